From an optimization exercise on the open Yosys and OpenROAD flow, aimed at small area, a short achievable clock period and few clock cycles per item; shortcuts taken in it are not production practice.
In this exercise RTL edits were held to simulation tests only and were not proved equivalent to the original.
The runs stand in the order in which they began. Some may have run side by side, so a run need not build on the results above it, and the first need not be the original design.
The series may have gaps, and a smaller design here may also do less where the tests do not look.
Power is estimated from default activity; no workload was simulated. The flow treats the clock pin as an ideal source, which a real chip does not have.

==> run.sh <==
#!/bin/bash
# synth_recipe.tcl (not shown) runs the flow's synth.tcl, then flattens the netlist and writes it again
# the make line also repeats each setting of config.mk as NAME=value (left out here)
make -C /OpenROAD-flow-scripts/flow DESIGN_CONFIG=/design/flow/config.mk WORK_HOME=/design/flow/orfs CLKGATE_MAP_FILE= SYNTH_SCRIPT=/design/flow/synth_recipe.tcl finish
==> config.mk <==
export PLATFORM = sky130hd
export DESIGN_NAME = cache
export DESIGN_NICKNAME = cache
export VERILOG_FILES = /design/flow/design.v
export SDC_FILE = /design/flow/constraint.sdc
export NUM_CORES = 4
export LEC_CHECK = 0
export CAP_MARGIN = 20
export CORE_MARGIN = 2
export CORE_UTILIZATION = 40
export SETUP_SLACK_MARGIN = 0.5
export SLEW_MARGIN = 20
==> constraint.sdc <==
create_clock -name core_clock -period 5.0 [get_ports {clk}]
set_input_delay 1.0000 -clock core_clock [delete_from_list [all_inputs] [get_ports {clk}]]
set_output_delay 1.0000 -clock core_clock [all_outputs]
set_load 0.01 [all_outputs]
==> design.v <==
module cache(
    clk,
    proc_reset,
    proc_read,
    proc_write,
    proc_addr,
    proc_rdata,
    proc_wdata,
    proc_stall,
    mem_read,
    mem_write,
    mem_addr,
    mem_rdata,
    mem_wdata,
    mem_ready
);
	parameter IDLE   = 4'b0000;
	parameter RCOM   = 4'b0001;
	parameter MRMEM  = 4'b0010;
	parameter RMEM   = 4'b0011;
	parameter ROK    = 4'b0100;
	parameter WCOM   = 4'b0101;
	parameter H_WMEM = 4'b0110;
	parameter M_WMEM = 4'b0111;
	parameter WMEM   = 4'b1000;
	parameter WOK    = 4'b1001;
	parameter WMRMEM = 4'b1010;
    input          clk;
    input          proc_reset;
    input          proc_read, proc_write;
    input   [29:0] proc_addr;
    input   [31:0] proc_wdata;
    output         proc_stall;
    output  [31:0] proc_rdata;
    input  [127:0] mem_rdata;
    input          mem_ready;
    output         mem_read, mem_write;
    output  [27:0] mem_addr;
    output [127:0] mem_wdata;
    reg proc_stall;
	reg mem_read;
	reg mem_write;
	wire [24:0] tag;
	wire [2:0] index;
	wire [1:0] offset;
	reg  [153:0] c[7:0];
	reg  [3:0] curr_state;
	reg  [3:0] next_state;
	wire [153:0] c_chosen;
	wire c_v;
	wire [24:0] c_tag;
	wire [31:0] c_data0;
	wire [31:0] c_data1;
	wire [31:0] c_data2;
	wire [31:0] c_data3;
	wire [31:0] data;
	wire tag_equal;
	wire prehit;
	wire hit;
	assign tag = proc_addr[29:5];
	assign index = proc_addr[4:2];
	assign offset = proc_addr[1:0];
	assign c_chosen = c[index];
	assign c_v = c_chosen[153];
	assign c_tag = c_chosen[152:128];
	assign c_data0 = c_chosen[127:96];
	assign c_data1 = c_chosen[95:64];
	assign c_data2 = c_chosen[63:32];
	assign c_data3 = c_chosen[31:0];
	assign prehit = (tag==c_tag)? 1 : 0;
	assign hit = (c_v&prehit)? 1 : 0;
	assign data = (!offset)? c_data0:
				  (offset==2'b01)? c_data1:
				  (offset==2'b10)? c_data2:
				  c_data3;
	assign proc_rdata=data;
	always@(*)
		case(curr_state)
			IDLE:	if     (proc_read  && !proc_write) next_state = RCOM;
					else if(!proc_read && proc_write ) next_state = WCOM;
					else                               next_state = IDLE;
			RCOM:	if     (hit)                       next_state = ROK;
					else                               next_state = MRMEM;
			MRMEM:	if     (mem_ready)                 next_state = RMEM;
					else                               next_state = MRMEM;
			RMEM:	                                   next_state = ROK;
			ROK:	                                   next_state = IDLE;
			WCOM:	if     (hit)                       next_state = H_WMEM;
					else                               next_state = WMRMEM;
			WMRMEM:	if     (mem_ready)                 next_state = M_WMEM;
					else                               next_state = WMRMEM;
			H_WMEM:                                    next_state = WMEM;
			M_WMEM:                                    next_state = WMEM;
			WMEM:   if     (mem_ready)                 next_state = WOK;
					else                               next_state = WMEM;
			WOK:	                                   next_state = IDLE;    
			default:                                   next_state = IDLE;
		endcase
	always@(*)
		case (curr_state)
			IDLE:begin	
						proc_stall=1;
						mem_read =0;
						mem_write=0;
			end
			RCOM:begin		
						proc_stall=1;
						mem_read =0;
						mem_write=0;
			end
			MRMEM:begin		
						proc_stall=1;
						mem_read =1;
						mem_write=0;
			end
			RMEM:begin		
						proc_stall=1;
						mem_read =0;
						mem_write=0;
			end
			ROK:begin		
						proc_stall=0;
						mem_read =0;
						mem_write=0;
			end
			WCOM:begin		
						proc_stall=1;
						mem_read =0;
						mem_write=0;
			end
			H_WMEM:begin	
						proc_stall=1;
						mem_read =0;
						mem_write=0; 
			end
			M_WMEM:begin		
						proc_stall=1;
						mem_read =0;
						mem_write=0;
			end
			WMRMEM:begin		
						proc_stall=1;
						mem_read =1;
						mem_write=0;
			end
			WMEM:begin		
						proc_stall=1;
						mem_read =0;
						mem_write=1;
			end
			WOK:begin
						proc_stall=0;
						mem_read =0;
						mem_write=0;
			end
			default: begin
						proc_stall=0;
						mem_read =0;
						mem_write=1;
			end
		endcase
	assign mem_wdata =  (!offset)?       {c_data3,c_data2,c_data1,proc_wdata}:
						(offset==2'b01)? {c_data3,c_data2,proc_wdata,c_data0}:
						(offset==2'b10)? {c_data3,proc_wdata,c_data1,c_data0}:
						{proc_wdata,c_data2,c_data1,c_data0};
	assign mem_addr = {tag,index};
always@( posedge clk or posedge proc_reset ) begin
    if( proc_reset ) begin
		c[0]<=154'b0;
		c[1]<=154'b0;
		c[2]<=154'b0;
		c[3]<=154'b0;
		c[4]<=154'b0;
		c[5]<=154'b0;
		c[6]<=154'b0;
		c[7]<=154'b0;
		curr_state<=IDLE;
    end
    else begin
		curr_state <= next_state;
		if( curr_state == M_WMEM ) begin
			case(offset)
				2'b00: c[index]<={1'b1,tag,proc_wdata,mem_rdata[63:32],mem_rdata[95:64],mem_rdata[127:96]};
				2'b01: c[index]<={1'b1,tag,mem_rdata[31:0],proc_wdata,mem_rdata[95:64],mem_rdata[127:96]};
				2'b10: c[index]<={1'b1,tag,mem_rdata[31:0],mem_rdata[63:32],proc_wdata,mem_rdata[127:96]};
				2'b11: c[index]<={1'b1,tag,mem_rdata[31:0],mem_rdata[63:32],mem_rdata[95:64],proc_wdata};
				default: c[index]<=154'b0;
			endcase
		end
		else if( curr_state == H_WMEM ) begin
			case(offset)
				2'b00: c[index]<={1'b1,tag,proc_wdata,c_data1,c_data2,c_data3};
				2'b01: c[index]<={1'b1,tag,c_data0,proc_wdata,c_data2,c_data3};
				2'b10: c[index]<={1'b1,tag,c_data0,c_data1,proc_wdata,c_data3};   
				2'b11: c[index]<={1'b1,tag,c_data0,c_data1,c_data2,proc_wdata};
				default: c[index]<=154'b0;
			endcase
		end
		else if(curr_state == RMEM)
			c[index]<={1'b1,tag,mem_rdata[31:0],mem_rdata[63:32],mem_rdata[95:64],mem_rdata[127:96]};
    end
end
endmodule
==> summary.txt, run 1 <==
sw frac: 0.339
die area: 147000 um^2
skew final: 0.0345 ns
pre-CTS setup slack: -0.0743 ns
DRC: 0
share of cells above drive strength 1: 0.198
Die W: 384 um
# rows: 139
Worst Setup Start Kind: input pin
sequential cell fraction of total power: 0.427
Mapped Area: 57600 um^2
Max Used Layer: met5
TritonCTS Buffers: 135
fmax: 215 MHz
antenna violations before repair: 35
Yosys cell types: 60
Clock Path Buffers: 3
Gate power share: 0.303
number of H-tree levels: 4
Leakage: 31.7 nW
# hold bufs at CTS: 0
Setup violations, final: 0
Mapped Cells: 5638
initial core utilization: 0.402
Post-synth top cells: dfrtp_1 (1236), nand2_1 (1092), o21ai_0 (967)
Synthesized Nets: 5838
Synth warnings: 2
maximum vdd drop: 0.380 mV
largest net degree at the start of global routing: 205
internal power: 24.9 mW
Primary FF master, synth: dfrtp_1
Post-synth EDFFs: 0
core footprint: 143000 um^2
first-pass GRT wire length: 339000 um
clock-pin transition on the worst setup and hold timing paths: 0.05 ns
critical path, cell by cell: buf_12, nand2b_2, buf_6, buf_4, o21ai_0, o221ai_1, o21a_1, mux2i_2, a21oi_1, clkdlybuf4s50_1
CP startpoint: proc_addr[4]
All-Layer GR Usage: 0.317
Final WS setup: 0.344 ns
Yosys reg bits: 1236
CTS root buf: clkbuf_16
Slew headroom: 0.148
R2R Setup Slk: 1.30 ns
post-DR vias/cell: 6.02
status: finished clean
slowest cell on the critical path: clkdlybuf4s50_1
Remaining Overflow, GRT: 0
minimum clock period: 4.66 ns
clk sink count: 1236
Die Ht: 384 um
Crit path required time: 4.00 ns
dominant cells by area after synthesis: dfrtp_1 (54%), o21ai_0 (8.4%), mux2_2 (7.7%)
area grow syn2layout: 23.0%
leading area contributor after synthesis: dfrtp_1
Metal-1 WL: 95300 um
top-area cell type share of the netlist area: 0.537
worst r2r dst: c[3][24]
unrepaired setup endpoints after global routing: true
DR WL/cell: 29.4 um
fin. max-slew vios: 0
crit path max fanout: 21
Async S/R FF share, synth: 1.00
IO Port Bufs: 385
number of global-route vias before repair: 46000
Hold Crit Start: c[1][153]
WL met2: 96400 um
Antenna Violating Nets Remaining: 0
TritonCTS clock tree: built
post-synthesis sequential area ratio: 0.537
worst hold path class: register to register
measured slew at the worst slew-check pin: 1.27 ns
Data arrival, critical path: 3.66 ns
WL final: 236000 um
PD cells: 530 nW/um^2
Pre-Repair DR Iteration Count: 10
initial drt markers: 6001
detailed placement HPWL: 156000 um
Mapped Avg Cell Area: 10.2 um^2
Worst R2R Start: curr_state[0]
vias: 48400
MaxCap Viol Count: 0
WS Path Type: input pin to output pin
final number of hold-violating endpoints: 0
NumNets Final: 6228
Ports: 386
P_sw: 12.7 mW
WL met3: 30500 um
Final GP Congestion: 0.930
top-count cell post-synth: dfrtp_1
Critical Path End Type: output pin
Clock Power Share: 0.270
CP Capture Point: proc_rdata[26]
Final period util: 0.931
worst-skew pair later-pin latency: 0.79 ns
Power, Total: 37.6 mW
Largest stage delay, worst path: 0.62 ns
Worst R2R Path Depth: 7
## worst min path at each step
stage / end / slack (ns) / cells after the start
after global routing: c[1][153] / 0.47 / 1
after global placement: c[3][153] / 0.44 / 1
after detailed placement: c[1][153] / 0.45 / 1
final: c[1][153] / 0.46 / 1
after CTS: c[1][153] / 0.46 / 1
after floorplan: c[3][153] / 0.43 / 1
## placed cells by master, fill, tap and decap left out, types with 10 or more instances in the layout
cell / n
clkdlybuf4s50_1: 360
o21ai_1: 39
a22oi_1: 18
a22o_1: 10
mux4_2: 89
buf_6: 15
dfrtp_1: 1236
xnor2_1: 13
o221ai_1: 78
nor2_2: 12
a221oi_2: 25
buf_4: 283
nor2_1: 305
nand2b_1: 12
a221oi_1: 37
o21a_1: 22
nand2_1: 1087
clkbuf_8: 32
dlymetal6s2s_1: 10
inv_1: 12
clkbuf_1: 33
a21boi_0: 21
a211oi_1: 11
buf_16: 12
a222oi_1: 127
o31ai_1: 15
a21oi_1: 187
mux2i_1: 128
buf_12: 73
mux2_2: 395
o2bb2ai_1: 23
nor2b_1: 17
clkbuf_16: 147
clkinv_2: 14
a21oi_2: 24
o22ai_1: 66
o21ai_0: 960
## through the flow
step           area, um^2  setup TNS, ns  hold WS, ns  std cells  utilization
2_1_floorplan       57600              -        0.426       5638            -
3_3_place_gp        65300        -0.0673        0.441       7758        0.456
3_5_place_dp        65300        -0.0743        0.447       7761        0.456
4_1_cts             70400              0        0.459       8018        0.491
5_1_grt             70800              0        0.473       8031        0.494
6_report            70900              0        0.457       8039        0.494
## cells by family after synthesis
group,after synthesis,synth area share
AOI/OAI and AO/OA,1718,0.180
xor gates and xnor gates,22,0.00334
adders and majority gates,5,0.00109
buffers and inverters,545,0.0428
DFF,1236,0.537
muxes,617,0.135
and+or+nand+nor,1495,0.101
## critical path: cells and delay by family
family	cells	cell delay, ns
mux	1	0.12
buf+inv	4	1.33
compound gates	4	0.83
simple gates	1	0.26
## flip-flops by register name, summed over array words and instances (netlist names)
register / flops
curr_state: 4
c: 1232
## area by class of cell
type	instances	area, um^2
Antenna cell	8	20.0
Clock buffer	209	4170
Clock inverter	28	288
Fill cell	13000	72400
Inverter	16	83.8
Multi-Input combinational cell	3857	24800
Sequential cell	1236	30900
Tap cell	1903	2380
Timing Repair Buffer	782	8210
## layer usage
layer / global-route usage / vias up
met2: 0.441 / 2644
met5: 0 / -
met1: 0.434 / 24300
li1: - / 20900
met4: 0.163 / 22
met3: 0.114 / 517
## power groups by stage
stage / registers [mW] / logic, mW / clock network, mW
floorplan: 15.7 / 6.64 / 0
global placement: 16.0 / 10.7 / 0
detailed placement: 16.1 / 10.9 / 0
CTS: 16.0 / 11.1 / 10.2
global route: 16.5 / 12.3 / 10.6
finish: 16.0 / 11.4 / 10.1
## repair_timing
action / CTS / global route
endpoints found under the setup margin: 94 / 47
cloned: 6 / 3
pin swaps: 5 / 5
resized for setup: 91 / 60
hold endpoints to repair: 0 / 0
buffers inserted: 14 / 4
Testbench counts, summed over its fixed seeds: cycles 208,236, items 32,000.
==> run 2, diff against run 1 <==
==> design.v (replaced) <==
module cache(
    clk,
    proc_reset,
    proc_read,
    proc_write,
    proc_addr,
    proc_rdata,
    proc_wdata,
    proc_stall,
    mem_read,
    mem_write,
    mem_addr,
    mem_rdata,
    mem_wdata,
    mem_ready
);
    input          clk;
    input          proc_reset;
    input          proc_read, proc_write;
    input   [29:0] proc_addr;
    input   [31:0] proc_wdata;
    output         proc_stall;
    output  [31:0] proc_rdata;
    input  [127:0] mem_rdata;
    input          mem_ready;
    output         mem_read, mem_write;
    output  [27:0] mem_addr;
    output [127:0] mem_wdata;
    localparam S_IDLE = 2'd0;
    localparam S_RD   = 2'd1;
    localparam S_WR   = 2'd2;
    reg  [1:0]   state;
    reg  [1:0]   next_state;
    reg  [7:0]   valid;
    reg  [24:0]  tags  [0:7];
    reg  [127:0] lines [0:7];
    wire [24:0]  tag    = proc_addr[29:5];
    wire [2:0]   index  = proc_addr[4:2];
    wire [1:0]   offset = proc_addr[1:0];
    wire [127:0] line = lines[index];
    wire         hit  = valid[index] && (tags[index] == tag);
    wire s_idle = (state == S_IDLE);
    wire s_rd   = (state == S_RD);
    wire s_wr   = (state == S_WR);
    reg  [127:0] merged;
    reg  [127:0] fill;
    always @(*) begin
        merged = line;
        merged[offset*32 +: 32] = proc_wdata;
        fill = mem_rdata;
        if (proc_write) fill[offset*32 +: 32] = proc_wdata;
    end
    wire [31:0] cache_word = line[offset*32 +: 32];
    wire [31:0] mem_word   = mem_rdata[offset*32 +: 32];
    assign proc_rdata = s_rd ? mem_word : cache_word;
    assign mem_addr   = proc_addr[29:2];
    assign mem_wdata  = merged;
    assign mem_read   = (s_idle && (proc_read || proc_write) && !hit) || s_rd;
    assign mem_write  = (s_idle && proc_write && hit) || s_wr;
    assign proc_stall = s_idle ? !(hit && !proc_write)
                               : !(mem_ready && (s_wr || !proc_write));
    always @(*) begin
        next_state = state;
        case (state)
            S_IDLE: if (proc_write && hit)                      next_state = S_WR;
                    else if ((proc_read || proc_write) && !hit) next_state = S_RD;
            S_RD:   if (mem_ready) next_state = proc_write ? S_WR : S_IDLE;
            S_WR:   if (mem_ready) next_state = S_IDLE;
            default:               next_state = S_IDLE;
        endcase
    end
    always @(posedge clk or posedge proc_reset) begin
        if (proc_reset) begin
            state <= S_IDLE;
            valid <= 8'b0;
        end else begin
            state <= next_state;
            if (s_rd) valid[index] <= 1'b1;
        end
    end
    integer i, w;
    always @(posedge clk) begin
        for (i = 0; i < 8; i = i + 1) begin
            if (s_rd && index == i) tags[i] <= tag;
            for (w = 0; w < 4; w = w + 1)
                if (index == i && (s_rd || (s_wr && offset == w)))
                    lines[i][w*32 +: 32] <= fill[w*32 +: 32];
        end
    end
endmodule
==> summary.txt, run 2 <==
Worst R2R Start: state[1]
slowest cell on the critical path: a222oi_1
sw frac: 0.281
Yosys cell types: 62
top-area cell type share of the netlist area: 0.714
Ports: 386
Async S/R FF share, synth: 0.00810
Top Registers: lines (1024), tags (200), valid (8)
Worst R2R Path Depth: 4
worst r2r dst: lines[0][6]
Antenna Violating Nets Remaining: 0
Die W: 363 um
max reg flops: 1024
measured slew at the worst slew-check pin: 1.19 ns
Mapped Avg Cell Area: 15.1 um^2
Hold Crit Start: valid[1]
Remaining Overflow, GRT: 0
fmax: 211 MHz
first-pass GRT wire length: 267000 um
All-Layer GR Usage: 0.285
Post-synth EDFFs: 1224
area grow syn2layout: 32.0%
Critical Path End Type: output pin
CTS root buf: clkbuf_16
clk sink count: 1234
post-route cell area: 67900 um^2
Yosys reg bits: 1234
TritonCTS clock tree: built
status: finished clean
DRC: 0
commonest cells after routing, fill and taps aside: edfxtp_1 (1224), buf_4 (455), clkdlybuf4s50_1 (234), nand2_1 (226), mux2_2 (206)
share of cells above drive strength 1: 0.311
sequential cell fraction of total power: 0.451
Register Area: 37000 um^2
Worst path most repeated cell: buf_8
WL final: 194000 um
worst-skew pair later-pin latency: 0.76 ns
antenna violations before repair: 16
Clock Power Share: 0.340
Post-synth top cells: edfxtp_1 (1224), o21ai_0 (263), nand2_1 (239)
IO Port Bufs: 385
minimum clock period: 4.73 ns
Die Ht: 363 um
Primary FF master, synth: edfxtp_1
hold_ws: 0.467 ns
skew final: 0.0349 ns
worst hold path class: register to register
most common cell after layout, fill and taps aside: edfxtp_1
NumNets Final: 4413
Setup violations, final: 0
Clock Path Buffers: 3
leading area contributor after synthesis: edfxtp_1
number of H-tree levels: 4
crit path max fanout: 10
Final GP Congestion: 0.874
vias: 37300
MaxCap Viol Count: 0
number of global-route vias before repair: 35700
WHS Endpoint: valid[1]
post-synthesis sequential area ratio: 0.719
fin. max-slew vios: 0
detailed placement HPWL: 119000 um
post-DR vias/cell: 6.24
Gate power share: 0.209
Synth warnings: 3
maximum vdd drop: 0.315 mV
Largest stage delay, worst path: 0.36 ns
DR WL/cell: 32.4 um
PD cells: 403 nW/um^2
Pre-Repair DR Iteration Count: 8
largest net degree at the start of global routing: 82
WS Path Type: input pin to output pin
R2R Setup Slk: 1.66 ns
Worst Setup Start Kind: input pin
core footprint: 128000 um^2
top-count cell post-synth: edfxtp_1
critical path, cell by cell: buf_8, buf_8, ha_4, buf_12, bufbuf_16, a222oi_1, nand3_1, o211ai_1, xor2_1, nand4_1, or3_4, nor4_4, buf_4, o31ai_2, buf_2
final number of hold-violating endpoints: 0
Data arrival, critical path: 3.73 ns
FILL cells: 10300
P_sw: 7.68 mW
TritonCTS Buffers: 130
initial drt markers: 5121
# rows: 131
area post-placement: 60600 um^2
Crit path required time: 4.00 ns
clock-pin transition on the worst setup and hold timing paths: 0.05 ns
most flop-heavy register: lines
Mapped Area: 51500 um^2
Final period util: 0.946
Leakage: 23.5 nW
initial core utilization: 0.403
Slew headroom: 0.209
die area: 132000 um^2
unrepaired setup endpoints after global routing: true
internal power: 19.7 mW
area of the multi-input gates: 14600 um^2
Mapped Cells: 3414
worst hold path depth: 1
dominant cells by area after synthesis: edfxtp_1 (71%), mux2_2 (4.5%), a22o_1 (2.9%)
Synthesized Nets: 3620
run 2: cell types whose count changed after synthesis, moves of 81 or more:
cell	before	now
a22oi_1	18	182
mux2_2	396	206
a21oi_1	213	117
clkbuf_1	333	170
nor2_1	323	168
o221ai_1	81	0
dfrtp_1	1236	10
nand2_1	1092	239
edfxtp_1	0	1224
a22o_1	10	170
o21ai_0	967	263
mux2i_1	130	2
run 2: metal layers:
metal | global-route usage | part of all wire
met5 | 0.0129 | 0.0020
met4 | 0.0941 | 0.031
met3 | 0.104 | 0.14
met2 | 0.432 | 0.45
met1 | 0.380 | 0.38
run 2: repair_timing:
| item | 4_1_cts | 5_1_grt |
|---|---|---|
| pin swaps | 90 | 102 |
| setup buffers | 65 | 54 |
| cloned | 16 | 10 |
| resized for setup | 464 | 284 |
| hold buffers | 0 | 0 |
| setup endpoints to repair | 163 | 93 |
run 2: area by class of cell:
type,count,area share
well taps,1662,0.0306
clock buffers,160,0.0518
flip-flops and latches,1234,0.545
repair buffers,991,0.149
diodes,9,0.000332
inverters,9,0.000553
multi-input cells,1841,0.214
clock inverters,69,0.00809
run 2: through the flow:
| stage | instances | utilization | total power, mW | TNS (ns) | setup slack (ns) |
|---|---|---|---|---|---|
| 2_1_floorplan | 3414 | - | 14.7 | 0 | 0.527 |
| 3_3_place_gp | 5592 | 0.474 | 17.7 | -33.80 | -0.787 |
| 3_5_place_dp | 5592 | 0.474 | 17.7 | -41.08 | -0.806 |
| 4_1_cts | 5902 | 0.519 | 27.0 | 0 | 0.288 |
| 5_1_grt | 5970 | 0.532 | 28.1 | 0 | 0.176 |
| 6_report | 5975 | 0.532 | 27.4 | 0 | 0.269 |
run 2: cells by family after synthesis:
family	count (synthesis)	synth area share
AO/OA/AOI/OAI	1032	0.143
XOR/XNOR	25	0.00426
adder cells (fa/ha/maj)	11	0.00267
buffers and inverters	339	0.0286
flip-flops	1234	0.719
multiplexers	238	0.0585
AND/OR/NAND/NOR	535	0.0441
run 2: worst max-delay path, delay by kind of cell:
family                     cells  cell delay [ns]
AOI/OAI and AO/OA              3             0.54
xor gates and xnor gates       1             0.23
adders and majority gates      1             0.19
buffers and inverters          6             0.99
and+or+nand+nor                4             0.76
run 2: how the worst max path moves through the flow:
stage,from,to,slack (ns),cells after the start
2_1_floorplan,proc_addr[3],lines[1][0],0.53,10
3_5_place_dp,proc_addr[3],proc_rdata[22],-0.81,13
6_report,proc_addr[3],mem_read,0.27,15
3_3_place_gp,proc_addr[3],proc_rdata[22],-0.79,13
5_1_grt,proc_addr[3],mem_read,0.18,16
4_1_cts,proc_addr[2],mem_read,0.29,16
run 2: power by group through the flow:
stage          clock (mW)  sequential [mW]  combinational [mW]
2_1_floorplan           0             12.5                2.22
3_3_place_gp            0             12.5                5.14
3_5_place_dp            0             12.5                5.16
4_1_cts              9.36             12.3                5.34
5_1_grt              9.76             12.4                5.93
6_report             9.31             12.3                5.72
Testbench counts for the RTL of run 2, summed over its fixed seeds: cycles 109,150, items 32,000.
==> run 3, diff against run 2 <==
--- a/design.v
+++ b/design.v
@@ -32,22 +32,41 @@
     reg  [1:0]   state;
     reg  [1:0]   next_state;
-    reg  [7:0]   valid;
-    reg  [24:0]  tags  [0:7];
-    reg  [127:0] lines [0:7];
     wire [24:0]  tag    = proc_addr[29:5];
     wire [2:0]   index  = proc_addr[4:2];
     wire [1:0]   offset = proc_addr[1:0];
-    wire [127:0] line = lines[index];
-    wire         hit  = valid[index] && (tags[index] == tag);
     wire s_idle = (state == S_IDLE);
     wire s_rd   = (state == S_RD);
     wire s_wr   = (state == S_WR);
+    reg  [127:0] fill;
+    always @(*) begin
+        fill = mem_rdata;
+        if (proc_write) fill[offset*32 +: 32] = proc_wdata;
+    end
+    reg  [7:0]   valid;
+    wire [7:0]   line_hit;
+    wire [127:0] line_data [0:7];
+    genvar gi, gw;
+    generate
+        for (gi = 0; gi < 8; gi = gi + 1) begin : g_line
+            reg  [24:0]  ltag;
+            reg  [127:0] ldata;
+            wire sel = (index == gi);
+            assign line_hit[gi]  = valid[gi] && (ltag == tag);
+            assign line_data[gi] = ldata;
+            always @(posedge clk)
+                if (sel && s_rd) ltag <= tag;
+            for (gw = 0; gw < 4; gw = gw + 1) begin : g_word
+                always @(posedge clk)
+                    if (sel && (s_rd || (s_wr && offset == gw)))
+                        ldata[gw*32 +: 32] <= fill[gw*32 +: 32];
+            end
+        end
+    endgenerate
+    wire         hit  = line_hit[index];
+    wire [127:0] line = line_data[index];
     reg  [127:0] merged;
-    reg  [127:0] fill;
     always @(*) begin
         merged = line;
         merged[offset*32 +: 32] = proc_wdata;
-        fill = mem_rdata;
-        if (proc_write) fill[offset*32 +: 32] = proc_wdata;
     end
     wire [31:0] cache_word = line[offset*32 +: 32];
@@ -79,12 +98,3 @@
         end
     end
-    integer i, w;
-    always @(posedge clk) begin
-        for (i = 0; i < 8; i = i + 1) begin
-            if (s_rd && index == i) tags[i] <= tag;
-            for (w = 0; w < 4; w = w + 1)
-                if (index == i && (s_rd || (s_wr && offset == w)))
-                    lines[i][w*32 +: 32] <= fill[w*32 +: 32];
-        end
-    end
 endmodule
==> summary.txt, run 3 <==
sequential cell fraction of total power: 0.449
commonest cells after routing, fill and taps aside: edfxtp_1 (1224), buf_4 (483), nand2_1 (328), a222oi_1 (226), clkdlybuf4s50_1 (193)
Mapped Avg Cell Area: 15.0 um^2
Primary FF master, synth: edfxtp_1
post-DR vias/cell: 6.36
fin. max-slew vios: 0
Setup violations, final: 0
Adder-Cell Fraction of Synth Area: 0.00270
detailed placement HPWL: 130000 um
Final GP Congestion: 0.974
pre-CTS setup slack: -0.955 ns
Data arrival, critical path: 3.72 ns
Worst Setup Start Kind: input pin
most common cell after layout, fill and taps aside: edfxtp_1
sw frac: 0.286
initial drt markers: 7087
post-route cell area: 68200 um^2
Yosys cell types: 58
All-Layer GR Usage: 0.300
top-area cell type share of the netlist area: 0.721
DR WL/cell: 33.5 um
post-synthesis sequential area ratio: 0.726
Synthesized Nets: 3606
leading area contributor after synthesis: edfxtp_1
dominant cells by area after synthesis: edfxtp_1 (72%), a222oi_1 (4.4%), a22o_1 (2.7%)
Clock Power Share: 0.329
minimum clock period: 4.72 ns
CTS root buf: clkbuf_16
crit path max fanout: 8
fmax: 212 MHz
TritonCTS clock tree: built
Final period util: 0.944
Synth warnings: 1
share of cells above drive strength 1: 0.291
WL met3: 31300 um
# rows: 130
top-count cell post-synth: edfxtp_1
Metal-1 WL: 77900 um
XOR/XNOR share of the synthesized area: 0.0344
final core occ: 0.541
largest net degree at the start of global routing: 68
Critical Path End Type: output pin
largest family of logic cells by synthesized area: compound AO/OA/AOI/OAI gates
Async S/R FF share, synth: 0.00810
worst-skew pair later-pin latency: 0.75 ns
Antenna Violating Nets Remaining: 0
most flop-heavy register: g_line.ldata
PD cells: 402 nW/um^2
initial core utilization: 0.404
Slew headroom: 0.204
WL final: 202000 um
critical path, cell by cell: buf_12, buf_8, ha_4, buf_12, buf_16, buf_4, buf_12, buf_6, a222oi_1, nand2_1, a221o_1, o21ai_2, o211ai_1, nand3_1, o31ai_4, buf_4, buf_6
P_sw: 7.84 mW
final number of hold-violating endpoints: 0
maximum vdd drop: 0.351 mV
vias: 38200
status: finished clean
clock-pin transition on the worst setup and hold timing paths: 0.06 ns
Worst path most repeated cell: buf_12
area post-placement: 61000 um^2
Final WS setup: 0.282 ns
Die Ht: 361 um
Top Registers: g_line.ldata (1024), g_line.ltag (200), valid (8)
DRC: 0
clk sink count: 1234
core footprint: 126000 um^2
slowest cell on the critical path: a222oi_1
WS Path Type: input pin to output pin
WL met2: 84400 um
Leakage: 23.7 nW
Largest stage delay, worst path: 0.38 ns
Compound-Gate Fraction of Synth Area: 0.155
first-pass GRT wire length: 277000 um
Ports: 386
Mapped Cells: 3400
max reg flops: 1024
Pre-Repair DR Iteration Count: 9
IO Port Bufs: 385
simple-gate share of the synthesized area: 0.0450
number of global-route vias before repair: 36000
Crit path required time: 4.00 ns
Post-synth EDFFs: 1224
MaxCap Viol Count: 0
post-synthesis mux area share: 0.00724
number of H-tree levels: 3
NumNets Final: 4463
Post-synth top cells: edfxtp_1 (1224), nand2_1 (332), o21ai_0 (246)
worst hold path class: register to register
skew final: 0.0547 ns
Yosys reg bits: 1234
measured slew at the worst slew-check pin: 1.19 ns
TritonCTS Buffers: 121
Gate power share: 0.222
Remaining Overflow, GRT: 0
die area: 130000 um^2
internal power: 19.6 mW
unrepaired setup endpoints after global routing: true
Max Used Layer: met5
area grow syn2layout: 33.8%
Die W: 361 um
Clock Path Buffers: 3
antenna violations before repair: 21
Mapped Area: 51000 um^2
==> run 3: changes by cell type after synthesis, moves of 27 or more <==
cell      change
xnor2_1      +47
a221o_1      +81
xor2_1      +128
mux2_2      -205
nand2_1      +93
a22oi_1     -122
mux2i_1      +27
nor4_1       +38
nor2_1       -83
a221oi_1     -77
clkbuf_1     +36
nand3_1      -54
a222oi_1    +147
==> run 3: worst paths after layout <==
path / start / end / slack [ns] / cells past startpoint
max in group asynchronous: proc_reset / valid[5] / 4.03 / 2
max reg2reg: state[1] / g_line[7].ldata[22] / 2.06 / 4
max: proc_addr[2] / proc_rdata[6] / 0.28 / 17
min reg2reg: valid[7] / valid[7] / 0.46 / 1
min: valid[7] / valid[7] / 0.46 / 1
min in group asynchronous: proc_reset / valid[2] / 0.66 / 2
==> run 3: worst max-delay path: cells and delay by family <==
family | cells | cell delay, ns
buffers and inverters | 9 | 1.24
adders and majority gates | 1 | 0.19
and+or+nand+nor | 2 | 0.26
AOI/OAI and AO/OA | 5 | 1.01
==> run 3: logic make-up (layout without fill, tap and decap cells) <==
logic type,count (synthesis),count (layout)
xor+xnor,200,200
fa+ha+maj,11,11
buf+inv,353,1311
mux,33,33
other cells,0,3
compound gates,1036,1036
simple gates,533,533
flops,1234,1234
==> run 3: metal layers <==
layer / vias up / GRT usage
li1: 15500 / -
met2: 2984 / 0.429
met1: 19300 / 0.421
met4: 18 / 0.113
met3: 443 / 0.105
met5: - / 0
==> run 3: final cells by class <==
| cell class | instances | area (um^2) |
|---|---|---|
| timing repair buffer | 1074 | 10900 |
| inverter | 13 | 63.8 |
| tap | 1650 | 2060 |
| antenna | 3 | 7.51 |
| clock buffer | 143 | 3130 |
| multi-input combinational | 1813 | 14200 |
| sequential | 1234 | 37000 |
| fill | 10000 | 57900 |
| clock inverter | 81 | 761 |
==> run 3: power groups by stage <==
stage / logic, mW / clock network (mW) / registers [mW]
finish: 6.08 / 9.02 / 12.3
global route: 6.25 / 9.47 / 12.4
CTS: 5.67 / 9.09 / 12.3
detailed placement: 5.32 / 0 / 12.5
global placement: 5.29 / 0 / 12.5
floorplan: 2.21 / 0 / 12.5
==> run 3: what timing repair did <==
item / CTS / global route
hold buffers: 0 / 0
buffers inserted: 61 / 40
resized for setup: 763 / 295
pin swaps: 176 / 198
endpoints found under the setup margin: 163 / 118
cloned: 18 / 5
==> run 3: metrics by stage <==
| stage | power (mW) | hold WS (ns) | setup TNS, ns | instances |
|---|---|---|---|---|
| final | 27.4 | 0.458 | 0 | 6011 |
| after detailed placement | 17.8 | 0.450 | -53.73 | 5660 |
| after global routing | 28.1 | 0.468 | 0 | 6011 |
| after CTS | 27.1 | 0.462 | 0 | 5963 |
| after floorplan | 14.7 | 0.427 | 0 | 3400 |
| after global placement | 17.8 | 0.441 | -53.14 | 5660 |
Testbench counts for the RTL of run 3, summed over its fixed seeds: cycles 109,150, items 32,000.
==> run 4, diff against run 3 <==
--- a/config.mk
+++ b/config.mk
@@ -9,4 +9,4 @@
 export CORE_MARGIN = 2
 export CORE_UTILIZATION = 40
-export SETUP_SLACK_MARGIN = 0.5
+export SETUP_SLACK_MARGIN = 1.8
 export SLEW_MARGIN = 20
==> summary.txt, run 4 <==
Top Registers: g_line.ldata (1024), g_line.ltag (200), valid (8)
pre-CTS setup slack: -0.883 ns
WS Path Type: input pin to output pin
Die Ht: 361 um
measured slew at the worst slew-check pin: 1.19 ns
final core occ: 0.560
Hold Crit Start: proc_addr[24]
most flop-heavy register: g_line.ldata
top-area cell type share of the netlist area: 0.721
Setup TNS: 0 ns
simple-gate share of the synthesized area: 0.0450
post-DR vias/cell: 6.39
sequential cell fraction of total power: 0.433
Mapped Cells: 3400
Setup violations, final: 0
Yosys cell types: 58
dominant cells by area after synthesis: edfxtp_1 (72%), a222oi_1 (4.4%), a22o_1 (2.7%)
skew final: 0.0305 ns
first-pass GRT wire length: 279000 um
die area: 130000 um^2
critical path, cell by cell: buf_12, clkinvlp_4, ha_4, ha_4, or4_4, buf_12, buf_16, o21ai_4, o211ai_1, buf_4, o211ai_1, buf_4, o31ai_4, buf_2
sw frac: 0.291
Ports: 386
initial drt markers: 6487
# rows: 130
Worst Setup Start Kind: input pin
IO Port Bufs: 385
Clock Path Buffers: 3
TritonCTS clock tree: built
PD cells: 404 nW/um^2
Die W: 361 um
WL final: 206000 um
Pre-Repair DR Iteration Count: 10
All-Layer GR Usage: 0.303
unrepaired setup endpoints after global routing: true
Post-synth top cells: edfxtp_1 (1224), nand2_1 (332), o21ai_0 (246)
Critical Path End Type: output pin
Data arrival, critical path: 3.78 ns
Power, Total: 28.5 mW
P_sw: 8.29 mW
detailed placement HPWL: 131000 um
antenna violations before repair: 6
core footprint: 126000 um^2
Antenna Violating Nets Remaining: 0
Final period util: 0.957
post-synthesis sequential area ratio: 0.726
number of H-tree levels: 4
CTS root buf: clkbuf_16
largest family of logic cells by synthesized area: compound AO/OA/AOI/OAI gates
Async S/R FF share, synth: 0.00810
fin. max-slew vios: 0
most common cell after layout, fill and taps aside: edfxtp_1
Buf/Inv on CP: 7
Clock Power Share: 0.335
DRC: 0
DR WL/cell: 34.0 um
crit path max fanout: 6
internal power: 20.2 mW
Leakage: 24.5 nW
MaxCap Viol Count: 0
R2R Setup Slk: 2.10 ns
Worst R2R Path Depth: 6
clock-pin transition on the worst setup and hold timing paths: 0.06 ns
commonest cells after routing, fill and taps aside: edfxtp_1 (1224), buf_4 (462), nand2_1 (327), a222oi_1 (226), clkdlybuf4s50_1 (193)
slowest cell on the critical path: or4_4
Synth warnings: 1
status: finished clean
post-synthesis mux area share: 0.00724
WHS Endpoint: g_line[1].ltag[19]
final number of hold-violating endpoints: 0
NumNets Final: 4523
area grow syn2layout: 38.6%
Post-synth EDFFs: 1224
Slew headroom: 0.206
Worst R2R Start: state[0]
Adder-Cell Fraction of Synth Area: 0.00270
Yosys reg bits: 1234
Primary FF master, synth: edfxtp_1
Gate power share: 0.233
fmax: 209 MHz
number of global-route vias before repair: 36100
XOR/XNOR share of the synthesized area: 0.0344
Mapped Avg Cell Area: 15.0 um^2
largest net degree at the start of global routing: 74
worst r2r dst: g_line[4].ldata[22]
Crit path required time: 4.00 ns
clk sink count: 1234
Final GP Congestion: 0.896
leading area contributor after synthesis: edfxtp_1
TritonCTS Buffers: 131
Finished Layout Cells: 6066
Largest stage delay, worst path: 0.65 ns
share of cells above drive strength 1: 0.352
maximum vdd drop: 0.378 mV
Final WS setup: 0.215 ns
worst-skew pair later-pin latency: 0.76 ns
vias: 38800
worst hold path class: input pin to register
worst hold path depth: 1
Mapped Area: 51000 um^2
Synthesized Nets: 3606
CP top delay family: buffers and inverters
minimum clock period: 4.78 ns
top-count cell post-synth: edfxtp_1
Remaining Overflow, GRT: 0
Compound-Gate Fraction of Synth Area: 0.155
max reg flops: 1024
initial core utilization: 0.404
Inst Count DP: 5667
run 4: cell count changes in the layout (fill, tap and decap cells not counted), sizes merged, moves of 2 or more:
| cell | before | now |
|---|---|---|
| bufinv | 12 | 10 |
| clkbuf | 180 | 208 |
| dlymetal6s2s | 23 | 20 |
| dlygate4sd2 | 74 | 6 |
| clkinvlp | 6 | 3 |
| clkinv | 60 | 50 |
| buf | 734 | 854 |
| clkdlybuf4s15 | 11 | 3 |
run 4: kinds of logic after synthesis:
| group | after synthesis |
|---|---|
| buf+inv | 353 |
| mux | 33 |
| fa+ha+maj | 11 |
| compound gates | 1036 |
| simple gates | 533 |
| flops | 1234 |
| xor+xnor | 200 |
run 4: how the worst max path moves through the flow:
stage	slack, ns	cells after the start	to	startpoint
finish	0.22	14	proc_rdata[15]	proc_addr[3]
global route	0.22	14	proc_rdata[24]	proc_addr[3]
CTS	0.31	14	proc_rdata[20]	proc_addr[3]
detailed placement	-0.88	14	proc_rdata[15]	proc_addr[3]
global placement	-0.87	11	proc_rdata[18]	proc_addr[3]
floorplan	0.83	11	proc_rdata[1]	proc_addr[3]
run 4: power by group through the flow:
stage / sequential, mW / clock [mW] / combinational [mW]
global route: 12.4 / 9.98 / 6.77
finish: 12.3 / 9.54 / 6.63
detailed placement: 12.5 / 0 / 5.62
CTS: 12.3 / 9.57 / 6.07
floorplan: 12.5 / 0 / 2.56
global placement: 12.5 / 0 / 5.60
run 4: area by class of cell:
type                       count  area [um^2]
tap                         1650         2060
sequential                  1234        37000
clock buffer                 164         3490
antenna                        3         7.51
inverter                      13         61.3
fill                        9914        55400
multi-input combinational   1814        15600
clock inverter                65          646
timing repair buffer        1123        11700
run 4: metal layers:
metal,track usage,part of all wire,vias to the layer above
li1,-,-,15600
met1,0.414,0.37,19600
met2,0.431,0.42,3037
met3,0.117,0.16,492
met4,0.121,0.045,10
met5,0.00999,0.0010,-
run 4: stage by stage:
step           hold slack [ns]  cell area, um^2
2_1_floorplan            0.427            52400
3_3_place_gp             0.460            61900
3_5_place_dp             0.463            61900
4_1_cts                  0.477            68400
5_1_grt                  0.438            70600
6_report                 0.451            70600
run 4: what timing repair did:
item                                    in CTS  in global routing
endpoints found under the setup margin     845                763
pin swaps                                  117                210
resized for setup                          549                710
setup buffers                               70                 62
gates cloned                                22                 13
hold buffers                                 0                  0
==> run 5, diff against run 4 <==
--- a/config.mk
+++ b/config.mk
@@ -6,7 +6,9 @@
 export NUM_CORES = 4
 export LEC_CHECK = 0
+export ABC_CLOCK_PERIOD_IN_PS = 1500
 export CAP_MARGIN = 20
 export CORE_MARGIN = 2
 export CORE_UTILIZATION = 40
+export CTS_BUF_LIST = sky130_fd_sc_hd__clkbuf_8
 export SETUP_SLACK_MARGIN = 1.8
 export SLEW_MARGIN = 20
==> summary.txt, run 5 <==
status: finished clean
Primary FF master, synth: edfxtp_1
DRC: 0
fin. max-slew vios: 0
post-synthesis sequential area ratio: 0.726
Synth warnings: 1
Mapped Area: 51000 um^2
Yosys reg bits: 1234
TritonCTS clock tree: built
WL final: 206000 um
unrepaired setup endpoints after global routing: true
NumNets Final: 4568
Clock Path Buffers: 3
Remaining Overflow, GRT: 0
Yosys cell types: 58
maximum vdd drop: 0.317 mV
All-Layer GR Usage: 0.306
Pre-Repair DR Iteration Count: 9
post-route cell area: 69400 um^2
Mapped Avg Cell Area: 15.0 um^2
vias: 38900
top-count cell post-synth: edfxtp_1
fmax: 211 MHz
area grow syn2layout: 36.1%
DR WL/cell: 33.4 um
TritonCTS Buffers: 196
area post-placement: 61900 um^2
dominant cells by area after synthesis: edfxtp_1 (72%), a222oi_1 (4.4%), a22o_1 (2.7%)
MaxCap Viol Count: 0
Final period util: 0.948
Critical Path End Type: output pin
minimum clock period: 4.74 ns
core footprint: 126000 um^2
worst-skew pair later-pin latency: 0.94 ns
most flop-heavy register: g_line.ldata
clock-pin transition on the worst setup and hold timing paths: 0.06 ns
Antenna Violating Nets Remaining: 0
Post-synth top cells: edfxtp_1 (1224), nand2_1 (332), o21ai_0 (246)
Synthesized Nets: 3606
crit path max fanout: 6
first-pass GRT wire length: 282000 um
max reg flops: 1024
initial core utilization: 0.404
Power, Total: 27.0 mW
top-area cell type share of the netlist area: 0.721
largest net degree at the start of global routing: 69
Post-synth EDFFs: 1224
PD cells: 389 nW/um^2
Ports: 386
die area: 130000 um^2
initial drt markers: 5877
worst hold path class: input pin to register
Die Ht: 361 um
most common cell after layout, fill and taps aside: edfxtp_1
number of global-route vias before repair: 36800
Top Registers: g_line.ldata (1024), g_line.ltag (200), valid (8)
IO Port Bufs: 385
post-DR vias/cell: 6.32
Leakage: 24.5 nW
WS Path Type: input pin to output pin
CTS root buf: clkbuf_8
number of H-tree levels: 4
Async S/R FF share, synth: 0.00810
Data arrival, critical path: 3.74 ns
Setup violations, final: 0
# hold bufs at CTS: 0
commonest cells after routing, fill and taps aside: edfxtp_1 (1224), buf_4 (482), nand2_1 (325), a222oi_1 (226), clkbuf_8 (200)
share of cells above drive strength 1: 0.346
# rows: 130
Slew headroom: 0.175
detailed placement HPWL: 131000 um
final number of hold-violating endpoints: 0
Final GP Congestion: 0.896
antenna violations before repair: 8
clk sink count: 1234
skew final: 0.0360 ns
Die W: 361 um
Worst Setup Start Kind: input pin
measured slew at the worst slew-check pin: 1.23 ns
leading area contributor after synthesis: edfxtp_1
Crit path required time: 4.00 ns
Mapped Cells: 3400
[run 5: cell counts after synthesis]
Identical to the previous run, type by type.
[run 5: critical path: stages]
cell and delay, ns:
buf_12 0.09, clkinvlp_4 0.13, ha_4 0.26, buf_12 0.18, nor4_4 0.31, buf_4 0.17
buf_12 0.14, buf_12 0.14, a221o_1 0.17, o21ai_4 0.08, o211ai_1 0.30, buf_4 0.22
a21oi_2 0.06, a21oi_2 0.19, buf_6 0.16, buf_6 0.10
[run 5: layout make-up]
cell class | count | area, um^2
Clock buffer | 200 | 2750
Sequential cell | 1234 | 37000
Fill cell | 10100 | 56700
Timing Repair Buffer | 1104 | 11400
Multi-Input combinational cell | 1813 | 15200
Clock inverter | 145 | 808
Tap cell | 1650 | 2060
Antenna cell | 3 | 7.51
Inverter | 13 | 58.8
[run 5: kinds of logic (layout without fill, tap and decap cells)]
group                      count (synthesis)  after routing  synth area share
DFF                                     1234           1234             0.726
AOI/OAI and AO/OA                       1036           1036             0.155
and+or+nand+nor                          533            533            0.0450
buffers and inverters                    353           1462            0.0298
xor gates and xnor gates                 200            200            0.0344
muxes                                     33             33           0.00724
adders and majority gates                 11             11           0.00270
other                                      0              3                 0
[run 5: through the flow]
step	TNS [ns]	instances	setup WS [ns]	hold slack, ns	util
after floorplan	0	3400	0.833	0.427	-
after global placement	-61.72	5667	-0.869	0.460	0.491
after detailed placement	-64.39	5667	-0.883	0.463	0.491
after CTS	0	6111	0.333	0.419	0.540
after global routing	0	6160	0.240	0.309	0.550
final	0	6162	0.259	0.343	0.550
[run 5: where the power goes]
part	switching [mW]	internal [mW]
Combinational	4.01	2.57
Sequential	0.190	12.1
Clock	4.07	3.98
Total	8.26	18.7
[run 5: timing repair]
action	CTS	global route
buffers inserted	73	42
gates cloned	26	6
setup endpoints to repair	222	355
resized for setup	612	507
pin swaps	145	169
[run 5: path summary, 6_finish.rpt]
| path | startpoint | endpoint | slack, ns | depth (start not counted) |
|---|---|---|---|---|
| setup / recovery | proc_addr[3] | proc_rdata[17] | 0.26 | 16 |
| min in group asynchronous | proc_reset | valid[4] | 0.51 | 2 |
| hold / removal | proc_addr[24] | g_line[1].ltag[19] | 0.34 | 1 |
| hold reg to reg | valid[3] | valid[3] | 0.48 | 1 |
| max in group asynchronous | proc_reset | valid[1] | 4.20 | 2 |
| setup reg to reg | state[0] | g_line[4].ldata[23] | 1.95 | 6 |
[run 5: metal layers]
layer	vias to the layer above	routed length, um	GRT usage
met5	-	273	0
met4	8	9690	0.132
met3	499	31400	0.111
met2	3071	86700	0.435
met1	19600	77800	0.421
li1	15700	-	-
==> run 6, diff against run 5 <==
==> design.v (replaced) <==
module cache(
    clk,
    proc_reset,
    proc_read,
    proc_write,
    proc_addr,
    proc_rdata,
    proc_wdata,
    proc_stall,
    mem_read,
    mem_write,
    mem_addr,
    mem_rdata,
    mem_wdata,
    mem_ready
);
    input          clk;
    input          proc_reset;
    input          proc_read, proc_write;
    input   [29:0] proc_addr;
    input   [31:0] proc_wdata;
    output         proc_stall;
    output  [31:0] proc_rdata;
    input  [127:0] mem_rdata;
    input          mem_ready;
    output         mem_read, mem_write;
    output  [27:0] mem_addr;
    output [127:0] mem_wdata;
    localparam S_IDLE = 2'd0;
    localparam S_RD   = 2'd1;
    localparam S_WR   = 2'd2;
    reg  [1:0]   state;
    reg  [1:0]   next_state;
    wire [24:0]  tag    = proc_addr[29:5];
    wire [2:0]   index  = proc_addr[4:2];
    wire [1:0]   offset = proc_addr[1:0];
    wire s_idle = (state == S_IDLE);
    wire s_rd   = (state == S_RD);
    wire s_wr   = (state == S_WR);
    wire req    = proc_read || proc_write;
    reg  [2:0]   lb_idx;
    reg          lb_v;
    reg  [24:0]  lb_tag;
    reg  [127:0] lb_data;
    wire lmatch = (lb_idx == index);
    wire hit    = lb_v && (lb_tag == tag);
    wire go     = s_idle && req && lmatch;
    wire done = (go && hit && !proc_write)
             || (s_rd && mem_ready && !proc_write)
             || (s_wr && mem_ready);
    reg  [127:0] fill;
    always @(*) begin
        fill = mem_rdata;
        if (proc_write) fill[offset*32 +: 32] = proc_wdata;
    end
    reg  [127:0] merged;
    always @(*) begin
        merged = lb_data;
        merged[offset*32 +: 32] = proc_wdata;
    end
    wire [31:0] lb_word  = lb_data[offset*32 +: 32];
    wire [31:0] mem_word = mem_rdata[offset*32 +: 32];
    assign proc_rdata = s_rd ? mem_word : lb_word;
    assign mem_addr   = proc_addr[29:2];
    assign mem_wdata  = merged;
    assign mem_read   = (go && !hit) || s_rd;
    assign mem_write  = (go && hit && proc_write) || s_wr;
    assign proc_stall = !done;
    always @(*) begin
        next_state = state;
        case (state)
            S_IDLE: if (go) next_state = hit ? (proc_write ? S_WR : S_IDLE) : S_RD;
            S_RD:   if (mem_ready) next_state = proc_write ? S_WR : S_IDLE;
            S_WR:   if (mem_ready) next_state = S_IDLE;
            default:               next_state = S_IDLE;
        endcase
    end
    reg  [7:0]   valid;
    reg  [24:0]  tags  [0:7];
    reg  [127:0] lines [0:7];
    wire load_miss = s_idle && req && !lmatch;
    wire load_next = done && (offset == 2'd3);
    wire [2:0] load_idx = load_miss ? index : index + 3'd1;
    always @(posedge clk or posedge proc_reset) begin
        if (proc_reset) begin
            state  <= S_IDLE;
            valid  <= 8'b0;
            lb_idx <= 3'd0;
            lb_v   <= 1'b0;
        end else begin
            state <= next_state;
            if (s_rd) valid[index] <= 1'b1;
            if (load_miss || load_next) begin
                lb_idx <= load_idx;
                lb_v   <= valid[load_idx];
            end else if (s_rd) begin
                lb_v   <= 1'b1;
            end
        end
    end
    integer i, w;
    always @(posedge clk) begin
        for (i = 0; i < 8; i = i + 1) begin
            if (s_rd && index == i) tags[i] <= tag;
            for (w = 0; w < 4; w = w + 1)
                if (index == i && (s_rd || (s_wr && offset == w)))
                    lines[i][w*32 +: 32] <= fill[w*32 +: 32];
        end
        if (load_miss || load_next) begin
            lb_tag  <= tags[load_idx];
            lb_data <= lines[load_idx];
        end else begin
            if (s_rd) lb_tag <= tag;
            for (w = 0; w < 4; w = w + 1)
                if (s_rd || (s_wr && offset == w))
                    lb_data[w*32 +: 32] <= fill[w*32 +: 32];
        end
    end
endmodule
--- a/config.mk
+++ b/config.mk
@@ -6,9 +6,7 @@
 export NUM_CORES = 4
 export LEC_CHECK = 0
-export ABC_CLOCK_PERIOD_IN_PS = 1500
 export CAP_MARGIN = 20
 export CORE_MARGIN = 2
 export CORE_UTILIZATION = 40
-export CTS_BUF_LIST = sky130_fd_sc_hd__clkbuf_8
-export SETUP_SLACK_MARGIN = 1.8
+export SETUP_SLACK_MARGIN = 0.5
 export SLEW_MARGIN = 20
==> summary.txt, run 6 <==
status: finished clean
Clock Path Buffers: 3
CTS root buf: clkbuf_16
number of global-route vias before repair: 37700
TritonCTS clock tree: built
minimum clock period: 4.53 ns
Inst Count DP: 6307
Die Ht: 386 um
initial core utilization: 0.402
Slew headroom: 0.255
Synth warnings: 3
Async S/R FF share, synth: 0.0101
Remaining Overflow, GRT: 0
share of cells above drive strength 1: 0.128
final number of hold-violating endpoints: 0
Setup violations, final: 0
R2R Setup Slk: 1.27 ns
most flop-heavy register: lines
area grow syn2layout: 21.0%
Mapped Avg Cell Area: 14.2 um^2
Largest stage delay, worst path: 0.64 ns
Power, Total: 38.2 mW
sw frac: 0.336
Worst Setup Start Kind: input pin
core footprint: 145000 um^2
initial drt markers: 5892
critical path, cell by cell: buf_4, inv_1, buf_4, ha_2, buf_4, o21ai_0, clkdlybuf4s50_1
WL met2: 92400 um
# hold bufs at CTS: 0
All-Layer GR Usage: 0.278
Die W: 386 um
TritonCTS Buffers: 141
WS Path Type: input pin to output pin
Final period util: 0.906
internal power: 25.3 mW
worst hold path class: register to register
Mapped Area: 58300 um^2
post-synthesis sequential area ratio: 0.715
worst-skew pair later-pin latency: 0.77 ns
die area: 149000 um^2
P_sw: 12.8 mW
largest net degree at the start of global routing: 103
maximum vdd drop: 0.686 mV
Max Used Layer: met5
antenna violations before repair: 16
final core occ: 0.486
post-route cell area: 70600 um^2
Synthesized Nets: 4322
max reg flops: 1024
vias: 40200
DRC: 0
Metal-1 WL: 82900 um
crit path max fanout: 22
area post-placement: 65800 um^2
leading area contributor after synthesis: edfxtp_1
Data arrival, critical path: 3.53 ns
Clock Power Share: 0.277
DR WL/cell: 32.1 um
PD cells: 541 nW/um^2
# rows: 140
Worst path most repeated cell: buf_4
top-area cell type share of the netlist area: 0.709
Post-synth EDFFs: 1377
dominant cells by area after synthesis: edfxtp_1 (71%), o21ai_0 (4.2%), nand2_1 (3.8%)
Leakage: 24.0 nW
Primary FF master, synth: edfxtp_1
Yosys reg bits: 1391
hold_ws: 0.452 ns
skew final: 0.0291 ns
Gate power share: 0.320
unrepaired setup endpoints after global routing: true
fin. max-slew vios: 0
clock-pin transition on the worst setup and hold timing paths: 0.05 ns
Yosys cell types: 63
slowest cell on the critical path: ha_2
Pre-Repair DR Iteration Count: 8
IO Port Bufs: 385
Crit path required time: 4.00 ns
commonest cells after routing, fill and taps aside: edfxtp_1 (1377), nand2_1 (591), o21ai_0 (480), clkdlybuf4s50_1 (377), buf_4 (182)
detailed placement HPWL: 135000 um
clk sink count: 1391
Antenna Violating Nets Remaining: 0
WL met3: 27100 um
post-DR vias/cell: 6.12
top-count cell post-synth: edfxtp_1
Ports: 386
number of H-tree levels: 4
NumNets Final: 4745
fmax: 221 MHz
sequential cell fraction of total power: 0.403
first-pass GRT wire length: 291000 um
Post-synth top cells: edfxtp_1 (1377), nand2_1 (596), o21ai_0 (484)
most common cell after layout, fill and taps aside: edfxtp_1
WL final: 211000 um
Critical Path End Type: output pin
MaxCap Viol Count: 0
Top Registers: lines (1024), tags (200), lb_data (128)
Finished Layout Cells: 6564
Final GP Congestion: 0.914
measured slew at the worst slew-check pin: 1.12 ns
Mapped Cells: 4113
[run 6: changes by cell type in the layout (fill, tap and decap cells not counted), moves of 87 or more]
cell / previous run / this run
clkbuf_8: 200 / 0
xor2_1: 130 / 14
buf_4: 482 / 182
o21ai_0: 21 / 480
o21ai_2: 137 / 0
buf_6: 149 / 2
a222oi_1: 226 / 54
edfxtp_1: 1224 / 1377
o211a_1: 11 / 98
and3_1: 2 / 145
nand2_1: 325 / 591
clkdlybuf4s50_1: 192 / 377
clkbuf_16: 6 / 148
[run 6: kinds of logic (layout without fill, tap and decap cells)]
logic type	after synthesis	after routing	share of synthesized area
multiplexers	172	172	0.0433
AO/OA/AOI/OAI	1169	1169	0.133
flip-flops	1391	1391	0.715
buffers and inverters	476	1002	0.0354
adder cells (fa/ha/maj)	14	14	0.00300
other	0	8	0
AND/OR/NAND/NOR	860	860	0.0653
XOR/XNOR	31	31	0.00465
[run 6: cell type report]
cell class	count	area [um^2]
Antenna cell	8	20.0
Clock buffer	172	3790
Clock inverter	74	776
Fill cell	12300	74600
Inverter	136	510
Multi-Input combinational cell	2246	15100
Sequential cell	1391	41700
Tap cell	1917	2400
Timing Repair Buffer	620	6300
[run 6: power groups by stage]
stage	clock network (mW)	logic [mW]	registers (mW)
floorplan	0	6.40	15.1
detailed placement	0	11.9	15.6
global placement	0	11.8	15.6
CTS	10.7	12.0	15.4
global route	11.1	12.8	15.5
finish	10.6	12.2	15.4
[run 6: what timing repair did]
action,in CTS,in global routing
cloned,1,0
buffers inserted,2,0
gates resized for setup,12,19
setup endpoints to repair,18,13
pin swaps,2,6
[run 6: worst max-delay path, delay by kind of cell]
family	cells	cell delay (ns)
buffers and inverters	5	1.66
adders and majority gates	1	0.64
AOI/OAI and AO/OA	1	0.20
[run 6: path summary, 6_finish.rpt]
check,from,to,cells after the start
max in group asynchronous,proc_reset,valid[1],2
setup / recovery,proc_addr[0],mem_wdata[64],7
hold reg to reg,valid[2],valid[2],1
min in group asynchronous,proc_reset,state[1],2
hold / removal,valid[2],valid[2],1
setup reg to reg,state[0],lb_data[17],8
[run 6: stage by stage]
| stage | TNS [ns] | setup WS (ns) |
|---|---|---|
| floorplan | 0 | 0.690 |
| global placement | 0 | 0.00207 |
| detailed placement | -0.0378 | -0.0378 |
| CTS | 0 | 0.413 |
| global route | 0 | 0.482 |
| finish | 0 | 0.468 |
[run 6: routing by layer]
layer  track usage  up-vias
li1              -    16600
met4         0.108       10
met2         0.409     2713
met3        0.0847      379
met5       0.00292        -
met1         0.385    20500
Testbench counts for the RTL of run 6, summed over its fixed seeds: cycles 121,768, items 32,000.
==> run 7, diff against run 6 <==
--- a/config.mk
+++ b/config.mk
@@ -9,4 +9,4 @@
 export CORE_MARGIN = 2
 export CORE_UTILIZATION = 40
-export SETUP_SLACK_MARGIN = 0.5
+export SETUP_SLACK_MARGIN = 2.0
 export SLEW_MARGIN = 20
==> summary.txt, run 7 <==
final number of hold-violating endpoints: 0
leading area contributor after synthesis: edfxtp_1
Die Ht: 386 um
minimum clock period: 4.13 ns
Final GP Congestion: 0.991
Critical Path End Type: output pin
All-Layer GR Usage: 0.284
Pre-Repair DR Iteration Count: 8
DR WL/cell: 34.0 um
vias: 42000
die area: 149000 um^2
Post-synth top cells: edfxtp_1 (1377), nand2_1 (596), o21ai_0 (484)
MaxCap Viol Count: 0
Final period util: 0.826
Setup violations, final: 0
measured slew at the worst slew-check pin: 1.11 ns
WL met3: 31100 um
max reg flops: 1024
Clock Path Buffers: 3
Primary FF master, synth: edfxtp_1
CTS root buf: clkbuf_16
fmax: 242 MHz
Metal-1 WL: 85900 um
Remaining Overflow, GRT: 0
Ports: 386
Max Used Layer: met5
initial core utilization: 0.402
share of cells above drive strength 1: 0.251
PD cells: 538 nW/um^2
WL met2: 101000 um
number of global-route vias before repair: 38400
Leakage: 26.4 nW
Mapped Avg Cell Area: 14.2 um^2
Setup TNS: 0 ns
WL final: 230000 um
IO Port Bufs: 385
DRC: 0
detailed placement HPWL: 133000 um
first-pass GRT wire length: 297000 um
Power, Total: 40.1 mW
# rows: 140
Worst Setup Start Kind: input pin
largest net degree at the start of global routing: 92
Antenna Violating Nets Remaining: 0
commonest cells after routing, fill and taps aside: edfxtp_1 (1377), nand2_1 (439), o21ai_0 (333), buf_4 (223), clkdlybuf4s50_1 (171)
maximum vdd drop: 0.436 mV
Post-synth EDFFs: 1377
FILL cells: 12000
Yosys cell types: 63
unrepaired setup endpoints after global routing: true
Crit path required time: 4.00 ns
initial drt markers: 6420
Mapped Area: 58300 um^2
status: finished clean
antenna violations before repair: 15
Mapped Cells: 4113
area of the multi-input gates: 16700 um^2
top-area cell type share of the netlist area: 0.709
Async S/R FF share, synth: 0.0101
Synth warnings: 3
NumNets Final: 4946
fin. max-slew vios: 0
Slew headroom: 0.261
Die W: 386 um
number of H-tree levels: 4
TritonCTS clock tree: built
post-DR vias/cell: 6.21
TritonCTS Buffers: 141
dominant cells by area after synthesis: edfxtp_1 (71%), o21ai_0 (4.2%), nand2_1 (3.8%)
Synthesized Nets: 4322
# hold bufs at CTS: 0
clock-pin transition on the worst setup and hold timing paths: 0.06 ns
Register Area: 41700 um^2
top-count cell post-synth: edfxtp_1
most flop-heavy register: lines
skew final: 0.0366 ns
clk sink count: 1391
Data arrival, critical path: 3.13 ns
worst-skew pair later-pin latency: 0.79 ns
post-synthesis sequential area ratio: 0.715
crit path max fanout: 2
most common cell after layout, fill and taps aside: edfxtp_1
Yosys reg bits: 1391
worst hold path class: register to register
area grow syn2layout: 27.8%
Top Registers: lines (1024), tags (200), lb_data (128)
WS Path Type: input pin to output pin
core footprint: 145000 um^2
-- run 7: cell types whose count changed in the layout (fill, tap and decap cells not counted), sizes merged --
cell	before	now
o211ai	1	2
clkinv	52	51
dlymetal6s2s	6	22
bufinv	15	10
inv	140	144
diode	8	4
clkbuf	172	218
clkdlybuf4s50	377	171
buf	236	535
clkdlybuf4s15	0	8
dlygate4sd2	0	40
-- run 7: worst paths after layout --
check	start	to	slack, ns	cells after the start
min	valid[2]	valid[2]	0.45	1
max in group asynchronous	proc_reset	state[1]	3.78	2
min in group asynchronous	proc_reset	state[0]	0.74	2
max reg2reg	state[1]	lb_data[39]	1.73	13
min reg2reg	valid[2]	valid[2]	0.45	1
max	proc_addr[27]	proc_stall	0.87	11
-- run 7: cells by family (layout without fill, tap and decap cells) --
group,after synthesis,in the layout,share of synthesized area
adder cells (fa/ha/maj),14,14,0.00300
flip-flops,1391,1391,0.715
AND/OR/NAND/NOR,860,860,0.0653
multiplexers,172,172,0.0433
XOR/XNOR,31,31,0.00465
buffers and inverters,476,1203,0.0354
AO/OA/AOI/OAI,1169,1170,0.133
other,0,4,0
-- run 7: cell type report --
| type | instances | area share |
|---|---|---|
| inverters | 136 | 0.00696 |
| repair buffers | 820 | 0.120 |
| clock buffers | 175 | 0.0493 |
| diodes | 4 | 0.000134 |
| flip-flops and latches | 1391 | 0.559 |
| multi-input cells | 2247 | 0.224 |
| clock inverters | 72 | 0.00856 |
| well taps | 1917 | 0.0322 |
-- run 7: what timing repair did --
action / CTS / global route
buffers inserted: 83 / 115
hold endpoints to repair: 0 / 0
cloned: 10 / 31
setup endpoints to repair: 992 / 1595
pin swaps: 30 / 16
gates resized for setup: 507 / 684
-- run 7: layer usage --
metal | vias to the layer above | track usage
met3 | 485 | 0.0843
met1 | 21300 | 0.389
met4 | 18 | 0.132
li1 | 17000 | -
met5 | - | 0
met2 | 3140 | 0.415
-- run 7: power breakdown --
part | switching (mW) | total (mW) | internal [mW]
Clock | 4.44 | 10.2 | 5.73
Combinational | 8.99 | 14.5 | 5.55
Sequential | 0.812 | 15.4 | 14.6
-- run 7: critical path, stage by stage --
cell and delay [ns]:
dlygate4sd2_1 0.27, xnor2_2 0.27, nand4_1 0.19, nor4_4 0.23, buf_4 0.18, nand2b_4 0.07
nor3_4 0.38, buf_6 0.18, a21oi_4 0.04, a2bb2oi_2 0.16, buf_2 0.17
-- run 7: metrics by stage --
stage | instances | hold WS, ns | worst slack (ns) | utilization | area (um^2)
floorplan | 4113 | 0.424 | 1.45 | - | 59300
global placement | 6272 | 0.442 | -0.460 | 0.454 | 66000
detailed placement | 6272 | 0.445 | -0.398 | 0.454 | 66000
CTS | 6612 | 0.458 | 0.873 | 0.496 | 72100
global route | 6760 | 0.478 | 0.798 | 0.513 | 74500
finish | 6762 | 0.454 | 0.869 | 0.513 | 74600
==> run 8, diff against run 7 <==
--- a/design.v
+++ b/design.v
@@ -80,5 +80,8 @@
     reg  [127:0] lines [0:7];
     wire load_miss = s_idle && req && !lmatch;
-    wire load_next = done && (offset == 2'd3);
+    wire load_next = (offset == 2'd3)
+                  && ((s_idle && proc_read && lmatch)
+                   || (s_rd && mem_ready && !proc_write)
+                   || (s_wr && mem_ready));
     wire [2:0] load_idx = load_miss ? index : index + 3'd1;
     always @(posedge clk or posedge proc_reset) begin
@@ -95,4 +98,5 @@
                 lb_v   <= valid[load_idx];
             end else if (s_rd) begin
+                lb_idx <= index;
                 lb_v   <= 1'b1;
             end
==> summary.txt, run 8 <==
Die W: 398 um
Yosys reg bits: 1391
Critical Path End Type: output pin
WL final: 279000 um
Mapped Avg Cell Area: 13.4 um^2
TritonCTS clock tree: built
FILL cells: 12400
Worst path most repeated cell: nand4_1
minimum clock period: 4.11 ns
P_sw: 21.2 mW
sequential cell fraction of total power: 0.300
PD cells: 630 nW/um^2
TritonCTS Buffers: 149
fin. max-slew vios: 0
DR WL/cell: 36.9 um
most common cell after layout, fill and taps aside: edfxtp_1
GR Util met1: 0.437
antenna violations before repair: 17
GRT met3 Usage: 0.136
Worst Setup Start Kind: register
Post-synth top cells: edfxtp_1 (1377), nand2_1 (929), o21ai_0 (297)
CP top delay family: simple AND/OR/NAND/NOR gates
Mapped Cells: 4630
Setup TNS: 0 ns
measured slew at the worst slew-check pin: 1.37 ns
unrepaired setup endpoints after global routing: true
Post-synth EDFFs: 1377
final number of hold-violating endpoints: 0
maximum vdd drop: 0.412 mV
top-count cell post-synth: edfxtp_1
Die Ht: 398 um
post-synthesis sequential area ratio: 0.672
clock-pin transition on the worst setup and hold timing paths: 0.06 ns
CTS root buf: clkbuf_16
largest net degree at the start of global routing: 97
# rows: 144
max reg flops: 1024
Yosys cell types: 64
slowest cell on the critical path: edfxtp_1
Buf/Inv on CP: 3
WS Path Type: register to output pin
skew final: 0.0409 ns
initial drt markers: 9072
detailed placement HPWL: 151000 um
All-Layer GR Usage: 0.329
Antenna Violating Nets Remaining: 0
top-area cell type share of the netlist area: 0.666
worst hold path class: register to register
Synth warnings: 3
MaxCap Viol Count: 0
hold_ws: 0.466 ns
Clock Power Share: 0.207
area grow syn2layout: 35.0%
Top Usage Layer GRT: met2
Gate power share: 0.493
number of H-tree levels: 4
initial core utilization: 0.403
crit path max fanout: 2
dominant cells by area after synthesis: edfxtp_1 (67%), nand2_1 (5.6%), o21ai_0 (2.4%)
Data arrival, critical path: 3.11 ns
share of cells above drive strength 1: 0.351
vias: 50200
worst-skew pair later-pin latency: 0.83 ns
post-DR vias/cell: 6.66
core footprint: 154000 um^2
Remaining Overflow, GRT: 0
Mapped Area: 62100 um^2
internal power: 31.7 mW
number of global-route vias before repair: 46300
Clock Path Buffers: 3
first-pass GRT wire length: 364000 um
NumNets Final: 5582
Final period util: 0.822
Final GP Congestion: 0.878
status: finished clean
Ports: 386
IO Port Bufs: 385
# hold bufs at CTS: 0
die area: 158000 um^2
critical path, cell by cell: xnor2_2, nand4_1, nor4_2, nand4_1, buf_4, nor3_4, buf_6, a21oi_2, a2bb2oi_2, buf_2
fmax: 243 MHz
Primary FF master, synth: edfxtp_1
Leakage: 29.5 nW
Synthesized Nets: 4838
Largest stage delay, worst path: 0.51 ns
Top Registers: lines (1024), tags (200), lb_data (128)
DRC: 0
clk sink count: 1391
Pre-Repair DR Iteration Count: 8
Async S/R FF share, synth: 0.0101
commonest cells after routing, fill and taps aside: edfxtp_1 (1377), nand2_1 (652), buf_4 (229), buf_6 (209), clkbuf_16 (179)
Setup violations, final: 0
met2 GRT Util: 0.465
Crit path required time: 4.00 ns
sw frac: 0.401
leading area contributor after synthesis: edfxtp_1
most flop-heavy register: lines
Slew headroom: 0.0879
-- run 8: changes by cell type after synthesis, sizes merged, moves of 70 or more --
| cell | previous run | this run |
|---|---|---|
| a211oi | 1 | 82 |
| a221oi | 2 | 81 |
| nand3 | 14 | 84 |
| o211a | 98 | 1 |
| clkbuf | 239 | 310 |
| nand2 | 596 | 931 |
| mux2i | 107 | 12 |
| o21a | 0 | 76 |
| o221ai | 0 | 72 |
| and3 | 146 | 5 |
| a32o | 0 | 139 |
| mux2 | 1 | 81 |
| a221o | 1 | 89 |
| o21ai | 588 | 381 |
-- run 8: power groups by stage --
stage / clock, mW / combinational (mW) / sequential (mW)
floorplan: 0 / 10.8 / 15.4
global placement: 0 / 18.2 / 16.0
detailed placement: 0 / 18.4 / 16.0
CTS: 11.0 / 22.3 / 15.8
global route: 11.4 / 26.6 / 15.9
finish: 10.9 / 26.0 / 15.9
-- run 8: cells by family (layout without fill, tap and decap cells) --
kind of cell	count (synthesis)	count (layout)	share of synthesized area
flip-flops	1391	1391	0.672
AO/OA/AOI/OAI	1340	1340	0.169
AND/OR/NAND/NOR	1125	1133	0.0729
buffers and inverters	573	1426	0.0400
multiplexers	157	157	0.0398
XOR/XNOR	31	31	0.00437
adder cells (fa/ha/maj)	13	13	0.00262
other	0	9	0
-- run 8: metal layers --
metal,share of wire,up-vias
met5,0.0020,-
met2,0.42,4562
met1,0.36,25200
met3,0.17,789
met4,0.051,12
li1,-,19700
-- run 8: final cells by class --
cell class / count / area, um^2 / share of cell area
antenna: 9 / 22.5 / 0.000269
clock buffer: 181 / 3910 / 0.0466
clock inverter: 87 / 827 / 0.00986
inverter: 136 / 532 / 0.00634
multi-input combinational: 2674 / 21800 / 0.260
sequential: 1391 / 41700 / 0.497
tap: 2044 / 2560 / 0.0305
timing repair buffer: 1022 / 12500 / 0.149
-- run 8: worst register-to-register path, stage by stage (launching register included) --
cell	delay (ns)
dfrtp_1	0.38
buf_4	0.15
buf_4	0.15
or2_4	0.30
nor2_4	0.14
buf_4	0.23
a32oi_4	0.19
a211oi_4	0.24
buf_6	0.16
buf_12	0.13
buf_16	0.16
buf_12	0.16
buf_16	0.15
nand2_1	0.06
a32o_1	0.25
-- run 8: what timing repair did --
item	4_1_cts	5_1_grt
cloned	52	37
buffers inserted	203	118
hold endpoints to repair	0	0
resized for setup	1204	526
pin swaps	126	247
setup endpoints to repair	1013	630
-- run 8: metrics by stage --
step	worst slack, ns	cells	total power, mW	instance area (um^2)	util
6_report	0.890	7544	52.9	83800	0.544
5_1_grt	0.771	7539	53.9	83800	0.544
4_1_cts	0.916	7380	49.1	80000	0.519
3_5_place_dp	0.249	6857	34.4	70600	0.458
3_3_place_gp	0.214	6857	34.2	70600	0.458
2_1_floorplan	1.38	4630	26.2	63700	-
-- run 8: final timing paths --
kind,startpoint,endpoint,slack [ns],depth (start not counted)
max in group asynchronous,proc_reset,lb_idx[2],3.84,2
max,lb_tag[23],proc_stall,0.89,10
max reg2reg,state[0],lb_tag[7],1.88,14
min in group asynchronous,proc_reset,state[0],0.69,2
min reg2reg,valid[6],valid[6],0.47,1
min,valid[6],valid[6],0.47,1
Testbench counts for the RTL of run 8, summed over its fixed seeds: cycles 121,768, items 32,000.
==> run 9, diff against run 8 <==
==> design.v: back to that of run 2 <==
==> flow/run.sh (new file) <==
#!/bin/bash
# Layout flow: the standard ORFS flow (standard.sh, standard synthesis
# unchanged), with two changes to how the layout is made:
#  - the port buffers that global placement inserts are buf_2 cells rather
#    than the delay cells the resizer picks by default;
#  - clock tree synthesis runs with ORFS's default arguments plus
#    -dont_use_dummy_load, so no dummy loads are added to the clock tree.
# make's full output goes to standard.log in this folder; ORFS's per-step
# logs stay under orfs/logs/.
set -euo pipefail
export BUFFER_PORTS_ARGS="-buffer_cell sky130_fd_sc_hd__buf_2"
export CTS_ARGS="-sink_clustering_enable -repair_clock_nets -dont_use_dummy_load"
bash standard.sh > standard.log 2>&1
==> standard.sh (new file) <==
#!/bin/bash
# synth_recipe.tcl (not shown) runs the flow's synth.tcl, then flattens the netlist and writes it again
# the make line also repeats each setting of config.mk as NAME=value (left out here)
make -C /OpenROAD-flow-scripts/flow DESIGN_CONFIG=/design/flow/config.mk WORK_HOME=/design/flow/orfs CLKGATE_MAP_FILE= SYNTH_SCRIPT=/design/flow/synth_recipe.tcl "${@:-finish}"
--- a/config.mk
+++ b/config.mk
@@ -9,4 +9,4 @@
 export CORE_MARGIN = 2
 export CORE_UTILIZATION = 40
-export SETUP_SLACK_MARGIN = 2.0
+export SETUP_SLACK_MARGIN = 0.5
 export SLEW_MARGIN = 20
removed: run.sh
==> summary.txt, run 9 <==
top-area cell type share of the netlist area: 0.714
clock-pin transition on the worst setup and hold timing paths: 0.05 ns
number of H-tree levels: 3
fin. max-slew vios: 0
Remaining Overflow, GRT: 0
minimum clock period: 4.71 ns
simple-gate share of the synthesized area: 0.0441
Final WS setup: 0.287 ns
worst hold path class: input pin to async pin
All-Layer GR Usage: 0.271
Finished Layout Cells: 5617
clk sink count: 1234
Top Registers: lines (1024), tags (200), valid (8)
Antenna Violating Nets Remaining: 0
dominant cells by area after synthesis: edfxtp_1 (71%), mux2_2 (4.5%), a22o_1 (2.9%)
first-pass GRT wire length: 254000 um
IO Port Bufs: 385
detailed placement HPWL: 115000 um
CTS root buf: clkbuf_16
NumNets Final: 4154
unrepaired setup endpoints after global routing: true
Synthesized Nets: 3620
post-synthesis sequential area ratio: 0.719
Crit path required time: 4.00 ns
Mapped Area: 51500 um^2
Setup violations, final: 0
Worst R2R Path Depth: 5
Slew headroom: 0.332
Die W: 363 um
PD cells: 403 nW/um^2
WL met2: 82500 um
Leakage: 21.0 nW
skew final: 0.0993 ns
most flop-heavy register: lines
Final period util: 0.943
Setup TNS: 0 ns
core footprint: 128000 um^2
Clock Path Buffers: 3
TritonCTS Buffers: 121
number of global-route vias before repair: 34200
Critical Path End Type: output pin
Async S/R FF share, synth: 0.00810
commonest cells after routing, fill and taps aside: edfxtp_1 (1224), buf_2 (373), buf_4 (241), nand2_1 (223), mux2_2 (206)
maximum vdd drop: 0.307 mV
antenna violations before repair: 30
DR WL/cell: 33.2 um
final number of hold-violating endpoints: 0
status: finished clean
Max Used Layer: met5
WS Path Type: input pin to output pin
XOR/XNOR share of the synthesized area: 0.00426
Primary FF master, synth: edfxtp_1
worst r2r dst: lines[2][120]
initial drt markers: 5386
Post-synth EDFFs: 1224
Yosys cell types: 62
TritonCTS clock tree: built
Data arrival, critical path: 3.71 ns
post-DR vias/cell: 6.43
DRC: 0
Worst Setup Start Kind: input pin
worst-skew pair later-pin latency: 0.74 ns
# rows: 131
leading area contributor after synthesis: edfxtp_1
area grow syn2layout: 21.3%
vias: 36100
Compound-Gate Fraction of Synth Area: 0.143
area of the multi-input gates: 14100 um^2
pre-CTS setup slack: -0.148 ns
Yosys reg bits: 1234
WL met3: 25900 um
Post-synth top cells: edfxtp_1 (1224), o21ai_0 (263), nand2_1 (239)
fmax: 212 MHz
WL final: 187000 um
Metal-1 WL: 70700 um
Register Area: 37000 um^2
measured slew at the worst slew-check pin: 0.999 ns
Worst R2R Start: state[0]
initial core utilization: 0.403
most common cell after layout, fill and taps aside: edfxtp_1
post-synthesis mux area share: 0.0585
Mapped Avg Cell Area: 15.1 um^2
top-count cell post-synth: edfxtp_1
largest family of logic cells by synthesized area: compound AO/OA/AOI/OAI gates
crit path max fanout: 18
share of cells above drive strength 1: 0.330
Synth warnings: 3
Pre-Repair DR Iteration Count: 8
MaxCap Viol Count: 0
R2R Setup Slk: 2.06 ns
Ports: 386
Final GP Congestion: 0.875
Die Ht: 363 um
die area: 132000 um^2
max reg flops: 1024
Inst Count DP: 5376
largest net degree at the start of global routing: 76
FILL cells: 10700
Mapped Cells: 3414
CP startpoint: proc_addr[2]
Adder-Cell Fraction of Synth Area: 0.00267
## run 9: cell count changes in the layout (fill, tap and decap cells not counted), sizes merged, moves of 93 or more
cell           change
mux2             +126
edfxtp           -153
inv              -138
clkdlybuf4s50    -167
a22oi            +110
a21oi             +93
o21ai            -118
a32o             -138
nand2            -696
nor2             +134
## run 9: cell type report
class                           count  area share
Sequential cell                  1234       0.593
Multi-Input combinational cell   1842       0.226
Timing Repair Buffer              740      0.0987
Clock buffer                      121      0.0485
Tap cell                         1662      0.0333
Inverter                            9    0.000682
Antenna cell                        9    0.000361
## run 9: kinds of logic after synthesis
logic type | count (synthesis)
AOI/OAI and AO/OA | 1032
DFF | 1234
and+or+nand+nor | 535
adders and majority gates | 11
buffers and inverters | 339
xor gates and xnor gates | 25
muxes | 238
## run 9: what timing repair did
item	4_1_cts	5_1_grt
hold buffers	0	0
pin swaps	45	77
gates cloned	12	12
endpoints found under the setup margin	41	39
buffers inserted	57	30
resized for setup	153	176
## run 9: stage by stage
stage	hold slack [ns]	util	cell area [um^2]	total power, mW
after floorplan	0.423	-	51500	14.7
after global placement	0.451	0.446	56900	17.0
after detailed placement	0.455	0.446	56900	17.0
after CTS	0.307	0.480	61200	24.8
after global routing	0.368	0.489	62400	25.8
final	0.339	0.489	62400	25.1
## run 9: how the worst max path moves through the flow
stage                     endpoint  slack, ns  depth (start not counted)
global route              mem_read       0.23                         14
floorplan              lines[1][0]       0.53                         10
detailed placement   proc_rdata[1]      -0.15                         14
finish              proc_rdata[10]       0.29                         13
global placement     proc_rdata[1]      -0.12                         14
CTS                       mem_read       0.35                         15
## run 9: power by group
| group | leakage (nW) | internal (mW) | switching, mW |
|---|---|---|---|
| registers | 11.2 | 12.2 | 0.162 |
| clock network | 1.49 | 4.20 | 3.54 |
| logic | 8.32 | 1.68 | 3.38 |
## run 9: worst max-delay path: stages
cell and delay, ns:
buf_8 0.11, buf_6 0.12, ha_4 0.20, or3_4 0.45
buf_12 0.19, buf_12 0.17, buf_4 0.17, nor2_1 0.10
a21oi_1 0.08, mux4_2 0.67, nand2_1 0.11, o21ai_0 0.12
buf_2 0.20
## run 9: per-layer routing
metal,global-route usage,vias up
met4,0.100,14
met3,0.0803,424
li1,-,14700
met2,0.410,2629
met1,0.371,18400
met5,0,-
Testbench counts for the RTL of run 9, summed over its fixed seeds: cycles 109,150, items 32,000.
==> run 10, diff against run 9 <==
==> design.v (replaced) <==
module cache(
    clk,
    proc_reset,
    proc_read,
    proc_write,
    proc_addr,
    proc_rdata,
    proc_wdata,
    proc_stall,
    mem_read,
    mem_write,
    mem_addr,
    mem_rdata,
    mem_wdata,
    mem_ready
);
    input          clk;
    input          proc_reset;
    input          proc_read, proc_write;
    input   [29:0] proc_addr;
    input   [31:0] proc_wdata;
    output         proc_stall;
    output  [31:0] proc_rdata;
    input  [127:0] mem_rdata;
    input          mem_ready;
    output         mem_read, mem_write;
    output  [27:0] mem_addr;
    output [127:0] mem_wdata;
    localparam S_IDLE = 2'd0;
    localparam S_RD   = 2'd1;
    localparam S_WR   = 2'd2;
    reg  [1:0]   state;
    reg  [1:0]   next_state;
    wire [24:0]  tag    = proc_addr[29:5];
    wire [2:0]   index  = proc_addr[4:2];
    wire [1:0]   offset = proc_addr[1:0];
    wire s_idle = (state == S_IDLE);
    wire s_rd   = (state == S_RD);
    wire s_wr   = (state == S_WR);
    wire req    = proc_read || proc_write;
    reg  [2:0]   lb_idx;
    reg          lb_v;
    reg  [24:0]  lb_tag;
    reg  [127:0] lb_data;
    wire lmatch = (lb_idx == index);
    wire go     = s_idle && req && lmatch;
    wire hit;
    wire done;
    cache_tag_cmp u_cmp (
        .v(lb_v), .a(lb_tag), .b(tag), .hit(hit)
    );
    cache_ctl_out u_ctl (
        .hit(hit),
        .go_rd(go && !proc_write),
        .go_wr(go && proc_write),
        .ready_done((s_rd && mem_ready && !proc_write) || (s_wr && mem_ready)),
        .s_rd(s_rd), .s_wr(s_wr),
        .mem_read(mem_read), .mem_write(mem_write), .done(done)
    );
    reg  [127:0] fill;
    always @(*) begin
        fill = mem_rdata;
        if (proc_write) fill[offset*32 +: 32] = proc_wdata;
    end
    reg  [127:0] merged;
    always @(*) begin
        merged = lb_data;
        merged[offset*32 +: 32] = proc_wdata;
    end
    wire [31:0] lb_word  = lb_data[offset*32 +: 32];
    wire [31:0] mem_word = mem_rdata[offset*32 +: 32];
    assign proc_rdata = s_rd ? mem_word : lb_word;
    assign mem_addr   = proc_addr[29:2];
    assign mem_wdata  = merged;
    assign proc_stall = !done;
    always @(*) begin
        next_state = state;
        case (state)
            S_IDLE: if (go) next_state = hit ? (proc_write ? S_WR : S_IDLE) : S_RD;
            S_RD:   if (mem_ready) next_state = proc_write ? S_WR : S_IDLE;
            S_WR:   if (mem_ready) next_state = S_IDLE;
            default:               next_state = S_IDLE;
        endcase
    end
    reg  [7:0]   valid;
    reg  [24:0]  tags  [0:7];
    reg  [127:0] lines [0:7];
    wire load_miss = s_idle && req && !lmatch;
    wire load_next = (offset == 2'd3)
                  && ((s_idle && proc_read && lmatch)
                   || (s_rd && mem_ready && !proc_write)
                   || (s_wr && mem_ready));
    wire [2:0] load_idx = load_miss ? index : index + 3'd1;
    wire [7:0]   load_sel = 8'b1 << load_idx;
    wire [152:0] load_line;
    cache_sel8 u_sel (
        .sel(load_sel),
        .d0({tags[0], lines[0]}), .d1({tags[1], lines[1]}),
        .d2({tags[2], lines[2]}), .d3({tags[3], lines[3]}),
        .d4({tags[4], lines[4]}), .d5({tags[5], lines[5]}),
        .d6({tags[6], lines[6]}), .d7({tags[7], lines[7]}),
        .q(load_line)
    );
    always @(posedge clk or posedge proc_reset) begin
        if (proc_reset) begin
            state  <= S_IDLE;
            valid  <= 8'b0;
            lb_idx <= 3'd0;
            lb_v   <= 1'b0;
        end else begin
            state <= next_state;
            if (s_rd) valid[index] <= 1'b1;
            if (load_miss || load_next) begin
                lb_idx <= load_idx;
                lb_v   <= valid[load_idx];
            end else if (s_rd) begin
                lb_idx <= index;
                lb_v   <= 1'b1;
            end
        end
    end
    integer i, w;
    always @(posedge clk) begin
        for (i = 0; i < 8; i = i + 1) begin
            if (s_rd && index == i) tags[i] <= tag;
            for (w = 0; w < 4; w = w + 1)
                if (index == i && (s_rd || (s_wr && offset == w)))
                    lines[i][w*32 +: 32] <= fill[w*32 +: 32];
        end
        if (load_miss || load_next) begin
            {lb_tag, lb_data} <= load_line;
        end else begin
            if (s_rd) lb_tag <= tag;
            for (w = 0; w < 4; w = w + 1)
                if (s_rd || (s_wr && offset == w))
                    lb_data[w*32 +: 32] <= fill[w*32 +: 32];
        end
    end
endmodule
module cache_tag_cmp(v, a, b, hit);
    input        v;
    input [24:0] a, b;
    output       hit;
    assign hit = v && (a == b);
endmodule
module cache_ctl_out(hit, go_rd, go_wr, ready_done, s_rd, s_wr,
                     mem_read, mem_write, done);
    input  hit, go_rd, go_wr, ready_done, s_rd, s_wr;
    output mem_read, mem_write, done;
    assign mem_read  = ((go_rd || go_wr) && !hit) || s_rd;
    assign mem_write = (go_wr && hit) || s_wr;
    assign done      = (go_rd && hit) || ready_done;
endmodule
module cache_sel8(sel, d0, d1, d2, d3, d4, d5, d6, d7, q);
    input  [7:0]   sel;
    input  [152:0] d0, d1, d2, d3, d4, d5, d6, d7;
    output [152:0] q;
    assign q = ({153{sel[0]}} & d0) | ({153{sel[1]}} & d1)
             | ({153{sel[2]}} & d2) | ({153{sel[3]}} & d3)
             | ({153{sel[4]}} & d4) | ({153{sel[5]}} & d5)
             | ({153{sel[6]}} & d6) | ({153{sel[7]}} & d7);
endmodule
==> run.sh (new file) <==
#!/bin/bash
# synth_recipe.tcl (not shown) runs the flow's synth.tcl, then flattens the netlist and writes it again
# the make line also repeats each setting of config.mk as NAME=value (left out here)
make -C /OpenROAD-flow-scripts/flow DESIGN_CONFIG=/design/flow/config.mk WORK_HOME=/design/flow/orfs CLKGATE_MAP_FILE= SYNTH_SCRIPT=/design/flow/synth_recipe.tcl finish
--- a/config.mk
+++ b/config.mk
@@ -9,4 +9,6 @@
 export CORE_MARGIN = 2
 export CORE_UTILIZATION = 40
-export SETUP_SLACK_MARGIN = 0.5
+export SETUP_SLACK_MARGIN = 2.0
 export SLEW_MARGIN = 20
+export SYNTH_HIERARCHICAL = 1
+export TNS_END_PERCENT = 0
removed: flow/run.sh
removed: standard.sh
==> summary.txt, run 10 <==
status: finished clean
Critical Path End Type: output pin
Final period util: 0.794
Setup TNS: 0 ns
post-route cell area: 69700 um^2
Async S/R FF share, synth: 0.0101
WL met3: 28300 um
final number of hold-violating endpoints: 0
Largest stage delay, worst path: 1.11 ns
TritonCTS Buffers: 145
minimum clock period: 3.97 ns
Mapped Cells: 3895
Buf/Inv on CP: 2
Hold Crit Start: valid[6]
commonest cells after routing, fill and taps aside: edfxtp_1 (1377), nand2_1 (706), a22oi_1 (542), clkdlybuf4s50_1 (195), buf_4 (183)
Synthesized Nets: 4104
Finished Layout Cells: 6366
clock-pin transition on the worst setup and hold timing paths: 0.06 ns
Post-synth top cells: edfxtp_1 (1377), nand2_1 (740), a22oi_1 (542)
number of H-tree levels: 4
All-Layer GR Usage: 0.279
max reg flops: 1024
share of cells above drive strength 1: 0.175
area grow syn2layout: 21.5%
fmax: 252 MHz
WHS Endpoint: valid[6]
top-area cell type share of the netlist area: 0.720
skew final: 0.0469 ns
Worst path most repeated cell: clkdlybuf4s50_1
vias: 39300
cell count along the critical path: 4
Yosys reg bits: 1391
worst r2r dst: lb_data[21]
Data arrival, critical path: 2.97 ns
critical path, cell by cell: clkdlybuf4s50_1, nand3_1, o21ai_2, clkdlybuf4s50_1
Top Registers: lines (1024), tags (200), lb_data (128)
dominant cells by area after synthesis: edfxtp_1 (72%), a22oi_1 (7.1%), nand2_1 (4.8%)
Leakage: 24.1 nW
IO Port Bufs: 385
Power, Total: 39.1 mW
core footprint: 143000 um^2
FILL cells: 12200
Clock Power Share: 0.269
Yosys cell types: 58
slowest cell on the critical path: clkdlybuf4s50_1
Ports: 386
Worst Setup Start Kind: input pin
Metal-1 WL: 80900 um
worst hold path depth: 2
worst-skew pair later-pin latency: 0.80 ns
CP top delay family: buffers and inverters
Final GP Congestion: 0.983
CTS root buf: clkbuf_16
fin. max-slew vios: 0
measured slew at the worst slew-check pin: 1.11 ns
crit path max fanout: 8
Die W: 383 um
sequential cell fraction of total power: 0.401
largest net degree at the start of global routing: 94
Setup violations, final: 0
antenna violations before repair: 12
Crit path required time: 4.00 ns
internal power: 25.0 mW
post-DR vias/cell: 6.17
Synth warnings: 9
sw frac: 0.359
Die Ht: 383 um
clk sink count: 1391
PD cells: 560 nW/um^2
Worst R2R Start: state[1]
Mapped Avg Cell Area: 14.7 um^2
Inst Count DP: 6062
Post-synth EDFFs: 1377
TritonCTS clock tree: built
WS Path Type: input pin to output pin
Primary FF master, synth: edfxtp_1
P_sw: 14.0 mW
WL final: 209000 um
Mapped Area: 57400 um^2
Remaining Overflow, GRT: 0
number of global-route vias before repair: 37000
DR WL/cell: 32.9 um
Pre-Repair DR Iteration Count: 5
Clock Path Buffers: 3
detailed placement HPWL: 127000 um
unrepaired setup endpoints after global routing: true
initial drt markers: 5869
final core occ: 0.487
DRC: 0
die area: 147000 um^2
maximum vdd drop: 0.489 mV
R2R Setup Slk: 1.32 ns
first-pass GRT wire length: 290000 um
post-synthesis sequential area ratio: 0.726
MaxCap Viol Count: 0
WL met2: 89600 um
top-count cell post-synth: edfxtp_1
initial core utilization: 0.401
Register Area: 41700 um^2
# rows: 139
worst hold path class: register to register
leading area contributor after synthesis: edfxtp_1
Gate power share: 0.330
Antenna Violating Nets Remaining: 0
most flop-heavy register: lines
Slew headroom: 0.262
area of the multi-input gates: 14300 um^2
most common cell after layout, fill and taps aside: edfxtp_1
Max Used Layer: met5
NumNets Final: 4561
Worst R2R Path Depth: 13
area post-placement: 64100 um^2
run 10: logic make-up after synthesis:
| kind of cell | synth area share |
|---|---|
| flops | 0.726 |
| simple gates | 0.0775 |
| compound gates | 0.120 |
| buf+inv | 0.0430 |
| mux | 0.0260 |
| xor+xnor | 0.00427 |
| fa+ha+maj | 0.00305 |
run 10: worst max-delay path by stage:
stage               slack, ns       endpoint          start
finish                   1.03   mem_wdata[3]  proc_wdata[3]
global route             1.01    lb_data[46]      proc_read
CTS                      1.03     proc_stall      lb_tag[3]
detailed placement      -0.02    lb_data[69]   proc_addr[2]
global placement         0.07    lb_data[86]   proc_addr[2]
floorplan                1.44  lines[0][100]   proc_addr[0]
run 10: final cells by class:
class / instances / area share
flip-flops and latches: 1391 / 0.598
multi-input cells: 2048 / 0.205
repair buffers: 626 / 0.0898
clock buffers: 190 / 0.0555
well taps: 1903 / 0.0341
clock inverters: 64 / 0.00994
inverters: 140 / 0.00779
diodes: 4 / 0.000144
run 10: worst register-to-register path: stages, from the launching register on:
cell and delay [ns]:
dfrtp_2 0.41, buf_4 0.17, buf_4 0.17, or2_1 0.27, a311oi_4 0.32, buf_12 0.19
nor2_1 0.05, a31oi_1 0.63, nor2_4 0.30, buf_12 0.30, a22oi_1 0.37, nand4_1 0.11
nand2_1 0.08, nand2_1 0.06
run 10: per-layer routing:
metal	up-vias	global-route usage
met5	-	0.00794
met4	6	0.114
met3	440	0.0873
met2	2999	0.401
met1	19900	0.392
li1	15900	-
run 10: per-module statistics from Yosys, one instance, submodules excluded:
module	flops+latches	cells	cell area [um^2]
cache	1391	2956	50200
cache_sel8	0	901	6940
cache_tag_cmp	0	34	279
cache_ctl_out	0	4	30.0
run 10: repair_timing:
action,4_1_cts,5_1_grt
cloned,9,4
buffers inserted,28,5
hold endpoints to repair,0,0
hold buffers,0,0
resized for setup,338,94
pin swaps,17,17
setup endpoints to repair,2051,1755
run 10: power groups by stage:
stage               Sequential [mW]  Combinational [mW]  Clock (mW)
detailed placement             15.8                12.3           0
CTS                            15.6                12.5        10.6
floorplan                      15.2                6.89           0
finish                         15.7                12.9        10.5
global placement               15.8                12.2           0
global route                   15.7                13.5        11.0
run 10: metrics by stage:
step           hold slack, ns  worst slack (ns)
2_1_floorplan           0.414              1.44
3_3_place_gp            0.431            0.0743
3_5_place_dp            0.441           -0.0240
4_1_cts                 0.455              1.03
5_1_grt                 0.483              1.01
6_report                0.457              1.03
Testbench counts for the RTL of run 10, summed over its fixed seeds: cycles 121,768, items 32,000.
==> run 11, diff against run 10 <==
==> design.v (replaced) <==
module cache(
    clk,
    proc_reset,
    proc_read,
    proc_write,
    proc_addr,
    proc_rdata,
    proc_wdata,
    proc_stall,
    mem_read,
    mem_write,
    mem_addr,
    mem_rdata,
    mem_wdata,
    mem_ready
);
    input          clk;
    input          proc_reset;
    input          proc_read, proc_write;
    input   [29:0] proc_addr;
    input   [31:0] proc_wdata;
    output         proc_stall;
    output  [31:0] proc_rdata;
    input  [127:0] mem_rdata;
    input          mem_ready;
    output         mem_read, mem_write;
    output  [27:0] mem_addr;
    output [127:0] mem_wdata;
    localparam S_IDLE = 2'd0;
    localparam S_RD   = 2'd1;
    localparam S_WR   = 2'd2;
    reg  [1:0]   state;
    reg  [1:0]   next_state;
    wire [24:0]  tag    = proc_addr[29:5];
    wire [2:0]   index  = proc_addr[4:2];
    wire [1:0]   offset = proc_addr[1:0];
    wire s_idle = (state == S_IDLE);
    wire s_rd   = (state == S_RD);
    wire s_wr   = (state == S_WR);
    wire req    = proc_read || proc_write;
    reg  [127:0] fill;
    always @(*) begin
        fill = mem_rdata;
        if (proc_write) fill[offset*32 +: 32] = proc_wdata;
    end
    reg  [7:0]   valid;
    wire [7:0]   line_hit;
    wire [127:0] line_data [0:7];
    wire [7:0]   sel = 8'b1 << index;
    genvar gi, gw;
    generate
        for (gi = 0; gi < 8; gi = gi + 1) begin : g_line
            reg  [24:0]  ltag;
            reg  [127:0] ldata;
            cache_tag_cmp u_cmp (
                .v(valid[gi]), .a(ltag), .b(tag), .hit(line_hit[gi])
            );
            assign line_data[gi] = ldata;
            always @(posedge clk)
                if (sel[gi] && s_rd) ltag <= tag;
            for (gw = 0; gw < 4; gw = gw + 1) begin : g_word
                always @(posedge clk)
                    if (sel[gi] && (s_rd || (s_wr && offset == gw)))
                        ldata[gw*32 +: 32] <= fill[gw*32 +: 32];
            end
        end
    endgenerate
    wire [128:0] picked;
    cache_sel8 u_sel (
        .sel(sel),
        .d0({line_hit[0], line_data[0]}), .d1({line_hit[1], line_data[1]}),
        .d2({line_hit[2], line_data[2]}), .d3({line_hit[3], line_data[3]}),
        .d4({line_hit[4], line_data[4]}), .d5({line_hit[5], line_data[5]}),
        .d6({line_hit[6], line_data[6]}), .d7({line_hit[7], line_data[7]}),
        .q(picked)
    );
    wire         hit  = picked[128];
    wire [127:0] line = picked[127:0];
    reg  [127:0] merged;
    always @(*) begin
        merged = line;
        merged[offset*32 +: 32] = proc_wdata;
    end
    wire [31:0] cache_word = line[offset*32 +: 32];
    wire [31:0] mem_word   = mem_rdata[offset*32 +: 32];
    wire        done;
    assign proc_rdata = s_rd ? mem_word : cache_word;
    assign mem_addr   = proc_addr[29:2];
    assign mem_wdata  = merged;
    assign proc_stall = !done;
    cache_ctl_out u_ctl (
        .hit(hit),
        .go_rd(s_idle && proc_read && !proc_write),
        .go_wr(s_idle && proc_write),
        .ready_done(mem_ready && (s_wr || (s_rd && !proc_write))),
        .s_rd(s_rd), .s_wr(s_wr),
        .mem_read(mem_read), .mem_write(mem_write), .done(done)
    );
    always @(*) begin
        next_state = state;
        case (state)
            S_IDLE: if (proc_write && hit)                      next_state = S_WR;
                    else if ((proc_read || proc_write) && !hit) next_state = S_RD;
            S_RD:   if (mem_ready) next_state = proc_write ? S_WR : S_IDLE;
            S_WR:   if (mem_ready) next_state = S_IDLE;
            default:               next_state = S_IDLE;
        endcase
    end
    always @(posedge clk or posedge proc_reset) begin
        if (proc_reset) begin
            state <= S_IDLE;
            valid <= 8'b0;
        end else begin
            state <= next_state;
            if (s_rd) valid[index] <= 1'b1;
        end
    end
endmodule
module cache_tag_cmp(v, a, b, hit);
    input        v;
    input [24:0] a, b;
    output       hit;
    assign hit = v && (a == b);
endmodule
module cache_sel8(sel, d0, d1, d2, d3, d4, d5, d6, d7, q);
    input  [7:0]   sel;
    input  [128:0] d0, d1, d2, d3, d4, d5, d6, d7;
    output [128:0] q;
    assign q = ({129{sel[0]}} & d0) | ({129{sel[1]}} & d1)
             | ({129{sel[2]}} & d2) | ({129{sel[3]}} & d3)
             | ({129{sel[4]}} & d4) | ({129{sel[5]}} & d5)
             | ({129{sel[6]}} & d6) | ({129{sel[7]}} & d7);
endmodule
module cache_ctl_out(hit, go_rd, go_wr, ready_done, s_rd, s_wr,
                     mem_read, mem_write, done);
    input  hit, go_rd, go_wr, ready_done, s_rd, s_wr;
    output mem_read, mem_write, done;
    assign mem_read  = ((go_rd || go_wr) && !hit) || s_rd;
    assign mem_write = (go_wr && hit) || s_wr;
    assign done      = (go_rd && hit) || ready_done;
endmodule
==> summary.txt, run 11 <==
critical path, cell by cell: buf_6, buf_4, ha_4, nand2_8, inv_16, bufbuf_16, a22oi_1, nand4_1, mux4_2, mux2_4, buf_2
pre-CTS setup slack: -0.536 ns
final number of hold-violating endpoints: 0
unrepaired setup endpoints after global routing: true
TritonCTS clock tree: built
commonest cells after routing, fill and taps aside: edfxtp_1 (1224), buf_4 (436), a22oi_1 (430), clkdlybuf4s50_1 (321), nand4_1 (145)
vias: 34500
max reg flops: 1024
Leakage: 22.4 nW
Slew headroom: 0.222
Data arrival, critical path: 3.51 ns
Max Used Layer: met5
DRC: 0
top-area cell type share of the netlist area: 0.721
Yosys cell types: 44
# rows: 130
WS Path Type: input pin to output pin
Post-synth top cells: edfxtp_1 (1224), a22oi_1 (516), nand4_1 (145)
WL final: 188000 um
number of H-tree levels: 4
maximum vdd drop: 0.348 mV
crit path max fanout: 10
most flop-heavy register: g_line.ldata
P_sw: 7.21 mW
share of cells above drive strength 1: 0.266
minimum clock period: 4.51 ns
TritonCTS Buffers: 132
dominant cells by area after synthesis: edfxtp_1 (72%), a22oi_1 (7.6%), mux4_2 (2.8%)
status: finished clean
Crit path required time: 4.00 ns
Final WS setup: 0.494 ns
Antenna Violating Nets Remaining: 0
WL met2: 84900 um
largest net degree at the start of global routing: 65
initial core utilization: 0.404
CP top delay family: multiplexers
IO Port Bufs: 385
fin. max-slew vios: 0
Largest stage delay, worst path: 0.67 ns
skew final: 0.0442 ns
fmax: 222 MHz
post-DR vias/cell: 6.05
Synthesized Nets: 3340
Setup violations, final: 0
WL met3: 19700 um
clk sink count: 1234
Worst Setup Start Kind: input pin
PD cells: 406 nW/um^2
Ports: 386
Remaining Overflow, GRT: 0
post-synthesis sequential area ratio: 0.726
sequential cell fraction of total power: 0.458
Yosys reg bits: 1234
Mapped Area: 50900 um^2
leading area contributor after synthesis: edfxtp_1
Die Ht: 361 um
Power, Total: 27.0 mW
post-route cell area: 66400 um^2
initial drt markers: 4473
Gate power share: 0.182
DR WL/cell: 32.9 um
sw frac: 0.268
worst hold path class: register to register
die area: 130000 um^2
Mapped Cells: 3133
measured slew at the worst slew-check pin: 1.15 ns
slowest cell on the critical path: mux4_2
Metal-1 WL: 68700 um
Primary FF master, synth: edfxtp_1
worst-skew pair later-pin latency: 0.77 ns
internal power: 19.7 mW
Clock Power Share: 0.360
FILL cells: 10200
Critical Path End Type: output pin
MaxCap Viol Count: 0
Final period util: 0.901
Die W: 361 um
area post-placement: 59400 um^2
first-pass GRT wire length: 259000 um
Async S/R FF share, synth: 0.00810
antenna violations before repair: 10
All-Layer GR Usage: 0.284
detailed placement HPWL: 118000 um
Buf/Inv on CP: 5
most common cell after layout, fill and taps aside: edfxtp_1
area grow syn2layout: 30.4%
clock-pin transition on the worst setup and hold timing paths: 0.06 ns
top-count cell post-synth: edfxtp_1
Top Registers: g_line.ldata (1024), g_line.ltag (200), valid (8)
CTS root buf: clkbuf_16
core footprint: 126000 um^2
Post-synth EDFFs: 1224
final core occ: 0.527
Final GP Congestion: 0.968
Mapped Avg Cell Area: 16.3 um^2
Clock Path Buffers: 3
number of global-route vias before repair: 33200
Synth warnings: 7
NumNets Final: 4161
Pre-Repair DR Iteration Count: 5
==> run 11: power groups by stage <==
| stage | Combinational [mW] | Sequential (mW) | Clock (mW) |
|---|---|---|---|
| after floorplan | 2.00 | 12.5 | 0 |
| after global placement | 4.50 | 12.5 | 0 |
| after detailed placement | 4.53 | 12.6 | 0 |
| after CTS | 4.75 | 12.3 | 9.79 |
| after global routing | 5.01 | 12.4 | 10.2 |
| final | 4.91 | 12.4 | 9.69 |
==> run 11: path summary, 6_finish.rpt <==
kind | cells past startpoint | slack, ns | endpoint | from
setup / recovery | 11 | 0.49 | proc_rdata[17] | proc_addr[3]
min in group asynchronous | 2 | 0.59 | state[1] | proc_reset
max in group asynchronous | 2 | 4.03 | valid[7] | proc_reset
hold reg to reg | 1 | 0.46 | valid[7] | valid[7]
hold / removal | 1 | 0.46 | valid[7] | valid[7]
setup reg to reg | 4 | 1.74 | g_line[5].ldata[12] | state[0]
==> run 11: cell families after synthesis <==
| family | Yosys count | synth area share |
|---|---|---|
| simple gates | 437 | 0.0450 |
| compound gates | 791 | 0.113 |
| xor+xnor | 200 | 0.0344 |
| buf+inv | 363 | 0.0420 |
| fa+ha+maj | 12 | 0.00295 |
| flops | 1234 | 0.726 |
| mux | 96 | 0.0357 |
==> run 11: layout make-up <==
cell class / count / area (um^2) / area share
clock buffers: 169 / 3580 / 0.0539
flip-flops and latches: 1234 / 37000 / 0.557
multi-input cells: 1536 / 13000 / 0.196
diodes: 6 / 15.0 / 0.000226
repair inverters: 4 / 40.0 / 0.000603
repair buffers: 933 / 9460 / 0.142
well taps: 1650 / 2060 / 0.0311
clock inverters: 69 / 696 / 0.0105
inverters: 113 / 524 / 0.00789
==> run 11: what timing repair did <==
| item | CTS | global route |
|---|---|---|
| gates cloned | 22 | 1 |
| hold buffers | 0 | 0 |
| setup endpoints to repair | 1496 | 1009 |
| endpoints found under the hold margin | 0 | 0 |
| buffers inserted | 94 | 25 |
| gates resized for setup | 371 | 58 |
| pin swaps | 104 | 42 |
==> run 11: worst register-to-register path, stage by stage (launching register included) <==
cell and delay [ns]:
dfrtp_1 0.48, nor2b_1 0.87, a21oi_2 0.49, nor2_4 0.74
buf_4 0.35
==> run 11: stage by stage <==
step                setup TNS (ns)  instances  hold WS [ns]
floorplan                        0       3133         0.427
detailed placement          -16.48       5328         0.447
finish                           0       5714         0.458
global route                     0       5708         0.476
CTS                              0       5682         0.460
global placement            -14.00       5328         0.437
==> run 11: layer usage <==
metal | up-vias | track usage
met5 | - | 0
met4 | 4 | 0.191
met3 | 473 | 0.0714
met2 | 2217 | 0.433
met1 | 17600 | 0.357
li1 | 14200 | -
==> run 11: per-module statistics from Yosys (local to each module, per instance) <==
module / copies in the design / area [um^2] / cells inside
cache_tag_cmp: 8 / 279 / 34
cache_sel8: 1 / 5660 / 757
cache_ctl_out: 1 / 30.0 / 4
cache: 1 / 43000 / 2100
Testbench counts for the RTL of run 11, summed over its fixed seeds: cycles 109,150, items 32,000.
==> run 12, diff against run 11 <==
==> design.v: back to that of run 10 <==
==> flow/run.sh (new file) <==
#!/bin/bash
# Layout flow: the standard ORFS flow (standard.sh, standard synthesis
# unchanged), with two changes to how the layout is made:
#  - the port buffers that global placement inserts are buf_2 cells rather
#    than the delay cells the resizer picks by default;
#  - clock tree synthesis runs with ORFS's default arguments plus
#    -dont_use_dummy_load, so no dummy loads are added to the clock tree.
# make's full output goes to standard.log in this folder; ORFS's per-step
# logs stay under orfs/logs/.
set -euo pipefail
export BUFFER_PORTS_ARGS="-buffer_cell sky130_fd_sc_hd__buf_2"
export CTS_ARGS="-sink_clustering_enable -repair_clock_nets -dont_use_dummy_load"
bash standard.sh > standard.log 2>&1
==> standard.sh (new file) <==
#!/bin/bash
# synth_recipe.tcl (not shown) runs the flow's synth.tcl, then flattens the netlist and writes it again
# the make line also repeats each setting of config.mk as NAME=value (left out here)
make -C /OpenROAD-flow-scripts/flow DESIGN_CONFIG=/design/flow/config.mk WORK_HOME=/design/flow/orfs CLKGATE_MAP_FILE= SYNTH_SCRIPT=/design/flow/synth_recipe.tcl "${@:-finish}"
removed: run.sh
==> summary.txt, run 12 <==
Setup TNS: 0 ns
P_sw: 13.2 mW
Top Registers: lines (1024), tags (200), lb_data (128)
XOR/XNOR share of the synthesized area: 0.00427
first-pass GRT wire length: 277000 um
sw frac: 0.358
Data arrival, critical path: 2.73 ns
Synth warnings: 9
Mapped Area: 57400 um^2
Setup violations, final: 0
share of cells above drive strength 1: 0.233
maximum vdd drop: 0.562 mV
minimum clock period: 3.73 ns
number of global-route vias before repair: 35800
vias: 37900
sequential cell fraction of total power: 0.422
WS Path Type: input pin to output pin
final number of hold-violating endpoints: 0
area grow syn2layout: 15.3%
WL final: 201000 um
NumNets Final: 4466
final core occ: 0.463
simple-gate share of the synthesized area: 0.0775
Yosys cell types: 58
max reg flops: 1024
Leakage: 22.7 nW
fin. max-slew vios: 0
antenna violations before repair: 21
post-synthesis mux area share: 0.0260
Adder-Cell Fraction of Synth Area: 0.00305
Die W: 383 um
Pre-Repair DR Iteration Count: 6
Slew headroom: 0.266
Compound-Gate Fraction of Synth Area: 0.120
largest family of logic cells by synthesized area: compound AO/OA/AOI/OAI gates
internal power: 23.7 mW
post-route cell area: 66200 um^2
initial core utilization: 0.401
Gate power share: 0.330
Worst Setup Start Kind: input pin
die area: 147000 um^2
most flop-heavy register: lines
dominant cells by area after synthesis: edfxtp_1 (72%), a22oi_1 (7.1%), nand2_1 (4.8%)
most common cell after layout, fill and taps aside: edfxtp_1
Die Ht: 383 um
IO Port Bufs: 385
TritonCTS Buffers: 146
Post-synth top cells: edfxtp_1 (1377), nand2_1 (740), a22oi_1 (542)
unrepaired setup endpoints after global routing: true
Ports: 386
CTS root buf: clkbuf_16
skew final: 0.0937 ns
Critical Path End Type: output pin
leading area contributor after synthesis: edfxtp_1
Clock Path Buffers: 3
Antenna Violating Nets Remaining: 0
largest net degree at the start of global routing: 116
Async S/R FF share, synth: 0.0101
worst hold path class: input pin to async pin
TritonCTS clock tree: built
Clock Power Share: 0.248
Synthesized Nets: 4104
fmax: 268 MHz
top-area cell type share of the netlist area: 0.720
number of H-tree levels: 4
status: finished clean
# hold bufs at CTS: 0
Final GP Congestion: 0.971
area post-placement: 61600 um^2
initial drt markers: 5398
Mapped Avg Cell Area: 14.7 um^2
top-count cell post-synth: edfxtp_1
worst-skew pair later-pin latency: 0.80 ns
Remaining Overflow, GRT: 0
All-Layer GR Usage: 0.268
post-DR vias/cell: 6.15
MaxCap Viol Count: 0
crit path max fanout: 17
DRC: 0
Mapped Cells: 3895
commonest cells after routing, fill and taps aside: edfxtp_1 (1377), nand2_1 (702), a22oi_1 (542), buf_2 (371), nand4_1 (155)
Final period util: 0.746
Primary FF master, synth: edfxtp_1
core footprint: 143000 um^2
detailed placement HPWL: 120000 um
post-synthesis sequential area ratio: 0.726
Post-synth EDFFs: 1377
clock-pin transition on the worst setup and hold timing paths: 0.06 ns
Crit path required time: 4.00 ns
measured slew at the worst slew-check pin: 1.10 ns
Yosys reg bits: 1391
DR WL/cell: 32.6 um
# rows: 139
clk sink count: 1391
PD cells: 558 nW/um^2
FILL cells: 12500
[run 12: cell types whose count changed after synthesis, sizes merged, moves of 33 or more]
cell,change
xnor2,-60
buf,+60
o21ai,+33
xor2,-112
edfxtp,+153
nand2,+599
a22oi,+96
nor4,-34
[run 12: final timing paths]
kind                                   start             to  slack (ns)  cells after the start
worst max-delay path            proc_addr[0]  mem_wdata[95]        1.27                      9
worst min-delay path              proc_reset       valid[0]        0.35                      2
worst max register to register      state[0]    lb_data[46]        1.57                     13
worst min register to register      valid[6]       valid[6]        0.45                      2
max in group asynchronous         proc_reset       state[0]        4.22                      2
min in group core_clock             valid[6]       valid[6]        0.45                      2
[run 12: per-layer routing]
metal / wire, um / global-route usage
met5: 45 / 0
met4: 10100 / 0.121
met3: 28000 / 0.0946
met2: 85700 / 0.381
met1: 77100 / 0.369
[run 12: cell type report]
type	count	area, um^2	area share
antenna	5	12.5	0.000189
clock buffer	146	3650	0.0552
inverter	140	533	0.00805
multi-input combinational	2044	14100	0.214
sequential	1391	41700	0.630
tap	1903	2380	0.0360
timing repair buffer	534	3790	0.0572
[run 12: repair_timing]
item / CTS / global route
pin swaps: 10 / 4
endpoints found under the setup margin: 1147 / 536
setup buffers: 16 / 2
resized for setup: 167 / 10
gates cloned: 8 / 0
[run 12: critical path: stages]
cell and delay (ns):
buf_6 0.14, inv_8 0.10, ha_4 0.33, nor4b_4 0.26, buf_12 0.19, buf_12 0.18
nand2_1 0.09, o21ai_2 0.19, buf_2 0.21
[run 12: logic make-up (layout without fill, tap and decap cells)]
logic type,after synthesis,after routing
DFF,1391,1391
and+or+nand+nor,1026,1027
AOI/OAI and AO/OA,906,906
buffers and inverters,461,820
muxes,69,69
xor gates and xnor gates,28,28
adders and majority gates,14,14
other,0,5
[run 12: power by group through the flow]
stage          logic [mW]  registers (mW)  clock network (mW)
2_1_floorplan        6.89            15.2                   0
3_3_place_gp         11.3            15.8                   0
3_5_place_dp         11.4            15.7                   0
4_1_cts              12.0            15.5                9.26
5_1_grt              12.9            15.6                9.66
6_report             12.2            15.6                9.18
[run 12: modules after synthesis (local to each module, per instance)]
module / flip-flops and latches / copies in the design / cell area [um^2]
cache_tag_cmp: 0 / 1 / 279
cache_ctl_out: 0 / 1 / 30.0
cache_sel8: 0 / 1 / 6940
cache: 1391 / 1 / 50200
[run 12: metrics by stage]
step	hold WS, ns	setup slack [ns]	power, mW	instances
floorplan	0.414	1.44	22.1	3895
global placement	0.436	0.848	27.1	5986
detailed placement	0.442	0.793	27.1	5986
CTS	0.333	1.33	36.8	6156
global route	0.392	1.26	38.2	6160
finish	0.354	1.27	37.0	6163
Testbench counts for the RTL of run 12, summed over its fixed seeds: cycles 121,768, items 32,000.
==> run 13, diff against run 12 <==
==> design.v: back to that of run 11 <==
==> summary.txt, run 13 <==
slowest cell on the critical path: mux4_2
Ports: 386
area of the multi-input gates: 12700 um^2
Worst R2R Start: state[0]
Final period util: 0.888
Largest stage delay, worst path: 0.56 ns
Setup TNS: 0 ns
CTS root buf: clkbuf_16
Worst path most repeated cell: buf_6
Remaining Overflow, GRT: 0
Synth warnings: 7
Critical Path End Type: output pin
status: finished clean
max reg flops: 1024
Die W: 361 um
unrepaired setup endpoints after global routing: true
Crit path required time: 4.00 ns
NumNets Final: 3857
Primary FF master, synth: edfxtp_1
Async S/R FF share, synth: 0.00810
Mapped Area: 50900 um^2
WL final: 182000 um
number of global-route vias before repair: 31600
Final WS setup: 0.558 ns
worst r2r dst: g_line[4].ldata[15]
core footprint: 126000 um^2
first-pass GRT wire length: 249000 um
largest net degree at the start of global routing: 65
most flop-heavy register: g_line.ldata
antenna violations before repair: 1
clock-pin transition on the worst setup and hold timing paths: 0.06 ns
initial drt markers: 4891
leading area contributor after synthesis: edfxtp_1
Post-synth EDFFs: 1224
measured slew at the worst slew-check pin: 1.12 ns
Yosys cell types: 44
IO Port Bufs: 385
top-area cell type share of the netlist area: 0.721
Register Area: 37000 um^2
share of cells above drive strength 1: 0.276
crit path max fanout: 23
Post-synth top cells: edfxtp_1 (1224), a22oi_1 (516), nand4_1 (145)
dominant cells by area after synthesis: edfxtp_1 (72%), a22oi_1 (7.6%), mux4_2 (2.8%)
TritonCTS Buffers: 133
Setup violations, final: 0
MaxCap Viol Count: 0
CP Capture Point: proc_rdata[11]
post-DR vias/cell: 6.34
area grow syn2layout: 18.5%
fin. max-slew vios: 0
DRC: 0
fmax: 225 MHz
maximum vdd drop: 0.475 mV
Power, Total: 24.9 mW
Worst Setup Start Kind: input pin
Synthesized Nets: 3340
Worst R2R Path Depth: 5
area post-placement: 54800 um^2
clk sink count: 1234
TritonCTS clock tree: built
PD cells: 412 nW/um^2
Antenna Violating Nets Remaining: 0
worst-skew pair later-pin latency: 0.76 ns
post-synthesis sequential area ratio: 0.726
WS Path Type: input pin to output pin
Mapped Cells: 3133
Yosys reg bits: 1234
# rows: 130
initial core utilization: 0.404
R2R Setup Slk: 1.81 ns
CP startpoint: proc_addr[4]
pre-CTS setup slack: 0.246 ns
Die Ht: 361 um
All-Layer GR Usage: 0.273
most common cell after layout, fill and taps aside: edfxtp_1
Mapped Avg Cell Area: 16.3 um^2
Clock Path Buffers: 3
DR WL/cell: 34.4 um
minimum clock period: 4.44 ns
Final GP Congestion: 0.964
FILL cells: 10700
detailed placement HPWL: 110000 um
die area: 130000 um^2
post-route cell area: 60400 um^2
Data arrival, critical path: 3.44 ns
# hold bufs at CTS: 0
commonest cells after routing, fill and taps aside: edfxtp_1 (1224), a22oi_1 (465), buf_2 (377), buf_4 (175), nand4_1 (145)
Pre-Repair DR Iteration Count: 6
Top Registers: g_line.ldata (1024), g_line.ltag (200), valid (8)
vias: 33600
top-count cell post-synth: edfxtp_1
number of H-tree levels: 4
Slew headroom: 0.244
Leakage: 20.1 nW
critical path, cell by cell: buf_6, clkinvlp_4, buf_12, nand2_8, inv_16, buf_6, a22oi_1, nand4_1, mux4_2, mux2_4, buf_2
skew final: 0.0552 ns
final number of hold-violating endpoints: 0
worst hold path class: input pin to async pin
## run 13: cell count changes after synthesis, moves of 28 or more
cell      change
o21ai_0      -33
edfxtp_1    -153
nand2_1     -599
xor2_1      +112
nor4_1       +28
xnor2_1      +60
a22oi_2      -70
buf_2        -73
a22o_1       +32
## run 13: how the worst min path moves through the flow
stage | start | end | depth (start not counted)
after global routing | proc_reset | state[1] | 2
after floorplan | valid[5] | valid[5] | 1
final | proc_reset | state[0] | 2
after global placement | valid[7] | valid[7] | 1
after CTS | proc_reset | state[1] | 2
after detailed placement | valid[7] | valid[7] | 1
## run 13: kinds of logic (layout without fill, tap and decap cells)
logic type	after synthesis	count (layout)	share of synthesized area
AOI/OAI and AO/OA	791	791	0.113
adders and majority gates	12	12	0.00295
DFF	1234	1234	0.726
muxes	96	96	0.0357
other	0	5	0
buffers and inverters	363	878	0.0420
xor gates and xnor gates	200	200	0.0344
and+or+nand+nor	437	437	0.0450
## run 13: cell type report
type	instances	share of cell area
sequential	1234	0.613
multi-input combinational	1536	0.210
timing repair buffer	622	0.0767
clock buffer	133	0.0551
tap	1650	0.0342
inverter	113	0.00916
timing repair inverter	10	0.00158
antenna	5	0.000207
## run 13: through the flow
stage | util | hold slack [ns] | instances
floorplan | - | 0.427 | 3133
global placement | 0.435 | 0.445 | 5039
detailed placement | 0.435 | 0.450 | 5039
CTS | 0.477 | 0.306 | 5290
global route | 0.479 | 0.337 | 5298
finish | 0.479 | 0.349 | 5303
## run 13: repair_timing
item | 4_1_cts | 5_1_grt
gates cloned | 24 | 2
resized for setup | 156 | 18
pin swaps | 84 | 7
endpoints found under the setup margin | 2145 | 1580
setup buffers | 94 | 6
## run 13: modules after synthesis, one instance, submodules excluded
module,area (um^2),copies in the design
cache,43000,1
cache_sel8,5660,1
cache_tag_cmp,279,8
cache_ctl_out,30.0,1
## run 13: where the power goes
| group | switching (mW) | internal [mW] | total (mW) |
|---|---|---|---|
| clock | 3.60 | 4.65 | 8.25 |
| combinational | 2.88 | 1.39 | 4.27 |
| sequential | 0.179 | 12.2 | 12.4 |
## run 13: worst max-delay path, delay by kind of cell
family,cells,cell delay (ns)
buf+inv,6,0.91
compound gates,1,0.21
mux,2,0.86
simple gates,2,0.43
## run 13: routing by layer
layer	GRT usage	vias up	share of wire
met4	0.174	2	0.076
met3	0.0702	462	0.12
met2	0.408	2527	0.44
met1	0.355	17100	0.36
met5	0.00592	-	0.00057
li1	-	13500	-
Testbench counts for the RTL of run 13, summed over its fixed seeds: cycles 109,150, items 32,000.
==> run 14, diff against run 13 <==
==> design.v (replaced) <==
module cache(
    clk,
    proc_reset,
    proc_read,
    proc_write,
    proc_addr,
    proc_rdata,
    proc_wdata,
    proc_stall,
    mem_read,
    mem_write,
    mem_addr,
    mem_rdata,
    mem_wdata,
    mem_ready
);
    input          clk;
    input          proc_reset;
    input          proc_read, proc_write;
    input   [29:0] proc_addr;
    input   [31:0] proc_wdata;
    output         proc_stall;
    output  [31:0] proc_rdata;
    input  [127:0] mem_rdata;
    input          mem_ready;
    output         mem_read, mem_write;
    output  [27:0] mem_addr;
    output [127:0] mem_wdata;
    localparam S_IDLE = 2'd0;
    localparam S_RD   = 2'd1;
    localparam S_WR   = 2'd2;
    reg  [1:0]   state;
    reg  [1:0]   next_state;
    wire [24:0]  tag    = proc_addr[29:5];
    wire [2:0]   index  = proc_addr[4:2];
    wire [1:0]   offset = proc_addr[1:0];
    wire s_idle = (state == S_IDLE);
    wire s_rd   = (state == S_RD);
    wire s_wr   = (state == S_WR);
    wire req    = proc_read || proc_write;
    reg  [7:0]   lb_sel;    
    reg          lb_v;
    reg  [24:0]  lb_tag;
    reg  [127:0] lb_data;
    wire [7:0] isel;
    genvar gk;
    generate
        for (gk = 0; gk < 8; gk = gk + 1) begin : g_isel
            assign isel[gk] = (index == gk);
        end
    endgenerate
    wire [7:0] isel_next = {isel[6:0], isel[7]};
    wire lmatch = |(lb_sel & isel);
    wire go     = s_idle && req && lmatch;
    wire hit;
    wire done;
    cache_tag_cmp u_cmp (
        .v(lb_v), .a(lb_tag), .b(tag), .hit(hit)
    );
    cache_ctl_out u_ctl (
        .hit(hit),
        .go_rd(go && !proc_write),
        .go_wr(go && proc_write),
        .ready_done((s_rd && mem_ready && !proc_write) || (s_wr && mem_ready)),
        .s_rd(s_rd), .s_wr(s_wr),
        .mem_read(mem_read), .mem_write(mem_write), .done(done)
    );
    wire [3:0] wsel = {offset == 2'd3, offset == 2'd2, offset == 2'd1, offset == 2'd0};
    reg  [127:0] fill;
    integer fw;
    always @(*)
        for (fw = 0; fw < 4; fw = fw + 1)
            fill[fw*32 +: 32] = (proc_write && wsel[fw]) ? proc_wdata
                                                         : mem_rdata[fw*32 +: 32];
    reg  [127:0] merged;
    integer mw;
    always @(*)
        for (mw = 0; mw < 4; mw = mw + 1)
            merged[mw*32 +: 32] = wsel[mw] ? proc_wdata : lb_data[mw*32 +: 32];
    wire [31:0] lb_word  = lb_data[offset*32 +: 32];
    wire [31:0] mem_word = mem_rdata[offset*32 +: 32];
    assign proc_rdata = s_rd ? mem_word : lb_word;
    assign mem_addr   = proc_addr[29:2];
    assign mem_wdata  = merged;
    assign proc_stall = !done;
    always @(*) begin
        next_state = state;
        case (state)
            S_IDLE: if (go) next_state = hit ? (proc_write ? S_WR : S_IDLE) : S_RD;
            S_RD:   if (mem_ready) next_state = proc_write ? S_WR : S_IDLE;
            S_WR:   if (mem_ready) next_state = S_IDLE;
            default:               next_state = S_IDLE;
        endcase
    end
    reg  [7:0]   valid;
    reg  [24:0]  tags  [0:7];
    reg  [127:0] lines [0:7];
    wire load_miss = s_idle && req && !lmatch;
    wire load_next = (offset == 2'd3)
                  && ((s_idle && proc_read && lmatch)
                   || (s_rd && mem_ready && !proc_write)
                   || (s_wr && mem_ready));
    wire [7:0]   load_sel = load_miss ? isel : isel_next;
    wire [152:0] load_line;
    cache_sel8 u_sel (
        .sel(load_sel),
        .d0({tags[0], lines[0]}), .d1({tags[1], lines[1]}),
        .d2({tags[2], lines[2]}), .d3({tags[3], lines[3]}),
        .d4({tags[4], lines[4]}), .d5({tags[5], lines[5]}),
        .d6({tags[6], lines[6]}), .d7({tags[7], lines[7]}),
        .q(load_line)
    );
    always @(posedge clk or posedge proc_reset) begin
        if (proc_reset) begin
            state  <= S_IDLE;
            valid  <= 8'b0;
            lb_sel <= 8'b1;
            lb_v   <= 1'b0;
        end else begin
            state <= next_state;
            if (s_rd) valid[index] <= 1'b1;
            if (load_miss || load_next) begin
                lb_sel <= load_sel;
                lb_v   <= |(valid & load_sel);
            end else if (s_rd) begin
                lb_sel <= isel;
                lb_v   <= 1'b1;
            end
        end
    end
    integer i, w;
    always @(posedge clk) begin
        for (i = 0; i < 8; i = i + 1) begin
            if (s_rd && index == i) tags[i] <= tag;
            for (w = 0; w < 4; w = w + 1)
                if (index == i && (s_rd || (s_wr && offset == w)))
                    lines[i][w*32 +: 32] <= fill[w*32 +: 32];
        end
        if (load_miss || load_next) begin
            {lb_tag, lb_data} <= load_line;
        end else begin
            if (s_rd) lb_tag <= tag;
            for (w = 0; w < 4; w = w + 1)
                if (s_rd || (s_wr && offset == w))
                    lb_data[w*32 +: 32] <= fill[w*32 +: 32];
        end
    end
endmodule
module cache_tag_cmp(v, a, b, hit);
    input        v;
    input [24:0] a, b;
    output       hit;
    assign hit = v && (a == b);
endmodule
module cache_ctl_out(hit, go_rd, go_wr, ready_done, s_rd, s_wr,
                     mem_read, mem_write, done);
    input  hit, go_rd, go_wr, ready_done, s_rd, s_wr;
    output mem_read, mem_write, done;
    assign mem_read  = ((go_rd || go_wr) && !hit) || s_rd;
    assign mem_write = (go_wr && hit) || s_wr;
    assign done      = (go_rd && hit) || ready_done;
endmodule
module cache_sel8(sel, d0, d1, d2, d3, d4, d5, d6, d7, q);
    input  [7:0]   sel;
    input  [152:0] d0, d1, d2, d3, d4, d5, d6, d7;
    output [152:0] q;
    assign q = ({153{sel[0]}} & d0) | ({153{sel[1]}} & d1)
             | ({153{sel[2]}} & d2) | ({153{sel[3]}} & d3)
             | ({153{sel[4]}} & d4) | ({153{sel[5]}} & d5)
             | ({153{sel[6]}} & d6) | ({153{sel[7]}} & d7);
endmodule
==> summary.txt, run 14 <==
status: finished clean
number of global-route vias before repair: 36600
initial core utilization: 0.404
Final WS setup: 1.16 ns
Remaining Overflow, GRT: 0
fin. max-slew vios: 0
Final GP Congestion: 0.938
R2R Setup Slk: 1.51 ns
antenna violations before repair: 39
Yosys cell types: 45
IO Port Bufs: 385
crit path max fanout: 19
Worst R2R Start: state[0]
worst-skew pair later-pin latency: 0.80 ns
Post-synth EDFFs: 1377
post-synthesis sequential area ratio: 0.730
MaxCap Viol Count: 0
measured slew at the worst slew-check pin: 1.17 ns
Worst path most repeated cell: buf_6
core footprint: 142000 um^2
# rows: 138
top-count cell post-synth: edfxtp_1
area post-placement: 62000 um^2
dominant cells by area after synthesis: edfxtp_1 (72%), a22oi_1 (7.1%), nand2_1 (4.2%)
Mapped Area: 57300 um^2
Inst Count DP: 6127
Ports: 386
pre-CTS setup slack: 0.475 ns
hold_ws: 0.363 ns
detailed placement HPWL: 131000 um
Synthesized Nets: 4184
worst hold path class: input pin to async pin
Mapped Cells: 3983
Final period util: 0.769
share of cells above drive strength 1: 0.250
DRC: 0
Data arrival, critical path: 2.84 ns
Setup violations, final: 0
PD cells: 516 nW/um^2
Slew headroom: 0.214
critical path, cell by cell: buf_4, nand2_4, buf_12, a21oi_2, buf_6, or4_4, buf_6
final number of hold-violating endpoints: 0
Worst Setup Start Kind: input pin
leading area contributor after synthesis: edfxtp_1
WS Path Type: input pin to output pin
maximum vdd drop: 0.352 mV
Power, Total: 34.4 mW
slowest cell on the critical path: or4_4
Crit path required time: 4.00 ns
Async S/R FF share, synth: 0.0136
most flop-heavy register: lines
Top Registers: lines (1024), tags (200), lb_data (128)
skew final: 0.107 ns
Yosys reg bits: 1396
NumNets Final: 4623
commonest cells after routing, fill and taps aside: edfxtp_1 (1377), nand2_1 (631), a22oi_1 (545), nor2_1 (399), buf_2 (379)
# hold bufs at CTS: 0
TritonCTS Buffers: 145
Leakage: 22.6 nW
Worst R2R Path Depth: 7
post-DR vias/cell: 6.23
FILL cells: 12300
largest net degree at the start of global routing: 104
top-area cell type share of the netlist area: 0.722
clock-pin transition on the worst setup and hold timing paths: 0.06 ns
Critical Path End Type: output pin
initial drt markers: 6088
Synth warnings: 9
Clock Path Buffers: 3
Setup TNS: 0 ns
Antenna Violating Nets Remaining: 0
minimum clock period: 3.84 ns
WL final: 214000 um
post-route cell area: 66600 um^2
most common cell after layout, fill and taps aside: edfxtp_1
Primary FF master, synth: edfxtp_1
die area: 146000 um^2
Mapped Avg Cell Area: 14.4 um^2
fmax: 260 MHz
number of H-tree levels: 4
area grow syn2layout: 16.3%
Die Ht: 382 um
CTS root buf: clkbuf_16
vias: 39500
max reg flops: 1024
Die W: 382 um
unrepaired setup endpoints after global routing: true
worst r2r dst: lines[0][21]
DR WL/cell: 33.8 um
Post-synth top cells: edfxtp_1 (1377), nand2_1 (641), a22oi_1 (545)
Largest stage delay, worst path: 0.59 ns
All-Layer GR Usage: 0.287
final core occ: 0.470
TritonCTS clock tree: built
Pre-Repair DR Iteration Count: 8
first-pass GRT wire length: 294000 um
clk sink count: 1396
Finished Layout Cells: 6337
## run 14: cell count changes after synthesis, moves of 101 or more
cell      delta
a21oi_1    +144
edfxtp_1   +153
nor2_1     +401
xor2_1     -112
o21ai_0    -124
nand2_1    +500
mux2_2     +139
inv_1      -101
a22o_1     -128
## run 14: modules after synthesis (local to each module, per instance)
module | area (um^2) | cells inside | flops+latches
cache_ctl_out | 30.0 | 4 | 0
cache | 50000 | 3044 | 1396
cache_sel8 | 6940 | 901 | 0
cache_tag_cmp | 279 | 34 | 0
## run 14: cells by family (layout without fill, tap and decap cells)
kind of cell    Yosys count  count (layout)  synth area share
flops                  1396            1396             0.730
simple gates           1294            1296            0.0949
compound gates          790             790             0.104
buf+inv                 298             733            0.0320
mux                     174             174            0.0340
xor+xnor                 25              25           0.00382
fa+ha+maj                 6               6           0.00131
other cells               0              27                 0
## run 14: how the worst max path moves through the flow
| stage | startpoint | end | slack, ns | cells after the start |
|---|---|---|---|---|
| after CTS | state[1] | proc_rdata[2] | 1.20 | 8 |
| final | proc_addr[1] | proc_rdata[25] | 1.16 | 7 |
| after global placement | proc_addr[0] | proc_rdata[16] | 0.42 | 6 |
| after floorplan | proc_addr[3] | proc_stall | 1.58 | 8 |
| after global routing | state[0] | proc_rdata[27] | 1.15 | 8 |
| after detailed placement | proc_addr[0] | proc_rdata[17] | 0.47 | 6 |
## run 14: report_power, final
part	internal [mW]	switching (mW)	total (mW)
Combinational	2.95	6.75	9.70
Sequential	14.7	0.859	15.5
Clock	5.06	4.07	9.14
Total	22.7	11.7	34.4
## run 14: critical path: cells and delay by family
family	cells	cell delay (ns)
AND/OR/NAND/NOR	2	0.97
buffers and inverters	4	0.76
AO/OA/AOI/OAI	1	0.05
## run 14: cell type report
cell class              instances  area (um^2)  share of cell area
well taps                    1890         2360              0.0355
repair inverters                4         46.3            0.000695
diodes                         27         67.6             0.00101
repair buffers                573         4110              0.0617
inverters                      11         77.6             0.00116
flip-flops and latches       1396        41800               0.628
multi-input cells            2291        14500               0.217
clock buffers                 145         3630              0.0545
## run 14: per-layer routing
layer  wire length (um)  global-route usage  up-vias
met5                276                   0        -
met4               8990               0.106       28
met3              31700               0.109      431
met2              90900               0.411     2930
met1              82400               0.397    20000
li1                   -                   -    16100
## run 14: repair_timing
| item | CTS | global route |
|---|---|---|
| cloned | 10 | 0 |
| gates resized for setup | 98 | 9 |
| buffers inserted | 22 | 5 |
| endpoints found under the setup margin | 1678 | 1323 |
| pin swaps | 13 | 7 |
Testbench counts for the RTL of run 14, summed over its fixed seeds: cycles 121,768, items 32,000.
==> run 15, diff against run 14 <==
==> flow/run.sh (replaced) <==
#!/bin/bash
# Layout flow: the standard ORFS flow (standard.sh, standard synthesis
# unchanged), with two changes to how the layout is made:
#  - the port buffers that global placement inserts are buf_2 cells rather
#    than the delay cells the resizer picks by default;
#  - clock tree synthesis runs with ORFS's default arguments plus
#    -dont_use_dummy_load, so no dummy loads are added to the clock tree,
#    and with sinks clustered 30 to a leaf buffer (at most 120 um across).
# make's full output goes to standard.log in this folder; ORFS's per-step
# logs stay under orfs/logs/.
set -euo pipefail
export BUFFER_PORTS_ARGS="-buffer_cell sky130_fd_sc_hd__buf_2"
export CTS_ARGS="-sink_clustering_enable -repair_clock_nets -dont_use_dummy_load -sink_clustering_size 30 -sink_clustering_max_diameter 120"
bash standard.sh > standard.log 2>&1
==> summary.txt, run 15 <==
status: finished clean
die area: 146000 um^2
top-count cell post-synth: edfxtp_1
Critical Path End Type: output pin
Final period util: 0.766
crit path max fanout: 19
clock-pin transition on the worst setup and hold timing paths: 0.12 ns
Slew headroom: 0.242
Yosys cell types: 45
Mapped Cells: 3983
Primary FF master, synth: edfxtp_1
R2R Setup Slk: 1.54 ns
Synthesized Nets: 4184
largest net degree at the start of global routing: 104
Setup violations, final: 0
Worst R2R Start: lb_sel[6]
sw frac: 0.359
worst hold path class: input pin to async pin
All-Layer GR Usage: 0.281
detailed placement HPWL: 131000 um
Crit path required time: 4.00 ns
share of cells above drive strength 1: 0.229
Worst path most repeated cell: buf_4
Clock Power Share: 0.178
Final GP Congestion: 0.938
antenna violations before repair: 40
measured slew at the worst slew-check pin: 1.13 ns
dominant cells by area after synthesis: edfxtp_1 (72%), a22oi_1 (7.1%), nand2_1 (4.2%)
fin. max-slew vios: 0
max reg flops: 1024
post-DR vias/cell: 6.19
post-route cell area: 64100 um^2
TritonCTS Buffers: 54
worst r2r dst: lb_data[30]
P_sw: 10.9 mW
IO Port Bufs: 385
Mapped Avg Cell Area: 14.4 um^2
minimum clock period: 3.83 ns
initial core utilization: 0.404
worst-skew pair later-pin latency: 0.73 ns
core footprint: 142000 um^2
critical path, cell by cell: buf_4, nand2_4, buf_4, a21oi_1, buf_4, or4_1, buf_2
first-pass GRT wire length: 289000 um
MaxCap Viol Count: 0
number of global-route vias before repair: 35800
Die Ht: 382 um
# hold bufs at CTS: 0
initial drt markers: 5920
Async S/R FF share, synth: 0.0136
vias: 38500
most flop-heavy register: lines
unrepaired setup endpoints after global routing: true
CP top delay family: buffers and inverters
Ports: 386
# rows: 138
slowest cell on the critical path: or4_1
Gate power share: 0.311
fmax: 261 MHz
Mapped Area: 57300 um^2
maximum vdd drop: 0.341 mV
NumNets Final: 4520
Setup TNS: 0 ns
Clock Path Buffers: 3
TritonCTS clock tree: built
Synth warnings: 9
DRC: 0
Worst R2R Path Depth: 11
skew final: 0.130 ns
DR WL/cell: 33.8 um
Data arrival, critical path: 2.83 ns
internal power: 19.4 mW
number of H-tree levels: 2
Buf/Inv on CP: 4
WL final: 211000 um
Worst Setup Start Kind: input pin
Top Registers: lines (1024), tags (200), lb_data (128)
Pre-Repair DR Iteration Count: 6
sequential cell fraction of total power: 0.511
area post-placement: 62000 um^2
Yosys reg bits: 1396
CTS root buf: clkbuf_16
area grow syn2layout: 11.9%
Leakage: 21.4 nW
Die W: 382 um
leading area contributor after synthesis: edfxtp_1
clk sink count: 1396
Largest stage delay, worst path: 0.43 ns
final number of hold-violating endpoints: 0
Antenna Violating Nets Remaining: 0
WS Path Type: input pin to output pin
Post-synth EDFFs: 1377
Post-synth top cells: edfxtp_1 (1377), nand2_1 (641), a22oi_1 (545)
Remaining Overflow, GRT: 0
top-area cell type share of the netlist area: 0.722
hold_ws: 0.405 ns
post-synthesis sequential area ratio: 0.730
most common cell after layout, fill and taps aside: edfxtp_1
PD cells: 473 nW/um^2
commonest cells after routing, fill and taps aside: edfxtp_1 (1377), nand2_1 (632), a22oi_1 (545), nor2_1 (399), buf_2 (378)
==> run 15: cell counts after synthesis <==
Identical to the previous run, type by type.
==> run 15: kinds of logic (layout without fill, tap and decap cells) <==
| group | Yosys count | in the layout | share of synthesized area |
|---|---|---|---|
| compound gates | 790 | 790 | 0.104 |
| xor+xnor | 25 | 25 | 0.00382 |
| fa+ha+maj | 6 | 6 | 0.00131 |
| buf+inv | 298 | 630 | 0.0320 |
| flops | 1396 | 1396 | 0.730 |
| mux | 174 | 174 | 0.0340 |
| other cells | 0 | 23 | 0 |
| simple gates | 1294 | 1296 | 0.0949 |
==> run 15: final cells by class <==
type | instances | area (um^2)
inverters | 11 | 77.6
repair inverters | 1 | 11.3
multi-input cells | 2291 | 14400
flip-flops and latches | 1396 | 41800
repair buffers | 564 | 3970
diodes | 23 | 57.6
clock buffers | 54 | 1350
well taps | 1890 | 2360
fillers | 12600 | 77700
==> run 15: repair_timing <==
action                     4_1_cts  5_1_grt
setup endpoints to repair     1665     1325
cloned                           6        0
resized for setup               74       10
pin swaps                        8        8
buffers inserted                19        0
==> run 15: worst max-delay path by stage <==
| stage | startpoint | endpoint | slack [ns] | cells after the start |
|---|---|---|---|---|
| finish | proc_addr[1] | proc_rdata[19] | 1.17 | 7 |
| global route | state[1] | proc_rdata[2] | 1.16 | 8 |
| CTS | state[1] | proc_rdata[2] | 1.21 | 8 |
| detailed placement | proc_addr[0] | proc_rdata[17] | 0.47 | 6 |
| global placement | proc_addr[0] | proc_rdata[16] | 0.42 | 6 |
| floorplan | proc_addr[3] | proc_stall | 1.58 | 8 |
==> run 15: worst reg2reg max path, cell delays in order (launching register included) <==
cell      delay, ns
dfrtp_1        0.40
mux2_2         0.27
a222oi_1       0.39
buf_4          0.20
nand3_1        0.07
buf_4          0.26
mux2i_4        0.33
buf_4          0.71
a22oi_1        0.29
nand4_1        0.16
nor2_1         0.06
nor2_1         0.10
==> run 15: metal layers <==
metal  part of all wire  vias up  GRT usage
met5             0.0011        -          0
li1                   -    15800          -
met4              0.040       34      0.103
met1               0.39    19700      0.389
met3               0.14      374      0.104
met2               0.43     2633      0.404
==> run 15: through the flow <==
stage | cells | worst slack (ns) | power (mW) | utilization
2_1_floorplan | 3983 | 1.58 | 20.2 | -
3_3_place_gp | 6127 | 0.425 | 24.4 | 0.437
3_5_place_dp | 6127 | 0.475 | 24.4 | 0.437
4_1_cts | 6206 | 1.21 | 30.1 | 0.451
5_1_grt | 6211 | 1.16 | 31.2 | 0.452
6_report | 6230 | 1.17 | 30.3 | 0.452
==> run 15: power groups by stage <==
stage                     Clock, mW  Sequential (mW)  Combinational (mW)
final                          5.39             15.5                9.44
after global routing           5.74             15.6                9.93
after CTS                      5.41             15.4                9.24
after detailed placement          0             15.7                8.77
after global placement            0             15.7                8.68
after floorplan                   0             15.2                4.95
==> run 15: Yosys stat by module (local to each module, per instance) <==
| module | flops+latches | cell area (um^2) | copies in the design |
|---|---|---|---|
| cache_tag_cmp | 0 | 279 | 1 |
| cache_sel8 | 0 | 6940 | 1 |
| cache_ctl_out | 0 | 30.0 | 1 |
| cache | 1396 | 50000 | 1 |
==> run 16, diff against run 15 <==
==> design.v (replaced) <==
module cache(
    clk,
    proc_reset,
    proc_read,
    proc_write,
    proc_addr,
    proc_rdata,
    proc_wdata,
    proc_stall,
    mem_read,
    mem_write,
    mem_addr,
    mem_rdata,
    mem_wdata,
    mem_ready
);
    input          clk;
    input          proc_reset;
    input          proc_read, proc_write;
    input   [29:0] proc_addr;
    input   [31:0] proc_wdata;
    output         proc_stall;
    output  [31:0] proc_rdata;
    input  [127:0] mem_rdata;
    input          mem_ready;
    output         mem_read, mem_write;
    output  [27:0] mem_addr;
    output [127:0] mem_wdata;
    localparam S_IDLE = 2'd0;
    localparam S_RD   = 2'd1;
    localparam S_WR   = 2'd2;
    reg  [1:0]   state;
    reg  [1:0]   next_state;
    wire [24:0]  tag    = proc_addr[29:5];
    wire [2:0]   index  = proc_addr[4:2];
    wire [1:0]   offset = proc_addr[1:0];
    wire s_idle = (state == S_IDLE);
    wire s_rd   = (state == S_RD);
    wire s_wr   = (state == S_WR);
    wire req    = proc_read || proc_write;
    reg  [127:0] fill;
    always @(*) begin
        fill = mem_rdata;
        if (proc_write) fill[offset*32 +: 32] = proc_wdata;
    end
    reg  [7:0]   valid;
    wire [7:0]   line_hit;
    wire [127:0] line_data [0:7];
    wire [7:0]   sel = 8'b1 << index;
    genvar gi, gw;
    generate
        for (gi = 0; gi < 8; gi = gi + 1) begin : g_line
            reg  [24:0]  ltag;
            reg  [127:0] ldata;
            cache_tag_cmp u_cmp (
                .v(valid[gi]), .a(ltag), .b(tag), .hit(line_hit[gi])
            );
            assign line_data[gi] = ldata;
            always @(posedge clk)
                if (sel[gi] && s_rd) ltag <= tag;
            for (gw = 0; gw < 4; gw = gw + 1) begin : g_word
                always @(posedge clk)
                    if (sel[gi] && (s_rd || (s_wr && offset == gw)))
                        ldata[gw*32 +: 32] <= fill[gw*32 +: 32];
            end
        end
    endgenerate
    wire [128:0] picked;
    cache_sel8 u_sel (
        .sel(sel),
        .d0({line_hit[0], line_data[0]}), .d1({line_hit[1], line_data[1]}),
        .d2({line_hit[2], line_data[2]}), .d3({line_hit[3], line_data[3]}),
        .d4({line_hit[4], line_data[4]}), .d5({line_hit[5], line_data[5]}),
        .d6({line_hit[6], line_data[6]}), .d7({line_hit[7], line_data[7]}),
        .q(picked)
    );
    wire         hit  = picked[128];
    wire [127:0] line = picked[127:0];
    wire [3:0] wsel = {offset == 2'd3, offset == 2'd2, offset == 2'd1, offset == 2'd0};
    wire       done;
    cache_rsel8 u_rsel (
        .sel({{4{s_rd}} & wsel, {4{!s_rd}} & wsel}),
        .d0(line[31:0]),       .d1(line[63:32]),
        .d2(line[95:64]),      .d3(line[127:96]),
        .d4(mem_rdata[31:0]),  .d5(mem_rdata[63:32]),
        .d6(mem_rdata[95:64]), .d7(mem_rdata[127:96]),
        .q(proc_rdata)
    );
    reg  [127:0] merged;
    integer mw;
    always @(*)
        for (mw = 0; mw < 4; mw = mw + 1)
            merged[mw*32 +: 32] = wsel[mw] ? proc_wdata : line[mw*32 +: 32];
    assign mem_addr   = proc_addr[29:2];
    assign mem_wdata  = merged;
    assign proc_stall = !done;
    cache_ctl_out u_ctl (
        .hit(hit),
        .go_rd(s_idle && proc_read && !proc_write),
        .go_wr(s_idle && proc_write),
        .ready_done(mem_ready && (s_wr || (s_rd && !proc_write))),
        .s_rd(s_rd), .s_wr(s_wr),
        .mem_read(mem_read), .mem_write(mem_write), .done(done)
    );
    always @(*) begin
        next_state = state;
        case (state)
            S_IDLE: if (proc_write && hit)                      next_state = S_WR;
                    else if ((proc_read || proc_write) && !hit) next_state = S_RD;
            S_RD:   if (mem_ready) next_state = proc_write ? S_WR : S_IDLE;
            S_WR:   if (mem_ready) next_state = S_IDLE;
            default:               next_state = S_IDLE;
        endcase
    end
    always @(posedge clk or posedge proc_reset) begin
        if (proc_reset) begin
            state <= S_IDLE;
            valid <= 8'b0;
        end else begin
            state <= next_state;
            if (s_rd) valid[index] <= 1'b1;
        end
    end
endmodule
module cache_tag_cmp(v, a, b, hit);
    input        v;
    input [24:0] a, b;
    output       hit;
    assign hit = v && (a == b);
endmodule
module cache_sel8(sel, d0, d1, d2, d3, d4, d5, d6, d7, q);
    input  [7:0]   sel;
    input  [128:0] d0, d1, d2, d3, d4, d5, d6, d7;
    output [128:0] q;
    assign q = ({129{sel[0]}} & d0) | ({129{sel[1]}} & d1)
             | ({129{sel[2]}} & d2) | ({129{sel[3]}} & d3)
             | ({129{sel[4]}} & d4) | ({129{sel[5]}} & d5)
             | ({129{sel[6]}} & d6) | ({129{sel[7]}} & d7);
endmodule
module cache_rsel8(sel, d0, d1, d2, d3, d4, d5, d6, d7, q);
    input  [7:0]   sel;
    input  [31:0] d0, d1, d2, d3, d4, d5, d6, d7;
    output [31:0] q;
    assign q = ({32{sel[0]}} & d0) | ({32{sel[1]}} & d1)
             | ({32{sel[2]}} & d2) | ({32{sel[3]}} & d3)
             | ({32{sel[4]}} & d4) | ({32{sel[5]}} & d5)
             | ({32{sel[6]}} & d6) | ({32{sel[7]}} & d7);
endmodule
module cache_ctl_out(hit, go_rd, go_wr, ready_done, s_rd, s_wr,
                     mem_read, mem_write, done);
    input  hit, go_rd, go_wr, ready_done, s_rd, s_wr;
    output mem_read, mem_write, done;
    assign mem_read  = ((go_rd || go_wr) && !hit) || s_rd;
    assign mem_write = (go_wr && hit) || s_wr;
    assign done      = (go_rd && hit) || ready_done;
endmodule
==> flow/run.sh (replaced) <==
#!/bin/bash
# Layout flow: the standard ORFS flow (standard.sh, standard synthesis
# unchanged), with two changes to how the layout is made:
#  - the port buffers that global placement inserts are buf_2 cells rather
#    than the delay cells the resizer picks by default;
#  - clock tree synthesis runs with ORFS's default arguments plus
#    -dont_use_dummy_load, so no dummy loads are added to the clock tree.
# make's full output goes to standard.log in this folder; ORFS's per-step
# logs stay under orfs/logs/.
set -euo pipefail
export BUFFER_PORTS_ARGS="-buffer_cell sky130_fd_sc_hd__buf_2"
export CTS_ARGS="-sink_clustering_enable -repair_clock_nets -dont_use_dummy_load"
bash standard.sh > standard.log 2>&1
==> summary.txt, run 16 <==
dominant cells by area after synthesis: edfxtp_1 (73%), a22oi_1 (9.6%), mux2_2 (2.9%)
clock-pin transition on the worst setup and hold timing paths: 0.06 ns
Mapped Cells: 2971
core footprint: 124000 um^2
measured slew at the worst slew-check pin: 1.13 ns
# rows: 129
fmax: 232 MHz
worst hold path class: input pin to async pin
Post-synth EDFFs: 1224
DRC: 0
number of H-tree levels: 3
Worst Setup Start Kind: input pin
post-DR vias/cell: 6.45
share of cells above drive strength 1: 0.293
leading area contributor after synthesis: edfxtp_1
Pre-Repair DR Iteration Count: 9
number of global-route vias before repair: 31000
detailed placement HPWL: 117000 um
Slew headroom: 0.242
antenna violations before repair: 18
Critical Path End Type: output pin
fin. max-slew vios: 0
most flop-heavy register: g_line.ldata
vias: 33200
Gate power share: 0.164
MaxCap Viol Count: 0
top-area cell type share of the netlist area: 0.732
Die Ht: 358 um
Register Area: 37000 um^2
P_sw: 6.51 mW
die area: 128000 um^2
Yosys reg bits: 1234
sequential cell fraction of total power: 0.514
max reg flops: 1024
unrepaired setup endpoints after global routing: true
Mapped Avg Cell Area: 16.9 um^2
R2R Setup Slk: 2.20 ns
FILL cells: 10500
sw frac: 0.272
internal power: 17.5 mW
Leakage: 19.3 nW
Ports: 386
crit path max fanout: 43
area of the multi-input gates: 12200 um^2
first-pass GRT wire length: 248000 um
Top Registers: g_line.ldata (1024), g_line.ltag (200), valid (8)
NumNets Final: 3715
largest net degree at the start of global routing: 44
top-count cell post-synth: edfxtp_1
TritonCTS Buffers: 120
Final period util: 0.861
Die W: 358 um
Clock Path Buffers: 3
WS Path Type: input pin to output pin
PD cells: 407 nW/um^2
CTS root buf: clkbuf_16
Synth warnings: 7
skew final: 0.0688 ns
post-synthesis sequential area ratio: 0.737
Synthesized Nets: 3177
IO Port Bufs: 385
Power, Total: 24.0 mW
DR WL/cell: 35.5 um
Setup TNS: 0 ns
Final WS setup: 0.696 ns
commonest cells after routing, fill and taps aside: edfxtp_1 (1224), a22oi_1 (610), buf_2 (368), buf_4 (190), nand4_1 (177)
initial core utilization: 0.404
Remaining Overflow, GRT: 0
Final GP Congestion: 0.967
Setup violations, final: 0
Data arrival, critical path: 3.30 ns
Antenna Violating Nets Remaining: 0
Clock Power Share: 0.321
Post-synth top cells: edfxtp_1 (1224), a22oi_1 (643), nand4_1 (177)
status: finished clean
hold_ws: 0.305 ns
minimum clock period: 4.30 ns
initial drt markers: 5441
Async S/R FF share, synth: 0.00810
final number of hold-violating endpoints: 0
TritonCTS clock tree: built
Primary FF master, synth: edfxtp_1
most common cell after layout, fill and taps aside: edfxtp_1
All-Layer GR Usage: 0.278
Mapped Area: 50200 um^2
WL final: 183000 um
Yosys cell types: 43
area grow syn2layout: 17.5%
Crit path required time: 4.00 ns
clk sink count: 1234
worst-skew pair later-pin latency: 0.70 ns
pre-CTS setup slack: 0.332 ns
maximum vdd drop: 0.251 mV
## run 16: cell count changes in the layout (fill, tap and decap cells not counted), sizes merged, moves of 63 or more
cell,change
nand2,-564
edfxtp,-153
xor2,+112
a21oi,-143
xnor2,+63
clkbuf,+67
a22o,+96
nor2,-400
## run 16: final timing paths
check                              from             endpoint  depth (start not counted)
max in group asynchronous    proc_reset             valid[1]                          2
min reg2reg                    valid[5]             valid[5]                          1
max reg2reg                    state[1]  g_line[7].ldata[67]                          5
min                          proc_reset             valid[4]                          2
min in group core_clock        valid[5]             valid[5]                          1
max                        proc_addr[2]       proc_rdata[11]                         12
## run 16: cells by family (layout without fill, tap and decap cells)
group,count (synthesis),in the layout,synth area share
AND/OR/NAND/NOR,380,382,0.0427
flip-flops,1234,1234,0.737
multiplexers,128,128,0.0287
buffers and inverters,227,761,0.0337
other,0,11,0
adder cells (fa/ha/maj),11,11,0.00274
AO/OA/AOI/OAI,791,791,0.120
XOR/XNOR,200,200,0.0349
## run 16: repair_timing
| action | 4_1_cts | 5_1_grt |
|---|---|---|
| gates cloned | 13 | 1 |
| setup buffers | 52 | 6 |
| pin swaps | 73 | 9 |
| endpoints found under the setup margin | 455 | 699 |
| hold buffers | 0 | 0 |
| gates resized for setup | 187 | 10 |
## run 16: Yosys stat by module, one instance, submodules excluded
module / area (um^2) / times used
cache_ctl_out: 30.0 / 1
cache: 40900 / 1
cache_tag_cmp: 279 / 8
cache_rsel8: 1340 / 1
cache_sel8: 5660 / 1
## run 16: layer usage
metal	up-vias	GRT usage	share of wire
met2	2524	0.389	0.42
met1	17100	0.401	0.40
met5	-	0	0.00026
met3	361	0.101	0.15
met4	10	0.0885	0.034
li1	13200	-	-
## run 16: per-stage QoR
| stage | cells | area [um^2] | utilization |
|---|---|---|---|
| 3_5_place_dp | 4952 | 54300 | 0.437 |
| 6_report | 5155 | 59000 | 0.475 |
| 4_1_cts | 5137 | 58800 | 0.474 |
| 5_1_grt | 5149 | 59000 | 0.475 |
| 3_3_place_gp | 4952 | 54300 | 0.437 |
| 2_1_floorplan | 2971 | 50200 | - |
## run 16: power by group through the flow
stage               Sequential [mW]  Combinational (mW)  Clock [mW]
global route                   12.4                4.02        8.14
detailed placement             12.5                3.56           0
CTS                            12.3                3.80        7.78
finish                         12.3                3.93        7.71
global placement               12.5                3.55           0
floorplan                      12.5                1.67           0
## run 16: worst max-delay path, cell delays in order
cell,delay [ns]
buf_12,0.10
inv_4,0.04
ha_2,0.21
nand2_4,0.12
inv_12,0.10
buf_12,0.20
buf_4,0.18
a22oi_1,0.18
nand4_1,0.13
a22oi_1,0.37
nand4_1,0.33
buf_2,0.25
## run 16: final cells by class
type	count	area share
Timing Repair inverter	2	0.000297
Clock buffer	120	0.0509
Timing Repair Buffer	624	0.0763
Inverter	15	0.00253
Antenna cell	11	0.000467
Tap cell	1637	0.0347
Sequential cell	1234	0.628
Multi-Input combinational cell	1512	0.207
Testbench counts for the RTL of run 16, summed over its fixed seeds: cycles 109,150, items 32,000.
==> run 17, diff against run 16 <==
==> flow/run.sh (replaced) <==
#!/bin/bash
# Layout flow: the standard ORFS flow (standard.sh, standard synthesis
# unchanged), with two changes to how the layout is made:
#  - the port buffers that global placement inserts are buf_2 cells rather
#    than the delay cells the resizer picks by default;
#  - clock tree synthesis runs with ORFS's default arguments plus
#    -dont_use_dummy_load, so no dummy loads are added to the clock tree,
#    and with sinks clustered up to 22 to a leaf buffer (at most 100 um across).
# make's full output goes to standard.log in this folder; ORFS's per-step
# logs stay under orfs/logs/.
set -euo pipefail
export BUFFER_PORTS_ARGS="-buffer_cell sky130_fd_sc_hd__buf_2"
export CTS_ARGS="-sink_clustering_enable -repair_clock_nets -dont_use_dummy_load -sink_clustering_size 22 -sink_clustering_max_diameter 100"
bash standard.sh > standard.log 2>&1
==> summary.txt, run 17 <==
# hold bufs at CTS: 0
Clock Power Share: 0.255
internal power: 15.7 mW
worst-skew pair later-pin latency: 0.67 ns
max reg flops: 1024
Setup violations, final: 0
P_sw: 6.15 mW
most common cell after layout, fill and taps aside: edfxtp_1
Die W: 358 um
Post-synth EDFFs: 1224
Ports: 386
PD cells: 378 nW/um^2
area of the multi-input gates: 12200 um^2
dominant cells by area after synthesis: edfxtp_1 (73%), a22oi_1 (9.6%), mux2_2 (2.9%)
All-Layer GR Usage: 0.277
TritonCTS Buffers: 67
Slew headroom: 0.251
Primary FF master, synth: edfxtp_1
Register Area: 37000 um^2
Worst R2R Start: state[0]
Critical Path End Type: output pin
Final GP Congestion: 0.967
status: finished clean
WL final: 182000 um
worst hold path class: input pin to async pin
number of global-route vias before repair: 30400
sequential cell fraction of total power: 0.564
Pre-Repair DR Iteration Count: 8
Largest stage delay, worst path: 0.50 ns
unrepaired setup endpoints after global routing: true
Yosys reg bits: 1234
largest net degree at the start of global routing: 44
antenna violations before repair: 21
clk sink count: 1234
Finished Layout Cells: 5102
CTS root buf: clkbuf_16
Mapped Avg Cell Area: 16.9 um^2
Remaining Overflow, GRT: 0
Leakage: 18.7 nW
skew final: 0.0458 ns
Worst R2R Path Depth: 5
area grow syn2layout: 15.0%
Post-synth top cells: edfxtp_1 (1224), a22oi_1 (643), nand4_1 (177)
core footprint: 124000 um^2
slowest cell on the critical path: nand4_1
Mapped Cells: 2971
DR WL/cell: 35.7 um
top-count cell post-synth: edfxtp_1
Synthesized Nets: 3177
WS Path Type: input pin to output pin
TritonCTS clock tree: built
commonest cells after routing, fill and taps aside: edfxtp_1 (1224), a22oi_1 (607), buf_2 (368), buf_4 (190), nand4_1 (177)
measured slew at the worst slew-check pin: 1.12 ns
crit path max fanout: 43
# rows: 129
Setup TNS: 0 ns
fmax: 231 MHz
Data arrival, critical path: 3.32 ns
worst r2r dst: g_line[6].ldata[64]
hold_ws: 0.334 ns
DRC: 0
number of H-tree levels: 3
Clock Path Buffers: 3
first-pass GRT wire length: 246000 um
sw frac: 0.282
Gate power share: 0.181
Die Ht: 358 um
post-DR vias/cell: 6.45
Crit path required time: 4.00 ns
Inst Count DP: 4952
MaxCap Viol Count: 0
share of cells above drive strength 1: 0.283
most flop-heavy register: g_line.ldata
post-synthesis sequential area ratio: 0.737
Yosys cell types: 43
maximum vdd drop: 0.259 mV
clock-pin transition on the worst setup and hold timing paths: 0.09 ns
Final WS setup: 0.676 ns
Mapped Area: 50200 um^2
Antenna Violating Nets Remaining: 0
IO Port Bufs: 385
leading area contributor after synthesis: edfxtp_1
detailed placement HPWL: 117000 um
initial drt markers: 5638
NumNets Final: 3665
initial core utilization: 0.404
Worst Setup Start Kind: input pin
final number of hold-violating endpoints: 0
FILL cells: 10700
Top Registers: g_line.ldata (1024), g_line.ltag (200), valid (8)
Power, Total: 21.8 mW
critical path, cell by cell: buf_12, ha_2, nand2_4, inv_12, buf_12, a22oi_2, nand4_1, a22oi_2, nand4_1, buf_2
die area: 128000 um^2
Synth warnings: 7
fin. max-slew vios: 0
Async S/R FF share, synth: 0.00810
pre-CTS setup slack: 0.332 ns
vias: 32900
Final period util: 0.865
minimum clock period: 4.32 ns
R2R Setup Slk: 2.17 ns
top-area cell type share of the netlist area: 0.732
run 17: changes by cell type in the layout (fill, tap and decap cells not counted), sizes merged:
cell,before,now
clkbuf,121,69
diode,11,8
buf,616,618
run 17: routing by layer:
metal  share of wire  track usage  up-vias
met4           0.038       0.0879       14
met5          0.0011            0        -
met3            0.15        0.100      369
met2            0.42        0.387     2478
met1            0.40        0.399    17000
li1                -            -    13100
run 17: worst max path at each step:
stage                  from             endpoint  slack, ns  cells after the start
2_1_floorplan  proc_addr[0]  g_line[0].ldata[64]       1.60                      5
4_1_cts        proc_addr[2]       proc_rdata[15]       0.91                     11
3_5_place_dp   proc_addr[2]        proc_rdata[7]       0.33                     11
3_3_place_gp   proc_addr[2]        proc_rdata[7]       0.28                     11
5_1_grt        proc_addr[3]       proc_rdata[21]       0.72                     11
6_report       proc_addr[2]       proc_rdata[21]       0.68                     10
run 17: per-stage QoR:
step	utilization	area, um^2
floorplan	-	50200
global placement	0.437	54300
detailed placement	0.437	54300
CTS	0.464	57500
global route	0.465	57700
finish	0.465	57700
run 17: cells by family (layout without fill, tap and decap cells):
family | count (synthesis) | after routing | share of synthesized area
flip-flops | 1234 | 1234 | 0.737
buffers and inverters | 227 | 711 | 0.0337
XOR/XNOR | 200 | 200 | 0.0349
AO/OA/AOI/OAI | 791 | 791 | 0.120
AND/OR/NAND/NOR | 380 | 382 | 0.0427
multiplexers | 128 | 128 | 0.0287
adder cells (fa/ha/maj) | 11 | 11 | 0.00274
other | 0 | 8 | 0
run 17: layout make-up:
class,count,area share
Antenna cell,8,0.000347
Clock buffer,67,0.0290
Inverter,15,0.00264
Multi-Input combinational cell,1512,0.212
Sequential cell,1234,0.641
Tap cell,1637,0.0355
Timing Repair Buffer,627,0.0790
Timing Repair inverter,2,0.000303
run 17: power by group through the flow:
stage               sequential (mW)  clock (mW)  combinational (mW)
detailed placement             12.5           0                3.56
finish                         12.3        5.57                3.95
global placement               12.5           0                3.55
CTS                            12.3        5.62                3.80
floorplan                      12.5           0                1.67
global route                   12.4        5.95                4.03
run 17: timing repair:
item,CTS,global route
gates cloned,13,2
setup buffers,52,8
setup endpoints to repair,655,762
pin swaps,64,10
resized for setup,191,14
run 17: worst max-delay path: cells and delay by family:
| kind | cells | cell delay (ns) |
|---|---|---|
| simple gates | 3 | 0.82 |
| buf+inv | 4 | 0.79 |
| compound gates | 2 | 0.42 |
| fa+ha+maj | 1 | 0.23 |
run 17: per-module statistics from Yosys, one instance, submodules excluded:
module / flops+latches / area [um^2] / times used / cells
cache: 1234 / 40900 / 1 / 1754
cache_sel8: 0 / 5660 / 1 / 757
cache_rsel8: 0 / 1340 / 1 / 184
cache_tag_cmp: 0 / 279 / 8 / 34
cache_ctl_out: 0 / 30.0 / 1 / 4
==> run 18, diff against run 17 <==
==> flow/run.sh (replaced) <==
#!/bin/bash
# Layout flow: the standard ORFS flow (standard.sh, standard synthesis
# unchanged), with two changes to how the layout is made:
#  - the port buffers that global placement inserts are buf_2 cells rather
#    than the delay cells the resizer picks by default;
#  - clock tree synthesis runs with ORFS's default arguments plus
#    -dont_use_dummy_load, so no dummy loads are added to the clock tree.
# make's full output goes to standard.log in this folder; ORFS's per-step
# logs stay under orfs/logs/.
set -euo pipefail
export BUFFER_PORTS_ARGS="-buffer_cell sky130_fd_sc_hd__buf_2"
export CTS_ARGS="-sink_clustering_enable -repair_clock_nets -dont_use_dummy_load"
bash standard.sh > standard.log 2>&1
--- a/config.mk
+++ b/config.mk
@@ -8,5 +8,6 @@
 export CAP_MARGIN = 20
 export CORE_MARGIN = 2
-export CORE_UTILIZATION = 40
+export CORE_UTILIZATION = 55
+export PLACE_DENSITY = 0.68
 export SETUP_SLACK_MARGIN = 2.0
 export SLEW_MARGIN = 20
==> summary.txt, run 18 <==
DRC: 0
worst r2r dst: g_line[7].ldata[77]
post-synthesis sequential area ratio: 0.737
Die W: 306 um
Synthesized Nets: 3177
Setup violations, final: 0
NumNets Final: 3677
WL final: 171000 um
detailed placement HPWL: 107000 um
status: finished clean
Remaining Overflow, GRT: 0
skew final: 0.0798 ns
Mapped Cells: 2971
TritonCTS clock tree: built
CTS root buf: clkbuf_16
first-pass GRT wire length: 236000 um
Die Ht: 306 um
Synth warnings: 7
area of the multi-input gates: 12400 um^2
measured slew at the worst slew-check pin: 1.10 ns
fmax: 235 MHz
PD cells: 406 nW/um^2
hold_ws: 0.288 ns
met2 GRT Util: 0.517
initial drt markers: 5798
Top Registers: g_line.ldata (1024), g_line.ltag (200), valid (8)
Critical Path End Type: output pin
antenna violations before repair: 16
GR Util met1: 0.481
Pre-Repair DR Iteration Count: 8
clk sink count: 1234
IO Port Bufs: 385
top-count cell post-synth: edfxtp_1
post-DR vias/cell: 7.20
pre-CTS setup slack: 0.235 ns
Final period util: 0.850
Post-synth EDFFs: 1224
Primary FF master, synth: edfxtp_1
Worst R2R Start: state[0]
MaxCap Viol Count: 0
All-Layer GR Usage: 0.356
most common cell after layout, fill and taps aside: edfxtp_1
largest net degree at the start of global routing: 50
Mapped Area: 50200 um^2
crit path max fanout: 18
initial core utilization: 0.556
Mapped Avg Cell Area: 16.9 um^2
top-area cell type share of the netlist area: 0.732
TritonCTS Buffers: 120
leading area contributor after synthesis: edfxtp_1
worst hold path class: input pin to async pin
fin. max-slew vios: 0
unrepaired setup endpoints after global routing: true
Yosys cell types: 43
Async S/R FF share, synth: 0.00810
DR WL/cell: 36.8 um
final core occ: 0.646
worst-skew pair later-pin latency: 0.73 ns
# rows: 110
dominant cells by area after synthesis: edfxtp_1 (73%), a22oi_1 (9.6%), mux2_2 (2.9%)
number of H-tree levels: 3
WS Path Type: input pin to output pin
Leakage: 19.2 nW
clock-pin transition on the worst setup and hold timing paths: 0.06 ns
max reg flops: 1024
Worst Setup Start Kind: input pin
R2R Setup Slk: 1.91 ns
Data arrival, critical path: 3.25 ns
Antenna Violating Nets Remaining: 0
die area: 93700 um^2
Ports: 386
number of global-route vias before repair: 32200
Top Usage Layer GRT: met2
Crit path required time: 4.00 ns
Clock Path Buffers: 3
commonest cells after routing, fill and taps aside: edfxtp_1 (1224), a22oi_1 (592), buf_2 (368), nand4_1 (177), buf_4 (155)
Final WS setup: 0.751 ns
core footprint: 90300 um^2
area grow syn2layout: 16.2%
final number of hold-violating endpoints: 0
most flop-heavy register: g_line.ldata
Yosys reg bits: 1234
GRT met3 Usage: 0.150
share of cells above drive strength 1: 0.289
Final GP Congestion: 1.02
vias: 33500
minimum clock period: 4.25 ns
Worst R2R Path Depth: 4
maximum vdd drop: 0.291 mV
Register Area: 37000 um^2
FILL cells: 6193
Slew headroom: 0.268
Setup TNS: 0 ns
Post-synth top cells: edfxtp_1 (1224), a22oi_1 (643), nand4_1 (177)
[run 18: cell counts after synthesis]
No cell type changed its count.
[run 18: final cells by class]
class / count / area share
Clock buffer: 120 / 0.0515
Timing Repair Buffer: 585 / 0.0734
Sequential cell: 1234 / 0.634
Inverter: 15 / 0.00294
Timing Repair inverter: 5 / 0.000836
Antenna cell: 5 / 0.000214
Tap cell: 1176 / 0.0252
Multi-Input combinational cell: 1510 / 0.212
[run 18: how the worst max path moves through the flow]
| stage | startpoint | end | slack [ns] |
|---|---|---|---|
| finish | proc_addr[3] | proc_rdata[10] | 0.75 |
| global route | proc_addr[3] | proc_rdata[14] | 0.80 |
| CTS | proc_addr[2] | proc_rdata[10] | 0.96 |
| detailed placement | proc_addr[2] | proc_rdata[10] | 0.24 |
| global placement | proc_addr[2] | proc_rdata[10] | 0.21 |
| floorplan | proc_addr[0] | g_line[0].ldata[64] | 1.60 |
[run 18: logic make-up (layout without fill, tap and decap cells)]
logic type	count (synthesis)	in the layout	synth area share
AO/OA/AOI/OAI	791	791	0.120
multiplexers	128	128	0.0287
adder cells (fa/ha/maj)	11	11	0.00274
buffers and inverters	227	725	0.0337
other	0	5	0
XOR/XNOR	200	200	0.0349
flip-flops	1234	1234	0.737
AND/OR/NAND/NOR	380	380	0.0427
[run 18: modules after synthesis, one instance, submodules excluded]
module | flops+latches | area, um^2 | cells inside | copies in the design
cache_tag_cmp | 0 | 279 | 34 | 8
cache | 1234 | 40900 | 1754 | 1
cache_rsel8 | 0 | 1340 | 184 | 1
cache_ctl_out | 0 | 30.0 | 4 | 1
cache_sel8 | 0 | 5660 | 757 | 1
[run 18: layer usage]
layer,part of all wire,wire [um],up-vias
li1,-,-,13100
met1,0.35,60100,16800
met2,0.44,74600,3057
met3,0.17,29300,517
met4,0.042,7270,12
met5,0.00040,69,-
[run 18: report_power, final]
part,internal [mW],total (mW),switching [mW],leakage [nW]
Combinational,1.09,3.72,2.63,6.47
Clock,4.16,7.61,3.45,1.48
Sequential,12.2,12.4,0.189,11.2
Total,17.4,23.7,6.27,19.2
[run 18: through the flow]
step	cells	total power, mW	area (um^2)
2_1_floorplan	2971	14.2	50200
3_3_place_gp	4459	15.8	53600
3_5_place_dp	4459	15.9	53600
4_1_cts	4624	23.5	57900
5_1_grt	4646	24.2	58300
6_report	4650	23.7	58300
[run 18: critical path: stages]
cell	delay [ns]
buf_12	0.10
inv_4	0.05
ha_4	0.17
ha_4	0.27
buf_12	0.21
a22oi_2	0.19
nand4_1	0.22
a22oi_2	0.49
buf_4	0.20
nand4_1	0.12
buf_2	0.20
[run 18: timing repair]
| action | in CTS | in global routing |
|---|---|---|
| pin swaps | 52 | 24 |
| buffers inserted | 33 | 15 |
| hold buffers | 0 | 0 |
| cloned | 12 | 6 |
| endpoints found under the setup margin | 730 | 555 |
| gates resized for setup | 167 | 33 |
==> run 19, diff against run 18 <==
--- a/design.v
+++ b/design.v
@@ -66,30 +66,34 @@
         end
     endgenerate
-    wire [128:0] picked;
-    cache_sel8 u_sel (
-        .sel(sel),
-        .d0({line_hit[0], line_data[0]}), .d1({line_hit[1], line_data[1]}),
-        .d2({line_hit[2], line_data[2]}), .d3({line_hit[3], line_data[3]}),
-        .d4({line_hit[4], line_data[4]}), .d5({line_hit[5], line_data[5]}),
-        .d6({line_hit[6], line_data[6]}), .d7({line_hit[7], line_data[7]}),
-        .q(picked)
+    wire hit;
+    cache_hsel8 u_hsel (.sel(sel), .d(line_hit), .q(hit));
+    wire [3:0]  wsel = {offset == 2'd3, offset == 2'd2, offset == 2'd1, offset == 2'd0};
+    wire [3:0]  psel = {4{proc_write}} & wsel;
+    wire [31:0] lsel;
+    genvar gs, gt;
+    generate
+        for (gs = 0; gs < 8; gs = gs + 1) begin : g_lsel
+            for (gt = 0; gt < 4; gt = gt + 1) begin : g_wsel
+                assign lsel[gs*4+gt] = sel[gs] && !psel[gt];
+            end
+        end
+    endgenerate
+    wire [127:0] merged;
+    cache_merge u_merge (
+        .lsel(lsel), .psel(psel),
+        .d({line_data[7], line_data[6], line_data[5], line_data[4],
+            line_data[3], line_data[2], line_data[1], line_data[0]}),
+        .pw(proc_wdata),
+        .q(merged)
     );
-    wire         hit  = picked[128];
-    wire [127:0] line = picked[127:0];
-    wire [3:0] wsel = {offset == 2'd3, offset == 2'd2, offset == 2'd1, offset == 2'd0};
     wire       done;
     cache_rsel8 u_rsel (
         .sel({{4{s_rd}} & wsel, {4{!s_rd}} & wsel}),
-        .d0(line[31:0]),       .d1(line[63:32]),
-        .d2(line[95:64]),      .d3(line[127:96]),
+        .d0(merged[31:0]),     .d1(merged[63:32]),
+        .d2(merged[95:64]),    .d3(merged[127:96]),
         .d4(mem_rdata[31:0]),  .d5(mem_rdata[63:32]),
         .d6(mem_rdata[95:64]), .d7(mem_rdata[127:96]),
         .q(proc_rdata)
     );
-    reg  [127:0] merged;
-    integer mw;
-    always @(*)
-        for (mw = 0; mw < 4; mw = mw + 1)
-            merged[mw*32 +: 32] = wsel[mw] ? proc_wdata : line[mw*32 +: 32];
     assign mem_addr   = proc_addr[29:2];
     assign mem_wdata  = merged;
@@ -129,12 +133,25 @@
     assign hit = v && (a == b);
 endmodule
-module cache_sel8(sel, d0, d1, d2, d3, d4, d5, d6, d7, q);
-    input  [7:0]   sel;
-    input  [128:0] d0, d1, d2, d3, d4, d5, d6, d7;
-    output [128:0] q;
-    assign q = ({129{sel[0]}} & d0) | ({129{sel[1]}} & d1)
-             | ({129{sel[2]}} & d2) | ({129{sel[3]}} & d3)
-             | ({129{sel[4]}} & d4) | ({129{sel[5]}} & d5)
-             | ({129{sel[6]}} & d6) | ({129{sel[7]}} & d7);
+module cache_hsel8(sel, d, q);
+    input  [7:0] sel;
+    input  [7:0] d;
+    output       q;
+    assign q = |(sel & d);
+endmodule
+module cache_merge(lsel, psel, d, pw, q);
+    input  [31:0]   lsel;
+    input  [3:0]    psel;
+    input  [1023:0] d;
+    input  [31:0]   pw;
+    output [127:0]  q;
+    reg    [127:0]  q;
+    integer i, w;
+    always @(*) begin
+        for (w = 0; w < 4; w = w + 1) begin
+            q[32*w +: 32] = {32{psel[w]}} & pw;
+            for (i = 0; i < 8; i = i + 1)
+                q[32*w +: 32] = q[32*w +: 32] | ({32{lsel[4*i+w]}} & d[128*i + 32*w +: 32]);
+        end
+    end
 endmodule
 module cache_rsel8(sel, d0, d1, d2, d3, d4, d5, d6, d7, q);
==> flow/run.sh (replaced) <==
#!/bin/bash
# Layout flow: the standard ORFS flow (standard.sh, standard synthesis
# unchanged), with two changes to how the layout is made:
#  - the port buffers that global placement inserts are buf_2 cells rather
#    than the delay cells the resizer picks by default;
#  - clock tree synthesis runs with ORFS's default arguments plus
#    -dont_use_dummy_load, so no dummy loads are added to the clock tree,
#    and with sinks clustered up to 22 to a leaf buffer (at most 100 um across).
# make's full output goes to standard.log in this folder; ORFS's per-step
# logs stay under orfs/logs/.
set -euo pipefail
export BUFFER_PORTS_ARGS="-buffer_cell sky130_fd_sc_hd__buf_2"
export CTS_ARGS="-sink_clustering_enable -repair_clock_nets -dont_use_dummy_load -sink_clustering_size 22 -sink_clustering_max_diameter 100"
bash standard.sh > standard.log 2>&1
--- a/config.mk
+++ b/config.mk
@@ -8,6 +8,5 @@
 export CAP_MARGIN = 20
 export CORE_MARGIN = 2
-export CORE_UTILIZATION = 55
-export PLACE_DENSITY = 0.68
+export CORE_UTILIZATION = 40
 export SETUP_SLACK_MARGIN = 2.0
 export SLEW_MARGIN = 20
==> summary.txt, run 19 <==
final number of hold-violating endpoints: 0
Primary FF master, synth: edfxtp_1
Crit path required time: 4.00 ns
first-pass GRT wire length: 243000 um
Worst Setup Start Kind: input pin
Mapped Cells: 2798
CTS root buf: clkbuf_16
worst hold path class: input pin to async pin
top-count cell post-synth: edfxtp_1
status: finished clean
Largest stage delay, worst path: 0.30 ns
unrepaired setup endpoints after global routing: true
NumNets Final: 3653
detailed placement HPWL: 117000 um
post-DR vias/cell: 6.36
core footprint: 123000 um^2
critical path, cell by cell: buf_6, buf_6, ha_4, nand2_4, buf_12, nor2_4, buf_12, buf_4, a221oi_2, nand3_1, a22oi_1, buf_4, nand4_1, buf_4, buf_2
Post-synth EDFFs: 1224
All-Layer GR Usage: 0.276
die area: 127000 um^2
Synthesized Nets: 3006
MaxCap Viol Count: 0
Top Registers: g_line.ldata (1024), g_line.ltag (200), valid (8)
most flop-heavy register: g_line.ldata
skew final: 0.0623 ns
Worst R2R Start: state[0]
fin. max-slew vios: 0
internal power: 15.7 mW
Leakage: 19.8 nW
WS Path Type: input pin to output pin
FILL cells: 10500
Mapped Area: 49500 um^2
Slew headroom: 0.256
Post-synth top cells: edfxtp_1 (1224), a22oi_1 (259), a22o_1 (256)
Synth warnings: 8
vias: 32300
crit path max fanout: 6
Power, Total: 21.8 mW
TritonCTS Buffers: 66
minimum clock period: 4.64 ns
maximum vdd drop: 0.264 mV
Remaining Overflow, GRT: 0
slowest cell on the critical path: nand4_1
top-area cell type share of the netlist area: 0.743
measured slew at the worst slew-check pin: 1.12 ns
initial core utilization: 0.401
clk sink count: 1234
initial drt markers: 5204
PD cells: 371 nW/um^2
R2R Setup Slk: 1.67 ns
dominant cells by area after synthesis: edfxtp_1 (74%), a22o_1 (4.5%), a22oi_1 (3.9%)
largest net degree at the start of global routing: 36
area post-placement: 54600 um^2
Antenna Violating Nets Remaining: 0
Clock Path Buffers: 3
Data arrival, critical path: 3.64 ns
Die Ht: 356 um
most common cell after layout, fill and taps aside: edfxtp_1
Gate power share: 0.181
commonest cells after routing, fill and taps aside: edfxtp_1 (1224), buf_2 (378), buf_4 (303), a22o_1 (256), a22oi_1 (229)
Clock Power Share: 0.254
P_sw: 6.14 mW
# rows: 129
worst r2r dst: g_line[7].ldata[110]
number of global-route vias before repair: 30000
number of H-tree levels: 3
area grow syn2layout: 19.0%
Worst path most repeated cell: buf_4
Die W: 356 um
CP Capture Point: proc_rdata[1]
Mapped Avg Cell Area: 17.7 um^2
fmax: 215 MHz
area of the multi-input gates: 12600 um^2
DRC: 0
Setup violations, final: 0
sw frac: 0.281
IO Port Bufs: 385
Pre-Repair DR Iteration Count: 7
# hold bufs at CTS: 0
sequential cell fraction of total power: 0.565
Register Area: 37000 um^2
Final period util: 0.929
share of cells above drive strength 1: 0.334
Async S/R FF share, synth: 0.00810
DR WL/cell: 35.5 um
WL final: 180000 um
Worst R2R Path Depth: 4
Ports: 386
Final GP Congestion: 0.985
leading area contributor after synthesis: edfxtp_1
antenna violations before repair: 3
clock-pin transition on the worst setup and hold timing paths: 0.09 ns
CP startpoint: proc_addr[2]
post-route cell area: 58900 um^2
TritonCTS clock tree: built
max reg flops: 1024
post-synthesis sequential area ratio: 0.748
Yosys reg bits: 1234
worst-skew pair later-pin latency: 0.69 ns
Yosys cell types: 38
Critical Path End Type: output pin
==> run 19: cell types whose count changed after synthesis, sizes merged, moves of 63 or more <==
cell and delta:
a22o +160, nand4 -128, buf -70, a221oi +128, nand3 +128, nand2 -63, a22oi -384, a222oi +128
mux2 -128
==> run 19: repair_timing <==
action	4_1_cts	5_1_grt
endpoints found under the setup margin	471	514
gates resized for setup	151	48
pin swaps	66	54
setup buffers	122	32
cloned	21	2
==> run 19: logic make-up (layout without fill, tap and decap cells) <==
family / after synthesis / in the layout / share of synthesized area
other: 0 / 1 / 0
adder cells (fa/ha/maj): 13 / 13 / 0.00329
XOR/XNOR: 200 / 200 / 0.0354
AO/OA/AOI/OAI: 791 / 791 / 0.152
AND/OR/NAND/NOR: 352 / 370 / 0.0383
buffers and inverters: 208 / 835 / 0.0238
flip-flops: 1234 / 1234 / 0.748
==> run 19: cell type report <==
cell class / count / area share
Sequential cell: 1234 / 0.628
Multi-Input combinational cell: 1374 / 0.214
Timing Repair Buffer: 753 / 0.0929
Tap cell: 1637 / 0.0348
Clock buffer: 66 / 0.0280
Inverter: 16 / 0.00136
Antenna cell: 1 / 0.0000425
==> run 19: worst min-delay path by stage <==
stage | endpoint | slack (ns) | depth (start not counted)
2_1_floorplan | valid[5] | 0.43 | 1
4_1_cts | valid[6] | 0.32 | 2
5_1_grt | valid[7] | 0.35 | 2
3_3_place_gp | valid[4] | 0.46 | 1
3_5_place_dp | valid[4] | 0.46 | 1
6_report | valid[7] | 0.36 | 2
==> run 19: through the flow <==
step	utilization	std cells	TNS, ns	setup WS [ns]	hold WS, ns
after global placement	0.442	4834	-1.77	-0.308	0.462
after detailed placement	0.442	4835	-1.96	-0.320	0.460
after floorplan	-	2798	0	1.40	0.427
after CTS	0.473	5044	0	0.496	0.325
final	0.478	5081	0	0.356	0.358
after global routing	0.478	5080	0	0.424	0.354
==> run 19: metal layers <==
layer | GRT usage | vias to the layer above | wire length (um)
met2 | 0.406 | 2250 | 78000
met4 | 0.192 | 4 | 15500
met1 | 0.364 | 16500 | 66700
met5 | 0 | - | 23
li1 | - | 13100 | -
met3 | 0.0631 | 413 | 20000
==> run 19: modules after synthesis (local to each module, per instance) <==
| module | cells | area (um^2) | copies in the design |
|---|---|---|---|
| cache | 1585 | 39400 | 1 |
| cache_merge | 748 | 6460 | 1 |
| cache_rsel8 | 184 | 1340 | 1 |
| cache_tag_cmp | 34 | 279 | 8 |
| cache_hsel8 | 5 | 36.3 | 1 |
| cache_ctl_out | 4 | 30.0 | 1 |
==> run 19: worst max-delay path, delay by kind of cell <==
family,cells,cell delay (ns)
and+or+nand+nor,4,0.68
adders and majority gates,1,0.19
AOI/OAI and AO/OA,2,0.50
buffers and inverters,8,1.24
==> run 19: power groups by stage <==
stage / Combinational (mW) / Sequential, mW / Clock, mW
floorplan: 1.60 / 12.5 / 0
global placement: 3.54 / 12.5 / 0
detailed placement: 3.56 / 12.6 / 0
CTS: 3.77 / 12.3 / 5.61
global route: 4.03 / 12.4 / 5.93
finish: 3.96 / 12.3 / 5.56
Testbench counts for the RTL of run 19, summed over its fixed seeds: cycles 109,150, items 32,000.
==> run 20, diff against run 19 <==
--- a/design.v
+++ b/design.v
@@ -66,34 +66,39 @@
         end
     endgenerate
-    wire hit;
-    cache_hsel8 u_hsel (.sel(sel), .d(line_hit), .q(hit));
-    wire [3:0]  wsel = {offset == 2'd3, offset == 2'd2, offset == 2'd1, offset == 2'd0};
-    wire [3:0]  psel = {4{proc_write}} & wsel;
-    wire [31:0] lsel;
-    genvar gs, gt;
+    wire         hit;
+    wire [127:0] line;
+    wire [7:0]   hsel;
+    cache_dec8 u_hdec (.index(index), .sel(hsel));
+    cache_hsel8 u_hsel (.sel(hsel), .d(line_hit), .q(hit));
+    genvar gv;
     generate
-        for (gs = 0; gs < 8; gs = gs + 1) begin : g_lsel
-            for (gt = 0; gt < 4; gt = gt + 1) begin : g_wsel
-                assign lsel[gs*4+gt] = sel[gs] && !psel[gt];
-            end
+        for (gv = 0; gv < 4; gv = gv + 1) begin : g_lword
+            wire [7:0] dsel;
+            cache_dec8 u_dec (.index(index), .sel(dsel));
+            cache_wsel8 u_wsel (
+                .sel(dsel),
+                .d0(line_data[0][gv*32 +: 32]), .d1(line_data[1][gv*32 +: 32]),
+                .d2(line_data[2][gv*32 +: 32]), .d3(line_data[3][gv*32 +: 32]),
+                .d4(line_data[4][gv*32 +: 32]), .d5(line_data[5][gv*32 +: 32]),
+                .d6(line_data[6][gv*32 +: 32]), .d7(line_data[7][gv*32 +: 32]),
+                .q(line[gv*32 +: 32])
+            );
         end
     endgenerate
-    wire [127:0] merged;
-    cache_merge u_merge (
-        .lsel(lsel), .psel(psel),
-        .d({line_data[7], line_data[6], line_data[5], line_data[4],
-            line_data[3], line_data[2], line_data[1], line_data[0]}),
-        .pw(proc_wdata),
-        .q(merged)
-    );
+    wire [3:0] wsel = {offset == 2'd3, offset == 2'd2, offset == 2'd1, offset == 2'd0};
     wire       done;
     cache_rsel8 u_rsel (
         .sel({{4{s_rd}} & wsel, {4{!s_rd}} & wsel}),
-        .d0(merged[31:0]),     .d1(merged[63:32]),
-        .d2(merged[95:64]),    .d3(merged[127:96]),
+        .d0(line[31:0]),       .d1(line[63:32]),
+        .d2(line[95:64]),      .d3(line[127:96]),
         .d4(mem_rdata[31:0]),  .d5(mem_rdata[63:32]),
         .d6(mem_rdata[95:64]), .d7(mem_rdata[127:96]),
         .q(proc_rdata)
     );
+    reg  [127:0] merged;
+    integer mw;
+    always @(*)
+        for (mw = 0; mw < 4; mw = mw + 1)
+            merged[mw*32 +: 32] = wsel[mw] ? proc_wdata : line[mw*32 +: 32];
     assign mem_addr   = proc_addr[29:2];
     assign mem_wdata  = merged;
@@ -133,26 +138,4 @@
     assign hit = v && (a == b);
 endmodule
-module cache_hsel8(sel, d, q);
-    input  [7:0] sel;
-    input  [7:0] d;
-    output       q;
-    assign q = |(sel & d);
-endmodule
-module cache_merge(lsel, psel, d, pw, q);
-    input  [31:0]   lsel;
-    input  [3:0]    psel;
-    input  [1023:0] d;
-    input  [31:0]   pw;
-    output [127:0]  q;
-    reg    [127:0]  q;
-    integer i, w;
-    always @(*) begin
-        for (w = 0; w < 4; w = w + 1) begin
-            q[32*w +: 32] = {32{psel[w]}} & pw;
-            for (i = 0; i < 8; i = i + 1)
-                q[32*w +: 32] = q[32*w +: 32] | ({32{lsel[4*i+w]}} & d[128*i + 32*w +: 32]);
-        end
-    end
-endmodule
 module cache_rsel8(sel, d0, d1, d2, d3, d4, d5, d6, d7, q);
     input  [7:0]   sel;
@@ -172,2 +155,22 @@
     assign done      = (go_rd && hit) || ready_done;
 endmodule
+module cache_dec8(index, sel);
+    input  [2:0] index;
+    output [7:0] sel;
+    assign sel = 8'b1 << index;
+endmodule
+module cache_hsel8(sel, d, q);
+    input  [7:0] sel;
+    input  [7:0] d;
+    output       q;
+    assign q = |(sel & d);
+endmodule
+module cache_wsel8(sel, d0, d1, d2, d3, d4, d5, d6, d7, q);
+    input  [7:0]  sel;
+    input  [31:0] d0, d1, d2, d3, d4, d5, d6, d7;
+    output [31:0] q;
+    assign q = ({32{sel[0]}} & d0) | ({32{sel[1]}} & d1)
+             | ({32{sel[2]}} & d2) | ({32{sel[3]}} & d3)
+             | ({32{sel[4]}} & d4) | ({32{sel[5]}} & d5)
+             | ({32{sel[6]}} & d6) | ({32{sel[7]}} & d7);
+endmodule
==> summary.txt, run 20 <==
status: finished clean
Ports: 386
largest net degree at the start of global routing: 50
max reg flops: 1024
PD cells: 371 nW/um^2
hold_ws: 0.363 ns
WS Path Type: input pin to output pin
share of cells above drive strength 1: 0.305
die area: 128000 um^2
IO Port Bufs: 385
number of H-tree levels: 3
NumNets Final: 3767
maximum vdd drop: 0.311 mV
clk sink count: 1234
Post-synth top cells: edfxtp_1 (1224), a22oi_1 (639), nand4_1 (177)
Worst R2R Path Depth: 5
worst-skew pair later-pin latency: 0.66 ns
dominant cells by area after synthesis: edfxtp_1 (73%), a22oi_1 (9.5%), mux2_2 (2.9%)
DR WL/cell: 35.3 um
TritonCTS clock tree: built
Antenna Violating Nets Remaining: 0
Finished Layout Cells: 5215
Slew headroom: 0.298
CTS root buf: clkbuf_16
worst r2r dst: g_line[2].ldata[92]
Mapped Cells: 3002
area grow syn2layout: 17.3%
Final period util: 0.812
MaxCap Viol Count: 0
fmax: 246 MHz
Worst R2R Start: state[0]
most flop-heavy register: g_line.ldata
R2R Setup Slk: 2.22 ns
post-DR vias/cell: 6.45
unrepaired setup endpoints after global routing: true
number of global-route vias before repair: 30900
measured slew at the worst slew-check pin: 1.04 ns
initial core utilization: 0.402
TritonCTS Buffers: 67
fin. max-slew vios: 0
Setup TNS: 0 ns
skew final: 0.0676 ns
Synthesized Nets: 3208
Clock Path Buffers: 3
Setup violations, final: 0
Yosys cell types: 41
core footprint: 125000 um^2
# hold bufs at CTS: 0
Synth warnings: 7
Crit path required time: 4.00 ns
Data arrival, critical path: 3.06 ns
Final GP Congestion: 0.966
Critical Path End Type: output pin
Mapped Avg Cell Area: 16.7 um^2
worst hold path class: input pin to async pin
pre-CTS setup slack: 0.197 ns
Post-synth EDFFs: 1224
top-count cell post-synth: edfxtp_1
minimum clock period: 4.06 ns
area post-placement: 54600 um^2
detailed placement HPWL: 116000 um
antenna violations before repair: 20
Leakage: 19.3 nW
final core occ: 0.471
vias: 33600
top-area cell type share of the netlist area: 0.732
WL final: 184000 um
post-route cell area: 58900 um^2
All-Layer GR Usage: 0.278
# rows: 130
initial drt markers: 5496
Final WS setup: 0.938 ns
crit path max fanout: 8
commonest cells after routing, fill and taps aside: edfxtp_1 (1224), a22oi_1 (570), buf_2 (365), buf_4 (234), nand4_1 (177)
final number of hold-violating endpoints: 0
first-pass GRT wire length: 248000 um
clock-pin transition on the worst setup and hold timing paths: 0.08 ns
Top Registers: g_line.ldata (1024), g_line.ltag (200), valid (8)
leading area contributor after synthesis: edfxtp_1
DRC: 0
Worst Setup Start Kind: input pin
Pre-Repair DR Iteration Count: 8
Die Ht: 358 um
Inst Count DP: 5004
most common cell after layout, fill and taps aside: edfxtp_1
post-synthesis sequential area ratio: 0.737
Remaining Overflow, GRT: 0
Die W: 358 um
Async S/R FF share, synth: 0.00810
Mapped Area: 50200 um^2
Primary FF master, synth: edfxtp_1
Yosys reg bits: 1234
Power, Total: 21.9 mW
run 20: cell types whose count changed after synthesis, moves of 128 or more:
cell,delta
a22oi_1,+380
a22o_1,-160
a222oi_1,-128
mux2_2,+128
nand3_1,-128
nand4_1,+128
run 20: how the worst max path moves through the flow:
stage	startpoint	end	slack [ns]	cells after the start
after floorplan	proc_addr[0]	g_line[0].ldata[64]	1.41	5
after global placement	proc_addr[2]	proc_rdata[15]	0.23	10
after detailed placement	proc_addr[2]	proc_rdata[15]	0.20	10
after CTS	proc_addr[3]	proc_rdata[2]	1.05	13
after global routing	state[1]	proc_rdata[3]	0.95	7
final	proc_addr[3]	proc_rdata[21]	0.94	12
run 20: final cells by class:
cell class                 instances  area (um^2)
timing repair buffer             678         5150
fill                           10700        66100
multi-input combinational       1571        13000
antenna                            6         15.0
inverter                           9         37.5
sequential                      1234        37000
clock buffer                      67         1680
tap                             1650         2060
run 20: Yosys stat by module (local to each module, per instance):
| module | flops+latches | copies in the design | cell area (um^2) | cells inside |
|---|---|---|---|---|
| cache_tag_cmp | 0 | 8 | 279 | 34 |
| cache_ctl_out | 0 | 1 | 30.0 | 4 |
| cache_wsel8 | 0 | 4 | 1340 | 184 |
| cache_hsel8 | 0 | 1 | 36.3 | 5 |
| cache_rsel8 | 0 | 1 | 1340 | 184 |
| cache_dec8 | 0 | 5 | 65.1 | 8 |
| cache | 1234 | 1 | 40900 | 1761 |
run 20: cells by family after synthesis:
group / after synthesis / share of synthesized area
muxes: 128 / 0.0287
buffers and inverters: 206 / 0.0269
adders and majority gates: 11 / 0.00274
and+or+nand+nor: 432 / 0.0504
AOI/OAI and AO/OA: 791 / 0.120
xor gates and xnor gates: 200 / 0.0349
DFF: 1234 / 0.737
run 20: routing by layer:
| metal | GRT usage | wire, um | up-vias |
|---|---|---|---|
| met5 | 0 | 124 | - |
| met4 | 0.101 | 7960 | 20 |
| met3 | 0.111 | 28100 | 397 |
| met2 | 0.395 | 77500 | 2505 |
| met1 | 0.386 | 70300 | 17300 |
| li1 | - | - | 13400 |
run 20: what timing repair did:
action,CTS,global route
pin swaps,103,23
buffers inserted,98,11
gates resized for setup,225,18
gates cloned,25,3
setup endpoints to repair,746,932
run 20: worst max-delay path: stages:
cell and delay, ns:
buf_16 0.13, buf_12 0.13, buf_12 0.13, nor3b_4 0.05, buf_6 0.13, buf_12 0.15, buf_12 0.16, a22oi_2 0.16
nand4_1 0.27, a22oi_2 0.29, nand4_1 0.22, buf_2 0.21
run 20: where the power goes:
| group | leakage, nW | total, mW | switching (mW) | internal [mW] |
|---|---|---|---|---|
| registers | 11.2 | 12.3 | 0.176 | 12.1 |
| clock network | 0.826 | 5.54 | 3.15 | 2.40 |
| logic | 7.21 | 4.01 | 2.80 | 1.21 |
Testbench counts for the RTL of run 20, summed over its fixed seeds: cycles 109,150, items 32,000.
==> run 21, diff against run 20 <==
--- a/design.v
+++ b/design.v
@@ -73,14 +73,14 @@
     genvar gv;
     generate
-        for (gv = 0; gv < 4; gv = gv + 1) begin : g_lword
+        for (gv = 0; gv < 8; gv = gv + 1) begin : g_lhalf
             wire [7:0] dsel;
             cache_dec8 u_dec (.index(index), .sel(dsel));
             cache_wsel8 u_wsel (
                 .sel(dsel),
-                .d0(line_data[0][gv*32 +: 32]), .d1(line_data[1][gv*32 +: 32]),
-                .d2(line_data[2][gv*32 +: 32]), .d3(line_data[3][gv*32 +: 32]),
-                .d4(line_data[4][gv*32 +: 32]), .d5(line_data[5][gv*32 +: 32]),
-                .d6(line_data[6][gv*32 +: 32]), .d7(line_data[7][gv*32 +: 32]),
-                .q(line[gv*32 +: 32])
+                .d0(line_data[0][gv*16 +: 16]), .d1(line_data[1][gv*16 +: 16]),
+                .d2(line_data[2][gv*16 +: 16]), .d3(line_data[3][gv*16 +: 16]),
+                .d4(line_data[4][gv*16 +: 16]), .d5(line_data[5][gv*16 +: 16]),
+                .d6(line_data[6][gv*16 +: 16]), .d7(line_data[7][gv*16 +: 16]),
+                .q(line[gv*16 +: 16])
             );
         end
@@ -168,9 +168,9 @@
 module cache_wsel8(sel, d0, d1, d2, d3, d4, d5, d6, d7, q);
     input  [7:0]  sel;
-    input  [31:0] d0, d1, d2, d3, d4, d5, d6, d7;
-    output [31:0] q;
-    assign q = ({32{sel[0]}} & d0) | ({32{sel[1]}} & d1)
-             | ({32{sel[2]}} & d2) | ({32{sel[3]}} & d3)
-             | ({32{sel[4]}} & d4) | ({32{sel[5]}} & d5)
-             | ({32{sel[6]}} & d6) | ({32{sel[7]}} & d7);
+    input  [15:0] d0, d1, d2, d3, d4, d5, d6, d7;
+    output [15:0] q;
+    assign q = ({16{sel[0]}} & d0) | ({16{sel[1]}} & d1)
+             | ({16{sel[2]}} & d2) | ({16{sel[3]}} & d3)
+             | ({16{sel[4]}} & d4) | ({16{sel[5]}} & d5)
+             | ({16{sel[6]}} & d6) | ({16{sel[7]}} & d7);
 endmodule
==> summary.txt, run 21 <==
All-Layer GR Usage: 0.267
sequential cell fraction of total power: 0.566
Worst Setup Start Kind: register
dominant cells by area after synthesis: edfxtp_1 (72%), a22oi_1 (9.0%), buf_6 (2.9%)
critical path, cell by cell: nand2b_4, clkinvlp_4, and2_4, buf_12, buf_4, a22oi_2, nand4_1, buf_2
leading area contributor after synthesis: edfxtp_1
top-area cell type share of the netlist area: 0.716
IO Port Bufs: 385
Die Ht: 362 um
share of cells above drive strength 1: 0.302
unrepaired setup endpoints after global routing: true
Gate power share: 0.180
commonest cells after routing, fill and taps aside: edfxtp_1 (1224), a22oi_1 (569), buf_2 (367), buf_4 (209), nand4_1 (177)
post-DR vias/cell: 6.38
DRC: 0
Post-synth top cells: edfxtp_1 (1224), a22oi_1 (619), nand4_1 (177)
Leakage: 18.9 nW
TritonCTS Buffers: 66
max reg flops: 1024
Buf/Inv on CP: 4
final number of hold-violating endpoints: 0
Yosys reg bits: 1234
CTS root buf: clkbuf_16
# rows: 131
WL final: 180000 um
post-synthesis sequential area ratio: 0.720
Power, Total: 21.8 mW
Mapped Avg Cell Area: 16.8 um^2
GR Util met1: 0.366
R2R Setup Slk: 1.53 ns
maximum vdd drop: 0.265 mV
sw frac: 0.281
Die W: 362 um
P_sw: 6.11 mW
Clock Power Share: 0.253
worst-skew pair later-pin latency: 0.69 ns
slowest cell on the critical path: a22oi_2
Final GP Congestion: 1.01
first-pass GRT wire length: 245000 um
measured slew at the worst slew-check pin: 1.20 ns
Synth warnings: 7
PD cells: 373 nW/um^2
number of global-route vias before repair: 31000
minimum clock period: 4.16 ns
worst r2r dst: g_line[0].ldata[87]
Pre-Repair DR Iteration Count: 8
detailed placement HPWL: 119000 um
GRT met3 Usage: 0.108
Clock Path Buffers: 3
clock-pin transition on the worst setup and hold timing paths: 0.09 ns
number of H-tree levels: 3
Data arrival, critical path: 3.16 ns
initial drt markers: 5381
die area: 131000 um^2
Top Usage Layer GRT: met2
Synthesized Nets: 3272
area grow syn2layout: 13.5%
Setup TNS: 0 ns
status: finished clean
met2 GRT Util: 0.374
FILL cells: 11100
Largest stage delay, worst path: 0.44 ns
antenna violations before repair: 32
DR WL/cell: 34.6 um
most common cell after layout, fill and taps aside: edfxtp_1
NumNets Final: 3735
MaxCap Viol Count: 0
CP startpoint: state[0]
WS Path Type: register to output pin
Post-synth EDFFs: 1224
Yosys cell types: 42
Crit path required time: 4.00 ns
Setup violations, final: 0
Primary FF master, synth: edfxtp_1
fin. max-slew vios: 0
Antenna Violating Nets Remaining: 0
skew final: 0.0660 ns
Remaining Overflow, GRT: 0
internal power: 15.7 mW
most flop-heavy register: g_line.ldata
TritonCTS clock tree: built
Final period util: 0.833
Slew headroom: 0.199
top-count cell post-synth: edfxtp_1
Ports: 386
Mapped Cells: 3066
CP top delay family: buffers and inverters
vias: 33200
Critical Path End Type: output pin
Async S/R FF share, synth: 0.00810
Worst R2R Path Depth: 5
worst hold path class: input pin to async pin
initial core utilization: 0.403
core footprint: 128000 um^2
fmax: 240 MHz
Worst R2R Start: state[0]
Top Registers: g_line.ldata (1024), g_line.ltag (200), valid (8)
largest net degree at the start of global routing: 50
crit path max fanout: 8
clk sink count: 1234
Mapped Area: 51400 um^2
-- run 21: cell count changes in the layout (fill, tap and decap cells not counted), moves of 4 or more --
cell and delta:
buf_4 -25, buf_12 -17, nor3b_2 +16, diode_2 +10, buf_16 -8, nand3_1 -5, nand3_2 +5, and3b_2 +4
buf_6 -4, nor3b_4 -4
-- run 21: power groups by stage --
stage	sequential (mW)	combinational, mW	clock (mW)
after floorplan	12.5	1.71	0
after global placement	12.5	3.51	0
after detailed placement	12.6	3.53	0
after CTS	12.3	3.77	5.57
after global routing	12.4	4.01	5.90
final	12.3	3.93	5.52
-- run 21: logic make-up after synthesis --
| logic type | Yosys count | synth area share |
|---|---|---|
| buffers and inverters | 238 | 0.0413 |
| multiplexers | 128 | 0.0281 |
| flip-flops | 1234 | 0.720 |
| XOR/XNOR | 200 | 0.0341 |
| AO/OA/AOI/OAI | 791 | 0.119 |
| adder cells (fa/ha/maj) | 11 | 0.00268 |
| AND/OR/NAND/NOR | 464 | 0.0544 |
-- run 21: worst max path at each step --
stage | endpoint | slack, ns | cells past startpoint
3_5_place_dp | proc_rdata[4] | 0.17 | 8
2_1_floorplan | g_line[0].ldata[64] | 1.41 | 5
5_1_grt | proc_rdata[3] | 0.87 | 8
6_report | proc_rdata[3] | 0.84 | 8
4_1_cts | proc_rdata[0] | 1.0 | 8
3_3_place_gp | proc_rdata[4] | 0.19 | 8
-- run 21: per-layer routing --
metal / share of wire / wire, um
met5: 0.0021 / 375
met4: 0.045 / 8180
met3: 0.15 / 26500
met2: 0.42 / 75300
met1: 0.39 / 69500
-- run 21: timing repair --
action | 4_1_cts | 5_1_grt
hold buffers | 0 | 0
setup endpoints to repair | 854 | 1389
endpoints found under the hold margin | 0 | 0
gates cloned | 9 | 0
setup buffers | 54 | 5
pin swaps | 52 | 24
resized for setup | 161 | 21
-- run 21: through the flow --
stage | utilization | cell area, um^2 | setup slack (ns) | cells | hold WS [ns]
2_1_floorplan | - | 51400 | 1.41 | 3066 | 0.427
3_3_place_gp | 0.432 | 55100 | 0.194 | 5054 | 0.452
3_5_place_dp | 0.432 | 55100 | 0.170 | 5054 | 0.448
4_1_cts | 0.456 | 58100 | 1.00 | 5183 | 0.330
5_1_grt | 0.457 | 58300 | 0.872 | 5202 | 0.357
6_report | 0.457 | 58300 | 0.836 | 5205 | 0.366
-- run 21: final cells by class --
| type | instances | area, um^2 | share of cell area |
|---|---|---|---|
| diodes | 16 | 40.0 | 0.000687 |
| clock buffers | 66 | 1650 | 0.0283 |
| inverters | 9 | 37.5 | 0.000644 |
| multi-input cells | 1597 | 13300 | 0.228 |
| flip-flops and latches | 1234 | 37000 | 0.635 |
| well taps | 1662 | 2080 | 0.0357 |
| repair buffers | 621 | 4210 | 0.0722 |
-- run 21: Yosys stat by module (local to each module, per instance) --
| module | times used | cell area (um^2) | cells |
|---|---|---|---|
| cache_rsel8 | 1 | 1340 | 184 |
| cache_wsel8 | 8 | 779 | 96 |
| cache_tag_cmp | 8 | 279 | 34 |
| cache_ctl_out | 1 | 30.0 | 4 |
| cache_dec8 | 9 | 65.1 | 8 |
| cache_hsel8 | 1 | 36.3 | 5 |
| cache | 1 | 40900 | 1761 |
Testbench counts for the RTL of run 21, summed over its fixed seeds: cycles 109,150, items 32,000.
==> run 22, diff against run 21 <==
--- a/design.v
+++ b/design.v
@@ -73,14 +73,14 @@
     genvar gv;
     generate
-        for (gv = 0; gv < 8; gv = gv + 1) begin : g_lhalf
+        for (gv = 0; gv < 4; gv = gv + 1) begin : g_lword
             wire [7:0] dsel;
             cache_dec8 u_dec (.index(index), .sel(dsel));
             cache_wsel8 u_wsel (
                 .sel(dsel),
-                .d0(line_data[0][gv*16 +: 16]), .d1(line_data[1][gv*16 +: 16]),
-                .d2(line_data[2][gv*16 +: 16]), .d3(line_data[3][gv*16 +: 16]),
-                .d4(line_data[4][gv*16 +: 16]), .d5(line_data[5][gv*16 +: 16]),
-                .d6(line_data[6][gv*16 +: 16]), .d7(line_data[7][gv*16 +: 16]),
-                .q(line[gv*16 +: 16])
+                .d0(line_data[0][gv*32 +: 32]), .d1(line_data[1][gv*32 +: 32]),
+                .d2(line_data[2][gv*32 +: 32]), .d3(line_data[3][gv*32 +: 32]),
+                .d4(line_data[4][gv*32 +: 32]), .d5(line_data[5][gv*32 +: 32]),
+                .d6(line_data[6][gv*32 +: 32]), .d7(line_data[7][gv*32 +: 32]),
+                .q(line[gv*32 +: 32])
             );
         end
@@ -168,9 +168,9 @@
 module cache_wsel8(sel, d0, d1, d2, d3, d4, d5, d6, d7, q);
     input  [7:0]  sel;
-    input  [15:0] d0, d1, d2, d3, d4, d5, d6, d7;
-    output [15:0] q;
-    assign q = ({16{sel[0]}} & d0) | ({16{sel[1]}} & d1)
-             | ({16{sel[2]}} & d2) | ({16{sel[3]}} & d3)
-             | ({16{sel[4]}} & d4) | ({16{sel[5]}} & d5)
-             | ({16{sel[6]}} & d6) | ({16{sel[7]}} & d7);
+    input  [31:0] d0, d1, d2, d3, d4, d5, d6, d7;
+    output [31:0] q;
+    assign q = ({32{sel[0]}} & d0) | ({32{sel[1]}} & d1)
+             | ({32{sel[2]}} & d2) | ({32{sel[3]}} & d3)
+             | ({32{sel[4]}} & d4) | ({32{sel[5]}} & d5)
+             | ({32{sel[6]}} & d6) | ({32{sel[7]}} & d7);
 endmodule
--- a/config.mk
+++ b/config.mk
@@ -9,4 +9,5 @@
 export CORE_MARGIN = 2
 export CORE_UTILIZATION = 40
+export PLACE_DENSITY = 0.75
 export SETUP_SLACK_MARGIN = 2.0
 export SLEW_MARGIN = 20
==> summary.txt, run 22 <==
Leakage: 18.7 nW
Setup TNS: 0 ns
worst r2r dst: g_line[0].ldata[65]
most flop-heavy register: g_line.ldata
share of cells above drive strength 1: 0.277
Post-synth EDFFs: 1224
max reg flops: 1024
top-count cell post-synth: edfxtp_1
Async S/R FF share, synth: 0.00810
CP Capture Point: proc_rdata[4]
dominant cells by area after synthesis: edfxtp_1 (73%), a22oi_1 (9.5%), mux2_2 (2.9%)
core footprint: 125000 um^2
Metal-1 WL: 60300 um
first-pass GRT wire length: 232000 um
largest net degree at the start of global routing: 35
worst hold path class: input pin to async pin
PD cells: 375 nW/um^2
Yosys reg bits: 1234
R2R Setup Slk: 2.29 ns
Final period util: 0.839
vias: 33300
minimum clock period: 4.19 ns
antenna violations before repair: 25
Final GP Congestion: 0.995
# rows: 130
die area: 128000 um^2
area post-placement: 54800 um^2
Ports: 386
Synth warnings: 7
Top Registers: g_line.ldata (1024), g_line.ltag (200), valid (8)
status: finished clean
Worst R2R Path Depth: 7
Max Used Layer: met5
Die W: 358 um
measured slew at the worst slew-check pin: 1.00 ns
WS Path Type: input pin to output pin
clock-pin transition on the worst setup and hold timing paths: 0.08 ns
Primary FF master, synth: edfxtp_1
detailed placement HPWL: 115000 um
DR WL/cell: 33.7 um
Setup violations, final: 0
WL met3: 33200 um
Pre-Repair DR Iteration Count: 10
Worst R2R Start: state[0]
skew final: 0.0447 ns
Remaining Overflow, GRT: 0
Yosys cell types: 41
Crit path required time: 4.00 ns
worst-skew pair later-pin latency: 0.64 ns
CTS root buf: clkbuf_16
leading area contributor after synthesis: edfxtp_1
Clock Path Buffers: 3
post-DR vias/cell: 6.47
fin. max-slew vios: 0
Data arrival, critical path: 3.19 ns
Mapped Cells: 3002
maximum vdd drop: 0.289 mV
IO Port Bufs: 385
top-area cell type share of the netlist area: 0.732
area grow syn2layout: 14.7%
Mapped Avg Cell Area: 16.7 um^2
Mapped Area: 50200 um^2
post-route cell area: 57600 um^2
WL final: 173000 um
Post-synth top cells: edfxtp_1 (1224), a22oi_1 (639), nand4_1 (177)
initial drt markers: 6184
TritonCTS clock tree: built
MaxCap Viol Count: 0
initial core utilization: 0.402
Critical Path End Type: output pin
All-Layer GR Usage: 0.256
DRC: 0
WL met2: 70700 um
Antenna Violating Nets Remaining: 0
unrepaired setup endpoints after global routing: true
Synthesized Nets: 3208
fmax: 239 MHz
Worst Setup Start Kind: input pin
Slew headroom: 0.333
CP startpoint: proc_addr[0]
number of global-route vias before repair: 30700
crit path max fanout: 13
post-synthesis sequential area ratio: 0.737
number of H-tree levels: 3
most common cell after layout, fill and taps aside: edfxtp_1
commonest cells after routing, fill and taps aside: edfxtp_1 (1224), a22oi_1 (609), buf_2 (367), buf_4 (192), nand4_1 (177)
Die Ht: 358 um
final number of hold-violating endpoints: 0
clk sink count: 1234
TritonCTS Buffers: 66
NumNets Final: 3686
[run 22: cell types whose count changed in the layout (fill, tap and decap cells not counted), moves of 6 or more]
| cell | change |
|---|---|
| nor3b_2 | -15 |
| a22oi_2 | -40 |
| and3b_2 | -7 |
| buf_4 | -17 |
| a22oi_1 | +40 |
| buf_6 | -6 |
[run 22: cells by family (layout without fill, tap and decap cells)]
group / after synthesis / in the layout / share of synthesized area
DFF: 1234 / 1234 / 0.737
buffers and inverters: 206 / 679 / 0.0269
AOI/OAI and AO/OA: 791 / 791 / 0.120
muxes: 128 / 128 / 0.0287
other: 0 / 11 / 0
adders and majority gates: 11 / 11 / 0.00274
xor gates and xnor gates: 200 / 200 / 0.0349
and+or+nand+nor: 432 / 435 / 0.0504
[run 22: where the power goes]
part	leakage (nW)	switching, mW	total (mW)	internal, mW
clock network	0.813	3.07	5.43	2.36
registers	11.2	0.175	12.3	12.1
logic	6.64	2.73	3.85	1.12
total	18.7	5.98	21.6	15.6
[run 22: area by class of cell]
| cell class | count | area, um^2 |
|---|---|---|
| antenna | 11 | 27.5 |
| clock buffer | 66 | 1650 |
| fill | 10500 | 67500 |
| inverter | 9 | 37.5 |
| multi-input combinational | 1565 | 12700 |
| sequential | 1234 | 37000 |
| tap | 1650 | 2060 |
| timing repair buffer | 604 | 4100 |
[run 22: Yosys stat by module (local to each module, per instance)]
| module | flops+latches | cells inside | times used | area, um^2 |
|---|---|---|---|---|
| cache_tag_cmp | 0 | 34 | 8 | 279 |
| cache | 1234 | 1761 | 1 | 40900 |
| cache_dec8 | 0 | 8 | 5 | 65.1 |
| cache_ctl_out | 0 | 4 | 1 | 30.0 |
| cache_rsel8 | 0 | 184 | 1 | 1340 |
| cache_wsel8 | 0 | 184 | 4 | 1340 |
| cache_hsel8 | 0 | 5 | 1 | 36.3 |
[run 22: what timing repair did]
| item | 4_1_cts | 5_1_grt |
|---|---|---|
| buffers inserted | 12 | 19 |
| setup endpoints to repair | 608 | 501 |
| resized for setup | 113 | 31 |
| hold buffers | 0 | 0 |
| cloned | 4 | 5 |
| hold endpoints to repair | 0 | 0 |
| pin swaps | 31 | 20 |
[run 22: routing by layer]
layer | vias up | global-route usage
li1 | 13200 | -
met1 | 16500 | 0.328
met2 | 3011 | 0.353
met3 | 525 | 0.147
met4 | 32 | 0.107
met5 | - | 0.00481
[run 22: worst max-delay path, stage by stage]
cell and delay [ns]:
buf_2 0.13, inv_1 0.20, ha_2 0.39, and2_4 0.43, buf_4 0.34, a22oi_1 0.15, buf_4 0.22, nand4_1 0.14
buf_2 0.15
[run 22: stage by stage]
step / setup slack [ns] / util / hold slack (ns) / instances / total power, mW
floorplan: 1.41 / - / 0.427 / 3002 / 14.2
global placement: 0.342 / 0.438 / 0.446 / 5022 / 16.0
detailed placement: 0.248 / 0.438 / 0.458 / 5022 / 16.0
CTS: 0.934 / 0.457 / 0.342 / 5104 / 21.4
global route: 0.837 / 0.460 / 0.378 / 5131 / 22.1
finish: 0.807 / 0.461 / 0.382 / 5139 / 21.6
[run 22: worst min-delay path by stage]
| stage | startpoint | slack (ns) | depth (start not counted) | to |
|---|---|---|---|---|
| floorplan | valid[5] | 0.43 | 1 | valid[5] |
| global placement | valid[5] | 0.45 | 1 | valid[5] |
| detailed placement | valid[5] | 0.46 | 1 | valid[5] |
| CTS | proc_reset | 0.34 | 2 | state[0] |
| global route | proc_reset | 0.38 | 2 | state[1] |
| finish | proc_reset | 0.38 | 2 | state[1] |
Testbench counts for the RTL of run 22, summed over its fixed seeds: cycles 109,150, items 32,000.
==> run 23, diff against run 22 <==
==> flow/run.sh (replaced) <==
#!/bin/bash
# Layout flow: the standard ORFS flow (standard.sh, standard synthesis
# unchanged), with two changes to how the layout is made:
#  - the port buffers that global placement inserts are the smallest buffer
#    (buf_1) rather than the delay cells the resizer picks by default;
#  - clock tree synthesis runs with ORFS's default arguments plus
#    -dont_use_dummy_load, so no dummy loads are added to the clock tree,
#    and with sinks clustered up to 22 to a leaf buffer (at most 100 um across).
# make's full output goes to standard.log in this folder; ORFS's per-step
# logs stay under orfs/logs/.
set -euo pipefail
export BUFFER_PORTS_ARGS="-buffer_cell sky130_fd_sc_hd__buf_1"
export CTS_ARGS="-sink_clustering_enable -repair_clock_nets -dont_use_dummy_load -sink_clustering_size 22 -sink_clustering_max_diameter 100"
bash standard.sh > standard.log 2>&1
--- a/config.mk
+++ b/config.mk
@@ -9,5 +9,4 @@
 export CORE_MARGIN = 2
 export CORE_UTILIZATION = 40
-export PLACE_DENSITY = 0.75
 export SETUP_SLACK_MARGIN = 2.0
 export SLEW_MARGIN = 20
==> summary.txt, run 23 <==
Die W: 358 um
IO Port Bufs: 385
DRC: 0
top-count cell post-synth: edfxtp_1
Worst R2R Start: state[1]
Worst Setup Start Kind: input pin
PD cells: 375 nW/um^2
Max Used Layer: met5
first-pass GRT wire length: 242000 um
detailed placement HPWL: 121000 um
Critical Path End Type: output pin
Compound-Gate Fraction of Synth Area: 0.120
Remaining Overflow, GRT: 0
initial drt markers: 4951
R2R Setup Slk: 2.31 ns
Clock Path Buffers: 3
Inst Count DP: 5072
number of global-route vias before repair: 30700
largest family of logic cells by synthesized area: compound AO/OA/AOI/OAI gates
die area: 128000 um^2
Mapped Cells: 3002
Synth warnings: 7
most common cell after layout, fill and taps aside: edfxtp_1
worst hold path class: input pin to async pin
Yosys cell types: 41
sequential cell fraction of total power: 0.569
status: finished clean
vias: 32800
clk sink count: 1234
measured slew at the worst slew-check pin: 1.18 ns
crit path max fanout: 12
Setup TNS: 0 ns
maximum vdd drop: 0.269 mV
Post-synth EDFFs: 1224
final number of hold-violating endpoints: 0
Metal-1 WL: 69400 um
Die Ht: 358 um
max reg flops: 1024
Primary FF master, synth: edfxtp_1
P_sw: 6.03 mW
sw frac: 0.278
NumNets Final: 3760
Leakage: 18.0 nW
Mapped Avg Cell Area: 16.7 um^2
Setup violations, final: 0
clock-pin transition on the worst setup and hold timing paths: 0.09 ns
post-route cell area: 57800 um^2
Slew headroom: 0.215
WS Path Type: input pin to output pin
Crit path required time: 4.00 ns
initial core utilization: 0.402
DR WL/cell: 34.2 um
post-synthesis sequential area ratio: 0.737
TritonCTS Buffers: 67
number of H-tree levels: 3
commonest cells after routing, fill and taps aside: edfxtp_1 (1224), a22oi_1 (591), buf_1 (364), buf_4 (242), nand4_1 (177)
Gate power share: 0.176
unrepaired setup endpoints after global routing: true
Synthesized Nets: 3208
Post-synth top cells: edfxtp_1 (1224), a22oi_1 (639), nand4_1 (177)
Final WS setup: 0.708 ns
Async S/R FF share, synth: 0.00810
WL met2: 74900 um
Ports: 386
area grow syn2layout: 15.0%
post-DR vias/cell: 6.31
Top Registers: g_line.ldata (1024), g_line.ltag (200), valid (8)
area post-placement: 54900 um^2
Antenna Violating Nets Remaining: 0
leading area contributor after synthesis: edfxtp_1
worst-skew pair later-pin latency: 0.67 ns
All-Layer GR Usage: 0.271
minimum clock period: 4.29 ns
TritonCTS clock tree: built
antenna violations before repair: 24
core footprint: 125000 um^2
top-area cell type share of the netlist area: 0.732
post-synthesis mux area share: 0.0287
simple-gate share of the synthesized area: 0.0504
MaxCap Viol Count: 0
Clock Power Share: 0.255
Adder-Cell Fraction of Synth Area: 0.00274
Finished Layout Cells: 5208
hold_ws: 0.324 ns
fmax: 233 MHz
most flop-heavy register: g_line.ldata
Data arrival, critical path: 3.29 ns
Pre-Repair DR Iteration Count: 5
share of cells above drive strength 1: 0.193
pre-CTS setup slack: 0.208 ns
largest net degree at the start of global routing: 50
fin. max-slew vios: 0
WL met3: 26100 um
worst r2r dst: g_line[6].ldata[48]
internal power: 15.6 mW
Yosys reg bits: 1234
dominant cells by area after synthesis: edfxtp_1 (73%), a22oi_1 (9.5%), mux2_2 (2.9%)
# rows: 130
Final GP Congestion: 0.965
Worst R2R Path Depth: 6
XOR/XNOR share of the synthesized area: 0.0349
Mapped Area: 50200 um^2
Final period util: 0.858
skew final: 0.0881 ns
WL final: 178000 um
CTS root buf: clkbuf_16
run 23: worst max-delay path by stage:
stage	start	end	slack (ns)	depth (start not counted)
4_1_cts	proc_addr[2]	proc_rdata[8]	0.86	11
3_3_place_gp	proc_addr[3]	proc_rdata[30]	0.18	9
2_1_floorplan	proc_addr[0]	g_line[0].ldata[64]	1.41	5
3_5_place_dp	proc_addr[3]	proc_rdata[30]	0.21	9
6_report	proc_addr[4]	proc_rdata[1]	0.71	9
5_1_grt	proc_addr[2]	proc_rdata[8]	0.74	12
run 23: worst max-delay path: stages:
cell	delay, ns
clkbuf_8	0.17
buf_12	0.18
and3b_2	0.30
buf_12	0.16
a22oi_1	0.15
nand4_1	0.39
a22oi_1	0.39
nand4_1	0.25
buf_2	0.23
run 23: area by class of cell:
cell class,instances,area [um^2]
fillers,10800,67300
flip-flops and latches,1234,37000
multi-input cells,1563,12700
repair buffers,679,4320
well taps,1650,2060
clock buffers,67,1680
inverters,9,33.8
diodes,6,15.0
run 23: cells by family (layout without fill, tap and decap cells):
| family | after synthesis | count (layout) |
|---|---|---|
| xor+xnor | 200 | 200 |
| other cells | 0 | 6 |
| flops | 1234 | 1234 |
| simple gates | 432 | 433 |
| mux | 128 | 128 |
| compound gates | 791 | 791 |
| fa+ha+maj | 11 | 11 |
| buf+inv | 206 | 755 |
run 23: routing by layer:
layer  GRT usage  up-vias
met5           0        -
met4       0.101       24
met3       0.115      352
met2       0.382     2195
met1       0.373    16900
li1            -    13400
run 23: power groups by stage:
stage	registers (mW)	logic, mW	clock network (mW)
after floorplan	12.5	1.65	0
after global placement	12.5	3.49	0
after detailed placement	12.5	3.51	0
after CTS	12.3	3.68	5.58
after global routing	12.4	3.92	5.91
final	12.3	3.82	5.51
run 23: per-stage QoR:
step	power [mW]	util
final	21.6	0.462
after floorplan	14.2	-
after global placement	16.0	0.439
after CTS	21.6	0.461
after detailed placement	16.1	0.439
after global routing	22.2	0.462
run 23: what timing repair did:
item,in CTS,in global routing
pin swaps,41,13
gates resized for setup,127,15
buffers inserted,48,9
gates cloned,6,0
setup endpoints to repair,673,776
hold buffers,0,0
run 23: per-module statistics from Yosys (local to each module, per instance):
module,cells,area (um^2),flops+latches
cache,1761,40900,1234
cache_rsel8,184,1340,0
cache_wsel8,184,1340,0
cache_tag_cmp,34,279,0
cache_dec8,8,65.1,0
cache_hsel8,5,36.3,0
cache_ctl_out,4,30.0,0
==> run 24, diff against run 23 <==
--- a/design.v
+++ b/design.v
@@ -47,5 +47,11 @@
     wire [7:0]   line_hit;
     wire [127:0] line_data [0:7];
-    wire [7:0]   sel = 8'b1 << index;
+    reg  [7:0]   acc_sel;
+    reg  [3:0]   acc_wsel;
+    always @(posedge clk)
+        if (s_idle) begin
+            acc_sel  <= 8'b1 << index;
+            acc_wsel <= 4'b1 << offset;
+        end
     genvar gi, gw;
     generate
@@ -58,8 +64,8 @@
             assign line_data[gi] = ldata;
             always @(posedge clk)
-                if (sel[gi] && s_rd) ltag <= tag;
+                if (acc_sel[gi] && s_rd) ltag <= tag;
             for (gw = 0; gw < 4; gw = gw + 1) begin : g_word
                 always @(posedge clk)
-                    if (sel[gi] && (s_rd || (s_wr && offset == gw)))
+                    if (acc_sel[gi] && (s_rd || (s_wr && acc_wsel[gw])))
                         ldata[gw*32 +: 32] <= fill[gw*32 +: 32];
             end
@@ -128,5 +134,5 @@
         end else begin
             state <= next_state;
-            if (s_rd) valid[index] <= 1'b1;
+            if (s_rd) valid <= valid | acc_sel;
         end
     end
==> flow/run.sh (replaced) <==
#!/bin/bash
# Layout flow: the standard ORFS flow (standard.sh, standard synthesis
# unchanged), with two changes to how the layout is made:
#  - the port buffers that global placement inserts are buf_2 cells rather
#    than the delay cells the resizer picks by default;
#  - clock tree synthesis runs with ORFS's default arguments plus
#    -dont_use_dummy_load, so no dummy loads are added to the clock tree,
#    and with sinks clustered up to 22 to a leaf buffer (at most 100 um across).
# make's full output goes to standard.log in this folder; ORFS's per-step
# logs stay under orfs/logs/.
set -euo pipefail
export BUFFER_PORTS_ARGS="-buffer_cell sky130_fd_sc_hd__buf_2"
export CTS_ARGS="-sink_clustering_enable -repair_clock_nets -dont_use_dummy_load -sink_clustering_size 22 -sink_clustering_max_diameter 100"
bash standard.sh > standard.log 2>&1
==> summary.txt, run 24 <==
status: finished clean
Primary FF master, synth: edfxtp_1
number of global-route vias before repair: 31600
IO Port Bufs: 385
MaxCap Viol Count: 0
All-Layer GR Usage: 0.275
Final GP Congestion: 0.932
clk sink count: 1246
Async S/R FF share, synth: 0.00803
Slew headroom: 0.247
slowest cell on the critical path: nand4_1
TritonCTS clock tree: built
Leakage: 19.0 nW
Ports: 386
Worst R2R Start: state[1]
number of H-tree levels: 3
PD cells: 472 nW/um^2
Data arrival, critical path: 3.02 ns
CP Capture Point: proc_rdata[0]
area grow syn2layout: 14.9%
Top Registers: g_line.ldata (1024), g_line.ltag (200)
Synthesized Nets: 3191
NumNets Final: 3681
Worst Setup Start Kind: input pin
WS Path Type: input pin to output pin
initial core utilization: 0.403
Clock Path Buffers: 3
most flop-heavy register: g_line.ldata
Yosys cell types: 42
detailed placement HPWL: 116000 um
post-DR vias/cell: 6.45
unrepaired setup endpoints after global routing: true
die area: 129000 um^2
share of cells above drive strength 1: 0.280
Final period util: 0.804
CP top delay family: buffers and inverters
initial drt markers: 4893
top-count cell post-synth: edfxtp_1
Mapped Avg Cell Area: 16.9 um^2
max reg flops: 1024
skew final: 0.0700 ns
Die W: 359 um
pre-CTS setup slack: 0.370 ns
CTS root buf: clkbuf_16
fmax: 249 MHz
CP startpoint: proc_addr[2]
Yosys reg bits: 1246
Mapped Area: 50500 um^2
first-pass GRT wire length: 249000 um
fin. max-slew vios: 0
most common cell after layout, fill and taps aside: edfxtp_1
DRC: 0
TritonCTS Buffers: 66
WL final: 183000 um
R2R Setup Slk: 1.77 ns
clock-pin transition on the worst setup and hold timing paths: 0.09 ns
core footprint: 125000 um^2
dominant cells by area after synthesis: edfxtp_1 (73%), a22oi_1 (9.5%), mux2_2 (2.9%)
minimum clock period: 4.02 ns
Pre-Repair DR Iteration Count: 6
Setup violations, final: 0
Synth warnings: 7
# hold bufs at CTS: 0
Post-synth EDFFs: 1236
Antenna Violating Nets Remaining: 0
# rows: 130
commonest cells after routing, fill and taps aside: edfxtp_1 (1236), a22oi_1 (609), buf_2 (365), buf_4 (183), nand4_1 (177)
maximum vdd drop: 0.354 mV
Post-synth top cells: edfxtp_1 (1236), a22oi_1 (639), nand4_1 (177)
Remaining Overflow, GRT: 0
cell count along the critical path: 9
measured slew at the worst slew-check pin: 1.13 ns
worst-skew pair later-pin latency: 0.67 ns
Die Ht: 359 um
antenna violations before repair: 17
top-area cell type share of the netlist area: 0.735
Worst R2R Path Depth: 4
worst r2r dst: g_line[0].ldata[39]
Crit path required time: 4.00 ns
Final WS setup: 0.978 ns
post-synthesis sequential area ratio: 0.740
Mapped Cells: 2991
leading area contributor after synthesis: edfxtp_1
Critical Path End Type: output pin
critical path, cell by cell: buf_16, buf_8, nor3_2, buf_8, a22oi_2, nand4_1, a22oi_2, nand4_1, buf_2
Setup TNS: 0 ns
crit path max fanout: 32
vias: 33100
final number of hold-violating endpoints: 0
Buf/Inv on CP: 4
DR WL/cell: 35.6 um
Largest stage delay, worst path: 0.39 ns
worst hold path class: input pin to async pin
largest net degree at the start of global routing: 36
==> run 24: logic make-up after synthesis <==
family / count (synthesis) / synth area share
flip-flops: 1246 / 0.740
adder cells (fa/ha/maj): 5 / 0.00124
AND/OR/NAND/NOR: 426 / 0.0515
multiplexers: 129 / 0.0288
XOR/XNOR: 200 / 0.0347
buffers and inverters: 202 / 0.0265
AO/OA/AOI/OAI: 783 / 0.118
==> run 24: how the worst min path moves through the flow <==
stage | from | slack, ns | end
2_1_floorplan | valid[7] | 0.43 | valid[7]
3_3_place_gp | valid[7] | 0.45 | valid[7]
3_5_place_dp | valid[5] | 0.45 | valid[5]
4_1_cts | proc_reset | 0.40 | valid[4]
5_1_grt | proc_reset | 0.43 | valid[4]
6_report | proc_reset | 0.42 | valid[4]
==> run 24: area by class of cell <==
class / count / area (um^2)
diodes: 8 / 20.0
inverters: 6 / 22.5
flip-flops and latches: 1246 / 37400
multi-input cells: 1548 / 12500
fillers: 10800 / 67400
well taps: 1650 / 2060
repair buffers: 613 / 4450
clock buffers: 66 / 1650
==> run 24: per-stage QoR <==
stage | hold slack, ns | power (mW) | instances | util | instance area, um^2
floorplan | 0.433 | 18.3 | 2991 | - | 50500
global placement | 0.447 | 21.5 | 4977 | 0.436 | 54700
detailed placement | 0.454 | 21.7 | 4977 | 0.436 | 54700
CTS | 0.395 | 27.2 | 5111 | 0.460 | 57700
global route | 0.430 | 28.2 | 5132 | 0.463 | 58000
finish | 0.416 | 27.4 | 5137 | 0.463 | 58000
==> run 24: power breakdown <==
group	switching (mW)	internal [mW]	total (mW)
registers	0.682	14.7	15.3
clock network	3.15	2.37	5.52
logic	4.88	1.68	6.56
==> run 24: Yosys stat by module, one instance, submodules excluded <==
module / area (um^2) / times used / flip-flops and latches
cache: 41200 / 1 / 1246
cache_rsel8: 1340 / 1 / 0
cache_wsel8: 1340 / 4 / 0
cache_tag_cmp: 279 / 8 / 0
cache_dec8: 65.1 / 5 / 0
cache_hsel8: 36.3 / 1 / 0
cache_ctl_out: 30.0 / 1 / 0
==> run 24: metal layers <==
layer	vias to the layer above	routed length (um)	global-route usage
li1	13200	-	-
met1	16800	67800	0.361
met2	2548	79500	0.408
met3	515	24900	0.0900
met4	10	10800	0.140
met5	-	65	0
==> run 24: worst reg2reg max path, delay by kind of cell, from the launching register on <==
| kind | cells | cell delay [ns] |
|---|---|---|
| buffers and inverters | 1 | 0.54 |
| and+or+nand+nor | 2 | 1.45 |
| DFF | 1 | 0.48 |
| AOI/OAI and AO/OA | 1 | 0.40 |
==> run 24: what timing repair did <==
item,in CTS,in global routing
gates cloned,16,0
gates resized for setup,118,45
buffers inserted,52,18
pin swaps,30,52
setup endpoints to repair,687,877
Testbench counts for the RTL of run 24, summed over its fixed seeds: cycles 109,150, items 32,000.
==> run 25, diff against run 24 <==
--- a/config.mk
+++ b/config.mk
@@ -9,6 +9,6 @@
 export CORE_MARGIN = 2
 export CORE_UTILIZATION = 40
-export SETUP_SLACK_MARGIN = 2.0
+export SETUP_SLACK_MARGIN = 1.3
 export SLEW_MARGIN = 20
 export SYNTH_HIERARCHICAL = 1
-export TNS_END_PERCENT = 0
+export TNS_END_PERCENT = 100
==> summary.txt, run 25 <==
Post-synth top cells: edfxtp_1 (1236), a22oi_1 (639), nand4_1 (177)
post-synthesis sequential area ratio: 0.740
Final period util: 0.807
top-count cell post-synth: edfxtp_1
All-Layer GR Usage: 0.279
slowest cell on the critical path: nor3b_4
CP top delay family: buffers and inverters
area post-placement: 54700 um^2
Setup TNS: 0 ns
Setup violations, final: 0
Leakage: 20.8 nW
sequential cell fraction of total power: 0.545
Worst Setup Start Kind: input pin
minimum clock period: 4.03 ns
Clock Power Share: 0.199
post-route cell area: 62500 um^2
fmax: 248 MHz
PD cells: 453 nW/um^2
Mapped Cells: 2991
CTS root buf: clkbuf_16
worst hold path class: input pin to async pin
Critical Path End Type: output pin
Ports: 386
WS Path Type: input pin to output pin
Mapped Avg Cell Area: 16.9 um^2
Die Ht: 359 um
Primary FF master, synth: edfxtp_1
Data arrival, critical path: 3.03 ns
clock-pin transition on the worst setup and hold timing paths: 0.09 ns
Finished Layout Cells: 5312
final core occ: 0.499
Largest stage delay, worst path: 0.33 ns
Antenna Violating Nets Remaining: 0
WL final: 191000 um
Mapped Area: 50500 um^2
Pre-Repair DR Iteration Count: 6
leading area contributor after synthesis: edfxtp_1
first-pass GRT wire length: 254000 um
MaxCap Viol Count: 0
final number of hold-violating endpoints: 0
Clock Path Buffers: 3
maximum vdd drop: 0.346 mV
Synthesized Nets: 3191
critical path, cell by cell: buf_16, buf_16, buf_4, nor3b_4, buf_6, clkbuf_16, a22oi_1, nand4_1, a22oi_1, buf_4, nand4_1, buf_2
antenna violations before repair: 17
initial drt markers: 5298
# rows: 130
hold_ws: 0.343 ns
initial core utilization: 0.403
NumNets Final: 3858
Slew headroom: 0.157
sw frac: 0.318
largest net degree at the start of global routing: 36
core footprint: 125000 um^2
most flop-heavy register: g_line.ldata
internal power: 19.3 mW
max reg flops: 1024
Yosys reg bits: 1246
number of global-route vias before repair: 31900
unrepaired setup endpoints after global routing: true
TritonCTS Buffers: 68
Final GP Congestion: 0.902
TritonCTS clock tree: built
skew final: 0.0904 ns
pre-CTS setup slack: 0.412 ns
Crit path required time: 4.00 ns
top-area cell type share of the netlist area: 0.735
Buf/Inv on CP: 7
Inst Count DP: 4979
Yosys cell types: 42
status: finished clean
Gate power share: 0.256
IO Port Bufs: 385
share of cells above drive strength 1: 0.373
most common cell after layout, fill and taps aside: edfxtp_1
crit path max fanout: 10
worst-skew pair later-pin latency: 0.70 ns
Top Registers: g_line.ldata (1024), g_line.ltag (200)
number of H-tree levels: 3
fin. max-slew vios: 0
Power, Total: 28.4 mW
DRC: 0
detailed placement HPWL: 117000 um
Die W: 359 um
post-DR vias/cell: 6.47
area grow syn2layout: 23.8%
Final WS setup: 0.966 ns
vias: 34400
P_sw: 9.03 mW
measured slew at the worst slew-check pin: 1.26 ns
clk sink count: 1246
Synth warnings: 7
commonest cells after routing, fill and taps aside: edfxtp_1 (1236), a22oi_1 (402), buf_2 (291), a22oi_2 (242), buf_4 (217)
DR WL/cell: 35.9 um
Post-synth EDFFs: 1236
Remaining Overflow, GRT: 0
die area: 129000 um^2
dominant cells by area after synthesis: edfxtp_1 (73%), a22oi_1 (9.5%), mux2_2 (2.9%)
Async S/R FF share, synth: 0.00803
[run 25: cell counts after synthesis]
Identical to the previous run, type by type.
[run 25: repair_timing]
action | CTS | global route
setup buffers | 136 | 74
gates cloned | 37 | 12
gates resized for setup | 406 | 319
pin swaps | 179 | 176
setup endpoints to repair | 163 | 130
hold buffers | 0 | 0
[run 25: worst register-to-register path, cell delays in order (launching register included)]
cell	delay, ns
dfrtp_1	0.48
nor2b_1	0.57
a21o_1	0.31
and2_2	0.67
buf_4	0.51
[run 25: cells by family after synthesis]
group	synth area share
buffers and inverters	0.0265
adder cells (fa/ha/maj)	0.00124
AND/OR/NAND/NOR	0.0515
flip-flops	0.740
AO/OA/AOI/OAI	0.118
XOR/XNOR	0.0347
multiplexers	0.0288
[run 25: area by class of cell]
class	instances	area (um^2)
multi-input cells	1558	14000
flip-flops and latches	1246	37400
inverters	6	22.5
clock buffers	68	1700
fillers	10300	62900
well taps	1650	2060
repair buffers	778	7360
diodes	6	15.0
[run 25: path summary, 6_finish.rpt]
kind / start / end / slack, ns / depth (start not counted)
worst max-delay path: proc_addr[2] / proc_rdata[7] / 0.97 / 12
min in group core_clock: valid[7] / valid[7] / 0.48 / 1
max in group asynchronous: proc_reset / state[0] / 4.34 / 2
worst min register to register: valid[7] / valid[7] / 0.48 / 1
worst min-delay path: proc_reset / valid[4] / 0.34 / 2
worst max register to register: state[1] / g_line[0].ldata[61] / 2.08 / 4
[run 25: Yosys stat by module (local to each module, per instance)]
module	cell area, um^2	cells inside
cache	41200	1750
cache_wsel8	1340	184
cache_tag_cmp	279	34
cache_dec8	65.1	8
cache_rsel8	1340	184
cache_hsel8	36.3	5
cache_ctl_out	30.0	4
[run 25: routing by layer]
metal / part of all wire / GRT usage / vias to the layer above
met3: 0.15 / 0.0983 / 419
met1: 0.36 / 0.372 / 17500
li1: - / - / 13600
met4: 0.047 / 0.114 / 14
met5: 0.0021 / 0.0185 / -
met2: 0.44 / 0.414 / 2791
[run 25: power by group through the flow]
stage | logic, mW | clock network (mW) | registers [mW]
floorplan | 2.93 | 0 | 15.4
global placement | 5.99 | 0 | 15.5
detailed placement | 6.05 | 0 | 15.6
CTS | 6.68 | 5.67 | 15.4
global route | 7.39 | 5.99 | 15.7
finish | 7.25 | 5.65 | 15.5
==> run 26, diff against run 25 <==
--- a/config.mk
+++ b/config.mk
@@ -9,6 +9,6 @@
 export CORE_MARGIN = 2
 export CORE_UTILIZATION = 40
-export SETUP_SLACK_MARGIN = 1.3
+export SETUP_SLACK_MARGIN = 2.0
 export SLEW_MARGIN = 20
 export SYNTH_HIERARCHICAL = 1
-export TNS_END_PERCENT = 100
+export TNS_END_PERCENT = 10
==> summary.txt, run 26 <==
Clock Path Buffers: 3
number of H-tree levels: 3
Largest stage delay, worst path: 0.53 ns
slowest cell on the critical path: a22oi_2
DRC: 0
Synth warnings: 7
Yosys cell types: 42
Crit path required time: 4.00 ns
core footprint: 125000 um^2
Synthesized Nets: 3191
fmax: 239 MHz
die area: 129000 um^2
FILL cells: 10600
Leakage: 20.0 nW
antenna violations before repair: 26
Async S/R FF share, synth: 0.00803
NumNets Final: 3793
top-area cell type share of the netlist area: 0.735
Inst Count DP: 4959
MaxCap Viol Count: 0
post-synthesis sequential area ratio: 0.740
Die Ht: 359 um
Post-synth top cells: edfxtp_1 (1236), a22oi_1 (639), nand4_1 (177)
# rows: 130
critical path, cell by cell: buf_12, buf_16, nor3_4, buf_12, buf_4, a22oi_1, nand4_1, a22oi_2, nand4_1, buf_2
leading area contributor after synthesis: edfxtp_1
All-Layer GR Usage: 0.272
final number of hold-violating endpoints: 0
Setup TNS: 0 ns
largest net degree at the start of global routing: 36
Final period util: 0.837
Remaining Overflow, GRT: 0
WL final: 182000 um
status: finished clean
Ports: 386
Mapped Area: 50500 um^2
Finished Layout Cells: 5253
fin. max-slew vios: 0
skew final: 0.0774 ns
DR WL/cell: 34.7 um
Slew headroom: 0.229
Die W: 359 um
Mapped Avg Cell Area: 16.9 um^2
area grow syn2layout: 20.0%
initial core utilization: 0.403
CTS root buf: clkbuf_16
WS Path Type: input pin to output pin
clock-pin transition on the worst setup and hold timing paths: 0.09 ns
commonest cells after routing, fill and taps aside: edfxtp_1 (1236), a22oi_1 (457), buf_2 (344), buf_4 (215), a22oi_2 (187)
number of global-route vias before repair: 30900
Post-synth EDFFs: 1236
IO Port Bufs: 385
Primary FF master, synth: edfxtp_1
first-pass GRT wire length: 249000 um
Setup violations, final: 0
Antenna Violating Nets Remaining: 0
hold_ws: 0.333 ns
top-count cell post-synth: edfxtp_1
unrepaired setup endpoints after global routing: true
initial drt markers: 5252
# hold bufs at CTS: 0
Yosys reg bits: 1246
clk sink count: 1246
Top Registers: g_line.ldata (1024), g_line.ltag (200)
post-DR vias/cell: 6.34
Data arrival, critical path: 3.18 ns
Worst R2R Path Depth: 3
Mapped Cells: 2991
most flop-heavy register: g_line.ldata
measured slew at the worst slew-check pin: 1.16 ns
worst hold path class: input pin to async pin
vias: 33300
Worst Setup Start Kind: input pin
most common cell after layout, fill and taps aside: edfxtp_1
PD cells: 459 nW/um^2
worst-skew pair later-pin latency: 0.67 ns
TritonCTS Buffers: 68
TritonCTS clock tree: built
final core occ: 0.483
max reg flops: 1024
Pre-Repair DR Iteration Count: 6
crit path max fanout: 15
Final GP Congestion: 0.979
detailed placement HPWL: 118000 um
Critical Path End Type: output pin
dominant cells by area after synthesis: edfxtp_1 (73%), a22oi_1 (9.5%), mux2_2 (2.9%)
minimum clock period: 4.18 ns
maximum vdd drop: 0.414 mV
share of cells above drive strength 1: 0.346
==> run 26: cell type report <==
type | instances | area (um^2) | area share
diodes | 12 | 30.0 | 0.000496
clock buffers | 68 | 1700 | 0.0281
inverters | 6 | 40.0 | 0.000661
multi-input cells | 1550 | 13500 | 0.222
flip-flops and latches | 1246 | 37400 | 0.617
well taps | 1650 | 2060 | 0.0341
repair buffers | 721 | 5920 | 0.0977
==> run 26: cells by family after synthesis <==
family | after synthesis | share of synthesized area
adder cells (fa/ha/maj) | 5 | 0.00124
XOR/XNOR | 200 | 0.0347
AND/OR/NAND/NOR | 426 | 0.0515
multiplexers | 129 | 0.0288
flip-flops | 1246 | 0.740
buffers and inverters | 202 | 0.0265
AO/OA/AOI/OAI | 783 | 0.118
==> run 26: critical path, delay by kind of cell <==
kind / cells / cell delay [ns]
AOI/OAI and AO/OA: 2 / 0.78
and+or+nand+nor: 3 / 0.57
buffers and inverters: 5 / 0.79
==> run 26: report_power, final <==
part | switching [mW] | leakage [nW] | total, mW | internal (mW)
logic | 4.80 | 7.62 | 6.74 | 1.94
clock network | 3.19 | 0.838 | 5.62 | 2.43
registers | 0.759 | 11.6 | 15.5 | 14.7
==> run 26: per-module statistics from Yosys (local to each module, per instance) <==
module,cell area [um^2],cells,flip-flops and latches,copies in the design
cache_hsel8,36.3,5,0,1
cache_rsel8,1340,184,0,1
cache_wsel8,1340,184,0,4
cache_tag_cmp,279,34,0,8
cache_dec8,65.1,8,0,5
cache,41200,1750,1246,1
cache_ctl_out,30.0,4,0,1
==> run 26: worst paths after layout <==
path,from,endpoint,slack [ns]
hold / removal,proc_reset,valid[2],0.33
min in group core_clock,valid[3],valid[3],0.47
setup / recovery,proc_addr[3],proc_rdata[24],0.82
hold reg to reg,valid[3],valid[3],0.47
max in group asynchronous,proc_reset,state[0],4.36
setup reg to reg,state[1],g_line[7].ldata[26],2.16
==> run 26: per-stage QoR <==
| step | instance area, um^2 | setup WS (ns) | total power, mW |
|---|---|---|---|
| finish | 60600 | 0.816 | 27.8 |
| global route | 60600 | 0.859 | 28.6 |
| CTS | 59300 | 0.940 | 27.5 |
| detailed placement | 54900 | 0.337 | 21.5 |
| global placement | 54900 | 0.145 | 21.4 |
| floorplan | 51100 | 1.77 | 18.4 |
==> run 26: per-layer routing <==
layer / part of all wire / global-route usage / vias to the layer above
met5: 0.00031 / 0 / -
met4: 0.042 / 0.0985 / 8
met3: 0.13 / 0.0815 / 322
met2: 0.44 / 0.401 / 2244
met1: 0.40 / 0.380 / 17200
li1: - / - / 13500
==> run 26: what timing repair did <==
action	4_1_cts	5_1_grt
cloned	18	6
setup buffers	137	53
pin swaps	151	111
endpoints found under the setup margin	505	485
gates resized for setup	270	158

-- what the ideal ports hide --
Ports are ideal in the flow. The routed layouts listed here were re-timed in OpenROAD. Step 1, drivers: a clkbuf_16 drives clk and a buf_2 each remaining input, both assumed. Step 2 also shifts input and output timing later by t, the mid clock arrival at the registers, as if the neighbouring blocks saw the same clock. Slacks: ideal / step 1 / step 2; pairs: ideal / step 1.
run	t (ns)	setup WS [ns]	hold WS [ns]	slew at the worst register clock pin (ns)
run 1	0.846	0.344 / 0.165 / 0.165	0.457 / 0.457 / 0.457	0.07 / 0.07
run 2	0.825	0.269 / 0.227 / 0.227	0.467 / 0.467 / 0.467	0.06 / 0.06
run 3	0.807	0.282 / 0.231 / 0.231	0.458 / 0.458 / 0.458	0.07 / 0.07
run 4	0.816	0.215 / 0.139 / 0.139	0.451 / 0.409 / 0.477	0.06 / 0.06
run 5	0.991	0.259 / 0.183 / 0.183	0.343 / 0.286 / 0.481	0.07 / 0.07
run 6	0.840	0.468 / 0.434 / 0.320	0.452 / 0.452 / 0.452	0.07 / 0.07
run 7	0.859	0.869 / 0.788 / 0.850	0.454 / 0.454 / 0.454	0.07 / 0.07
run 8	0.892	0.890 / 0.806 / 0.879	0.466 / 0.466 / 0.466	0.06 / 0.06
run 9	0.769	0.287 / 0.169 / 0.169	0.339 / 0.277 / 0.462	0.07 / 0.07
run 10	0.838	1.029 / 0.977 / 0.330	0.457 / 0.457 / 0.457	0.07 / 0.07
run 11	0.826	0.494 / 0.461 / 0.461	0.458 / 0.458 / 0.458	0.07 / 0.07
run 12	0.812	1.270 / 1.226 / 0.846	0.354 / 0.376 / 0.452	0.06 / 0.06
run 13	0.781	0.558 / 0.498 / 0.120	0.349 / 0.294 / 0.465	0.07 / 0.07
run 14	0.842	1.156 / 1.082 / 0.660	0.363 / 0.295 / 0.465	0.06 / 0.06
run 15	0.758	1.172 / 1.091 / 0.654	0.405 / 0.340 / 0.480	0.12 / 0.12
run 16	0.766	0.696 / 0.624 / 0.624	0.305 / 0.252 / 0.454	0.07 / 0.07
run 17	0.732	0.676 / 0.621 / 0.621	0.334 / 0.280 / 0.459	0.10 / 0.10
run 18	0.758	0.751 / 0.669 / 0.669	0.288 / 0.237 / 0.468	0.06 / 0.06
run 19	0.709	0.356 / 0.206 / 0.206	0.358 / 0.313 / 0.482	0.10 / 0.10
run 20	0.726	0.938 / 0.567 / 0.567	0.363 / 0.304 / 0.485	0.09 / 0.09
run 21	0.743	0.836 / 0.510 / 0.510	0.366 / 0.306 / 0.468	0.09 / 0.09
run 22	0.700	0.807 / 0.570 / 0.570	0.382 / 0.334 / 0.475	0.10 / 0.10
run 23	0.712	0.708 / 0.592 / 0.592	0.324 / 0.264 / 0.474	0.09 / 0.09
run 24	0.724	0.978 / 0.724 / 0.590	0.416 / 0.351 / 0.473	0.09 / 0.09
run 25	0.692	0.966 / 0.620 / 0.620	0.343 / 0.301 / 0.476	0.09 / 0.09
run 26	0.702	0.816 / 0.604 / 0.604	0.333 / 0.282 / 0.474	0.10 / 0.10
After both steps setup and hold are still met in every run listed. The setup slack of run 10, which loses most, moves by -0.052 ns with the drivers and by -0.699 ns with both steps.
